Source: an optimization exercise on an open RTL-to-GDS flow (aim: small area). Production flows keep margins and buffers that such runs may drop.
Function was checked by simulation only, so behaviour that the tests miss may differ from the original.
Runs are listed by start time; runs that overlapped did not see each other's results, and the first one shown may already differ from the original design.
Not every run is shown, and edits may drop behaviour that the tests do not exercise.

===== flow/design.v =====
module  crc16(
  input   wire          rst,
  input   wire          clk,
  input   wire          crc_en,
  input   wire          crc_clr,
  input   wire          crc_typ,
  input   wire          crc_calcu,
  input   wire  [7:0]   crc_din,
  output  wire  [15:0]  crc_dout,
  output  wire          crc_rlt
);
reg           crc_calcu_r;
reg   [15:0]  crcdata;
wire  [7:0]   ch;
always
@(negedge rst or posedge clk)
begin
  if(~rst)
  begin
    crc_calcu_r<=1'b0;
    crcdata <= 16'hffff;
  end
  else  
  begin
    crc_calcu_r <=  crc_calcu;
    if(~crc_en | crc_clr) crcdata <=  16'hffff;
    if(crc_en & crc_calcu & ~crc_calcu_r)
    begin
      crcdata <= {ch,crcdata[15:8]}^{5'h0,ch,3'h0}^{12'h0,ch[7:4]};
    end
  end
end
assign ch = (crc_din[7:0]^crcdata[7:0])^{crc_din[3:0]^crcdata[3:0],4'h0};
assign crc_dout = (crc_typ)?crcdata:~crcdata; 
assign crc_rlt=(crc_dout==16'h0)?1'b1:1'b0;
endmodule
`timescale 1ns/1ns
module owl_trcv
#(
  parameter   CNT_WIDTH     = 8     
)
(
  input   wire                    rst       ,
  input   wire                    clk       ,
  input   wire                    owl_di    ,
  output  reg                     owl_do    ,
  output  reg                     owl_oe    ,
  output  wire  [CNT_WIDTH-1:0]   rx_bps    ,
  input   wire  [CNT_WIDTH-1:0]   bps_set   ,
  input   wire                    bsyn_en   ,
  input   wire                    fsyn_en   ,
  input   wire  [7:0]             fsyn_head ,
  input   wire                    owl_rx_en ,
  input   wire                    owl_wctrl ,
  input   wire                    owl_rctrl ,
  input   wire  [7:0]             owl_wdata ,
  output  wire  [7:0]             owl_rdata ,
  output  reg                     owl_wflag ,
  output  reg                     owl_rflag ,
  output  reg                     rxbit_err ,
  output  reg                     owl_rxsof ,
  output  reg                     owl_rxeof
);
reg     owl_di_r0;
reg     owl_di_r1;
wire    owl_di_pos;
wire    owl_di_neg;
wire    owl_di_edge;
always
@(negedge rst or posedge clk)
begin
  if(~rst)
  begin
    owl_di_r0<=1'b0;
    owl_di_r1<=1'b0;
  end
  else  
  begin
    owl_di_r0<=owl_di;
    owl_di_r1<=owl_di_r0;
  end
end
assign  owl_di_pos =  owl_di_r0  & ~owl_di_r1;
assign  owl_di_neg = ~owl_di_r0  &  owl_di_r1;
assign  owl_di_edge=  owl_di_pos |  owl_di_neg;
reg   [2:0]   pstate,nstate;
localparam    s_owl_idle          = 3'h0;
localparam    s_owl_rx_fsyn       = 3'h1;
localparam    s_owl_rx_data       = 3'h2;
localparam    s_owl_tx_bsyn       = 3'h3;
localparam    s_owl_tx_fsyn       = 3'h4;
localparam    s_owl_tx_data       = 3'h5;
localparam    s_owl_tx_eof        = 3'h6;
localparam    s_owl_tx_stop       = 3'h7;
reg   [CNT_WIDTH-1:0]   clk_cnt;
reg   [3-1:0]       qbit_cnt;
reg   [2:0]             bit_cnt;
wire  [2:0]             bit_cnt_inc;
reg   [7:0]             shift_reg;
reg   [7:0]             owl_buff;
reg                     bit_stream;
reg   [CNT_WIDTH-1:0]   owl_high_width;
reg   [CNT_WIDTH-1:0]   rx_brate_width;
reg                     owl_oe_w;
reg                     owl_do_w;
always
@(negedge rst or posedge clk)
begin
  if(~rst)
    pstate<=s_owl_idle;
  else  
    pstate<=nstate;
end
always
@(*)
begin
  nstate  = pstate;
  case(pstate)
    s_owl_idle:
      if(owl_di_edge & owl_rx_en)   nstate  = s_owl_rx_fsyn;
      else if(owl_wctrl)
      begin
        if(bsyn_en)                 nstate  = s_owl_tx_bsyn;
        else if(fsyn_en)            nstate  = s_owl_tx_fsyn;
        else                        nstate  = s_owl_tx_data;
      end
    s_owl_rx_fsyn:
      if(rxbit_err)                 nstate  = s_owl_idle;
      else if(shift_reg==fsyn_head & owl_di_pos)
                                    nstate  = s_owl_rx_data;
    s_owl_rx_data:
      if(rxbit_err)                 nstate  = s_owl_idle;
      else if((qbit_cnt==3'h4))    nstate  = s_owl_idle;
    s_owl_tx_bsyn:
      if(bit_cnt==3'h7 & (qbit_cnt==3'h2) & clk_cnt==bps_set)
                                    nstate  = s_owl_tx_fsyn;
    s_owl_tx_fsyn:
      if(bit_cnt==3'h7 & (qbit_cnt==3'h2) & clk_cnt==bps_set)
                                    nstate  = s_owl_tx_data;
    s_owl_tx_data:
      if(bit_cnt==3'h7 & (qbit_cnt==3'h2) & clk_cnt==bps_set & ~owl_wflag)
                                    nstate  = s_owl_tx_eof;
    s_owl_tx_eof:
      if(bit_cnt==3'h1 & (qbit_cnt==3'h2) & clk_cnt==bps_set)
                                    nstate  = s_owl_tx_stop;
    s_owl_tx_stop:
      if(bit_cnt==3'h3 & (qbit_cnt==3'h2) & clk_cnt==bps_set)
                                    nstate  = s_owl_idle;
  endcase
end
always
@(negedge rst or posedge clk)
begin
  if(~rst)
    clk_cnt<={CNT_WIDTH{1'b0}};
  else  
  begin
    if(pstate!=nstate)
      clk_cnt<={CNT_WIDTH{1'b0}};
    else if(pstate==s_owl_tx_bsyn | pstate==s_owl_tx_fsyn | pstate==s_owl_tx_data | pstate==s_owl_tx_eof | pstate==s_owl_tx_stop)
    begin
      if(clk_cnt==bps_set)  clk_cnt<={CNT_WIDTH{1'b0}};
      else                  clk_cnt<=clk_cnt+1'b1;
    end
    else if(pstate==s_owl_rx_fsyn)
    begin
      if(owl_di_pos | owl_di_neg)
        clk_cnt<={CNT_WIDTH{1'b0}};
      else if(clk_cnt==rx_brate_width)
        clk_cnt<={CNT_WIDTH{1'b0}};
      else
        clk_cnt<=clk_cnt+1'b1;
    end
    else if(pstate==s_owl_rx_data)
    begin
      if(owl_di_pos | owl_di_neg)
        clk_cnt<={CNT_WIDTH{1'b0}};
      else if(clk_cnt==(rx_brate_width+rx_bps))
        clk_cnt<={CNT_WIDTH{1'b0}};
      else
        clk_cnt<=clk_cnt+1'b1;
    end
  end
end
always
@(negedge rst or posedge clk)
begin
  if(~rst)
    qbit_cnt<={(3){1'b0}};
  else  
  begin
    if(pstate!=nstate)
      qbit_cnt<={(3){1'b0}};
    else if(pstate>=s_owl_rx_fsyn & pstate<s_owl_tx_bsyn)
    begin
      if(owl_di_pos) qbit_cnt<={(3){1'b0}};
      else if(owl_di_neg) qbit_cnt<=qbit_cnt+1'b1;
      else if(clk_cnt>=(rx_brate_width+rx_bps))  qbit_cnt<=qbit_cnt+1'b1;
    end
    else if(pstate==s_owl_tx_bsyn | pstate==s_owl_tx_fsyn | pstate==s_owl_tx_data | pstate==s_owl_tx_eof | pstate==s_owl_tx_stop)
    begin
      if(clk_cnt==bps_set)
      begin
        if((qbit_cnt==3'h2)) qbit_cnt<={(3){1'b0}};
        else                  qbit_cnt<=qbit_cnt+1'b1;
      end
    end
  end
end
assign  bit_cnt_inc = bit_cnt+1'b1;
always
@(negedge rst or posedge clk)
begin
  if(~rst)
    bit_cnt<=3'h0;
  else  
  begin
    if(pstate!=nstate)
      bit_cnt<=3'h0;
    else
    begin
      if(nstate==s_owl_rx_fsyn | nstate==s_owl_rx_data)
      begin
        if(owl_di_pos)  bit_cnt<=bit_cnt_inc;
      end
      else if(nstate==s_owl_tx_bsyn | nstate==s_owl_tx_fsyn | nstate==s_owl_tx_data | pstate==s_owl_tx_eof | pstate==s_owl_tx_stop)
      begin
        if((qbit_cnt==3'h2) & clk_cnt==bps_set) bit_cnt<=bit_cnt_inc;
      end
    end
  end
end
always
@(negedge rst or posedge clk)
begin
  if(~rst)
    owl_rxsof <=  1'b0;
  else  
    owl_rxsof <= (pstate==s_owl_rx_fsyn & nstate==s_owl_rx_data);
end
always
@(negedge rst or posedge clk)
begin
  if(~rst)
    owl_rxeof <=  1'b0;
  else  
  begin
    if(pstate==s_owl_rx_data & nstate!=pstate)
      owl_rxeof <=  1'b1;
    else
      owl_rxeof <=  1'b0;
  end
end
always
@(negedge rst or posedge clk)
begin
  if(~rst)
    owl_high_width <={CNT_WIDTH{1'b0}};
  else  
  begin
    if(owl_di_neg)
      owl_high_width <=clk_cnt;
  end
end
always
@(*)
begin
  rxbit_err=1'b0;
  if(pstate==s_owl_rx_fsyn | pstate==s_owl_rx_data)
  begin
    if(owl_di_edge & (clk_cnt<={{(CNT_WIDTH-2){1'b0}},2'h0})) rxbit_err=1'b1;
    if(& clk_cnt) rxbit_err=1'b1;
  end
end
always
@(negedge rst or posedge clk)
begin
  if(~rst)
    bit_stream  <=  1'b0;
  else  
  begin
    if(owl_di_pos)
    begin
      if     (owl_high_width<clk_cnt) bit_stream<=1'b1;
      else if(clk_cnt<owl_high_width) bit_stream<=1'b0;
    end
  end
end
always
@(negedge rst or posedge clk)
begin
  if(~rst)
    rx_brate_width  <={CNT_WIDTH{1'b0}};
  else  
  begin
    if(nstate==s_owl_rx_fsyn)
    begin
      if(owl_di_pos)  rx_brate_width <={CNT_WIDTH{1'b0}};
      else rx_brate_width<=rx_brate_width + 1'b1;
    end
  end
end
always
@(negedge rst or posedge clk)
begin
  if(~rst)
    shift_reg<=8'hff;
  else  
  begin
    case(nstate)
      s_owl_tx_fsyn:
        if(pstate!=s_owl_tx_fsyn)  shift_reg<=fsyn_head;
        else if((qbit_cnt==3'h2) & clk_cnt==bps_set)  shift_reg<={shift_reg[6:0],1'b0};
      s_owl_tx_data:
        if((qbit_cnt==3'h2) & clk_cnt==bps_set)
        begin
          if(bit_cnt==3'h7 & owl_wflag)
            shift_reg<=owl_buff;
          else
            shift_reg<={shift_reg[6:0],1'b0};
        end
      s_owl_rx_fsyn:
        if(owl_di_pos) shift_reg<={shift_reg[6:0],bit_stream};
      s_owl_rx_data:
        if(owl_di_pos) shift_reg<={shift_reg[6:0],bit_stream};
      default:  shift_reg<=8'h0;
    endcase
  end
end
always
@(negedge rst or posedge clk)
begin
  if(~rst)
    owl_buff<=8'hff;
  else  
  begin
    if(nstate==s_owl_idle | nstate==s_owl_tx_bsyn | nstate==s_owl_tx_fsyn | nstate==s_owl_tx_data)
    begin
      if(owl_wctrl) owl_buff<=owl_wdata;
    end
    else if(nstate==s_owl_rx_fsyn | nstate==s_owl_rx_data)
    begin
      if(bit_cnt==3'h7 & ~(| clk_cnt)) owl_buff<=shift_reg;
    end
  end
end
assign  owl_rdata=owl_buff;
always
@(negedge rst or posedge clk)
begin
  if(~rst)
  begin
    owl_rflag<=1'b0;
    owl_wflag<=1'b0;
  end
  else  
  begin
    if(owl_rctrl) owl_rflag<=1'b0;
    if(nstate==s_owl_idle | nstate==s_owl_tx_bsyn | nstate==s_owl_tx_fsyn | nstate==s_owl_tx_data)
    begin
      if(nstate==s_owl_tx_data & bit_cnt==3'h7 & (qbit_cnt==3'h2) & clk_cnt==bps_set) owl_wflag<=1'b0;
    end
    else if(nstate==s_owl_rx_data)
    begin
      if(bit_cnt==3'h7 & qbit_cnt=={(3){1'b0}} & ~(| clk_cnt)) owl_rflag<=1'b1;
    end
    if(owl_wctrl) owl_wflag<=1'b1;
  end
end
always
@(*)
begin
  case(pstate)
    s_owl_tx_bsyn: begin owl_oe_w=1'b1;  owl_do_w=((qbit_cnt==3'h0));end
    s_owl_tx_fsyn: begin owl_oe_w=1'b1;  owl_do_w=(shift_reg[7])?((qbit_cnt==3'h0)):((qbit_cnt<=3'h1));  end
    s_owl_tx_data: begin owl_oe_w=1'b1;  owl_do_w=(shift_reg[7])?((qbit_cnt==3'h0)):((qbit_cnt<=3'h1));  end
    s_owl_tx_eof:  begin owl_oe_w=1'b1;  owl_do_w=((qbit_cnt==3'h0));end
    default:       begin owl_oe_w=1'b0;  owl_do_w=1'b0;            end
  endcase
end
always
@(negedge rst or posedge clk)
begin
  if(~rst)
  begin
    owl_oe  <=  1'b0;
    owl_do  <=  1'b0;
  end
  else  
  begin
    owl_oe  <=  owl_oe_w;
    owl_do  <=  owl_do_w;
  end
end
assign  rx_bps  = rx_brate_width[CNT_WIDTH-1:1]-rx_brate_width[CNT_WIDTH-1:2]+1'b1;
endmodule
`timescale 1ns/1ns
module owl_ctrl
#(
  parameter   CNT_WIDTH     = 12      
)
(
  input   wire          rst         ,
  input   wire          clk         ,
  input   wire          clk_sel     ,
  input   wire          owl_di_w    ,
  output  wire          owl_do_w    ,
  output  wire          owl_oe_w    ,
  input   wire          sfr_ready   ,
  input   wire  [7:0]   sfr_rdata   ,
  output  reg   [7:0]   sfr_wdata   ,
  output  reg   [5:0]   sfr_addrs   ,
  output  reg           sfr_rctrl   ,
  output  reg           sfr_wctrl
);
localparam    s_owl_idle      = 4'h0;
localparam    s_owl_rx_cmd    = 4'h1;
localparam    s_owl_rx_size   = 4'h2;
localparam    s_owl_rx_data   = 4'h3;
localparam    s_owl_rx_crc1   = 4'h4;
localparam    s_owl_rx_crc0   = 4'h5;
localparam    s_owl_rx_eof    = 4'h6;
localparam    s_owl_rx2tx     = 4'h7;
localparam    s_owl_tx_start  = 4'h8;
localparam    s_owl_tx_fsyn   = 4'h9;
localparam    s_owl_tx_data   = 4'ha;
localparam    s_owl_tx_wait   = 4'hb;
localparam    s_owl_tx_crc1   = 4'hc;
localparam    s_owl_tx_crc0   = 4'hd;
localparam    s_owl_tx_eof    = 4'he;
localparam    s_owl_rx_ovf    = 4'hf;
reg   [3:0]           pstate,nstate;
reg   [CNT_WIDTH-1:0] clk_cnt   ;
reg                   cmd_reg   ;
reg   [5:0]           addr_reg  ;
reg   [5:0]           size_reg  ;
reg   [5:0]           byte_cnt  ;
reg   [7:0]           wdata_reg ;
wire  [CNT_WIDTH-1:0] rx_bps    ;
reg   [CNT_WIDTH-1:0] bps_set   ;
wire                  bsyn_en   ;
wire                  fsyn_en   ;
wire  [7:0]           fsyn_head ;
wire                  owl_rx_en ;
reg                   owl_wctrl ;
reg                   owl_rctrl ;
reg   [7:0]           owl_wdata ;
wire  [7:0]           owl_rdata ;
wire                  owl_wflag ;
wire                  owl_rflag ;
wire                  owl_bterr ;
wire                  owl_rxsof ;
wire                  owl_rxeof ;
reg                   crc_clr   ;
reg                   crc_calcu ;
reg   [7:0]           crc_din   ;
wire  [15:0]          crc_dout  ;
wire                  crc_rlt   ;
reg                   rxcrc_err ;
reg                   rxcmd_err ;
reg                   rxbit_err ;
reg                   rxovf_err ;
always
@(negedge rst or posedge clk)
begin
  if(~rst)
    pstate<=s_owl_idle;
  else  
    pstate<=nstate;
end
always
@(*)
begin
  nstate  = pstate;
  case(pstate)
    s_owl_idle:     if(owl_rxsof)             nstate  = s_owl_rx_cmd  ;
    s_owl_rx_cmd:   if(& clk_cnt)             nstate  = s_owl_rx_ovf  ;
                    else if(owl_rflag)        nstate  = s_owl_rx_size ;
    s_owl_rx_size:  if(& clk_cnt)             nstate  = s_owl_rx_ovf  ;
                    else if(owl_rflag)
                    begin
                      if(cmd_reg)             nstate  = s_owl_rx_data ;
                      else                    nstate  = s_owl_rx_crc1 ;
                    end
    s_owl_rx_data:  if(& clk_cnt)             nstate  = s_owl_rx_ovf  ;
                    else if(owl_rflag)        nstate  = s_owl_rx_crc1 ;
    s_owl_rx_crc1:  if(& clk_cnt)             nstate  = s_owl_rx_ovf  ;
                    else if(owl_rflag)        nstate  = s_owl_rx_crc0 ;
    s_owl_rx_crc0:  if(& clk_cnt)             nstate  = s_owl_rx_ovf  ;
                    else if(owl_rflag)        nstate  = s_owl_rx_eof  ;
    s_owl_rx_eof:   if(& clk_cnt)             nstate  = s_owl_rx_ovf  ;
                    else if(owl_rxeof)        nstate  = s_owl_rx2tx   ;
    s_owl_rx_ovf:   if(clk_cnt==rx_bps)       nstate  = s_owl_rx2tx   ;
    s_owl_rx2tx:    if(rxcrc_err | rxcmd_err | rxbit_err | rxovf_err)
                                              nstate  = s_owl_idle;
                    else if(clk_cnt==rx_bps)  nstate  = s_owl_tx_start;
    s_owl_tx_start: if(sfr_ready)             nstate  = s_owl_tx_fsyn ;
    s_owl_tx_fsyn:  if(~owl_wflag)
                    begin
                      if(cmd_reg)             nstate  = s_owl_tx_crc1 ;
                      else                    nstate  = s_owl_tx_data ;
                    end
    s_owl_tx_data:                            nstate  = s_owl_tx_wait ;
    s_owl_tx_wait:  if(~owl_wflag)
                    begin
                      if(byte_cnt==size_reg)  nstate  = s_owl_tx_crc1 ;
                      else                    nstate  = s_owl_tx_data ;
                    end
    s_owl_tx_crc1:  if(~owl_wflag)            nstate  = s_owl_tx_crc0 ;
    s_owl_tx_crc0:  if(~owl_wflag)            nstate  = s_owl_tx_eof  ;
    s_owl_tx_eof:   if(clk_cnt==12'h010)      nstate  = s_owl_idle    ;
  endcase
end
always
@(negedge rst or posedge clk)
begin
  if(~rst)
    clk_cnt<={CNT_WIDTH{1'b0}};
  else  
  begin
    if(pstate!=nstate)
      clk_cnt<={CNT_WIDTH{1'b0}};
    else
      clk_cnt<=clk_cnt+1'b1;
  end
end
always
@(negedge rst or posedge clk)
begin
  if(~rst)
  begin
    rxcrc_err <=  1'b0;
    rxcmd_err <=  1'b0;
    rxbit_err <=  1'b0;
    rxovf_err <=  1'b0;
  end
  else  
  begin
    if(pstate==s_owl_rx_eof & clk_cnt=={CNT_WIDTH{1'b0}}) rxcrc_err <=  ~crc_rlt;
    if(pstate==s_owl_rx_ovf)  rxovf_err <=  1'b1;
    if(owl_bterr)             rxbit_err <=  1'b1;
    if(pstate==s_owl_tx_eof | pstate==s_owl_idle)
    begin
      rxbit_err <=  1'b0;
      rxovf_err <=  1'b0;
      rxcrc_err <=  1'b0;
    end
  end
end
always
@(negedge rst or posedge clk)
begin
  if(~rst)
  begin
    cmd_reg     <=  1'b0;
    addr_reg    <=  6'h0;
    size_reg    <=  6'h0;
    byte_cnt    <=  6'h0;
    wdata_reg   <=  8'h0;
  end
  else  
  begin
    if(pstate==s_owl_rx_cmd   & pstate!=nstate) {cmd_reg,addr_reg}  <=  {owl_rdata[7],owl_rdata[5:0]};
    if(pstate==s_owl_rx_size  & pstate!=nstate) size_reg            <=  owl_rdata[5:0];
    if(pstate==s_owl_rx_data  & pstate!=nstate) wdata_reg           <=  owl_rdata;
    if(pstate==s_owl_rx_eof   & pstate!=nstate) byte_cnt            <=  6'h0;
    if(pstate==s_owl_tx_data  & pstate!=nstate)
    begin
                                                byte_cnt            <=  byte_cnt+1'b1;
                                                addr_reg            <=  addr_reg+1'b1;
    end
    if(pstate==s_owl_tx_eof   & pstate!=nstate)
    begin                                       cmd_reg             <=  1'b0;
                                                addr_reg            <=  6'h0;
                                                size_reg            <=  6'h0;
                                                byte_cnt            <=  6'h0;
    end
  end
end
always
@(*)
begin
  sfr_addrs = addr_reg;
  sfr_wdata = wdata_reg;
  sfr_wctrl = 1'b0;
  sfr_rctrl = ~cmd_reg;
  if(pstate==s_owl_rx_eof & ~(| clk_cnt))  sfr_wctrl = (crc_rlt & cmd_reg);
end
assign    bsyn_en   = 1'b1;
assign    fsyn_en   = 1'b1;
assign    fsyn_head = 8'h1d;
assign    owl_rx_en = 1'b1;
always
@(*)
begin
  bps_set   = rx_bps;
  if(clk_sel  & rx_bps<=12'h040)  bps_set = 12'h040;
end
always
@(*)
begin
  owl_wctrl = 1'b0;
  owl_wdata = 8'h0;
  owl_rctrl = 1'b0;
  case(nstate)
    s_owl_rx_size:  owl_rctrl = 1'b1;
    s_owl_rx_data:  owl_rctrl = 1'b1;
    s_owl_rx_crc1:  owl_rctrl = 1'b1;
    s_owl_rx_crc0:  owl_rctrl = 1'b1;
    s_owl_rx_eof:   owl_rctrl = 1'b1;
    s_owl_tx_fsyn:  if(pstate!=nstate) begin owl_wctrl = 1'b1; owl_wdata = {1'b1,rxovf_err,3'h0,rxcrc_err,rxcmd_err,rxbit_err};  end
    s_owl_tx_data:  if(pstate!=nstate) begin owl_wctrl = ~owl_wflag; owl_wdata = sfr_rdata;  end
    s_owl_tx_crc1:  if(pstate!=nstate) begin owl_wctrl = 1'b1; owl_wdata = crc_dout[7:0]; end
    s_owl_tx_crc0:  if(pstate!=nstate) begin owl_wctrl = 1'b1; owl_wdata = crc_dout[15:8];  end
    default:        ;
  endcase
end
owl_trcv
#(  .CNT_WIDTH(CNT_WIDTH) )
u_owl(
  .rst        (rst        ),
  .clk        (clk        ),
  .owl_di     (owl_di_w   ),
  .owl_do     (owl_do_w   ),
  .owl_oe     (owl_oe_w   ),
  .rx_bps     (rx_bps     ),
  .bps_set    (bps_set    ),
  .bsyn_en    (bsyn_en    ),
  .fsyn_en    (fsyn_en    ),
  .fsyn_head  (fsyn_head  ),
  .owl_rx_en  (owl_rx_en  ),
  .owl_wctrl  (owl_wctrl  ),
  .owl_rctrl  (owl_rctrl  ),
  .owl_wdata  (owl_wdata  ),
  .owl_rdata  (owl_rdata  ),
  .owl_wflag  (owl_wflag  ),
  .owl_rflag  (owl_rflag  ),
  .rxbit_err  (owl_bterr  ),
  .owl_rxsof  (owl_rxsof  ),
  .owl_rxeof  (owl_rxeof  )
);
always
@(*)
begin
  crc_clr   = 1'b0;
  crc_calcu = 1'b0;
  crc_din   = 8'h0;
  if(pstate!=nstate)
  begin
    case(pstate)
      s_owl_rx_cmd:   begin   crc_calcu = 1'b1; crc_din = owl_rdata;  end
      s_owl_rx_size:  begin   crc_calcu = 1'b1; crc_din = owl_rdata;  end
      s_owl_rx_data:  begin   crc_calcu = 1'b1; crc_din = owl_rdata;  end
      s_owl_rx_crc1:  begin   crc_calcu = 1'b1; crc_din = owl_rdata;  end
      s_owl_rx_crc0:  begin   crc_calcu = 1'b1; crc_din = owl_rdata;  end
      s_owl_rx_eof :  begin   crc_clr   = 1'b1;                       end
      s_owl_tx_start: begin   crc_calcu = 1'b1; crc_din = owl_wdata;  end
      s_owl_tx_data:  begin   crc_calcu = 1'b1; crc_din = owl_wdata;  end
      s_owl_tx_eof:   begin   crc_clr   = 1'b1;                       end
    endcase
  end
end
crc16   u_crc(
  .rst        (rst        ),
  .clk        (clk        ),
  .crc_en     (1'b1       ),
  .crc_clr    (crc_clr    ),
  .crc_typ    (1'b1       ),
  .crc_calcu  (crc_calcu  ),
  .crc_din    (crc_din    ),
  .crc_dout   (crc_dout   ),
  .crc_rlt    (crc_rlt    )
);
endmodule

===== flow/constraint.sdc =====
create_clock -name core_clock -period 10.0 [get_ports {clk}]
set_input_delay 2.0000 -clock core_clock [delete_from_list [all_inputs] [get_ports {clk}]]
set_output_delay 2.0000 -clock core_clock [all_outputs]
set_load 0.01 [all_outputs]

===== flow/config.mk =====
export PLATFORM = sky130hd
export DESIGN_NAME = owl_ctrl
export DESIGN_NICKNAME = owl_ctrl
export VERILOG_FILES = /design/flow/design.v
export SDC_FILE = /design/flow/constraint.sdc
export NUM_CORES = 4
export LEC_CHECK = 0
export CAP_MARGIN = 20
export CORE_MARGIN = 2
export CORE_UTILIZATION = 40
export SLEW_MARGIN = 20

===== flow/run.sh =====
#!/bin/bash
# synth_recipe.tcl (not shown) runs the flow's synth.tcl, then flattens the netlist and writes it again
# the make line also repeats each setting of config.mk as NAME=value (left out here)
make -C /OpenROAD-flow-scripts/flow DESIGN_CONFIG=/design/flow/config.mk WORK_HOME=/design/flow/orfs CLKGATE_MAP_FILE= SYNTH_SCRIPT=/design/flow/synth_recipe.tcl finish

==> flow_metrics.env, run 1 <==
export IMPL_worstReg2RegEnd="u_owl.owl_buff[1]$_DFFE_PN1P_"
export IMPL_synth_fp_nets=1277
export IMPL_die_width_um=165
export IMPL_cts_sinks=133
export IMPL_yosys_area_share_adder=0.0980
export IMPL_gp_routability_congestion=0.897
export IMPL_min_path_type="reg2reg"
export IMPL_ys_ff_latch=133
export IMPL_max_slew_margin_rel=0.350
export IMPL_largest_family_of_logic_cells_by_synthesized_area="simple AND/OR/NAND/NOR gates"
export IMPL_route_detailed_wl_per_inst_um=18.2
export IMPL_drt_initial_drc_count=688
export IMPL_run_status="timing/DRC/antenna clean"
export IMPL_synth_main_ff_cell="dfrtp_1"
export IMPL_cts_tree="done"
export IMPL_first_global_vias=8414
export IMPL_ioPinCount=31
export IMPL_detailroute_via_count=8802
export IMPL_synth_cells_most_frequent="nor2_1, dfrtp_1, nand2_1, ha_1, o21ai_0"
export IMPL_grt_setup_unrepaired="false"
export IMPL_fin_tns_setup_ns=0
export IMPL_antenna_cell_count=0
export IMPL_synth_simple_gate_area_frac=0.205
export IMPL_vias_per_cell=5.75
export IMPL_crit_path_end_kind="register"
export IMPL_crit_end="u_owl.owl_buff[1]$_DFFE_PN1P_"
export IMPL_numPortBuffers=30
export IMPL_fmaxAchievable_mhz=160
export IMPL_cp_arrival_ns=6.59
export IMPL_row_count=59
export IMPL_holdBufCountCts=0
export IMPL_worstSetupPathType="reg2reg"
export IMPL_core_region_area_um2=25800
export IMPL_compound_gate_portion_of_the_synthesized_area=0.185
export IMPL_post_synth_top_count_cell="nor2_1"
export IMPL_post_detailed_placement_cell_area_um2=11000
export IMPL_drc_violations_left=0
export IMPL_r2r_cells=19
export IMPL_worst_skew_pair_late_latency_ns=0.43
export IMPL_grt_max_degree=82
export IMPL_detailed_place_hpwl_mm=20.3
export IMPL_cts_max_path_buffers=2
export IMPL_final_layout_size_suffix_gt1_frac=0.110
export IMPL_synth_edf_count=0
export IMPL_grt_pass1_wl_mm=44.8
export IMPL_global_route_overflow_total=0
export IMPL_finish_net_count=1278
export IMPL_worst_slew_pin_slew_ns=0.975
export IMPL_synth_lib_cells_used_distinct=85
export IMPL_final_design_area_no_fill_um2=11600
export IMPL_post_cts_resize_count=0
export IMPL_drt_antenna_violating_nets=0
export IMPL_chipHeight_um=165
export IMPL_synth_mux_area_frac=0.0562
export IMPL_worstPathRequired_ns=10.35
export IMPL_number_of_flip_flops_in_the_largest_register=16
export IMPL_maxCapViolations=0
export IMPL_r2r_start="u_owl.rx_brate_width[2]$_DFFE_PN0P_"
export IMPL_drt_wl_total_mm=27.9
export IMPL_final_setup_skew_ns=0.0141
export IMPL_synth_warning_count=3
export IMPL_grt_antenna_before_repair=0
export IMPL_critical_path_startpoint="u_owl.rx_brate_width[2]$_DFFE_PN0P_"
export IMPL_floorplan_initialDensity=0.403
export IMPL_seq_area_frac_synth=0.323
export IMPL_number_of_setup_buffers_added_after_cts=0
export IMPL_synthTopCellsByArea="dfrtp_1, ha_1, dfstp_2, xnor2_1, nor2_1"
export IMPL_reg2reg_slack_ns=3.76
export IMPL_hold_viol=0
export IMPL_area_of_the_die_um2=27300
export IMPL_synth_async_reset_ratio=1.00
export IMPL_cts_root_buffer="clkbuf_16"
export IMPL_finalCritPeriodShare=0.624
export IMPL_synth_xor_area_share=0.0885
export IMPL_cts_reportedPaths_clkPinSlew_ns=0.06
export IMPL_worstPathMaxFanout=28
export IMPL_cts_htree_levels=4
export IMPL_setup_viol_count_final=0
export IMPL_yosysTopAreaCell="dfrtp_1"
export IMPL_detailedRoute_firstPassIterationCount=5
export IMPL_crit_path_start_kind="register"
export IMPL_grt_usage=0.208
export IMPL_netlist_area_leader_share=0.243
export IMPL_synth_cell_area_um2=10400
export IMPL_clock_buffer_count_from_cts=17
export IMPL_syn_to_final_growth_pct=11.2
export IMPL_max_flop_register="u_crc.crcdata"
export IMPL_synth_area_per_cell_um2=8.80
export IMPL_final_max_slew_violation_count=0
export IMPL_syn_instance_count=1183
export IMPL_min_period_ns=6.24
## routing by layer
metal  up-vias  track usage  part of all wire
met5         -            0                 0
met4         0       0.0525             0.016
met3        35       0.0357             0.042
met2       210        0.338              0.47
met1      4287        0.288              0.47
li1       4270            -                 -
## how the worst min path moves through the flow
stage / start / end / depth (start not counted)
6_report: u_owl.owl_di_r0$_DFF_PN0_ / u_owl.owl_di_r1$_DFF_PN0_ / 0
5_1_grt: u_owl.owl_di_r0$_DFF_PN0_ / u_owl.owl_di_r1$_DFF_PN0_ / 0
4_1_cts: u_owl.owl_di_r0$_DFF_PN0_ / u_owl.owl_di_r1$_DFF_PN0_ / 0
3_5_place_dp: u_owl.owl_di_r0$_DFF_PN0_ / u_owl.owl_di_r1$_DFF_PN0_ / 0
3_3_place_gp: u_owl.owl_di_r0$_DFF_PN0_ / u_owl.owl_di_r1$_DFF_PN0_ / 0
2_1_floorplan: u_owl.owl_di_r0$_DFF_PN0_ / u_owl.owl_di_r1$_DFF_PN0_ / 0
## cell usage in the layout (no fill, tap or decap), types with 42 or more instances in the layout
cell type	n
a21oi_1	68
dfrtp_1	101
ha_1	80
inv_1	61
nand2_1	93
nor2_1	110
o21ai_0	79
xnor2_1	53
xor2_1	42
## worst max-delay path: stages (launching register included)
cell      delay, ns
dfrtp_1        0.47
inv_1          0.12
ha_1           0.30
inv_1          0.06
ha_1           0.17
inv_1          0.06
fa_1           0.39
nand2b_1       0.22
a211oi_2       0.46
or4_4          0.23
nand3_2        0.10
xnor2_1        0.15
or4_4          0.58
o21ai_4        0.68
a21oi_1        0.16
a31oi_2        0.62
nor2_2         0.12
a311oi_4       0.55
mux2_2         0.41
mux2_1         0.29
## logic make-up after synthesis
kind of cell | count (synthesis)
compound gates | 286
mux | 53
fa+ha+maj | 81
flops | 133
xor+xnor | 99
buf+inv | 115
simple gates | 416
## stage by stage
step | hold slack, ns | util | std cells | setup slack [ns]
finish | 0.411 | 0.448 | 1532 | 3.76
global route | 0.422 | 0.448 | 1532 | 3.17
CTS | 0.417 | 0.448 | 1532 | 3.73
detailed placement | 0.403 | 0.424 | 1500 | 3.54
global placement | 0.396 | 0.424 | 1500 | 3.70
floorplan | 0.378 | - | 1183 | 4.77
## area by class of cell
type,instances,area [um^2]
fill,2547,14300
multi-input combinational,935,6590
sequential,133,3370
clock buffer,21,504
tap,335,419
timing repair buffer,35,339
inverter,62,245
clock inverter,11,120
Power of run 1 is not shown: the default activity estimate is doubtful for this run.
==> run 2: changes to the inputs <==
--- a/flow/config.mk
+++ b/flow/config.mk
@@ -5,7 +5,8 @@
 export SDC_FILE = /design/flow/constraint.sdc
 export NUM_CORES = 4
 export LEC_CHECK = 0
+export ABC_AREA = 1
 export CAP_MARGIN = 20
 export CORE_MARGIN = 2
-export CORE_UTILIZATION = 40
+export CORE_UTILIZATION = 60
 export SLEW_MARGIN = 20
==> run 2 against run 1 <==
Effect of this change: final cell count rose by 16%; non-clock buffer count fell by 4; clock-buffer cell count fell by 2; via count rose by 20%; first-iteration DRC count rose by 49%; still clean; global-route usage rose by 14 points.
==> flow_metrics.env, run 2 <==
export IMPL_run_status="timing/DRC/antenna clean"
export IMPL_floorplan_initialDensity=0.612
export IMPL_drt_antenna_violating_nets=0
export IMPL_holdBufCountCts=0
export IMPL_ioPinCount=31
export IMPL_worst_skew_pair_late_latency_ns=0.43
export IMPL_fmaxAchievable_mhz=173
export IMPL_synth_simple_gate_area_frac=0.328
export IMPL_synth_mux_area_frac=0
export IMPL_grt_setup_unrepaired="false"
export IMPL_die_width_um=137
export IMPL_synth_cell_area_um2=10600
export IMPL_cts_sinks=133
export IMPL_grt_pass1_wl_mm=50.3
export IMPL_syn_instance_count=1507
export IMPL_antenna_cell_count=0
export IMPL_cts_htree_levels=4
export IMPL_compound_gate_portion_of_the_synthesized_area=0.129
export IMPL_finalCritPeriodShare=0.578
export IMPL_critical_path_startpoint="u_owl.rx_brate_width[2]$_DFFE_PN0P_"
export IMPL_crit_path_start_kind="register"
export IMPL_max_slew_margin_rel=0.259
export IMPL_worstPathRequired_ns=10.30
export IMPL_largest_family_of_logic_cells_by_synthesized_area="simple AND/OR/NAND/NOR gates"
export IMPL_worstSetupPathType="reg2reg"
export IMPL_global_route_overflow_total=0
export IMPL_mostFrequentLayoutCells="nand2_1, inv_1, nand3_1"
export IMPL_crit_path_end_kind="register"
export IMPL_seq_area_frac_synth=0.318
export IMPL_cts_max_path_buffers=2
export IMPL_drt_wl_total_mm=31.2
export IMPL_clock_buffer_count_from_cts=17
export IMPL_fin_tns_setup_ns=0
export IMPL_numPortBuffers=30
export IMPL_final_max_slew_violation_count=0
export IMPL_worst_slew_pin_slew_ns=1.10
export IMPL_row_count=48
export IMPL_synth_async_reset_ratio=1.00
export IMPL_area_of_the_die_um2=18700
export IMPL_min_path_type="reg2reg"
export IMPL_synth_fp_nets=1601
export IMPL_detailed_place_hpwl_mm=23.5
export IMPL_number_of_flip_flops_in_the_largest_register=16
export IMPL_critPathMaxStageDelay_ns=0.52
export IMPL_worstPathMaxFanout=6
export IMPL_grt_usage=0.346
export IMPL_drt_initial_drc_count=1028
export IMPL_vias_per_cell=5.93
export IMPL_netlist_area_leader_share=0.239
export IMPL_crit_family="compound AO/OA/AOI/OAI gates"
export IMPL_cts_reportedPaths_clkPinSlew_ns=0.07
export IMPL_synth_xor_area_share=0.0413
export IMPL_final_setup_skew_ns=0.0140
export IMPL_max_flop_register="u_crc.crcdata"
export IMPL_synth_warning_count=3
export IMPL_synth_area_per_cell_um2=7.03
export IMPL_ys_ff_latch=133
export IMPL_core_region_area_um2=17300
export IMPL_gp_routability_congestion=1.00
export IMPL_synth_lib_cells_used_distinct=54
export IMPL_post_cts_resize_count=0
export IMPL_detailedRoute_firstPassIterationCount=7
export IMPL_grt_antenna_before_repair=0
export IMPL_cts_tree="done"
export IMPL_post_synth_top_count_cell="nand2_1"
export IMPL_number_of_setup_buffers_added_after_cts=0
export IMPL_synth_edf_count=0
export IMPL_route_detailed_wl_per_inst_um=17.6
export IMPL_cp_buffers_inverters=5
export IMPL_hold_viol=0
export IMPL_num_fill_cells=1616
export IMPL_synthTopCellsByArea="dfrtp_1, nand2_1, ha_1, dfstp_2, inv_1"
export IMPL_first_global_vias=9868
export IMPL_setup_viol_count_final=0
export IMPL_detailroute_via_count=10500
export IMPL_r2r_start="u_owl.rx_brate_width[2]$_DFFE_PN0P_"
export IMPL_critPathSlowestCell="fa_1"
export IMPL_yosysTopAreaCell="dfrtp_1"
export IMPL_critical_path_top_cell_by_count="inv_1"
export IMPL_syn_to_final_growth_pct=10.1
export IMPL_finish_net_count=1631
export IMPL_cts_root_buffer="clkbuf_16"
export IMPL_maxCapViolations=0
export IMPL_most_common_cell_after_layout_fill_and_taps_aside="nand2_1"
export IMPL_min_period_ns=5.78
export IMPL_cp_arrival_ns=6.07
export IMPL_final_layout_size_suffix_gt1_frac=0.0845
export IMPL_synth_main_ff_cell="dfrtp_1"
export IMPL_worst_hold_startpoint="u_owl.owl_di_r0$_DFF_PN0_"
export IMPL_drc_violations_left=0
export IMPL_yosys_area_share_adder=0.0964
export IMPL_grt_max_degree=83
export IMPL_synth_cells_most_frequent="nand2_1, inv_1, nand3_1, nor2_1, dfrtp_1"
export IMPL_chipHeight_um=137
==> run 2: cell types whose count changed in the layout (fill, tap and decap cells not counted), moves of 15 or more <==
| cell | previous run | this run |
|---|---|---|
| and3_1 | 19 | 1 |
| inv_1 | 61 | 204 |
| mux2_2 | 35 | 0 |
| nand2_1 | 93 | 384 |
| nand2_2 | 0 | 20 |
| nand2b_1 | 19 | 0 |
| nand3_1 | 35 | 132 |
| nor2b_1 | 15 | 0 |
| xnor2_1 | 53 | 14 |
==> run 2: layout make-up <==
type	instances	area (um^2)	area share
clock inverter	13	131	0.0113
timing repair buffer	31	313	0.0268
sequential	133	3370	0.289
multi-input combinational	1137	6300	0.540
tap	225	282	0.0241
clock buffer	19	453	0.0388
inverter	217	815	0.0698
==> run 2: cells by family after synthesis <==
logic type               count (synthesis)
adder cells (fa/ha/maj)                 81
XOR/XNOR                                50
AND/OR/NAND/NOR                        772
flip-flops                             133
buffers and inverters                  237
AO/OA/AOI/OAI                          234
==> run 2: per-layer routing <==
| metal | vias up | track usage | routed length [um] |
|---|---|---|---|
| met1 | 4928 | 0.496 | 14000 |
| met3 | 61 | 0.0700 | 2750 |
| li1 | 5084 | - | - |
| met2 | 450 | 0.530 | 13700 |
| met5 | - | 0 | 0 |
| met4 | 0 | 0.0974 | 679 |
==> run 2: worst reg2reg max path: cells and delay by family, from the launching register on <==
kind,cells,cell delay [ns]
flops,1,0.42
simple gates,8,1.10
fa+ha+maj,5,1.65
xor+xnor,1,0.08
compound gates,11,1.99
buf+inv,5,0.40
==> run 2: metrics by stage <==
| step | cells | cell area (um^2) | worst slack (ns) | util | hold slack (ns) |
|---|---|---|---|---|---|
| 2_1_floorplan | 1507 | 10600 | 4.97 | - | 0.378 |
| 3_3_place_gp | 1743 | 11100 | 4.50 | 0.640 | 0.388 |
| 3_5_place_dp | 1743 | 11100 | 4.27 | 0.640 | 0.391 |
| 4_1_cts | 1775 | 11700 | 4.27 | 0.674 | 0.421 |
| 5_1_grt | 1775 | 11700 | 3.63 | 0.674 | 0.447 |
| 6_report | 1775 | 11700 | 4.22 | 0.674 | 0.420 |
==> run 2: path summary, 6_finish.rpt <==
kind	depth (start not counted)	slack [ns]	to
setup / recovery	30	4.22	u_owl.clk_cnt[9]$_DFFE_PN0P_
setup reg to reg	30	4.22	u_owl.clk_cnt[9]$_DFFE_PN0P_
hold reg to reg	0	0.42	u_owl.owl_di_r1$_DFF_PN0_
hold / removal	0	0.42	u_owl.owl_di_r1$_DFF_PN0_
max in group asynchronous	2	7.36	pstate[3]$_DFF_PN0_
min in group asynchronous	1	1.50	u_owl.rx_brate_width[8]$_DFFE_PN0P_
Power of run 2 is not shown: the default activity estimate is doubtful for this run.
==> run 3: changes to the inputs <==
--- a/flow/config.mk
+++ b/flow/config.mk
@@ -9,4 +9,7 @@
 export CAP_MARGIN = 20
 export CORE_MARGIN = 2
 export CORE_UTILIZATION = 60
+export CTS_CLUSTER_DIAMETER = 150
+export CTS_CLUSTER_SIZE = 40
+export PLACE_DENSITY = 0.7
 export SLEW_MARGIN = 20
==> run 3 against run 2 <==
Effect of this change: final cell count is the same; design area is the same; hold slack unchanged; synthesized area did not move; first-iteration DRC count did not move; sequential cell count stayed put; via count unchanged; global-route usage unchanged; fmax unchanged.
==> flow_metrics.env, run 3 <==
export IMPL_run_status="timing/DRC/antenna clean"
export IMPL_crit_path_start_kind="register"
export IMPL_numPortBuffers=30
export IMPL_grt_pass1_wl_mm=50.3
export IMPL_area_of_the_die_um2=18700
export IMPL_synth_lib_cells_used_distinct=54
export IMPL_final_setup_skew_ns=0.0140
export IMPL_synth_area_per_cell_um2=7.03
export IMPL_min_path_type="reg2reg"
export IMPL_ys_ff_latch=133
export IMPL_number_of_setup_buffers_added_after_cts=0
export IMPL_worst_slew_pin_slew_ns=1.10
export IMPL_cts_root_buffer="clkbuf_16"
export IMPL_drc_violations_left=0
export IMPL_grt_max_degree=83
export IMPL_drt_wl_total_mm=31.2
export IMPL_final_util=0.674
export IMPL_synth_fp_nets=1601
export IMPL_worstReg2RegEnd="u_owl.clk_cnt[9]$_DFFE_PN0P_"
export IMPL_finalWorstSetupSlack_ns=4.22
export IMPL_cts_sinks=133
export IMPL_synth_cell_area_um2=10600
export IMPL_worstPathMaxFanout=6
export IMPL_max_slew_margin_rel=0.259
export IMPL_cp_arrival_ns=6.07
export IMPL_drt_antenna_violating_nets=0
export IMPL_core_region_area_um2=17300
export IMPL_row_count=48
export IMPL_r2r_cells=30
export IMPL_syn_to_final_growth_pct=10.1
export IMPL_critical_path_startpoint="u_owl.rx_brate_width[2]$_DFFE_PN0P_"
export IMPL_num_fill_cells=1616
export IMPL_critPathMaxStageDelay_ns=0.52
export IMPL_die_width_um=137
export IMPL_syn_instance_count=1507
export IMPL_ioPinCount=31
export IMPL_gp_routability_congestion=1.00
export IMPL_worstSetupPathType="reg2reg"
export IMPL_finalCritPeriodShare=0.578
export IMPL_synthTopCellsByArea="dfrtp_1, nand2_1, ha_1, dfstp_2, inv_1"
export IMPL_global_route_overflow_total=0
export IMPL_max_flop_register="u_crc.crcdata"
export IMPL_seq_area_frac_synth=0.318
export IMPL_reg2reg_slack_ns=4.22
export IMPL_cts_reportedPaths_clkPinSlew_ns=0.07
export IMPL_synth_edf_count=0
export IMPL_drt_initial_drc_count=1028
export IMPL_maxCapViolations=0
export IMPL_floorplan_initialDensity=0.612
export IMPL_chipHeight_um=137
export IMPL_antenna_cell_count=0
export IMPL_most_common_cell_after_layout_fill_and_taps_aside="nand2_1"
export IMPL_detailed_place_hpwl_mm=23.5
export IMPL_post_cts_resize_count=0
export IMPL_crit_path_end_kind="register"
export IMPL_cts_htree_levels=4
export IMPL_synth_async_reset_ratio=1.00
export IMPL_post_synth_top_count_cell="nand2_1"
export IMPL_number_of_flip_flops_in_the_largest_register=16
export IMPL_critical_path_top_cell_by_count="inv_1"
export IMPL_grt_usage=0.346
export IMPL_netlist_area_leader_share=0.239
export IMPL_final_layout_size_suffix_gt1_frac=0.0845
export IMPL_synth_cells_most_frequent="nand2_1, inv_1, nand3_1, nor2_1, dfrtp_1"
export IMPL_synth_warning_count=3
export IMPL_final_max_slew_violation_count=0
export IMPL_fin_tns_setup_ns=0
export IMPL_clock_buffer_count_from_cts=17
export IMPL_min_period_ns=5.78
export IMPL_critPathSlowestCell="fa_1"
export IMPL_mostFrequentLayoutCells="nand2_1, inv_1, nand3_1"
export IMPL_hold_viol=0
export IMPL_holdBufCountCts=0
export IMPL_pre_cts_ws_ns=4.27
export IMPL_grt_antenna_before_repair=0
export IMPL_finish_net_count=1631
export IMPL_worstPathRequired_ns=10.30
export IMPL_fmaxAchievable_mhz=173
export IMPL_vias_per_cell=5.93
export IMPL_detailedRoute_firstPassIterationCount=7
export IMPL_r2r_start="u_owl.rx_brate_width[2]$_DFFE_PN0P_"
export IMPL_crit_end="u_owl.clk_cnt[9]$_DFFE_PN0P_"
export IMPL_route_detailed_wl_per_inst_um=17.6
export IMPL_synth_main_ff_cell="dfrtp_1"
export IMPL_setup_viol_count_final=0
export IMPL_detailroute_via_count=10500
export IMPL_worst_skew_pair_late_latency_ns=0.43
export IMPL_cts_tree="done"
export IMPL_grt_setup_unrepaired="false"
export IMPL_first_global_vias=9868
export IMPL_cts_max_path_buffers=2
export IMPL_yosysTopAreaCell="dfrtp_1"
export IMPL_worst_hold_startpoint="u_owl.owl_di_r0$_DFF_PN0_"
## run 3: cell counts after synthesis
Identical to the previous run, type by type.
## run 3: kinds of logic after synthesis
family / Yosys count / synth area share
AOI/OAI and AO/OA: 234 / 0.129
xor gates and xnor gates: 50 / 0.0413
adders and majority gates: 81 / 0.0964
buffers and inverters: 237 / 0.0871
DFF: 133 / 0.318
and+or+nand+nor: 772 / 0.328
## run 3: critical path, delay by kind of cell (launching register included)
family | cells | cell delay [ns]
compound gates | 11 | 1.99
xor+xnor | 1 | 0.08
fa+ha+maj | 5 | 1.65
buf+inv | 5 | 0.40
flops | 1 | 0.42
simple gates | 8 | 1.10
## run 3: metrics by stage
stage / cells / instance area, um^2 / hold slack, ns
2_1_floorplan: 1507 / 10600 / 0.378
3_3_place_gp: 1743 / 11100 / 0.388
3_5_place_dp: 1743 / 11100 / 0.391
4_1_cts: 1775 / 11700 / 0.421
5_1_grt: 1775 / 11700 / 0.447
6_report: 1775 / 11700 / 0.420
## run 3: how the worst min path moves through the flow
stage                                endpoint  slack [ns]  cells past startpoint
floorplan           u_owl.owl_di_r1$_DFF_PN0_        0.38                      0
detailed placement  u_owl.owl_di_r1$_DFF_PN0_        0.39                      0
global route        u_owl.owl_di_r1$_DFF_PN0_        0.45                      0
global placement    u_owl.owl_di_r1$_DFF_PN0_        0.39                      0
CTS                 u_owl.owl_di_r1$_DFF_PN0_        0.42                      0
finish              u_owl.owl_di_r1$_DFF_PN0_        0.42                      0
## run 3: layout make-up
cell class | count | area, um^2 | area share
clock buffer | 19 | 453 | 0.0388
timing repair buffer | 31 | 313 | 0.0268
inverter | 217 | 815 | 0.0698
clock inverter | 13 | 131 | 0.0113
multi-input combinational | 1137 | 6300 | 0.540
tap | 225 | 282 | 0.0241
sequential | 133 | 3370 | 0.289
## run 3: metal layers
| metal | part of all wire | wire length [um] | track usage |
|---|---|---|---|
| met2 | 0.44 | 13700 | 0.530 |
| met3 | 0.088 | 2750 | 0.0700 |
| met1 | 0.45 | 14000 | 0.496 |
| met5 | 0 | 0 | 0 |
| met4 | 0.022 | 679 | 0.0974 |
Power of run 3 is not shown: the default activity estimate is doubtful for this run.
==> run 4: changes to the inputs <==
==> flow/flow/run.sh (new file) <==
#!/bin/bash
# Own flow: the standard synthesis, then an area re-map of the combinational
# logic (flip-flops untouched), then the standard layout from floorplan on.
set -euo pipefail
HERE=$(pwd)
RES=$HERE/orfs/results/$FLOW_PLATFORM/owl_ctrl/base
LIB=$FLOW_HOME/platforms/sky130hd/lib/sky130_fd_sc_hd__tt_025C_1v80.lib

bash standard.sh synth > $HERE/log_1_standard_synth.log 2>&1
cp $RES/1_2_yosys.v $HERE/std_1_2_yosys.v

REMAP_LIB=$LIB REMAP_NET=$HERE/std_1_2_yosys.v REMAP_OUT=$HERE/remap.v \
REMAP_DONTUSE=$HERE/flow/dontuse.txt REMAP_ABC=$HERE/flow/area.abc REMAP_STAT=$HERE/remap_stat.txt \
  yosys -c $HERE/flow/remap.tcl > $HERE/log_2_remap.log 2>&1

# prove the re-mapped netlist equals the standard one before using it
yosys -p "read_liberty -ignore_miss_func $LIB; read_verilog $HERE/std_1_2_yosys.v; rename $FLOW_TOP gold; \
  read_verilog $HERE/remap.v; rename $FLOW_TOP gate; flatten gold gate; async2sync; \
  rename -hide gold/w:_* gate/w:_*; opt_clean -purge; \
  equiv_make gold gate eq; hierarchy -top eq; equiv_simple; equiv_induct; equiv_status -assert" > $HERE/log_3_equiv.log 2>&1

cp $HERE/remap.v $RES/1_2_yosys.v
rm -f $RES/1_synth.odb
bash standard.sh > $HERE/log_4_standard_layout.log 2>&1
test -f out/final.def
==> flow/flow/area.abc (new file) <==
strash
&get -n
&deepsyn -T 60
&put
dch -f
amap
topo
==> flow/flow/dontuse.txt (new file) <==
-dont_use sky130_fd_sc_hd__lpflow_bleeder_1 -dont_use sky130_fd_sc_hd__lpflow_clkbufkapwr_1 -dont_use sky130_fd_sc_hd__lpflow_clkbufkapwr_16 -dont_use sky130_fd_sc_hd__lpflow_clkbufkapwr_2 -dont_use sky130_fd_sc_hd__lpflow_clkbufkapwr_4 -dont_use sky130_fd_sc_hd__lpflow_clkbufkapwr_8 -dont_use sky130_fd_sc_hd__lpflow_clkinvkapwr_1 -dont_use sky130_fd_sc_hd__lpflow_clkinvkapwr_16 -dont_use sky130_fd_sc_hd__lpflow_clkinvkapwr_2 -dont_use sky130_fd_sc_hd__lpflow_clkinvkapwr_4 -dont_use sky130_fd_sc_hd__lpflow_clkinvkapwr_8 -dont_use sky130_fd_sc_hd__lpflow_decapkapwr_12 -dont_use sky130_fd_sc_hd__lpflow_decapkapwr_3 -dont_use sky130_fd_sc_hd__lpflow_decapkapwr_4 -dont_use sky130_fd_sc_hd__lpflow_decapkapwr_6 -dont_use sky130_fd_sc_hd__lpflow_decapkapwr_8 -dont_use sky130_fd_sc_hd__lpflow_inputiso0n_1 -dont_use sky130_fd_sc_hd__lpflow_inputiso0p_1 -dont_use sky130_fd_sc_hd__lpflow_inputiso1n_1 -dont_use sky130_fd_sc_hd__lpflow_inputiso1p_1 -dont_use sky130_fd_sc_hd__lpflow_inputisolatch_1 -dont_use sky130_fd_sc_hd__lpflow_isobufsrc_1 -dont_use sky130_fd_sc_hd__lpflow_isobufsrc_16 -dont_use sky130_fd_sc_hd__lpflow_isobufsrc_2 -dont_use sky130_fd_sc_hd__lpflow_isobufsrc_4 -dont_use sky130_fd_sc_hd__lpflow_isobufsrc_8 -dont_use sky130_fd_sc_hd__lpflow_isobufsrckapwr_16 -dont_use sky130_fd_sc_hd__lpflow_lsbuf_lh_hl_isowell_tap_1 -dont_use sky130_fd_sc_hd__lpflow_lsbuf_lh_hl_isowell_tap_2 -dont_use sky130_fd_sc_hd__lpflow_lsbuf_lh_hl_isowell_tap_4 -dont_use sky130_fd_sc_hd__lpflow_lsbuf_lh_isowell_4 -dont_use sky130_fd_sc_hd__lpflow_lsbuf_lh_isowell_tap_1 -dont_use sky130_fd_sc_hd__lpflow_lsbuf_lh_isowell_tap_2 -dont_use sky130_fd_sc_hd__lpflow_lsbuf_lh_isowell_tap_4 -dont_use sky130_fd_sc_hd__probe_p_8 -dont_use sky130_fd_sc_hd__probec_p_8 
==> flow/flow/remap.tcl (new file) <==
# Re-map the combinational logic of the standard synthesis netlist for area.
# The flip-flops are kept as they are (same instances, names and cell types).
set lib $::env(REMAP_LIB)
set net $::env(REMAP_NET)
set out $::env(REMAP_OUT)
set dontuse [string trim [read [open $::env(REMAP_DONTUSE)]]]
yosys read_liberty -ignore_miss_func $lib
yosys read_verilog $net
yosys hierarchy -top $::env(FLOW_TOP)
yosys setattr -mod -set keep_hierarchy 1 sky130_fd_sc_hd__df*
yosys flatten
yosys rename -hide w:*.*
yosys opt_clean -purge
yosys abc -liberty $lib {*}$dontuse -script $::env(REMAP_ABC)
yosys rename -hide w:*.*
yosys splitnets
yosys opt_clean -purge
yosys tee -o $::env(REMAP_STAT) stat -liberty $lib
yosys select $::env(FLOW_TOP)
yosys write_verilog -noattr -selected $out
==> flow/standard.sh (new file) <==
#!/bin/bash
# synth_recipe.tcl (not shown) runs the flow's synth.tcl, then flattens the netlist and writes it again
# the make line also repeats each setting of config.mk as NAME=value (left out here)
make -C /OpenROAD-flow-scripts/flow DESIGN_CONFIG=/design/flow/config.mk WORK_HOME=/design/flow/orfs CLKGATE_MAP_FILE= SYNTH_SCRIPT=/design/flow/synth_recipe.tcl "${@:-finish}"
==> flow/config.mk (replaced) <==
export PLATFORM = sky130hd
export DESIGN_NAME = owl_ctrl
export DESIGN_NICKNAME = owl_ctrl
export VERILOG_FILES = /design/flow/design.v
export SDC_FILE = /design/flow/constraint.sdc
export NUM_CORES = 4
export LEC_CHECK = 0
export CAP_MARGIN = 20
export CORE_MARGIN = 2
export CORE_UTILIZATION = 60
export SLEW_MARGIN = 20
removed: flow/run.sh
==> run 4 against run 3 <==
Effect of this change: still clean; routed wire length decreased by 30%; register-to-register slack got worse by 2.3 ns; final cell count decreased by 31%; sequential cell count unchanged; hold slack got worse by 0.021 ns; fmax decreased by 28%; core utilization increased by 3.0 points; clock-buffer cell count increased by 4; worst setup slack got worse by 2.3 ns; clock skew decreased by 0.0056 ns; highest routed layer unchanged.
==> flow_metrics.env, run 4 <==
export IMPL_vias_per_cell=6.35
export IMPL_cts_reportedPaths_clkPinSlew_ns=0.06
export IMPL_worstPathRequired_ns=10.34
export IMPL_reg2reg_slack_ns=1.97
export IMPL_crit_path_start_kind="register"
export IMPL_gp_routability_congestion=0.977
export IMPL_worst_slew_pin_slew_ns=1.03
export IMPL_core_region_area_um2=12500
export IMPL_first_global_vias=6755
export IMPL_number_of_setup_buffers_added_after_cts=0
export IMPL_cp_arrival_ns=8.38
export IMPL_min_period_ns=8.03
export IMPL_min_path_type="reg2reg"
export IMPL_holdBufCountCts=0
export IMPL_ioPinCount=31
export IMPL_max_slew_margin_rel=0.308
export IMPL_antenna_cell_count=0
export IMPL_max_flop_register="u_crc.crcdata"
export IMPL_final_max_slew_violation_count=0
export IMPL_mostFrequentLayoutCells="nor2_1, clkinv_1, dfrtp_1"
export IMPL_worstPathMaxFanout=11
export IMPL_hold_path_cell_count=0
export IMPL_synth_warning_count=3
export IMPL_critPathMaxStageDelay_ns=0.73
export IMPL_area_of_the_die_um2=13600
export IMPL_grt_usage=0.331
export IMPL_drt_initial_drc_count=904
export IMPL_worstSetupPathType="reg2reg"
export IMPL_numPortBuffers=30
export IMPL_run_status="timing/DRC/antenna clean"
export IMPL_global_route_overflow_total=0
export IMPL_r2r_cells=35
export IMPL_r2r_start="u_owl.rx_brate_width[3]$_DFFE_PN0P_"
export IMPL_cts_htree_levels=4
export IMPL_cts_sinks=133
export IMPL_hold_viol=0
export IMPL_grt_setup_unrepaired="false"
export IMPL_clock_buffer_count_from_cts=17
export IMPL_critical_path_top_cell_by_count="clkinv_1"
export IMPL_floorplan_initialDensity=0.610
export IMPL_synth_fp_nets=991
export IMPL_holdPathEnd="u_owl.owl_di_r1$_DFF_PN0_"
export IMPL_worst_skew_pair_late_latency_ns=0.43
export IMPL_final_setup_skew_ns=0.00837
export IMPL_post_cts_resize_count=0
export IMPL_drt_antenna_violating_nets=0
export IMPL_grt_pass1_wl_mm=34.7
export IMPL_synth_area_per_cell_um2=7.81
export IMPL_number_of_flip_flops_in_the_largest_register=16
export IMPL_chipHeight_um=117
export IMPL_worstReg2RegEnd="u_owl.shift_reg[2]$_DFFE_PN1P_"
export IMPL_fin_tns_setup_ns=0
export IMPL_die_width_um=117
export IMPL_cts_max_path_buffers=2
export IMPL_row_count=41
export IMPL_detailed_place_hpwl_mm=15.9
export IMPL_fmaxAchievable_mhz=124
export IMPL_grt_max_degree=87
export IMPL_final_layout_size_suffix_gt1_frac=0.0641
export IMPL_synth_cell_area_um2=7640
export IMPL_finish_net_count=1046
export IMPL_detailroute_via_count=7730
export IMPL_critPathSlowestCell="or4_1"
export IMPL_syn_instance_count=978
export IMPL_detailedRoute_firstPassIterationCount=8
export IMPL_finalCritPeriodShare=0.803
export IMPL_drt_wl_total_mm=21.7
export IMPL_route_detailed_wl_per_inst_um=17.8
export IMPL_crit_path_end_kind="register"
export IMPL_most_common_cell_after_layout_fill_and_taps_aside="nor2_1"
export IMPL_maxCapViolations=0
export IMPL_cts_root_buffer="clkbuf_16"
export IMPL_syn_to_final_growth_pct=15.4
export IMPL_grt_antenna_before_repair=0
export IMPL_setup_viol_count_final=0
export IMPL_worst_hold_startpoint="u_owl.owl_di_r0$_DFF_PN0_"
export IMPL_cts_tree="done"
export IMPL_drc_violations_left=0
run 4: final cells by class:
type                       instances  area, um^2
clock buffer                      23         468
multi-input combinational        696        3710
clock inverter                     9         150
sequential                       133        3370
tap                              172         215
fill                            1073        3700
timing repair buffer              36         347
inverter                         149         559
run 4: how the worst max path moves through the flow:
stage                                                   start  slack [ns]                             end  cells after the start
after floorplan           u_owl.rx_brate_width[3]$_DFFE_PN0P_        3.40   u_owl.owl_buff[2]$_DFFE_PN1P_                     35
after global placement    u_owl.rx_brate_width[3]$_DFFE_PN0P_        2.51   u_owl.owl_buff[4]$_DFFE_PN1P_                     37
after detailed placement  u_owl.rx_brate_width[3]$_DFFE_PN0P_        2.26  u_owl.shift_reg[0]$_DFFE_PN1P_                     35
after CTS                 u_owl.rx_brate_width[3]$_DFFE_PN0P_        2.16  u_owl.shift_reg[2]$_DFFE_PN1P_                     35
after global routing      u_owl.rx_brate_width[3]$_DFFE_PN0P_        0.94  u_owl.shift_reg[2]$_DFFE_PN1P_                     35
final                     u_owl.rx_brate_width[3]$_DFFE_PN0P_        1.97  u_owl.shift_reg[2]$_DFFE_PN1P_                     35
run 4: layer usage:
layer  track usage  routed length, um
met3        0.0870               2060
met2         0.466               9230
met1         0.507              10100
met5             0                  0
met4        0.0910                352
run 4: critical path: cells and delay by family (launching register included):
kind	cells	cell delay, ns
buf+inv	11	1.78
flops	1	0.56
compound gates	6	1.64
simple gates	18	4.00
run 4: metrics by stage:
| stage | worst slack, ns | utilization | std cells | hold WS, ns | area [um^2] |
|---|---|---|---|---|---|
| after floorplan | 3.40 | - | 978 | 0.374 | 7640 |
| after CTS | 2.16 | 0.704 | 1218 | 0.405 | 8820 |
| after detailed placement | 2.26 | 0.655 | 1186 | 0.392 | 8200 |
| after global routing | 0.943 | 0.704 | 1218 | 0.422 | 8820 |
| after global placement | 2.51 | 0.655 | 1186 | 0.393 | 8200 |
| final | 1.97 | 0.704 | 1218 | 0.398 | 8820 |
Power of run 4 is not shown: the default activity estimate is doubtful for this run.
==> run 5: changes to the inputs <==
--- a/flow/config.mk
+++ b/flow/config.mk
@@ -7,5 +7,5 @@
 export LEC_CHECK = 0
 export CAP_MARGIN = 20
 export CORE_MARGIN = 2
-export CORE_UTILIZATION = 60
+export CORE_UTILIZATION = 75
 export SLEW_MARGIN = 20
==> run 5 against run 4 <==
Effect of this change: worst setup slack worse by 0.28 ns; clock-buffer cell count is 2 lower; critical path depth rose by 1; sequential share of layout area grew 0.59 points; via count grew 11%; routed wire length is 18% higher; register-to-register slack worse by 0.28 ns; critical path type unchanged; highest routed layer unchanged.
==> flow_metrics.env, run 5 <==
export IMPL_worst_slew_pin_slew_ns=1.08
export IMPL_number_of_setup_buffers_added_after_cts=0
export IMPL_cts_reportedPaths_clkPinSlew_ns=0.06
export IMPL_syn_to_final_growth_pct=13.7
export IMPL_floorplan_initialDensity=0.778
export IMPL_core_region_area_um2=9820
export IMPL_fmaxAchievable_mhz=120
export IMPL_maxCapViolations=0
export IMPL_max_slew_margin_rel=0.277
export IMPL_gp_routability_congestion=1.01
export IMPL_chipHeight_um=105
export IMPL_detailed_place_hpwl_mm=16.7
export IMPL_min_path_type="reg2reg"
export IMPL_grt_pass1_wl_mm=40.8
export IMPL_number_of_flip_flops_in_the_largest_register=16
export IMPL_num_fill_cells=518
export IMPL_first_global_vias=7868
export IMPL_die_width_um=105
export IMPL_drc_violations_left=0
export IMPL_critPathSlowestCell="o21ai_0"
export IMPL_min_period_ns=8.31
export IMPL_cts_htree_levels=4
export IMPL_finish_net_count=1044
export IMPL_grt_setup_unrepaired="false"
export IMPL_mostFrequentLayoutCells="nor2_1, clkinv_1, dfrtp_1"
export IMPL_dp_cells=1145
export IMPL_clock_buffer_count_from_cts=17
export IMPL_hold_viol=0
export IMPL_grt_max_degree=84
export IMPL_post_cts_resize_count=0
export IMPL_worstPathRequired_ns=10.46
export IMPL_syn_instance_count=978
export IMPL_layout_cells_non_filler=1177
export IMPL_detailedRoute_firstPassIterationCount=7
export IMPL_antenna_cell_count=0
export IMPL_holdBufCountCts=0
export IMPL_max_flop_register="u_crc.crcdata"
export IMPL_cts_sinks=133
export IMPL_crit_path_start_kind="register"
export IMPL_synth_fp_nets=991
export IMPL_drt_wl_total_mm=25.7
export IMPL_global_route_overflow_total=0
export IMPL_finalCritPeriodShare=0.831
export IMPL_area_of_the_die_um2=11000
export IMPL_detailroute_via_count=8572
export IMPL_critPathMaxStageDelay_ns=0.67
export IMPL_worst_skew_pair_late_latency_ns=0.56
export IMPL_grt_antenna_before_repair=0
export IMPL_cts_tree="done"
export IMPL_drt_initial_drc_count=1537
export IMPL_critical_path_top_cell_by_count="nor2_1"
export IMPL_worstSetupPathType="reg2reg"
export IMPL_cts_max_path_buffers=2
export IMPL_numPortBuffers=30
export IMPL_timing_hold_ws_ns=0.417
export IMPL_synth_area_per_cell_um2=7.81
export IMPL_drt_antenna_violating_nets=0
export IMPL_final_layout_size_suffix_gt1_frac=0.0661
export IMPL_fin_tns_setup_ns=0
export IMPL_final_setup_skew_ns=0.0159
export IMPL_synth_cell_area_um2=7640
export IMPL_most_common_cell_after_layout_fill_and_taps_aside="nor2_1"
export IMPL_multiInputGateArea_um2=3710
export IMPL_row_count=36
export IMPL_run_status="timing/DRC/antenna clean"
export IMPL_synth_warning_count=3
export IMPL_ioPinCount=31
export IMPL_setup_viol_count_final=0
export IMPL_worstPathMaxFanout=11
export IMPL_final_max_slew_violation_count=0
export IMPL_cp_arrival_ns=8.77
export IMPL_ff_latch_area_um2=3370
export IMPL_route_detailed_wl_per_inst_um=21.8
export IMPL_crit_path_end_kind="register"
export IMPL_grt_usage=0.477
export IMPL_vias_per_cell=7.28
export IMPL_cts_root_buffer="clkbuf_8"
==> run 5: cell types whose count changed in the layout (fill, tap and decap cells not counted) <==
cell | before | now
bufinv_16 | 4 | 0
clkbuf_1 | 4 | 0
buf_4 | 6 | 3
clkbuf_8 | 2 | 5
clkinv_2 | 3 | 5
clkinv_4 | 0 | 2
inv_6 | 0 | 2
buf_6 | 1 | 2
clkbuf_16 | 17 | 16
==> run 5: per-layer routing <==
layer / GRT usage / vias to the layer above / routed length, um
met4: 0.218 / 0 / 1250
met1: 0.621 / 3916 / 9410
met5: 0 / - / 0
met3: 0.160 / 180 / 3730
li1: - / 3655 / -
met2: 0.725 / 821 / 11300
==> run 5: cell type report <==
cell class / instances / share of cell area
Clock inverter: 11 / 0.00865
Inverter: 149 / 0.0644
Clock buffer: 21 / 0.0540
Multi-Input combinational cell: 696 / 0.427
Tap cell: 133 / 0.0192
Sequential cell: 133 / 0.388
Timing Repair Buffer: 34 / 0.0386
==> run 5: worst max-delay path: cells and delay by family, from the launching register on <==
family	cells	cell delay, ns
AOI/OAI and AO/OA	7	2.17
buffers and inverters	9	1.42
DFF	1	0.55
and+or+nand+nor	20	4.05
==> run 5: final timing paths <==
path / startpoint / cells after the start / slack, ns / to
worst max-delay path: u_owl.rx_brate_width[3]$_DFFE_PN0P_ / 36 / 1.69 / u_owl.shift_reg[4]$_DFFE_PN1P_
worst min-delay path: u_owl.owl_di_r0$_DFF_PN0_ / 0 / 0.42 / u_owl.owl_di_r1$_DFF_PN0_
worst max register to register: u_owl.rx_brate_width[3]$_DFFE_PN0P_ / 36 / 1.69 / u_owl.shift_reg[4]$_DFFE_PN1P_
worst min register to register: u_owl.owl_di_r0$_DFF_PN0_ / 0 / 0.42 / u_owl.owl_di_r1$_DFF_PN0_
max in group asynchronous: rst / 2 / 7.52 / wdata_reg[3]$_DFFE_PN0P_
min in group asynchronous: rst / 1 / 1.37 / u_owl.owl_di_r0$_DFF_PN0_
==> run 5: per-stage QoR <==
stage	cell area [um^2]	setup slack, ns	utilization
2_1_floorplan	7640	3.40	-
5_1_grt	8680	0.931	0.884
3_3_place_gp	8140	2.74	0.828
3_5_place_dp	8140	2.32	0.828
6_report	8680	1.69	0.884
4_1_cts	8680	2.11	0.884
Power of run 5 is not shown: the default activity estimate is doubtful for this run.
==> run 6: changes to the inputs <==
--- a/flow/design.v
+++ b/flow/design.v
@@ -9,7 +9,6 @@
   output  wire  [15:0]  crc_dout,
   output  wire          crc_rlt
 );
-reg           crc_calcu_r;
 reg   [15:0]  crcdata;
 wire  [7:0]   ch;
 always
@@ -17,14 +16,12 @@
 begin
   if(~rst)
   begin
-    crc_calcu_r<=1'b0;
     crcdata <= 16'hffff;
   end
   else  
   begin
-    crc_calcu_r <=  crc_calcu;
     if(~crc_en | crc_clr) crcdata <=  16'hffff;
-    if(crc_en & crc_calcu & ~crc_calcu_r)
+    if(crc_en & crc_calcu)
     begin
       crcdata <= {ch,crcdata[15:8]}^{5'h0,ch,3'h0}^{12'h0,ch[7:4]};
     end
@@ -183,11 +180,8 @@
   end
 end
 always
-@(negedge rst or posedge clk)
+@(posedge clk)
 begin
-  if(~rst)
-    qbit_cnt<={(3){1'b0}};
-  else  
   begin
     if(pstate!=nstate)
       qbit_cnt<={(3){1'b0}};
@@ -195,7 +189,7 @@
     begin
       if(owl_di_pos) qbit_cnt<={(3){1'b0}};
       else if(owl_di_neg) qbit_cnt<=qbit_cnt+1'b1;
-      else if(clk_cnt>=(rx_brate_width+rx_bps))  qbit_cnt<=qbit_cnt+1'b1;
+      else if(clk_cnt==(rx_brate_width+rx_bps))  qbit_cnt<=qbit_cnt+1'b1;
     end
     else if(pstate==s_owl_tx_bsyn | pstate==s_owl_tx_fsyn | pstate==s_owl_tx_data | pstate==s_owl_tx_eof | pstate==s_owl_tx_stop)
     begin
@@ -252,11 +246,8 @@
   end
 end
 always
-@(negedge rst or posedge clk)
+@(posedge clk)
 begin
-  if(~rst)
-    owl_high_width <={CNT_WIDTH{1'b0}};
-  else  
   begin
     if(owl_di_neg)
       owl_high_width <=clk_cnt;
@@ -281,17 +272,14 @@
   begin
     if(owl_di_pos)
     begin
-      if     (owl_high_width<clk_cnt) bit_stream<=1'b1;
-      else if(clk_cnt<owl_high_width) bit_stream<=1'b0;
+      if     (owl_high_width<clk_cnt)   bit_stream<=1'b1;
+      else if(owl_high_width!=clk_cnt)  bit_stream<=1'b0;
     end
   end
 end
 always
-@(negedge rst or posedge clk)
+@(posedge clk)
 begin
-  if(~rst)
-    rx_brate_width  <={CNT_WIDTH{1'b0}};
-  else  
   begin
     if(nstate==s_owl_rx_fsyn)
     begin
@@ -301,11 +289,8 @@
   end
 end
 always
-@(negedge rst or posedge clk)
+@(posedge clk)
 begin
-  if(~rst)
-    shift_reg<=8'hff;
-  else  
   begin
     case(nstate)
       s_owl_tx_fsyn:
@@ -433,8 +418,7 @@
 reg   [CNT_WIDTH-1:0] clk_cnt   ;
 reg                   cmd_reg   ;
 reg   [5:0]           addr_reg  ;
-reg   [5:0]           size_reg  ;
-reg   [5:0]           byte_cnt  ;
+reg   [5:0]           rem_cnt   ;
 reg   [7:0]           wdata_reg ;
 wire  [CNT_WIDTH-1:0] rx_bps    ;
 reg   [CNT_WIDTH-1:0] bps_set   ;
@@ -456,10 +440,8 @@
 reg   [7:0]           crc_din   ;
 wire  [15:0]          crc_dout  ;
 wire                  crc_rlt   ;
-reg                   rxcrc_err ;
-reg                   rxcmd_err ;
+reg                   rxfrm_err ;    
 reg                   rxbit_err ;
-reg                   rxovf_err ;
 always
 @(negedge rst or posedge clk)
 begin
@@ -491,7 +473,7 @@
     s_owl_rx_eof:   if(& clk_cnt)             nstate  = s_owl_rx_ovf  ;
                     else if(owl_rxeof)        nstate  = s_owl_rx2tx   ;
     s_owl_rx_ovf:   if(clk_cnt==rx_bps)       nstate  = s_owl_rx2tx   ;
-    s_owl_rx2tx:    if(rxcrc_err | rxcmd_err | rxbit_err | rxovf_err)
+    s_owl_rx2tx:    if(rxfrm_err | rxbit_err)
                                               nstate  = s_owl_idle;
                     else if(clk_cnt==rx_bps)  nstate  = s_owl_tx_start;
     s_owl_tx_start: if(sfr_ready)             nstate  = s_owl_tx_fsyn ;
@@ -503,7 +485,7 @@
     s_owl_tx_data:                            nstate  = s_owl_tx_wait ;
     s_owl_tx_wait:  if(~owl_wflag)
                     begin
-                      if(byte_cnt==size_reg)  nstate  = s_owl_tx_crc1 ;
+                      if(rem_cnt==6'h0)       nstate  = s_owl_tx_crc1 ;
                       else                    nstate  = s_owl_tx_data ;
                     end
     s_owl_tx_crc1:  if(~owl_wflag)            nstate  = s_owl_tx_crc0 ;
@@ -512,11 +494,8 @@
   endcase
 end
 always
-@(negedge rst or posedge clk)
+@(posedge clk)
 begin
-  if(~rst)
-    clk_cnt<={CNT_WIDTH{1'b0}};
-  else  
   begin
     if(pstate!=nstate)
       clk_cnt<={CNT_WIDTH{1'b0}};
@@ -525,26 +504,18 @@
   end
 end
 always
-@(negedge rst or posedge clk)
+@(posedge clk)
 begin
-  if(~rst)
+  if(pstate==s_owl_tx_eof | pstate==s_owl_idle)
   begin
-    rxcrc_err <=  1'b0;
-    rxcmd_err <=  1'b0;
     rxbit_err <=  1'b0;
-    rxovf_err <=  1'b0;
+    rxfrm_err <=  1'b0;
   end
-  else  
+  else
   begin
-    if(pstate==s_owl_rx_eof & clk_cnt=={CNT_WIDTH{1'b0}}) rxcrc_err <=  ~crc_rlt;
-    if(pstate==s_owl_rx_ovf)  rxovf_err <=  1'b1;
+    if(pstate==s_owl_rx_eof & clk_cnt=={CNT_WIDTH{1'b0}} & ~crc_rlt) rxfrm_err <=  1'b1;
+    if(pstate==s_owl_rx_ovf)  rxfrm_err <=  1'b1;
     if(owl_bterr)             rxbit_err <=  1'b1;
-    if(pstate==s_owl_tx_eof | pstate==s_owl_idle)
-    begin
-      rxbit_err <=  1'b0;
-      rxovf_err <=  1'b0;
-      rxcrc_err <=  1'b0;
-    end
   end
 end
 always
@@ -554,30 +525,26 @@
   begin
     cmd_reg     <=  1'b0;
     addr_reg    <=  6'h0;
-    size_reg    <=  6'h0;
-    byte_cnt    <=  6'h0;
     wdata_reg   <=  8'h0;
   end
-  else  
+  else
   begin
     if(pstate==s_owl_rx_cmd   & pstate!=nstate) {cmd_reg,addr_reg}  <=  {owl_rdata[7],owl_rdata[5:0]};
-    if(pstate==s_owl_rx_size  & pstate!=nstate) size_reg            <=  owl_rdata[5:0];
     if(pstate==s_owl_rx_data  & pstate!=nstate) wdata_reg           <=  owl_rdata;
-    if(pstate==s_owl_rx_eof   & pstate!=nstate) byte_cnt            <=  6'h0;
-    if(pstate==s_owl_tx_data  & pstate!=nstate)
-    begin
-                                                byte_cnt            <=  byte_cnt+1'b1;
-                                                addr_reg            <=  addr_reg+1'b1;
-    end
+    if(pstate==s_owl_tx_data  & pstate!=nstate) addr_reg            <=  addr_reg+1'b1;
     if(pstate==s_owl_tx_eof   & pstate!=nstate)
     begin                                       cmd_reg             <=  1'b0;
                                                 addr_reg            <=  6'h0;
-                                                size_reg            <=  6'h0;
-                                                byte_cnt            <=  6'h0;
     end
   end
 end
 always
+@(posedge clk)
+begin
+  if(pstate==s_owl_rx_size  & pstate!=nstate) rem_cnt <=  owl_rdata[5:0];
+  if(pstate==s_owl_tx_data  & pstate!=nstate) rem_cnt <=  rem_cnt-1'b1;
+end
+always
 @(*)
 begin
   sfr_addrs = addr_reg;
@@ -608,8 +575,8 @@
     s_owl_rx_crc1:  owl_rctrl = 1'b1;
     s_owl_rx_crc0:  owl_rctrl = 1'b1;
     s_owl_rx_eof:   owl_rctrl = 1'b1;
-    s_owl_tx_fsyn:  if(pstate!=nstate) begin owl_wctrl = 1'b1; owl_wdata = {1'b1,rxovf_err,3'h0,rxcrc_err,rxcmd_err,rxbit_err};  end
-    s_owl_tx_data:  if(pstate!=nstate) begin owl_wctrl = ~owl_wflag; owl_wdata = sfr_rdata;  end
+    s_owl_tx_fsyn:  if(pstate!=nstate) begin owl_wctrl = 1'b1; owl_wdata = {7'h40,rxbit_err};  end
+    s_owl_tx_data:  if(pstate!=nstate) begin owl_wctrl = 1'b1; owl_wdata = sfr_rdata;  end
     s_owl_tx_crc1:  if(pstate!=nstate) begin owl_wctrl = 1'b1; owl_wdata = crc_dout[7:0]; end
     s_owl_tx_crc0:  if(pstate!=nstate) begin owl_wctrl = 1'b1; owl_wdata = crc_dout[15:8];  end
     default:        ;
@@ -654,8 +621,8 @@
       s_owl_rx_crc1:  begin   crc_calcu = 1'b1; crc_din = owl_rdata;  end
       s_owl_rx_crc0:  begin   crc_calcu = 1'b1; crc_din = owl_rdata;  end
       s_owl_rx_eof :  begin   crc_clr   = 1'b1;                       end
-      s_owl_tx_start: begin   crc_calcu = 1'b1; crc_din = owl_wdata;  end
-      s_owl_tx_data:  begin   crc_calcu = 1'b1; crc_din = owl_wdata;  end
+      s_owl_tx_start: begin   crc_calcu = 1'b1; crc_din = {7'h40,rxbit_err};  end
+      s_owl_tx_data:  begin   crc_calcu = 1'b1; crc_din = 8'h0;  end
       s_owl_tx_eof:   begin   crc_clr   = 1'b1;                       end
     endcase
   end
--- a/flow/flow/run.sh
+++ b/flow/flow/run.sh
@@ -13,11 +13,16 @@
 REMAP_DONTUSE=$HERE/flow/dontuse.txt REMAP_ABC=$HERE/flow/area.abc REMAP_STAT=$HERE/remap_stat.txt \
   yosys -c $HERE/flow/remap.tcl > $HERE/log_2_remap.log 2>&1
 
-# prove the re-mapped netlist equals the standard one before using it
-yosys -p "read_liberty -ignore_miss_func $LIB; read_verilog $HERE/std_1_2_yosys.v; rename $FLOW_TOP gold; \
-  read_verilog $HERE/remap.v; rename $FLOW_TOP gate; flatten gold gate; async2sync; \
-  rename -hide gold/w:_* gate/w:_*; opt_clean -purge; \
-  equiv_make gold gate eq; hierarchy -top eq; equiv_simple; equiv_induct; equiv_status -assert" > $HERE/log_3_equiv.log 2>&1
+# prove the re-mapped netlist equals the standard one before using it: flip-flops are cut
+# (same instances in both), the logic between them must be equal
+python3 $HERE/flow/cutff.py $HERE/std_1_2_yosys.v $HERE/cec_gold.v
+python3 $HERE/flow/cutff.py $HERE/remap.v $HERE/cec_gate.v
+yosys -p "read_liberty -ignore_miss_func $LIB; read_verilog $HERE/cec_gold.v; rename $FLOW_TOP gold; \
+  read_verilog $HERE/cec_gate.v; rename $FLOW_TOP gate; proc; flatten gold gate; opt_clean; \
+  miter -equiv -flatten -make_assert gold gate miter; hierarchy -top miter; \
+  sat -verify -prove-asserts miter" > $HERE/log_3_equiv.log 2>&1
+test $(grep -c "sky130_fd_sc_hd__[a-z]*df\|sky130_fd_sc_hd__[a-z]*dl" $HERE/std_1_2_yosys.v) -eq \
+     $(grep -c "sky130_fd_sc_hd__[a-z]*df\|sky130_fd_sc_hd__[a-z]*dl" $HERE/remap.v)
 
 cp $HERE/remap.v $RES/1_2_yosys.v
 rm -f $RES/1_synth.odb
==> flow/flow/cutff.py (new file) <==
#!/usr/bin/env python3
"""Turn a flat gate netlist into a purely combinational module for an equivalence check:
every flip-flop instance is removed, its output net becomes an input port ffq_<n> and its
data input an output port ffd_<n>, where <n> is the flip-flop's instance name."""
import re, sys
src = open(sys.argv[1]).read()
inst_re = re.compile(r'^\s*(sky130_fd_sc_hd__\w*df\w*)\s+(\\\S+|\w+)\s*\((.*?)\);', re.S | re.M)
ins, outs, assigns = [], [], []
def canon(n):
    return re.sub(r'[^A-Za-z0-9_]', '_', n.lstrip('\\'))
def repl(m):
    cell, name, body = m.group(1), m.group(2), m.group(3)
    pins = dict((p, v.strip() + ' ') for p, v in re.findall(r'\.(\w+)\(([^()]*)\)', body))
    c = canon(name)
    for p, v in pins.items():
        if p in ('Q', 'Q_N'):
            ins.append('ffq_%s_%s' % (p, c)); assigns.append('  assign %s = ffq_%s_%s;' % (v, p, c))
        elif p in ('CLK', 'CLK_N'):
            pass
        else:
            outs.append('ffd_%s_%s' % (p, c)); assigns.append('  assign ffd_%s_%s = %s;' % (p, c, v))
    return ''
body = inst_re.sub(repl, src)
hdr = re.search(r'module\s+(\w+)\s*\((.*?)\);', body, re.S)
ports = hdr.group(2).strip()
new_ports = ports + ''.join(', ' + x for x in ins + outs)
rest = body[hdr.end():]
end = rest.rindex('endmodule')
rest = rest[:end] + '\n'.join(assigns) + '\n' + rest[end:]
body = body[:hdr.start()] + 'module %s(%s);\n' % (hdr.group(1), new_ports) + \
    ''.join('  input %s;\n' % x for x in ins) + ''.join('  output %s;\n' % x for x in outs) + rest
open(sys.argv[2], 'w').write(body)
--- a/flow/flow/remap.tcl
+++ b/flow/flow/remap.tcl
@@ -7,7 +7,7 @@
 yosys read_liberty -ignore_miss_func $lib
 yosys read_verilog $net
 yosys hierarchy -top $::env(FLOW_TOP)
-yosys setattr -mod -set keep_hierarchy 1 sky130_fd_sc_hd__df*
+yosys setattr -mod -set keep_hierarchy 1 sky130_fd_sc_hd__*df* sky130_fd_sc_hd__*dl*
 yosys flatten
 yosys rename -hide w:*.*
 yosys opt_clean -purge
--- a/flow/config.mk
+++ b/flow/config.mk
@@ -7,5 +7,5 @@
 export LEC_CHECK = 0
 export CAP_MARGIN = 20
 export CORE_MARGIN = 2
-export CORE_UTILIZATION = 75
+export CORE_UTILIZATION = 60
 export SLEW_MARGIN = 20
==> run 6 against run 5 <==
Effect of this change: synthesized area decreased by 7.7%; sequential share of layout area increased by 1.3 points; first-iteration DRC count decreased by 37%; design area decreased by 6.2%; via count decreased by 17%; largest cell class unchanged; die area increased by 15%; global-route usage decreased by 14 points; core utilization decreased by 17 points; highest routed layer unchanged.
==> flow_metrics.env, run 6 <==
export IMPL_detailed_place_hpwl_mm=15.5
export IMPL_max_flop_register="u_crc.crcdata"
export IMPL_post_cts_resize_count=0
export IMPL_r2r_start="u_owl.rx_brate_width[3]$_SDFFCE_PP0P_"
export IMPL_die_width_um=112
export IMPL_synth_cell_area_um2=7050
export IMPL_synth_fp_nets=883
export IMPL_ioPinCount=31
export IMPL_cts_tree="done"
export IMPL_fmaxAchievable_mhz=116
export IMPL_grt_pass1_wl_mm=33.5
export IMPL_cts_max_path_buffers=2
export IMPL_drt_initial_drc_count=968
export IMPL_holdPathEnd="u_owl.owl_di_r1$_DFF_PN0_"
export IMPL_detailroute_via_count=7126
export IMPL_max_slew_margin_rel=0.375
export IMPL_syn_to_final_growth_pct=15.5
export IMPL_cts_htree_levels=4
export IMPL_cts_root_buffer="clkbuf_16"
export IMPL_cts_reportedPaths_clkPinSlew_ns=0.06
export IMPL_critPathSlowestCell="a2111oi_0"
export IMPL_mostFrequentLayoutCells="nor2_1, clkinv_1, o21ai_0"
export IMPL_hold_viol=0
export IMPL_numPortBuffers=30
export IMPL_holdBufCountCts=0
export IMPL_setup_viol_count_final=0
export IMPL_grt_max_degree=71
export IMPL_critical_path_top_cell_by_count="nor2_1"
export IMPL_worst_skew_pair_late_latency_ns=0.43
export IMPL_worstReg2RegEnd="u_owl.owl_buff[1]$_DFFE_PN1P_"
export IMPL_synth_warning_count=3
export IMPL_grt_usage=0.338
export IMPL_min_period_ns=8.59
export IMPL_floorplan_initialDensity=0.615
export IMPL_number_of_flip_flops_in_the_largest_register=16
export IMPL_critPathMaxStageDelay_ns=0.84
export IMPL_row_count=39
export IMPL_gp_routability_congestion=1.01
export IMPL_core_region_area_um2=11500
export IMPL_drt_wl_total_mm=21.0
export IMPL_worstPathMaxFanout=14
export IMPL_chipHeight_um=112
export IMPL_worst_hold_startpoint="u_owl.owl_di_r0$_DFF_PN0_"
export IMPL_finalCritPeriodShare=0.859
export IMPL_final_setup_skew_ns=0.0110
export IMPL_maxCapViolations=0
export IMPL_hold_path_cell_count=0
export IMPL_critical_path_startpoint="u_owl.rx_brate_width[3]$_SDFFCE_PP0P_"
export IMPL_cp_arrival_ns=8.93
export IMPL_first_global_vias=6587
export IMPL_worstSetupPathType="reg2reg"
export IMPL_crit_path_end_kind="register"
export IMPL_antenna_cell_count=0
export IMPL_most_common_cell_after_layout_fill_and_taps_aside="nor2_1"
export IMPL_final_layout_size_suffix_gt1_frac=0.0672
export IMPL_r2r_cells=38
export IMPL_grt_setup_unrepaired="false"
export IMPL_fin_tns_setup_ns=0
export IMPL_synth_area_per_cell_um2=8.11
export IMPL_reg2reg_slack_ns=1.41
export IMPL_vias_per_cell=6.59
export IMPL_min_path_type="reg2reg"
export IMPL_detailedRoute_firstPassIterationCount=12
export IMPL_syn_instance_count=870
export IMPL_worstPathRequired_ns=10.34
export IMPL_final_max_slew_violation_count=0
export IMPL_crit_path_start_kind="register"
export IMPL_route_detailed_wl_per_inst_um=19.5
export IMPL_drt_antenna_violating_nets=0
export IMPL_finish_net_count=938
export IMPL_global_route_overflow_total=0
export IMPL_run_status="timing/DRC/antenna clean"
export IMPL_drc_violations_left=0
export IMPL_number_of_setup_buffers_added_after_cts=0
export IMPL_worst_slew_pin_slew_ns=0.937
export IMPL_clock_buffer_count_from_cts=17
export IMPL_grt_antenna_before_repair=0
export IMPL_area_of_the_die_um2=12600
export IMPL_timing_hold_ws_ns=0.419
export IMPL_cts_sinks=125
run 6: cell types whose count changed in the layout (fill, tap and decap cells not counted), sizes merged, moves of 7 or more:
cell,delta
nor2b,+7
o221ai,+9
clkinv,-17
dfxtp,+17
o22ai,-9
edfxtp,+38
o21a,-8
dfrtp,-55
o21ai,-13
dfstp,-8
nor2,-23
a22oi,-10
nor3,-10
nand2,-8
run 6: through the flow:
step	worst slack [ns]	cell area, um^2	std cells	util
2_1_floorplan	2.84	7050	870	-
6_report	1.41	8150	1081	0.711
4_1_cts	1.60	8130	1079	0.709
3_5_place_dp	1.64	7560	1047	0.659
3_3_place_gp	2.27	7560	1047	0.659
5_1_grt	0.575	8150	1081	0.711
run 6: worst max path at each step:
| stage | end | slack (ns) |
|---|---|---|
| after global placement | u_owl.owl_buff[1]$_DFFE_PN1P_ | 2.27 |
| final | u_owl.owl_buff[1]$_DFFE_PN1P_ | 1.41 |
| after detailed placement | u_owl.owl_buff[1]$_DFFE_PN1P_ | 1.64 |
| after floorplan | u_owl.owl_buff[1]$_DFFE_PN1P_ | 2.84 |
| after global routing | u_owl.owl_buff[1]$_DFFE_PN1P_ | 0.58 |
| after CTS | u_owl.owl_buff[1]$_DFFE_PN1P_ | 1.60 |
run 6: critical path: cells and delay by family (launching register included):
family | cells | cell delay, ns
flops | 1 | 0.53
buf+inv | 12 | 1.96
simple gates | 20 | 3.78
compound gates | 6 | 2.23
run 6: final cells by class:
type / count / area [um^2]
multi-input cells: 608 / 3280
repair buffers: 36 / 344
fillers: 864 / 3320
well taps: 143 / 179
clock inverters: 12 / 100
flip-flops and latches: 125 / 3260
inverters: 137 / 514
clock buffers: 20 / 468
run 6: routing by layer:
layer	share of wire	global-route usage	wire length, um	up-vias
met1	0.45	0.504	9410	3287
met4	0.022	0.118	462	0
met5	0	0	0	-
li1	-	-	-	3311
met2	0.43	0.481	8970	473
met3	0.10	0.0848	2190	55
Power of run 6 is not shown: the default activity estimate is doubtful for this run.
==> run 7: changes to the inputs <==
--- a/flow/config.mk
+++ b/flow/config.mk
@@ -7,5 +7,8 @@
 export LEC_CHECK = 0
 export CAP_MARGIN = 20
 export CORE_MARGIN = 2
-export CORE_UTILIZATION = 60
+export CORE_UTILIZATION = 70
+export CTS_BUF_LIST = sky130_fd_sc_hd__clkbuf_4
+export CTS_CLUSTER_DIAMETER = 80
+export CTS_CLUSTER_SIZE = 30
 export SLEW_MARGIN = 20
==> run 7 against run 6 <==
Effect of this change: first-iteration DRC count is 24% higher; register-to-register slack worse by 0.08 ns; critical path depth stayed put; sequential share of layout area is 1.3 points higher; fmax is 0.95% lower; routed wire length is 0.98% higher; via count is 3.4% higher; critical endpoint unchanged; largest cell class unchanged; highest routed layer unchanged.
==> flow_metrics.env, run 7 <==
export IMPL_drt_initial_drc_count=1204
export IMPL_ioPinCount=31
export IMPL_syn_to_final_growth_pct=11.8
export IMPL_cts_htree_levels=4
export IMPL_setup_viol_count_final=0
export IMPL_cts_root_buffer="clkbuf_4"
export IMPL_core_region_area_um2=9770
export IMPL_cts_max_path_buffers=2
export IMPL_chipHeight_um=104
export IMPL_min_path_type="reg2reg"
export IMPL_floorplan_initialDensity=0.722
export IMPL_pre_cts_ws_ns=1.77
export IMPL_grt_max_degree=71
export IMPL_grt_antenna_before_repair=0
export IMPL_cts_sinks=125
export IMPL_number_of_flip_flops_in_the_largest_register=16
export IMPL_final_layout_size_suffix_gt1_frac=0.0662
export IMPL_critPathSlowestCell="a2111oi_0"
export IMPL_crit_path_end_kind="register"
export IMPL_drt_wl_total_mm=21.2
export IMPL_detailroute_via_count=7370
export IMPL_post_detailed_placement_cell_area_um2=7550
export IMPL_synth_cell_area_um2=7050
export IMPL_final_design_area_no_fill_um2=7890
export IMPL_finalCritPeriodShare=0.868
export IMPL_syn_instance_count=870
export IMPL_finish_net_count=937
export IMPL_number_of_setup_buffers_added_after_cts=0
export IMPL_drc_violations_left=0
export IMPL_maxCapViolations=0
export IMPL_synth_warning_count=3
export IMPL_numPortBuffers=30
export IMPL_dp_cells=1037
export IMPL_hold_path_cell_count=0
export IMPL_hold_viol=0
export IMPL_drt_antenna_violating_nets=0
export IMPL_finalWorstSetupSlack_ns=1.32
export IMPL_final_setup_skew_ns=0.0178
export IMPL_holdBufCountCts=0
export IMPL_first_global_vias=6906
export IMPL_vias_per_cell=6.89
export IMPL_max_flop_register="u_crc.crcdata"
export IMPL_run_status="timing/DRC/antenna clean"
export IMPL_final_max_slew_violation_count=0
export IMPL_crit_path_start_kind="register"
export IMPL_cp_arrival_ns=9.11
export IMPL_antenna_cell_count=0
export IMPL_synth_fp_nets=883
export IMPL_worst_slew_pin_slew_ns=1.02
export IMPL_max_slew_margin_rel=0.300
export IMPL_fin_tns_setup_ns=0
export IMPL_cts_reportedPaths_clkPinSlew_ns=0.12
export IMPL_detailed_place_hpwl_mm=15.7
export IMPL_most_common_cell_after_layout_fill_and_taps_aside="nor2_1"
export IMPL_critical_path_top_cell_by_count="nor2_1"
export IMPL_row_count=36
export IMPL_die_width_um=104
export IMPL_critPathMaxStageDelay_ns=0.73
export IMPL_grt_pass1_wl_mm=34.5
export IMPL_fmaxAchievable_mhz=115
export IMPL_layout_cells_non_filler=1070
export IMPL_worstPathMaxFanout=14
export IMPL_route_detailed_wl_per_inst_um=19.8
export IMPL_grt_setup_unrepaired="false"
export IMPL_detailedRoute_firstPassIterationCount=9
export IMPL_min_period_ns=8.68
export IMPL_cts_tree="done"
export IMPL_worstPathRequired_ns=10.44
export IMPL_r2r_cells=38
export IMPL_worst_skew_pair_late_latency_ns=0.57
export IMPL_mostFrequentLayoutCells="nor2_1, clkinv_1, o21ai_0"
export IMPL_global_route_overflow_total=0
export IMPL_gp_routability_congestion=1.08
export IMPL_synth_area_per_cell_um2=8.11
export IMPL_area_of_the_die_um2=10900
export IMPL_worstSetupPathType="reg2reg"
export IMPL_grt_usage=0.399
export IMPL_post_cts_resize_count=0
export IMPL_clock_buffer_count_from_cts=17
==> run 7: critical path: cells and delay by family (launching register included) <==
kind	cells	cell delay [ns]
and+or+nand+nor	20	3.78
buffers and inverters	12	1.97
DFF	1	0.55
AOI/OAI and AO/OA	6	2.23
==> run 7: worst paths after layout <==
kind / endpoint / from / slack, ns
max reg2reg: u_owl.owl_buff[1]$_DFFE_PN1P_ / u_owl.rx_brate_width[3]$_SDFFCE_PP0P_ / 1.32
max in group asynchronous: u_owl.pstate[0]$_DFF_PN0_ / rst / 7.76
min: u_owl.owl_di_r1$_DFF_PN0_ / u_owl.owl_di_r0$_DFF_PN0_ / 0.42
min reg2reg: u_owl.owl_di_r1$_DFF_PN0_ / u_owl.owl_di_r0$_DFF_PN0_ / 0.42
max: u_owl.owl_buff[1]$_DFFE_PN1P_ / u_owl.rx_brate_width[3]$_SDFFCE_PP0P_ / 1.32
min in group asynchronous: wdata_reg[0]$_DFFE_PN0P_ / rst / 1.62
==> run 7: area by class of cell <==
class	instances	area, um^2
clock inverters	14	194
clock buffers	18	135
well taps	133	166
multi-input cells	608	3280
fillers	651	1890
repair buffers	35	333
inverters	137	514
flip-flops and latches	125	3260
==> run 7: stage by stage <==
step	util	hold slack (ns)
floorplan	-	0.374
global placement	0.772	0.386
detailed placement	0.772	0.391
CTS	0.806	0.421
global route	0.807	0.438
finish	0.807	0.419
==> run 7: metal layers <==
layer  vias up  global-route usage  part of all wire
li1       3305                   -                 -
met1      3377               0.556              0.40
met2       579               0.597              0.44
met3       109               0.107              0.13
met4         0               0.156             0.034
met5         -                   0                 0
Power of run 7 is not shown: the default activity estimate is doubtful for this run.
==> run 8: changes to the inputs <==
--- a/flow/flow/run.sh
+++ b/flow/flow/run.sh
@@ -24,6 +24,11 @@
 test $(grep -c "sky130_fd_sc_hd__[a-z]*df\|sky130_fd_sc_hd__[a-z]*dl" $HERE/std_1_2_yosys.v) -eq \
      $(grep -c "sky130_fd_sc_hd__[a-z]*df\|sky130_fd_sc_hd__[a-z]*dl" $HERE/remap.v)
 
+# smaller port buffers than the default pick (every port still gets one), and a clock tree
+# without dummy balancing loads
+export BUFFER_PORTS_ARGS="-buffer_cell sky130_fd_sc_hd__buf_1"
+export CTS_ARGS="-sink_clustering_enable -repair_clock_nets -dont_use_dummy_load -buf_list sky130_fd_sc_hd__clkbuf_4 -sink_clustering_size 10 -sink_clustering_max_diameter 60"
+
 cp $HERE/remap.v $RES/1_2_yosys.v
 rm -f $RES/1_synth.odb
 bash standard.sh > $HERE/log_4_standard_layout.log 2>&1
--- a/flow/config.mk
+++ b/flow/config.mk
@@ -8,7 +8,4 @@
 export CAP_MARGIN = 20
 export CORE_MARGIN = 2
 export CORE_UTILIZATION = 70
-export CTS_BUF_LIST = sky130_fd_sc_hd__clkbuf_4
-export CTS_CLUSTER_DIAMETER = 80
-export CTS_CLUSTER_SIZE = 30
 export SLEW_MARGIN = 20
==> run 8 against run 7 <==
Effect of this change: synthesized cell count did not move; die area stayed put; first-iteration DRC count fell by 6.8%; synthesized area is the same; fmax up 0.87%; hold slack got worse by 0.0061 ns; worst setup slack better by 0.075 ns; sequential share of layout area up 2.2 points; final cell count down 1.5%; routed wire length down 3.9%; non-clock buffer count is 1 lower; critical path type unchanged; register-to-register slack better by 0.07 ns.
==> flow_metrics.env, run 8 <==
export IMPL_min_period_ns=8.60
export IMPL_detailed_place_hpwl_mm=15.5
export IMPL_worstPathRequired_ns=10.44
export IMPL_drt_wl_total_mm=20.4
export IMPL_fin_tns_setup_ns=0
export IMPL_cts_max_path_buffers=2
export IMPL_core_region_area_um2=9770
export IMPL_critical_path_top_cell_by_count="nor2_1"
export IMPL_dp_cells=1037
export IMPL_finalCritPeriodShare=0.860
export IMPL_cp_arrival_ns=9.05
export IMPL_drt_initial_drc_count=1122
export IMPL_post_cts_resize_count=0
export IMPL_fmaxAchievable_mhz=116
export IMPL_max_slew_margin_rel=0.244
export IMPL_cts_sinks=125
export IMPL_clock_buffer_count_from_cts=17
export IMPL_hold_viol=0
export IMPL_number_of_setup_buffers_added_after_cts=0
export IMPL_mostFrequentLayoutCells="nor2_1, clkinv_1, o21ai_0"
export IMPL_worstPathMaxFanout=14
export IMPL_run_status="timing/DRC/antenna clean"
export IMPL_floorplan_initialDensity=0.722
export IMPL_ioPinCount=31
export IMPL_pre_cts_ws_ns=1.63
export IMPL_synth_warning_count=3
export IMPL_cts_htree_levels=4
export IMPL_gp_routability_congestion=1.06
export IMPL_setup_viol_count_final=0
export IMPL_global_route_overflow_total=0
export IMPL_final_layout_size_suffix_gt1_frac=0.0510
export IMPL_worst_skew_pair_late_latency_ns=0.56
export IMPL_row_count=36
export IMPL_critPathMaxStageDelay_ns=0.78
export IMPL_drt_antenna_violating_nets=0
export IMPL_antenna_cell_count=0
export IMPL_detailroute_via_count=7271
export IMPL_first_global_vias=6698
export IMPL_cts_tree="done"
export IMPL_syn_instance_count=870
export IMPL_grt_pass1_wl_mm=32.9
export IMPL_detailedRoute_firstPassIterationCount=10
export IMPL_vias_per_cell=6.90
export IMPL_synth_cell_area_um2=7050
export IMPL_holdBufCountCts=0
export IMPL_most_common_cell_after_layout_fill_and_taps_aside="nor2_1"
export IMPL_cts_root_buffer="clkbuf_4"
export IMPL_finalWorstSetupSlack_ns=1.40
export IMPL_grt_antenna_before_repair=0
export IMPL_area_of_the_die_um2=10900
export IMPL_maxCapViolations=0
export IMPL_numPortBuffers=30
export IMPL_grt_setup_unrepaired="false"
export IMPL_die_width_um=104
export IMPL_final_setup_skew_ns=0.0286
export IMPL_cts_reportedPaths_clkPinSlew_ns=0.09
export IMPL_crit_path_end_kind="register"
export IMPL_layout_cells_non_filler=1054
export IMPL_grt_usage=0.385
export IMPL_number_of_flip_flops_in_the_largest_register=16
export IMPL_worst_slew_pin_slew_ns=1.13
export IMPL_route_detailed_wl_per_inst_um=19.4
export IMPL_crit_path_start_kind="register"
export IMPL_min_path_type="reg2reg"
export IMPL_max_flop_register="u_crc.crcdata"
export IMPL_worstSetupPathType="reg2reg"
export IMPL_synth_area_per_cell_um2=8.11
export IMPL_critPathSlowestCell="a2111oi_0"
export IMPL_drc_violations_left=0
export IMPL_synth_fp_nets=883
export IMPL_finish_net_count=936
export IMPL_chipHeight_um=104
export IMPL_grt_max_degree=71
export IMPL_syn_to_final_growth_pct=6.28
export IMPL_final_max_slew_violation_count=0
## run 8: cell types whose count changed in the layout (fill, tap and decap cells not counted), sizes merged
cell,change
buf,+29
bufinv,-4
clkbuf,-2
clkdlybuf4s50,-29
clkinv,-5
clkinvlp,-4
inv,-1
## run 8: critical path, delay by kind of cell (launching register included)
kind                   cells  cell delay [ns]
AO/OA/AOI/OAI              6             2.16
flip-flops                 1             0.53
buffers and inverters     12             1.97
AND/OR/NAND/NOR           20             3.83
## run 8: final cells by class
| cell class | count | area [um^2] |
|---|---|---|
| clock buffer | 17 | 128 |
| fill | 733 | 2280 |
| inverter | 137 | 514 |
| multi-input combinational | 608 | 3280 |
| sequential | 125 | 3260 |
| tap | 133 | 166 |
| timing repair buffer | 34 | 144 |
## run 8: stage by stage
stage	instance area (um^2)	util	hold WS, ns
2_1_floorplan	7050	-	0.374
3_3_place_gp	7370	0.754	0.386
3_5_place_dp	7370	0.754	0.393
4_1_cts	7500	0.767	0.413
5_1_grt	7500	0.767	0.427
6_report	7500	0.767	0.413
## run 8: metal layers
| metal | track usage | share of wire | vias to the layer above |
|---|---|---|---|
| li1 | - | - | 3297 |
| met4 | 0.142 | 0.031 | 0 |
| met3 | 0.109 | 0.14 | 79 |
| met1 | 0.542 | 0.40 | 3335 |
| met2 | 0.569 | 0.43 | 560 |
| met5 | 0 | 0 | - |
## run 8: worst paths after layout
check                                                      start                             to  slack [ns]  cells past startpoint
setup / recovery           u_owl.rx_brate_width[3]$_SDFFCE_PP0P_  u_owl.owl_buff[1]$_DFFE_PN1P_        1.40                     38
hold / removal                         u_owl.owl_di_r0$_DFF_PN0_      u_owl.owl_di_r1$_DFF_PN0_        0.41                      0
setup reg to reg           u_owl.rx_brate_width[3]$_SDFFCE_PP0P_  u_owl.owl_buff[1]$_DFFE_PN1P_        1.40                     38
hold reg to reg                        u_owl.owl_di_r0$_DFF_PN0_      u_owl.owl_di_r1$_DFF_PN0_        0.41                      0
max in group asynchronous                                    rst   u_owl.clk_cnt[1]$_DFFE_PN0P_        7.74                      2
min in group asynchronous                                    rst       wdata_reg[7]$_DFFE_PN0P_        1.63                      2
Power of run 8 is not shown: the default activity estimate is doubtful for this run.
==> run 9: changes to the inputs <==
--- a/flow/design.v
+++ b/flow/design.v
@@ -100,6 +100,9 @@
 reg   [CNT_WIDTH-1:0]   rx_brate_width;
 reg                     owl_oe_w;
 reg                     owl_do_w;
+wire  [CNT_WIDTH-1:0]   cnt_end = (pstate==s_owl_rx_fsyn) ? rx_brate_width :
+                                  (pstate==s_owl_rx_data) ? rx_brate_width+rx_bps : bps_set;
+wire                    cnt_hit = (clk_cnt==cnt_end);
 always
 @(negedge rst or posedge clk)
 begin
@@ -129,19 +132,19 @@
       if(rxbit_err)                 nstate  = s_owl_idle;
       else if((qbit_cnt==3'h4))    nstate  = s_owl_idle;
     s_owl_tx_bsyn:
-      if(bit_cnt==3'h7 & (qbit_cnt==3'h2) & clk_cnt==bps_set)
+      if(bit_cnt==3'h7 & (qbit_cnt==3'h2) & cnt_hit)
                                     nstate  = s_owl_tx_fsyn;
     s_owl_tx_fsyn:
-      if(bit_cnt==3'h7 & (qbit_cnt==3'h2) & clk_cnt==bps_set)
+      if(bit_cnt==3'h7 & (qbit_cnt==3'h2) & cnt_hit)
                                     nstate  = s_owl_tx_data;
     s_owl_tx_data:
-      if(bit_cnt==3'h7 & (qbit_cnt==3'h2) & clk_cnt==bps_set & ~owl_wflag)
+      if(bit_cnt==3'h7 & (qbit_cnt==3'h2) & cnt_hit & ~owl_wflag)
                                     nstate  = s_owl_tx_eof;
     s_owl_tx_eof:
-      if(bit_cnt==3'h1 & (qbit_cnt==3'h2) & clk_cnt==bps_set)
+      if(bit_cnt==3'h1 & (qbit_cnt==3'h2) & cnt_hit)
                                     nstate  = s_owl_tx_stop;
     s_owl_tx_stop:
-      if(bit_cnt==3'h3 & (qbit_cnt==3'h2) & clk_cnt==bps_set)
+      if(bit_cnt==3'h3 & (qbit_cnt==3'h2) & cnt_hit)
                                     nstate  = s_owl_idle;
   endcase
 end
@@ -156,14 +159,14 @@
       clk_cnt<={CNT_WIDTH{1'b0}};
     else if(pstate==s_owl_tx_bsyn | pstate==s_owl_tx_fsyn | pstate==s_owl_tx_data | pstate==s_owl_tx_eof | pstate==s_owl_tx_stop)
     begin
-      if(clk_cnt==bps_set)  clk_cnt<={CNT_WIDTH{1'b0}};
+      if(cnt_hit)  clk_cnt<={CNT_WIDTH{1'b0}};
       else                  clk_cnt<=clk_cnt+1'b1;
     end
     else if(pstate==s_owl_rx_fsyn)
     begin
       if(owl_di_pos | owl_di_neg)
         clk_cnt<={CNT_WIDTH{1'b0}};
-      else if(clk_cnt==rx_brate_width)
+      else if(cnt_hit)
         clk_cnt<={CNT_WIDTH{1'b0}};
       else
         clk_cnt<=clk_cnt+1'b1;
@@ -172,7 +175,7 @@
     begin
       if(owl_di_pos | owl_di_neg)
         clk_cnt<={CNT_WIDTH{1'b0}};
-      else if(clk_cnt==(rx_brate_width+rx_bps))
+      else if(cnt_hit)
         clk_cnt<={CNT_WIDTH{1'b0}};
       else
         clk_cnt<=clk_cnt+1'b1;
@@ -189,11 +192,11 @@
     begin
       if(owl_di_pos) qbit_cnt<={(3){1'b0}};
       else if(owl_di_neg) qbit_cnt<=qbit_cnt+1'b1;
-      else if(clk_cnt==(rx_brate_width+rx_bps))  qbit_cnt<=qbit_cnt+1'b1;
+      else if(cnt_hit)  qbit_cnt<=qbit_cnt+1'b1;
     end
     else if(pstate==s_owl_tx_bsyn | pstate==s_owl_tx_fsyn | pstate==s_owl_tx_data | pstate==s_owl_tx_eof | pstate==s_owl_tx_stop)
     begin
-      if(clk_cnt==bps_set)
+      if(cnt_hit)
       begin
         if((qbit_cnt==3'h2)) qbit_cnt<={(3){1'b0}};
         else                  qbit_cnt<=qbit_cnt+1'b1;
@@ -219,7 +222,7 @@
       end
       else if(nstate==s_owl_tx_bsyn | nstate==s_owl_tx_fsyn | nstate==s_owl_tx_data | pstate==s_owl_tx_eof | pstate==s_owl_tx_stop)
       begin
-        if((qbit_cnt==3'h2) & clk_cnt==bps_set) bit_cnt<=bit_cnt_inc;
+        if((qbit_cnt==3'h2) & cnt_hit) bit_cnt<=bit_cnt_inc;
       end
     end
   end
@@ -295,9 +298,9 @@
     case(nstate)
       s_owl_tx_fsyn:
         if(pstate!=s_owl_tx_fsyn)  shift_reg<=fsyn_head;
-        else if((qbit_cnt==3'h2) & clk_cnt==bps_set)  shift_reg<={shift_reg[6:0],1'b0};
+        else if((qbit_cnt==3'h2) & cnt_hit)  shift_reg<={shift_reg[6:0],1'b0};
       s_owl_tx_data:
-        if((qbit_cnt==3'h2) & clk_cnt==bps_set)
+        if((qbit_cnt==3'h2) & cnt_hit)
         begin
           if(bit_cnt==3'h7 & owl_wflag)
             shift_reg<=owl_buff;
@@ -343,7 +346,7 @@
     if(owl_rctrl) owl_rflag<=1'b0;
     if(nstate==s_owl_idle | nstate==s_owl_tx_bsyn | nstate==s_owl_tx_fsyn | nstate==s_owl_tx_data)
     begin
-      if(nstate==s_owl_tx_data & bit_cnt==3'h7 & (qbit_cnt==3'h2) & clk_cnt==bps_set) owl_wflag<=1'b0;
+      if(nstate==s_owl_tx_data & bit_cnt==3'h7 & (qbit_cnt==3'h2) & cnt_hit) owl_wflag<=1'b0;
     end
     else if(nstate==s_owl_rx_data)
     begin
--- a/flow/flow/run.sh
+++ b/flow/flow/run.sh
@@ -9,9 +9,21 @@
 bash standard.sh synth > $HERE/log_1_standard_synth.log 2>&1
 cp $RES/1_2_yosys.v $HERE/std_1_2_yosys.v
 
-REMAP_LIB=$LIB REMAP_NET=$HERE/std_1_2_yosys.v REMAP_OUT=$HERE/remap.v \
-REMAP_DONTUSE=$HERE/flow/dontuse.txt REMAP_ABC=$HERE/flow/area.abc REMAP_STAT=$HERE/remap_stat.txt \
-  yosys -c $HERE/flow/remap.tcl > $HERE/log_2_remap.log 2>&1
+# several ABC runs with different seeds; keep the smallest result
+for seed in 1 2 3 4; do
+  printf 'strash\n&get -n\n&deepsyn -T 60 -S %s\n&put\ndch -f\namap\ntopo\n' $seed > $HERE/area_$seed.abc
+  REMAP_LIB=$LIB REMAP_NET=$HERE/std_1_2_yosys.v REMAP_OUT=$HERE/remap_$seed.v \
+  REMAP_DONTUSE=$HERE/flow/dontuse.txt REMAP_ABC=$HERE/area_$seed.abc REMAP_STAT=$HERE/remap_stat_$seed.txt \
+    yosys -c $HERE/flow/remap.tcl > $HERE/log_2_remap_$seed.log 2>&1 &
+done
+wait
+best=""; best_area=""
+for seed in 1 2 3 4; do
+  a=$(grep "Chip area for top module" $HERE/remap_stat_$seed.txt | awk '{print $NF}')
+  if [[ -n "$a" ]] && { [[ -z "$best" ]] || awk -v x=$a -v y=$best_area 'BEGIN{exit !(x<y)}'; }; then best=$seed; best_area=$a; fi
+done
+echo "best seed $best area $best_area" > $HERE/remap_choice.txt
+cp $HERE/remap_$best.v $HERE/remap.v
 
 # prove the re-mapped netlist equals the standard one before using it: flip-flops are cut
 # (same instances in both), the logic between them must be equal
removed: flow/flow/area.abc
==> run 9 against run 8 <==
Effect of this change: core utilization decreased by 0.64 points; die area is 1.3% lower; critical path depth rose by 7; sequential share of layout area grew 0.57 points; design area is 1.3% lower; routed wire length down 2.2%; clock-buffer cell count unchanged; sequential cell count is the same; fmax up 0.74%; non-clock buffer count stayed put; critical path type unchanged; critical endpoint is now u_owl.owl_buff[7]$_DFFE_PN1P_; highest routed layer unchanged.
==> flow_metrics.env, run 9 <==
export IMPL_chipHeight_um=104
export IMPL_run_status="timing/DRC/antenna clean"
export IMPL_synth_cell_area_um2=6960
export IMPL_cts_max_path_buffers=2
export IMPL_r2r_start="u_owl.rx_brate_width[3]$_SDFFCE_PP0P_"
export IMPL_final_max_slew_violation_count=0
export IMPL_first_global_vias=6683
export IMPL_fin_tns_setup_ns=0
export IMPL_row_count=36
export IMPL_synth_fp_nets=859
export IMPL_grt_setup_unrepaired="false"
export IMPL_floorplan_initialDensity=0.715
export IMPL_die_width_um=104
export IMPL_worst_hold_startpoint="u_owl.owl_di_r0$_DFF_PN0_"
export IMPL_grt_max_degree=71
export IMPL_numPortBuffers=30
export IMPL_drt_wl_total_mm=20.0
export IMPL_holdBufCountCts=0
export IMPL_fmaxAchievable_mhz=117
export IMPL_drt_initial_drc_count=968
export IMPL_num_fill_cells=724
export IMPL_area_of_the_die_um2=10800
export IMPL_holdPathEnd="u_owl.owl_di_r1$_DFF_PN0_"
export IMPL_min_path_type="reg2reg"
export IMPL_maxCapViolations=0
export IMPL_worstReg2RegEnd="u_owl.owl_buff[7]$_DFFE_PN1P_"
export IMPL_cp_arrival_ns=8.96
export IMPL_layout_cells_non_filler=1030
export IMPL_cts_sinks=125
export IMPL_detailed_place_hpwl_mm=14.7
export IMPL_max_flop_register="u_crc.crcdata"
export IMPL_worst_slew_pin_slew_ns=1.07
export IMPL_antenna_cell_count=0
export IMPL_critPathMaxStageDelay_ns=0.76
export IMPL_cts_tree="done"
export IMPL_ioPinCount=31
export IMPL_post_cts_resize_count=0
export IMPL_clock_buffer_count_from_cts=17
export IMPL_vias_per_cell=6.91
export IMPL_grt_usage=0.380
export IMPL_crit_family="simple AND/OR/NAND/NOR gates"
export IMPL_min_period_ns=8.54
export IMPL_syn_to_final_growth_pct=6.37
export IMPL_cts_htree_levels=4
export IMPL_crit_path_start_kind="register"
export IMPL_critPathSlowestCell="nor3_1"
export IMPL_number_of_setup_buffers_added_after_cts=0
export IMPL_final_setup_skew_ns=0.0341
export IMPL_reg2reg_slack_ns=1.46
export IMPL_worstPathRequired_ns=10.42
export IMPL_hold_viol=0
export IMPL_dp_cells=1013
export IMPL_synth_area_per_cell_um2=8.22
export IMPL_worstSetupPathType="reg2reg"
export IMPL_finalCritPeriodShare=0.854
export IMPL_final_layout_size_suffix_gt1_frac=0.0524
export IMPL_drt_antenna_violating_nets=0
export IMPL_number_of_flip_flops_in_the_largest_register=16
export IMPL_detailroute_via_count=7116
export IMPL_hold_path_cell_count=0
export IMPL_finish_net_count=912
export IMPL_setup_viol_count_final=0
export IMPL_mostFrequentLayoutCells="nor2_1, clkinv_1, o21ai_0"
export IMPL_core_region_area_um2=9730
export IMPL_timing_critical_path_depth=45
export IMPL_cts_root_buffer="clkbuf_4"
export IMPL_r2r_cells=45
export IMPL_global_route_overflow_total=0
export IMPL_most_common_cell_after_layout_fill_and_taps_aside="nor2_1"
export IMPL_synth_warning_count=3
export IMPL_drc_violations_left=0
export IMPL_route_detailed_wl_per_inst_um=19.4
export IMPL_detailedRoute_firstPassIterationCount=11
export IMPL_cts_reportedPaths_clkPinSlew_ns=0.10
export IMPL_grt_pass1_wl_mm=32.7
export IMPL_worst_skew_pair_late_latency_ns=0.52
export IMPL_cp_buffers_inverters=12
export IMPL_max_slew_margin_rel=0.285
export IMPL_syn_instance_count=846
export IMPL_grt_antenna_before_repair=0
export IMPL_crit_path_end_kind="register"
export IMPL_worstPathMaxFanout=13
export IMPL_gp_routability_congestion=1.01
## run 9: changes by cell type in the layout (fill, tap and decap cells not counted), moves of 6 or more
cell	change
a222oi_1	+6
a22oi_1	+6
nor2b_1	-6
a21oi_1	-10
o221ai_1	-6
nor2_1	-11
a221oi_1	-6
## run 9: final cells by class
cell class | count | area (um^2) | share of cell area
Sequential cell | 125 | 3260 | 0.441
Multi-Input combinational cell | 583 | 3180 | 0.430
Inverter | 138 | 518 | 0.0700
Tap cell | 133 | 166 | 0.0225
Timing Repair Buffer | 34 | 144 | 0.0194
Clock buffer | 17 | 128 | 0.0172
## run 9: worst max-delay path by stage
stage | start | endpoint | slack [ns]
4_1_cts | u_owl.rx_brate_width[3]$_SDFFCE_PP0P_ | u_owl.owl_buff[7]$_DFFE_PN1P_ | 1.70
3_5_place_dp | u_owl.rx_brate_width[3]$_SDFFCE_PP0P_ | u_owl.owl_buff[7]$_DFFE_PN1P_ | 1.77
2_1_floorplan | u_owl.rx_brate_width[3]$_SDFFCE_PP0P_ | u_owl.owl_buff[7]$_DFFE_PN1P_ | 2.18
3_3_place_gp | u_owl.rx_brate_width[3]$_SDFFCE_PP0P_ | u_owl.owl_buff[6]$_DFFE_PN1P_ | 2.25
5_1_grt | u_owl.rx_brate_width[3]$_SDFFCE_PP0P_ | u_owl.owl_buff[6]$_DFFE_PN1P_ | 0.44
6_report | u_owl.rx_brate_width[3]$_SDFFCE_PP0P_ | u_owl.owl_buff[7]$_DFFE_PN1P_ | 1.46
## run 9: through the flow
stage	area [um^2]	hold WS, ns	util	setup WS, ns
floorplan	6960	0.374	-	2.18
global placement	7270	0.392	0.747	2.25
detailed placement	7270	0.398	0.747	1.77
CTS	7400	0.422	0.761	1.70
global route	7400	0.443	0.761	0.443
finish	7400	0.417	0.761	1.46
## run 9: worst register-to-register path, delay by kind of cell (launching register included)
kind | cells | cell delay (ns)
AOI/OAI and AO/OA | 13 | 2.35
DFF | 1 | 0.41
and+or+nand+nor | 20 | 4.03
buffers and inverters | 12 | 1.65
## run 9: routing by layer
metal,GRT usage,part of all wire
met1,0.541,0.39
met2,0.560,0.44
met5,0,0
met3,0.0906,0.13
met4,0.165,0.035
Power of run 9 is not shown: the default activity estimate is doubtful for this run.
==> run 10: changes to the inputs <==
==> flow/design.v: back to that of run 6 <==
==> run 10 against run 9 <==
Effect of this change: still clean on timing, DRC and antenna; sequential share of layout area is 0.27 points lower; routed wire length is 1.1% lower; global-route usage is 1.2 points lower; register-to-register slack better by 0.70 ns; worst setup slack better by 0.70 ns; sequential cell count stayed put; clock-buffer cell count stayed put; critical path depth is 16 lower; first-iteration DRC count is 16% higher; via count is 0.94% higher; final cell count is 1.6% higher; clock skew is 0.0052 ns higher.
==> flow_metrics.env, run 10 <==
export IMPL_globalRouteMet2Util=0.547
export IMPL_cts_sinks=125
export IMPL_r2r_start="u_owl.rx_brate_width[3]$_SDFFCE_PP0P_"
export IMPL_global_route_overflow_total=0
export IMPL_min_period_ns=7.84
export IMPL_vias_per_cell=6.87
export IMPL_synth_cell_area_um2=7010
export IMPL_num_fill_cells=696
export IMPL_maxCapViolations=0
export IMPL_critical_path_top_cell_by_count="nor2_1"
export IMPL_most_common_cell_after_layout_fill_and_taps_aside="nor2_1"
export IMPL_numPortBuffers=30
export IMPL_die_width_um=104
export IMPL_crit_path_end_kind="register"
export IMPL_fin_tns_setup_ns=0
export IMPL_grt_antenna_before_repair=0
export IMPL_hold_path_cell_count=0
export IMPL_detailroute_via_count=7183
export IMPL_use_met3=0.114
export IMPL_drt_initial_drc_count=1123
export IMPL_grtUsageMet1=0.513
export IMPL_grt_setup_unrepaired="false"
export IMPL_post_cts_resize_count=0
export IMPL_cts_root_buffer="clkbuf_4"
export IMPL_min_path_type="reg2reg"
export IMPL_holdBufCountCts=0
export IMPL_chipHeight_um=104
export IMPL_cp_arrival_ns=7.99
export IMPL_worstPathRequired_ns=10.15
export IMPL_reg2reg_slack_ns=2.16
export IMPL_fmaxAchievable_mhz=128
export IMPL_finish_net_count=928
export IMPL_crit_path_start_kind="register"
export IMPL_area_of_the_die_um2=10800
export IMPL_detailedRoute_firstPassIterationCount=9
export IMPL_gp_routability_congestion=1.01
export IMPL_grt_busiest_layer="met2"
export IMPL_syn_instance_count=862
export IMPL_setup_viol_count_final=0
export IMPL_grt_pass1_wl_mm=31.6
export IMPL_row_count=36
export IMPL_critPathMaxStageDelay_ns=0.60
export IMPL_final_setup_skew_ns=0.0393
export IMPL_synth_warning_count=3
export IMPL_dp_cells=1029
export IMPL_cts_tree="done"
export IMPL_core_region_area_um2=9730
export IMPL_worstReg2RegEnd="u_owl.shift_reg[2]$_DFFE_PP_"
export IMPL_syn_to_final_growth_pct=6.25
export IMPL_hold_viol=0
export IMPL_drt_wl_total_mm=19.7
export IMPL_first_global_vias=6514
export IMPL_final_max_slew_violation_count=0
export IMPL_number_of_setup_buffers_added_after_cts=0
export IMPL_cts_htree_levels=4
export IMPL_r2r_cells=29
export IMPL_mostFrequentLayoutCells="nor2_1, clkinv_1, o21ai_0"
export IMPL_worst_slew_pin_slew_ns=1.09
export IMPL_route_detailed_wl_per_inst_um=18.9
export IMPL_clock_buffer_count_from_cts=17
export IMPL_worst_hold_startpoint="u_owl.owl_di_r0$_DFF_PN0_"
export IMPL_worst_skew_pair_late_latency_ns=0.53
export IMPL_floorplan_initialDensity=0.720
export IMPL_cts_max_path_buffers=2
export IMPL_ioPinCount=31
export IMPL_worstSetupPathType="reg2reg"
export IMPL_worstPathMaxFanout=15
export IMPL_holdPathEnd="u_owl.owl_di_r1$_DFF_PN0_"
export IMPL_final_layout_size_suffix_gt1_frac=0.0504
export IMPL_cts_reportedPaths_clkPinSlew_ns=0.12
export IMPL_antenna_cell_count=0
export IMPL_critPathSlowestCell="edfxtp_1"
export IMPL_max_slew_margin_rel=0.270
export IMPL_max_flop_register="u_crc.crcdata"
export IMPL_drt_antenna_violating_nets=0
export IMPL_number_of_flip_flops_in_the_largest_register=16
export IMPL_synth_area_per_cell_um2=8.13
export IMPL_grt_usage=0.368
export IMPL_detailed_place_hpwl_mm=14.7
export IMPL_layout_cells_non_filler=1046
export IMPL_finalCritPeriodShare=0.784
export IMPL_synth_fp_nets=875
export IMPL_grt_max_degree=71
export IMPL_run_status="timing/DRC/antenna clean"
export IMPL_drc_violations_left=0
-- run 10: cell type report --
type / instances / area (um^2) / share of cell area
clock buffers: 17 / 128 / 0.0171
inverters: 112 / 420 / 0.0565
multi-input cells: 625 / 3320 / 0.446
flip-flops and latches: 125 / 3260 / 0.438
well taps: 133 / 166 / 0.0224
repair buffers: 34 / 144 / 0.0193
-- run 10: metrics by stage --
step / utilization / hold slack [ns] / instance area [um^2] / setup slack (ns)
floorplan: - / 0.367 / 7010 / 3.89
global placement: 0.752 / 0.379 / 7320 / 2.90
detailed placement: 0.752 / 0.405 / 7320 / 2.39
CTS: 0.765 / 0.446 / 7440 / 2.36
global route: 0.765 / 0.461 / 7440 / 1.22
finish: 0.765 / 0.447 / 7440 / 2.16
-- run 10: worst max-delay path by stage --
stage | cells past startpoint | endpoint | startpoint
floorplan | 29 | u_owl.shift_reg[0]$_DFFE_PP_ | u_owl.rx_brate_width[3]$_SDFFCE_PP0P_
global placement | 29 | u_owl.shift_reg[6]$_DFFE_PP_ | u_owl.rx_brate_width[3]$_SDFFCE_PP0P_
detailed placement | 29 | u_owl.shift_reg[7]$_DFFE_PP_ | u_owl.rx_brate_width[3]$_SDFFCE_PP0P_
CTS | 29 | u_owl.shift_reg[2]$_DFFE_PP_ | u_owl.rx_brate_width[3]$_SDFFCE_PP0P_
global route | 29 | u_owl.shift_reg[2]$_DFFE_PP_ | u_owl.rx_brate_width[3]$_SDFFCE_PP0P_
finish | 29 | u_owl.shift_reg[2]$_DFFE_PP_ | u_owl.rx_brate_width[3]$_SDFFCE_PP0P_
-- run 10: metal layers --
| layer | routed length (um) | vias up | part of all wire |
|---|---|---|---|
| li1 | - | 3279 | - |
| met1 | 7940 | 3277 | 0.40 |
| met2 | 8550 | 550 | 0.43 |
| met3 | 2720 | 77 | 0.14 |
| met4 | 538 | 0 | 0.027 |
| met5 | 0 | - | 0 |
-- run 10: critical path, delay by kind of cell (launching register included) --
family	cells	cell delay (ns)
AND/OR/NAND/NOR	15	2.65
flip-flops	1	0.60
buffers and inverters	5	1.30
AO/OA/AOI/OAI	9	2.89
Power of run 10 is not shown: the default activity estimate is doubtful for this run.
==> run 11: changes to the inputs <==
==> flow/design.v: back to that of run 9 <==
--- a/flow/config.mk
+++ b/flow/config.mk
@@ -7,5 +7,5 @@
 export LEC_CHECK = 0
 export CAP_MARGIN = 20
 export CORE_MARGIN = 2
-export CORE_UTILIZATION = 70
+export CORE_UTILIZATION = 80
 export SLEW_MARGIN = 20
==> run 11 against run 10 <==
Effect of this change: sequential cell count did not move; highest routed layer unchanged; first-iteration DRC count fell by 3.7%; final cell count fell by 3.8%; critical endpoint is now u_owl.owl_buff[4]$_DFFE_PN1P_; global-route usage rose by 5.7 points.
==> flow_metrics.env, run 11 <==
export IMPL_worstSetupPathType="reg2reg"
export IMPL_row_count=34
export IMPL_finish_net_count=913
export IMPL_grt_antenna_before_repair=0
export IMPL_highest_signal_layer="met4"
export IMPL_drt_antenna_violating_nets=0
export IMPL_finalCritPeriodShare=0.855
export IMPL_area_of_the_die_um2=9460
export IMPL_synth_warning_count=3
export IMPL_worstPathMaxFanout=13
export IMPL_cts_sinks=125
export IMPL_crit_end="u_owl.owl_buff[4]$_DFFE_PN1P_"
export IMPL_grt_setup_unrepaired="false"
export IMPL_r2r_start="u_owl.rx_brate_width[3]$_SDFFCE_PP0P_"
export IMPL_worst_slew_pin_slew_ns=0.981
export IMPL_mostFrequentLayoutCells="nor2_1, clkinv_1, o21ai_0"
export IMPL_final_util=0.858
export IMPL_num_fill_cells=525
export IMPL_grt_usage=0.425
export IMPL_worstPathRequired_ns=10.44
export IMPL_worst_skew_pair_late_latency_ns=0.54
export IMPL_crit_path_end_kind="register"
export IMPL_critical_path_startpoint="u_owl.rx_brate_width[3]$_SDFFCE_PP0P_"
export IMPL_detailroute_wirelength_met2_mm=8.85
export IMPL_numPortBuffers=30
export IMPL_cts_tree="done"
export IMPL_fin_tns_setup_ns=0
export IMPL_final_design_area_no_fill_um2=7380
export IMPL_post_detailed_placement_cell_area_um2=7240
export IMPL_final_max_slew_violation_count=0
export IMPL_critPathMaxStageDelay_ns=0.79
export IMPL_holdBufCountCts=0
export IMPL_drt_initial_drc_count=1081
export IMPL_ff_latch_area_um2=3260
export IMPL_core_region_area_um2=8590
export IMPL_clock_buffer_count_from_cts=17
export IMPL_cts_max_path_buffers=2
export IMPL_maxCapViolations=0
export IMPL_antenna_cell_count=0
export IMPL_fmaxAchievable_mhz=117
export IMPL_max_flop_register="u_crc.crcdata"
export IMPL_detailedRoute_firstPassIterationCount=14
export IMPL_vias_per_cell=7.25
export IMPL_syn_to_final_growth_pct=6.04
export IMPL_grt_max_degree=71
export IMPL_detailed_place_hpwl_mm=14.3
export IMPL_crit_path_start_kind="register"
export IMPL_synth_fp_nets=859
export IMPL_most_common_cell_after_layout_fill_and_taps_aside="nor2_1"
export IMPL_min_period_ns=8.55
export IMPL_drc_violations_left=0
export IMPL_first_global_vias=6641
export IMPL_run_status="timing/DRC/antenna clean"
export IMPL_die_width_um=97.3
export IMPL_cts_htree_levels=4
export IMPL_hold_viol=0
export IMPL_chipHeight_um=97.3
export IMPL_routed_length_on_met1_mm=7.26
export IMPL_critPathSlowestCell="nor3_1"
export IMPL_max_slew_margin_rel=0.341
export IMPL_ioPinCount=31
export IMPL_worstReg2RegEnd="u_owl.owl_buff[4]$_DFFE_PN1P_"
export IMPL_syn_instance_count=846
export IMPL_route_met3_wl_mm=2.62
export IMPL_reg2reg_slack_ns=1.45
export IMPL_final_setup_skew_ns=0.0416
export IMPL_synth_area_per_cell_um2=8.22
export IMPL_post_cts_resize_count=0
export IMPL_number_of_flip_flops_in_the_largest_register=16
export IMPL_grt_pass1_wl_mm=32.3
export IMPL_min_path_type="reg2reg"
export IMPL_r2r_cells=45
export IMPL_cts_reportedPaths_clkPinSlew_ns=0.12
export IMPL_finalWorstSetupSlack_ns=1.45
export IMPL_global_route_overflow_total=0
export IMPL_route_detailed_wl_per_inst_um=19.6
export IMPL_pre_cts_ws_ns=1.79
export IMPL_detailroute_via_count=7295
export IMPL_cp_arrival_ns=8.99
export IMPL_synth_cell_area_um2=6960
export IMPL_number_of_setup_buffers_added_after_cts=0
export IMPL_floorplan_initialDensity=0.810
export IMPL_multiInputGateArea_um2=3180
export IMPL_cts_root_buffer="clkbuf_4"
export IMPL_final_layout_size_suffix_gt1_frac=0.0546
export IMPL_setup_viol_count_final=0
export IMPL_gp_routability_congestion=1.13
export IMPL_drt_wl_total_mm=19.7
[run 11: worst max-delay path, delay by kind of cell, from the launching register on]
kind                   cells  cell delay [ns]
AO/OA/AOI/OAI             13             2.33
AND/OR/NAND/NOR           20             4.14
flip-flops                 1             0.40
buffers and inverters     12             1.64
[run 11: cell type report]
| class | instances | area share |
|---|---|---|
| timing repair buffer | 35 | 0.0202 |
| clock buffer | 17 | 0.0173 |
| tap | 108 | 0.0183 |
| inverter | 138 | 0.0702 |
| multi-input combinational | 583 | 0.432 |
| sequential | 125 | 0.442 |
[run 11: through the flow]
stage,std cells,hold slack (ns)
floorplan,846,0.374
global placement,988,0.387
detailed placement,988,0.395
CTS,1005,0.424
global route,1006,0.440
finish,1006,0.426
[run 11: worst min-delay path by stage]
stage / startpoint / endpoint / slack, ns / cells past startpoint
final: u_owl.owl_di_r0$_DFF_PN0_ / u_owl.owl_di_r1$_DFF_PN0_ / 0.43 / 0
after global routing: u_owl.owl_di_r0$_DFF_PN0_ / u_owl.owl_di_r1$_DFF_PN0_ / 0.44 / 0
after CTS: u_owl.owl_di_r0$_DFF_PN0_ / u_owl.owl_di_r1$_DFF_PN0_ / 0.42 / 0
after detailed placement: u_owl.owl_di_r0$_DFF_PN0_ / u_owl.owl_di_r1$_DFF_PN0_ / 0.39 / 0
after global placement: u_owl.owl_di_r0$_DFF_PN0_ / u_owl.owl_di_r1$_DFF_PN0_ / 0.39 / 0
after floorplan: u_owl.owl_di_r0$_DFF_PN0_ / u_owl.owl_di_r1$_DFF_PN0_ / 0.37 / 0
[run 11: layer usage]
| metal | GRT usage | up-vias |
|---|---|---|
| met5 | 0 | - |
| li1 | - | 3211 |
| met1 | 0.590 | 3292 |
| met4 | 0.187 | 0 |
| met3 | 0.100 | 141 |
| met2 | 0.648 | 651 |
Power of run 11 is not shown: the default activity estimate is doubtful for this run.
==> run 12: changes to the inputs <==
--- a/flow/flow/run.sh
+++ b/flow/flow/run.sh
@@ -10,7 +10,8 @@
 cp $RES/1_2_yosys.v $HERE/std_1_2_yosys.v
 
 # several ABC runs with different seeds; keep the smallest result
-for seed in 1 2 3 4; do
+for seed in 1 2 3 4 5 6 7 8; do
+  if [[ $seed -eq 5 ]]; then wait; fi
   printf 'strash\n&get -n\n&deepsyn -T 60 -S %s\n&put\ndch -f\namap\ntopo\n' $seed > $HERE/area_$seed.abc
   REMAP_LIB=$LIB REMAP_NET=$HERE/std_1_2_yosys.v REMAP_OUT=$HERE/remap_$seed.v \
   REMAP_DONTUSE=$HERE/flow/dontuse.txt REMAP_ABC=$HERE/area_$seed.abc REMAP_STAT=$HERE/remap_stat_$seed.txt \
@@ -18,7 +19,7 @@
 done
 wait
 best=""; best_area=""
-for seed in 1 2 3 4; do
+for seed in 1 2 3 4 5 6 7 8; do
   a=$(grep "Chip area for top module" $HERE/remap_stat_$seed.txt | awk '{print $NF}')
   if [[ -n "$a" ]] && { [[ -z "$best" ]] || awk -v x=$a -v y=$best_area 'BEGIN{exit !(x<y)}'; }; then best=$seed; best_area=$a; fi
 done
--- a/flow/config.mk
+++ b/flow/config.mk
@@ -7,5 +7,5 @@
 export LEC_CHECK = 0
 export CAP_MARGIN = 20
 export CORE_MARGIN = 2
-export CORE_UTILIZATION = 80
+export CORE_UTILIZATION = 70
 export SLEW_MARGIN = 20
==> run 12 against run 11 <==
Effect of this change: still clean on timing, DRC and antenna; sequential share of layout area decreased by 0.33 points; final cell count increased by 4.2%; routed wire length decreased by 1.4%; sequential cell count unchanged; critical path type unchanged; critical endpoint is now u_owl.owl_buff[2]$_DFFE_PN1P_.
==> flow_metrics.env, run 12 <==
export IMPL_worstSetupPathType="reg2reg"
export IMPL_min_period_ns=8.08
export IMPL_drt_initial_drc_count=794
export IMPL_vias_per_cell=6.70
export IMPL_synth_warning_count=3
export IMPL_final_util=0.764
export IMPL_number_of_setup_buffers_added_after_cts=0
export IMPL_cts_max_path_buffers=2
export IMPL_floorplan_initialDensity=0.715
export IMPL_crit_path_end_kind="register"
export IMPL_min_path_type="reg2reg"
export IMPL_detailed_place_hpwl_mm=14.6
export IMPL_drt_antenna_violating_nets=0
export IMPL_numPortBuffers=30
export IMPL_antenna_cell_count=0
export IMPL_final_max_slew_violation_count=0
export IMPL_detailroute_via_count=7024
export IMPL_finalCritPeriodShare=0.808
export IMPL_global_route_overflow_total=0
export IMPL_fin_tns_setup_ns=0
export IMPL_cts_tree="done"
export IMPL_run_status="timing/DRC/antenna clean"
export IMPL_first_global_vias=6356
export IMPL_syn_to_final_growth_pct=6.85
export IMPL_synth_fp_nets=874
export IMPL_r2r_start="u_owl.rx_brate_width[3]$_SDFFCE_PP0P_"
export IMPL_critical_path_top_cell_by_count="nor2_1"
export IMPL_r2r_cells=38
export IMPL_worstPathRequired_ns=10.46
export IMPL_final_layout_size_suffix_gt1_frac=0.0568
export IMPL_cts_reportedPaths_clkPinSlew_ns=0.10
export IMPL_cts_sinks=125
export IMPL_ioPinCount=31
export IMPL_synth_area_per_cell_um2=8.08
export IMPL_cp_arrival_ns=8.55
export IMPL_grt_setup_unrepaired="false"
export IMPL_synth_cell_area_um2=6960
export IMPL_max_slew_margin_rel=0.323
export IMPL_hold_viol=0
export IMPL_num_fill_cells=740
export IMPL_grt_pass1_wl_mm=31.0
export IMPL_crit_end="u_owl.owl_buff[2]$_DFFE_PN1P_"
export IMPL_area_of_the_die_um2=10700
export IMPL_critPathMaxStageDelay_ns=0.61
export IMPL_mostFrequentLayoutCells="nor2_1, clkinv_1, o21ai_0"
export IMPL_route_detailed_wl_per_inst_um=18.5
export IMPL_holdBufCountCts=0
export IMPL_fmaxAchievable_mhz=124
export IMPL_number_of_flip_flops_in_the_largest_register=16
export IMPL_max_flop_register="u_crc.crcdata"
export IMPL_worst_skew_pair_late_latency_ns=0.55
export IMPL_cts_htree_levels=4
export IMPL_grt_antenna_before_repair=0
export IMPL_clock_buffer_count_from_cts=17
export IMPL_row_count=36
export IMPL_gp_routability_congestion=1.05
export IMPL_cts_root_buffer="clkbuf_4"
export IMPL_chipHeight_um=104
export IMPL_final_setup_skew_ns=0.0259
export IMPL_maxCapViolations=0
export IMPL_critPathSlowestCell="nor3_2"
export IMPL_setup_viol_count_final=0
export IMPL_syn_instance_count=861
export IMPL_worstReg2RegEnd="u_owl.owl_buff[2]$_DFFE_PN1P_"
export IMPL_finish_net_count=930
export IMPL_critical_path_startpoint="u_owl.rx_brate_width[3]$_SDFFCE_PP0P_"
export IMPL_detailedRoute_firstPassIterationCount=9
export IMPL_worstPathMaxFanout=9
export IMPL_drt_wl_total_mm=19.4
export IMPL_drc_violations_left=0
export IMPL_most_common_cell_after_layout_fill_and_taps_aside="nor2_1"
export IMPL_grt_max_degree=71
export IMPL_core_region_area_um2=9730
export IMPL_grt_usage=0.365
export IMPL_reg2reg_slack_ns=1.92
export IMPL_die_width_um=104
export IMPL_crit_path_start_kind="register"
export IMPL_worst_slew_pin_slew_ns=1.02
export IMPL_post_cts_resize_count=0
==> run 12: cell type report <==
cell class	count	area, um^2	share of cell area
sequential	125	3260	0.439
multi-input combinational	597	3190	0.429
inverter	139	522	0.0702
timing repair buffer	37	166	0.0224
tap	133	166	0.0224
clock buffer	17	128	0.0172
==> run 12: critical path: cells and delay by family (launching register included) <==
kind / cells / cell delay (ns)
and+or+nand+nor: 18 / 3.50
buffers and inverters: 9 / 1.41
DFF: 1 / 0.52
AOI/OAI and AO/OA: 11 / 2.59
==> run 12: per-stage QoR <==
stage                     hold WS, ns  cell area, um^2  std cells  setup slack (ns)
after floorplan                 0.374             6960        861              2.45
after global placement          0.389             7300       1030              2.24
after detailed placement        0.407             7300       1031              2.16
after CTS                       0.431             7430       1048              2.12
after global routing            0.456             7430       1048             0.964
final                           0.430             7430       1048              1.92
==> run 12: worst min path at each step <==
| stage | startpoint | endpoint | slack, ns | cells past startpoint |
|---|---|---|---|---|
| finish | u_owl.owl_di_r0$_DFF_PN0_ | u_owl.owl_di_r1$_DFF_PN0_ | 0.43 | 0 |
| global placement | u_owl.owl_di_r0$_DFF_PN0_ | u_owl.owl_di_r1$_DFF_PN0_ | 0.39 | 0 |
| detailed placement | u_owl.owl_di_r0$_DFF_PN0_ | u_owl.owl_di_r1$_DFF_PN0_ | 0.41 | 0 |
| CTS | u_owl.owl_di_r0$_DFF_PN0_ | u_owl.owl_di_r1$_DFF_PN0_ | 0.43 | 0 |
| floorplan | u_owl.owl_di_r0$_DFF_PN0_ | u_owl.owl_di_r1$_DFF_PN0_ | 0.37 | 0 |
| global route | u_owl.owl_di_r0$_DFF_PN0_ | u_owl.owl_di_r1$_DFF_PN0_ | 0.46 | 0 |
==> run 12: metal layers <==
metal | share of wire | track usage
met2 | 0.45 | 0.547
met5 | 0 | 0
met4 | 0.026 | 0.140
met1 | 0.41 | 0.511
met3 | 0.11 | 0.101
Power of run 12 is not shown: the default activity estimate is doubtful for this run.
==> run 13: changes to the inputs <==
--- a/flow/design.v
+++ b/flow/design.v
@@ -9,21 +9,22 @@
   output  wire  [15:0]  crc_dout,
   output  wire          crc_rlt
 );
-reg   [15:0]  crcdata;
+reg   [15:0]  crcdata_n;    
+wire  [15:0]  crcdata = ~crcdata_n;
 wire  [7:0]   ch;
 always
 @(negedge rst or posedge clk)
 begin
   if(~rst)
   begin
-    crcdata <= 16'hffff;
+    crcdata_n <= 16'h0000;
   end
   else  
   begin
-    if(~crc_en | crc_clr) crcdata <=  16'hffff;
+    if(~crc_en | crc_clr) crcdata_n <=  16'h0000;
     if(crc_en & crc_calcu)
     begin
-      crcdata <= {ch,crcdata[15:8]}^{5'h0,ch,3'h0}^{12'h0,ch[7:4]};
+      crcdata_n <= ~({ch,crcdata[15:8]}^{5'h0,ch,3'h0}^{12'h0,ch[7:4]});
     end
   end
 end
@@ -94,7 +95,8 @@
 reg   [2:0]             bit_cnt;
 wire  [2:0]             bit_cnt_inc;
 reg   [7:0]             shift_reg;
-reg   [7:0]             owl_buff;
+reg   [7:0]             owl_buff_n;    
+wire  [7:0]             owl_buff = ~owl_buff_n;
 reg                     bit_stream;
 reg   [CNT_WIDTH-1:0]   owl_high_width;
 reg   [CNT_WIDTH-1:0]   rx_brate_width;
@@ -319,16 +321,16 @@
 @(negedge rst or posedge clk)
 begin
   if(~rst)
-    owl_buff<=8'hff;
+    owl_buff_n<=8'h00;
   else  
   begin
     if(nstate==s_owl_idle | nstate==s_owl_tx_bsyn | nstate==s_owl_tx_fsyn | nstate==s_owl_tx_data)
     begin
-      if(owl_wctrl) owl_buff<=owl_wdata;
+      if(owl_wctrl) owl_buff_n<=~owl_wdata;
     end
     else if(nstate==s_owl_rx_fsyn | nstate==s_owl_rx_data)
     begin
-      if(bit_cnt==3'h7 & ~(| clk_cnt)) owl_buff<=shift_reg;
+      if(bit_cnt==3'h7 & ~(| clk_cnt)) owl_buff_n<=~shift_reg;
     end
   end
 end
==> run 13 against run 12 <==
Effect of this change: still clean on timing, DRC and antenna; die area fell by 1.7%; sequential share of layout area is 0.54 points higher; global-route usage shrank 1.3 points; final cell count down 3.6%; worst setup slack got worse by 0.53 ns; synthesized cell count decreased by 3.8%; critical path type unchanged.
==> flow_metrics.env, run 13 <==
export IMPL_drt_wl_total_mm=17.9
export IMPL_clock_buffer_count_from_cts=17
export IMPL_cp_arrival_ns=9.03
export IMPL_cts_root_buffer="clkbuf_4"
export IMPL_synth_warning_count=3
export IMPL_antenna_cell_count=0
export IMPL_number_of_flip_flops_in_the_largest_register=16
export IMPL_grt_usage=0.352
export IMPL_first_global_vias=6133
export IMPL_grt_max_degree=71
export IMPL_grt_pass1_wl_mm=28.5
export IMPL_final_setup_skew_ns=0.0290
export IMPL_max_flop_register="u_crc.crcdata_n"
export IMPL_worst_slew_pin_slew_ns=1.13
export IMPL_synth_cell_area_um2=6830
export IMPL_drt_antenna_violating_nets=0
export IMPL_hold_viol=0
export IMPL_die_width_um=103
export IMPL_finish_net_count=892
export IMPL_floorplan_initialDensity=0.709
export IMPL_final_layout_size_suffix_gt1_frac=0.0262
export IMPL_critPathMaxStageDelay_ns=0.80
export IMPL_max_slew_margin_rel=0.242
export IMPL_multiInputGateArea_um2=3170
export IMPL_mostFrequentLayoutCells="nor2_1, clkinv_1, o21ai_0"
export IMPL_cts_htree_levels=4
export IMPL_maxCapViolations=0
export IMPL_core_region_area_um2=9640
export IMPL_crit_path_end_kind="register"
export IMPL_numPortBuffers=30
export IMPL_cts_sinks=125
export IMPL_crit_path_start_kind="register"
export IMPL_row_count=36
export IMPL_ioPinCount=31
export IMPL_grt_antenna_before_repair=0
export IMPL_synth_fp_nets=841
export IMPL_vias_per_cell=6.70
export IMPL_detailroute_via_count=6762
export IMPL_worstPathRequired_ns=10.42
export IMPL_worstPathMaxFanout=14
export IMPL_min_period_ns=8.61
export IMPL_finalWorstSetupSlack_ns=1.39
export IMPL_num_fill_cells=773
export IMPL_final_max_slew_violation_count=0
export IMPL_fin_tns_setup_ns=0
export IMPL_detailedRoute_firstPassIterationCount=8
export IMPL_cts_reportedPaths_clkPinSlew_ns=0.10
export IMPL_detailed_place_hpwl_mm=13.2
export IMPL_number_of_setup_buffers_added_after_cts=0
export IMPL_cts_tree="done"
export IMPL_grt_setup_unrepaired="false"
export IMPL_setup_viol_count_final=0
export IMPL_syn_instance_count=828
export IMPL_syn_to_final_growth_pct=6.44
export IMPL_finalCritPeriodShare=0.861
export IMPL_drt_initial_drc_count=663
export IMPL_worst_skew_pair_late_latency_ns=0.54
export IMPL_post_cts_resize_count=0
export IMPL_global_route_overflow_total=0
export IMPL_worstSetupPathType="reg2reg"
export IMPL_fmaxAchievable_mhz=116
export IMPL_holdBufCountCts=0
export IMPL_ff_latch_area_um2=3230
export IMPL_cts_max_path_buffers=2
export IMPL_pre_cts_ws_ns=1.17
export IMPL_gp_routability_congestion=0.988
export IMPL_most_common_cell_after_layout_fill_and_taps_aside="nor2_1"
export IMPL_min_path_type="reg2reg"
export IMPL_run_status="timing/DRC/antenna clean"
export IMPL_area_of_the_die_um2=10600
export IMPL_critPathSlowestCell="nor3_1"
export IMPL_drc_violations_left=0
export IMPL_synth_area_per_cell_um2=8.25
export IMPL_critical_path_top_cell_by_count="nor2_1"
export IMPL_route_detailed_wl_per_inst_um=17.7
export IMPL_chipHeight_um=103
[run 13: path summary, 6_finish.rpt]
check | depth (start not counted) | start | slack, ns | end
min in group asynchronous | 2 | rst | 1.66 | pstate[3]$_DFF_PN0_
min reg2reg | 0 | u_owl.owl_di_r0$_DFF_PN0_ | 0.41 | u_owl.owl_di_r1$_DFF_PN0_
max | 35 | u_owl.pstate[0]$_DFF_PN0_ | 1.39 | u_owl.owl_buff_n[7]$_DFFE_PN0P_
max in group asynchronous | 2 | rst | 7.72 | u_owl.clk_cnt[4]$_DFFE_PN0P_
min | 0 | u_owl.owl_di_r0$_DFF_PN0_ | 0.41 | u_owl.owl_di_r1$_DFF_PN0_
max reg2reg | 35 | u_owl.pstate[0]$_DFF_PN0_ | 1.39 | u_owl.owl_buff_n[7]$_DFFE_PN0P_
[run 13: per-stage QoR]
step / area [um^2] / std cells / utilization / hold WS [ns]
3_3_place_gp: 7130 / 993 / 0.740 / 0.383
5_1_grt: 7270 / 1010 / 0.755 / 0.431
6_report: 7270 / 1010 / 0.755 / 0.408
2_1_floorplan: 6830 / 828 / - / 0.374
4_1_cts: 7260 / 1010 / 0.753 / 0.410
3_5_place_dp: 7130 / 993 / 0.740 / 0.385
[run 13: layer usage]
layer,wire [um],vias to the layer above,GRT usage
met4,896,0,0.198
li1,-,3156,-
met2,8700,360,0.594
met5,0,-,0
met3,1410,99,0.0814
met1,6910,3147,0.417
[run 13: critical path, delay by kind of cell, from the launching register on]
family                 cells  cell delay, ns
buffers and inverters      6            1.20
DFF                        1            0.45
and+or+nand+nor           14            3.38
AOI/OAI and AO/OA         15            3.45
[run 13: final cells by class]
class / instances / area share
clock buffers: 17 / 0.0175
inverters: 120 / 0.0619
multi-input cells: 583 / 0.436
flip-flops and latches: 125 / 0.444
well taps: 133 / 0.0229
repair buffers: 32 / 0.0177
Power of run 13 is not shown: the default activity estimate is doubtful for this run.

-- static timing again, ports no longer ideal --
The flow's constraints put no driver on any port. The routed layouts listed below were extracted and timed again, unchanged, in two steps.
Step 1 sets driving cells, clkbuf_16 on the clock port and buf_2 on the other inputs (assumed; they add their load-dependent delay and slew).
Step 2 adds t to the input delays and takes it off the output delays; t is the mean of the earliest and latest rising clock arrival at the registers after step 1. Input paths then give back, and output paths get back, about the clock's delay inside the block.
Three values: no drivers, after step 1, after step 2; two values: the first two.
run	t, ns	slack for setup (ns)	worst hold slack (ns)	latest minus earliest clock arrival (ns)	worst data-port slew with drivers (ns)
run 1	0.468	3.761 / 3.761 / 3.532	0.411 / 0.411 / 0.411	0.014 / 0.014	0.04
run 2	0.473	4.225 / 4.225 / 4.225	0.420 / 0.420 / 0.420	0.016 / 0.016	0.04
run 3	0.473	4.225 / 4.225 / 4.225	0.420 / 0.420 / 0.420	0.016 / 0.016	0.04
run 4	0.472	1.966 / 1.966 / 1.966	0.398 / 0.398 / 0.398	0.008 / 0.009	0.04
run 5	0.588	1.688 / 1.688 / 1.688	0.417 / 0.417 / 0.417	0.016 / 0.016	0.04
run 6	0.472	1.405 / 1.405 / 1.405	0.419 / 0.419 / 0.419	0.011 / 0.011	0.04
run 7	0.592	1.322 / 1.322 / 1.322	0.419 / 0.419 / 0.419	0.018 / 0.018	0.04
run 8	0.581	1.397 / 1.397 / 1.397	0.413 / 0.413 / 0.413	0.029 / 0.029	0.03
run 9	0.533	1.460 / 1.460 / 1.460	0.417 / 0.417 / 0.417	0.034 / 0.034	0.04
run 10	0.547	2.157 / 2.157 / 2.157	0.447 / 0.447 / 0.447	0.039 / 0.039	0.03
run 11	0.551	1.450 / 1.450 / 1.450	0.426 / 0.426 / 0.426	0.042 / 0.041	0.03
run 12	0.573	1.916 / 1.916 / 1.916	0.430 / 0.430 / 0.430	0.026 / 0.026	0.03
run 13	0.566	1.389 / 1.389 / 1.346	0.408 / 0.408 / 0.408	0.029 / 0.029	0.04
After both steps every run listed still meets setup and hold. For run 1, which loses most, drivers alone change the setup slack by 0.000 ns; drivers and shift together by -0.229 ns.
